Background: an optimization exercise with open tools, aiming at a short achievable clock period and few clock cycles. Do not read the settings as production practice.
In this exercise RTL edits were held to simulation tests only and were not proved equivalent to the original.
The runs stand in the order in which they began. Some may have run side by side, so a run need not build on the results above it, and the first need not be the original design.
The series may have gaps, and a smaller design here may also do less where the tests do not look.

[design.v]
`default_nettype none
module synchronizer #(
    parameter int FF_COUNT = 3
) (
    input  logic clk,
    input  logic reset_n,
    input  logic in,
    output logic out
);
    reg [FF_COUNT-1:0] pipe;
    always_ff @(posedge clk, negedge reset_n) begin
        if (!reset_n) begin
            pipe <= '0;
        end else begin
            pipe <= {pipe[FF_COUNT-2:0], in};
        end
    end
    assign out = pipe[FF_COUNT-1];
endmodule
`default_nettype none
module spi_receiver (
    input  logic clk_i,     
    input  logic rst_ni,    
    input  logic spi_sclk_i,
    input  logic spi_mosi_i,
    output logic spi_miso_o,
    input  logic spi_cs_i,
    input  logic [7:0] data_i,  
    output logic [7:0] data_o,  
    output logic       stb_o    
);    
    logic spi_mosi_sync;
    synchronizer  #(
        .FF_COUNT(2)
    ) synchronizer_spi_mosi (
        .clk        (clk_i),
        .reset_n    (rst_ni),
        .in         (spi_mosi_i),
        .out        (spi_mosi_sync)
    );
    logic spi_cs_sync;
    synchronizer  #(
        .FF_COUNT(2)
    ) synchronizer_spi_cs (
        .clk        (clk_i),
        .reset_n    (rst_ni),
        .in         (spi_cs_i),
        .out        (spi_cs_sync)
    );
    logic spi_sclk_sync;
    synchronizer  #(
        .FF_COUNT(2)
    ) synchronizer_spi_sclk (
        .clk        (clk_i),
        .reset_n    (rst_ni),
        .in         (spi_sclk_i),
        .out        (spi_sclk_sync)
    );
    logic spi_sclk_delayed;
    always_ff @(posedge clk_i) begin
        spi_sclk_delayed <= spi_sclk_sync;
    end
    logic spi_sclk_falling, spi_sclk_rising;
    assign spi_sclk_rising = !spi_sclk_delayed && spi_sclk_sync;
    assign spi_sclk_falling = spi_sclk_delayed && !spi_sclk_sync;
    logic [2:0] spi_cnt;
    always_ff @(posedge clk_i, negedge rst_ni) begin
        if (!rst_ni) begin
            spi_cnt  <= 3'd0;
            data_o <= '0;
            spi_miso_o <= 1'b0;
        end else begin
            stb_o <= 1'b0;
            if (!spi_cs_sync && spi_sclk_falling) begin
                data_o <= {data_o[6:0], spi_mosi_sync};
                spi_cnt <= spi_cnt + 1;
                if (spi_cnt == 7) begin
                    stb_o <= 1'b1;
                end
            end
            if (!spi_cs_sync && spi_sclk_rising) begin
                spi_miso_o <= data_i[7-spi_cnt];
            end
        end
    end
endmodule
`default_nettype none
module latch_mem #(
    parameter NUM_BITS = 8,
    parameter NUM_WORDS = 64,
    parameter ADDR_BITS = $clog2(NUM_WORDS)
) (
    input  wire                 clk_i,
    input  wire                 rst_ni,
    input  wire [ADDR_BITS-1:0] addr_i,
    input  wire [NUM_BITS-1:0]  data_i,
    output wire [NUM_BITS-1:0]  data_o,
    input  wire                 we_i
);
    reg [NUM_BITS-1:0] RAM [NUM_WORDS];
    reg [NUM_BITS-1:0] rdata;
    always @(posedge clk_i) begin
        if (we_i) begin
            RAM[addr_i] <= data_i;
        end
        rdata <= RAM[addr_i];
    end
    assign data_o = rdata;
endmodule
`default_nettype none
module cpu #(
    parameter bit [5:0] RESET_ADDR = 0,
    parameter int       ADDR_WIDTH = 6
)(
    input  logic        clk_i,
    input  logic        rst_ni,
    input  logic        execute,
    output logic        stb_o,
    input  logic        ack_i,
    output logic [5:0]  addr_o,
    input  logic [7:0]  data_i,
    output logic [7:0]  data_o,
    output logic        write_o,
    input  logic [7:0]  port_i,
    output logic [7:0]  port_o,
    output logic [7:0]  port_sel_o,
    output logic        port_stb_o
);
    localparam NUM_REGS = 4;
    logic [5:0] ip;
    logic [7:0] regs [NUM_REGS];
    logic [7:0] r0, r1, r2, r3;
    assign r0 = regs[0];
    assign r1 = regs[1];
    assign r2 = regs[2];
    assign r3 = regs[3];
    logic skip;
    logic [7:0] instr;
    logic [7:0] data;
    assign port_sel_o = data;
    logic [1:0] arg0;
    logic [1:0] arg1;
    assign arg0 = instr[1:0];
    assign arg1 = instr[3:2];
    logic is_immediate, is_write, is_read;
    assign is_immediate = instr[7:2] == 6'b00_0110   
                      || instr == 8'b00_0000_01   
                      || instr == 8'b00_0000_10  
                      || instr == 8'b00_0000_11;  
    assign is_read = is_immediate
                  || instr[7:4] == 4'b00_11;  
    assign is_write = instr[7:4] == 4'b00_10;  
    typedef enum {
        INIT,
        FETCH,
        READ,
        EXECUTE,
        WRITE
    } state_t;
    state_t cpu_state, prev_state;
    always_comb begin
        stb_o = 1'b0;
        write_o = 1'b0;
        addr_o = '0;
        data_o = '0;
        case (cpu_state)
            FETCH: begin
                stb_o = prev_state != cpu_state;
                addr_o = ip;
            end
            READ: begin
                stb_o = prev_state != cpu_state;
                addr_o = is_immediate ? ip : regs[arg1][ADDR_WIDTH-1:0];
            end
            EXECUTE: begin
            end
            WRITE: begin
                stb_o = prev_state != cpu_state;
                write_o = 1'b1;
                addr_o = regs[arg0][ADDR_WIDTH-1:0];
                data_o = regs[arg1];
            end
        endcase
    end
    always_ff @(posedge clk_i, negedge rst_ni) begin
        if (!rst_ni) begin
            for (int i=0; i<NUM_REGS; i++) begin
                regs[i] <= '0;
            end
            ip          <= RESET_ADDR;
            skip        <= 1'b0;
            instr       <= '0;
            cpu_state   <= INIT;
            port_o      <= '0;
            port_stb_o  <= 1'b0;
            data <= '0;
        end else begin
            port_stb_o <= 1'b0;
            if (execute) begin
                prev_state <= cpu_state;
                case (cpu_state)
                    INIT: begin
                        cpu_state <= FETCH;
                    end
                    FETCH: begin
                        if (ack_i) begin
                            instr <= data_i;
                            ip <= ip+1;
                            if (data_i[7:2] == 6'b00_0110  
                              || data_i == 8'b00_0000_01   
                              || data_i == 8'b00_0000_10   
                              || data_i == 8'b00_0000_11   
                              || data_i[7:4] == 4'b00_11   
                            ) begin
                                cpu_state <= READ;
                            end else begin
                                cpu_state <= EXECUTE;
                            end
                        end
                    end
                    READ: begin
                        if (ack_i) begin
                            data <= data_i;
                            if (is_immediate) begin
                                ip <= ip+1;
                            end
                            cpu_state <= EXECUTE;
                        end
                    end
                    EXECUTE: begin
                        if (is_write && !skip) begin
                            cpu_state <= WRITE;
                        end else begin
                            cpu_state <= FETCH;
                        end
                        if (skip) begin
                            skip <= 1'b0;
                        end else begin
                            casez (instr)
                                8'b00_0000_00: begin  
                                    ;
                                end
                                8'b00_0000_01: begin  
                                    ip <= data[ADDR_WIDTH-1:0];
                                end
                                8'b00_0000_10: begin  
                                    regs[0] <= port_i;
                                end
                                8'b00_0000_11: begin  
                                    port_o <= regs[0];
                                    port_stb_o <= 1'b1;
                                end
                                8'b00_0001_??: begin  
                                    regs[arg0] <= regs[arg0] + 1;
                                end
                                8'b00_0010_??: begin  
                                    regs[arg0] <= regs[arg0] - 1;
                                end
                                8'b00_0011_??: begin  
                                    ip <= regs[arg0][ADDR_WIDTH-1:0];
                                end
                                8'b00_0100_??: begin  
                                    regs[arg0] <= regs[arg0] << 1;
                                end
                                8'b00_0101_??: begin  
                                    regs[arg0] <= regs[arg0] >> 1;
                                end
                                8'b00_0110_??: begin  
                                    regs[arg0] <= data;
                                end
                                8'b00_0111_??: begin  
                                    regs[arg0] <= (~regs[arg0]) + 1;
                                end
                                8'b00_10_??_??: begin  
                                    ;
                                end
                                8'b00_11_??_??: begin  
                                    regs[arg0] <= data;
                                end
                                8'b01_00_??_??: begin  
                                    regs[arg0] <= regs[arg0] & regs[arg1];
                                end
                                8'b01_01_??_??: begin  
                                    regs[arg0] <= regs[arg0] | regs[arg1];
                                end
                                8'b01_10_??_??: begin  
                                    regs[arg0] <= ~regs[arg1];
                                end
                                8'b01_11_??_??: begin  
                                    regs[arg0] <= regs[arg0] ^ regs[arg1];
                                end         
                                8'b10_00_??_??: begin  
                                    regs[arg0] <= regs[arg1];
                                end
                                8'b10_01_??_??: begin  
                                    regs[arg0] <= regs[arg0] + regs[arg1];
                                end
                                8'b10_10_??_??: begin  
                                    regs[arg0] <= regs[arg0] << regs[arg1];
                                end
                                8'b10_11_??_??: begin  
                                    regs[arg0] <= regs[arg0] >> regs[arg1];
                                end
                                8'b11_00_??_??: begin  
                                    skip <= !(regs[arg0] == regs[arg1]);
                                end
                                8'b11_01_??_??: begin  
                                    skip <= !(regs[arg0] != regs[arg1]);
                                end
                                8'b11_10_??_??: begin  
                                    skip <= !(regs[arg0] >= regs[arg1]);
                                end
                                8'b11_11_??_??: begin  
                                    skip <= !(regs[arg0] < regs[arg1]);
                                end
                                default: begin
                                end
                            endcase
                        end
                    end
                    WRITE: begin
                        if (ack_i) begin
                            cpu_state <= FETCH;
                        end
                    end
                endcase
            end
        end
    end
endmodule
`default_nettype none
module dig_ctrl (
    input  logic        clk_i,
    input  logic        rst_ni,
    input  logic spi_sclk_i,
    input  logic spi_mosi_i,
    output logic spi_miso_o,
    input  logic spi_cs_i,
    input  logic mode_i,
    input  logic [7:0]  port_i,
    output logic [7:0]  port_o,
    input  logic        port_ms_i,
    output logic [7:0]  port_ms_o,
    input  logic       debug_i,
    output logic [1:0] debug_o
);
    logic [7:0] spi_data_i;
    logic [7:0] spi_data_o;
    logic       spi_stb_o;
    spi_receiver spi_receiver_inst (
        .clk_i          (clk_i),
        .rst_ni         (rst_ni),
        .spi_sclk_i     (spi_sclk_i),
        .spi_mosi_i     (spi_mosi_i),
        .spi_miso_o     (spi_miso_o),
        .spi_cs_i       (spi_cs_i),
        .data_i         (spi_data_i),
        .data_o         (spi_data_o),
        .stb_o          (spi_stb_o)
    );
    logic [7:0] data_out, cpu_data_out;
    logic [5:0] addr, spi_addr, cpu_addr;
    logic mode_sync;
    synchronizer #(
        .FF_COUNT (2)
    ) synchronizer_mode_i_inst (
        .clk        (clk_i),
        .reset_n    (rst_ni),
        .in         (mode_i),
        .out        (mode_sync)
    );
    always_comb begin
        if (mode_sync == 1'b1) begin
          data_out = spi_data_o;
          addr = spi_addr;
        end else begin
          data_out = cpu_data_out;
          addr = cpu_addr;
        end
    end
    logic mode_d;
    always_ff @(posedge clk_i, negedge rst_ni) begin
        if (!rst_ni) begin
            mode_d <= 1'b0;
            spi_addr <= '0;
        end else begin
            mode_d <= mode_sync;
            if (mode_sync) begin
                if (spi_stb_o) begin
                    spi_addr <= spi_addr + 1;
                end
            end
            if (!mode_d && mode_sync) begin
                spi_addr <= '0;
            end
        end
    end
    logic [7:0] data_in;
    logic wr_en;
    latch_mem #(
        .NUM_WORDS (64)
    ) latch_mem_inst (
        .clk_i      (clk_i),
        .rst_ni     (rst_ni),
        .addr_i     (addr),
        .data_i     (data_out),
        .data_o     (data_in),
        .we_i       (wr_en || (mode_sync && spi_stb_o))
    );
    logic stb_d;
    logic stb, ack;
    always_ff @(posedge clk_i, negedge rst_ni) begin
        if (!rst_ni) begin
            stb_d <= 1'b0;
        end else begin
            stb_d <= stb && !wr_en;
        end
    end
    assign ack = wr_en ? stb : stb_d;
    logic [7:0] port_in;
    logic [7:0] port_out;
    logic [7:0] port_sel;
    logic port_stb;
    cpu #(
        .RESET_ADDR (6'd0) 
    ) cpu_inst (
        .clk_i      (clk_i),
        .rst_ni     (rst_ni && !mode_sync),
        .execute    (1'b1),
        .stb_o      (stb),
        .ack_i      (ack),
        .addr_o     (cpu_addr),
        .data_i     (data_in),
        .data_o     (cpu_data_out),
        .write_o    (wr_en),
        .port_i     (port_in),
        .port_o     (port_out),
        .port_sel_o (port_sel),
        .port_stb_o (port_stb)
    );
    always_ff @(posedge clk_i, negedge rst_ni) begin
        if (!rst_ni) begin
            port_o      <= '0;
            port_ms_o   <= '0;
            spi_data_i  <= '0;
        end else begin
            if (port_stb) begin
                case (port_sel)
                    8'h00: port_o     <= port_out;  
                    8'h01: port_ms_o  <= port_out;  
                    8'h02: spi_data_i <= port_out;  
                    default: ;
                endcase
            end
        end
    end
    logic port_ms_sync_i;
    synchronizer #(
        .FF_COUNT (2)
    ) synchronizer_port_ms_i_inst (
        .clk        (clk_i),
        .reset_n    (rst_ni),
        .in         (port_ms_i),
        .out        (port_ms_sync_i)
    );
    logic [7:0] port_sync_i;
    synchronizer #(
        .FF_COUNT (2)
    ) synchronizer_port_i_inst[7:0] (
        .clk        (clk_i),
        .reset_n    (rst_ni),
        .in         (port_i),
        .out        (port_sync_i)
    );
    always_comb begin
        case (port_sel)
            8'h00: port_in = port_sync_i;                
            8'h01: port_in = {7'b0, port_ms_sync_i};     
            8'h02: port_in = spi_data_o;                 
            default: port_in = 8'h00;
        endcase
    end
    always_comb begin
        case (debug_i)
            1'b0: debug_o = {mode_sync, port_ms_sync_i};
            1'b1: debug_o = {wr_en, spi_stb_o};
        endcase
    end
endmodule
`default_nettype none
module dig_ctrl_top (
    input  logic [7:0] ui_in,     
    output logic [7:0] uo_out,    
    input  logic [7:0] uio_in,    
    output logic [7:0] uio_out,   
    output logic [7:0] uio_oe,    
    input  logic       ena,       
    input  logic       clk,       
    input  logic       rst_n,      
    input  logic       port_ms_i,
    output logic [7:0] port_ms_o
);
    logic rst_n_sync;
    always_ff @(negedge clk) begin
        rst_n_sync <= rst_n;
    end
    logic spi_sclk;
    logic spi_mosi;
    logic spi_miso;
    logic spi_cs;
    logic mode;
    logic debug_i;
    logic [1:0] debug_o;
    dig_ctrl #(
    ) dig_ctrl_inst (
        .clk_i          (clk),
        .rst_ni         (rst_n_sync),
        .spi_sclk_i     (spi_sclk),
        .spi_mosi_i     (spi_mosi),
        .spi_miso_o     (spi_miso),
        .spi_cs_i       (spi_cs),
        .mode_i         (mode),
        .port_i         (ui_in),
        .port_o         (uo_out),
        .port_ms_i      (port_ms_i),
        .port_ms_o      (port_ms_o),
        .debug_i        (debug_i),
        .debug_o        (debug_o)
    );
    assign spi_cs     = uio_in[0];  assign uio_oe[0] = 1'b0; assign uio_out[0] = 1'b0;
    assign spi_mosi   = uio_in[1];  assign uio_oe[1] = 1'b0; assign uio_out[1] = 1'b0;
    assign uio_out[2] = spi_miso;   assign uio_oe[2] = 1'b1;
    assign spi_sclk   = uio_in[3];  assign uio_oe[3] = 1'b0; assign uio_out[3] = 1'b0;
    assign mode = uio_in[4]; assign uio_out[4] = 1'b0; assign uio_oe[4] = 1'b0;  
    assign debug_i = uio_in[5]; assign uio_out[5] = 1'b0; assign uio_oe[5] = 1'b0;  
    assign uio_out[6] = debug_o[0]; assign uio_oe[6] = 1'b1;  
    assign uio_out[7] = debug_o[1]; assign uio_oe[7] = 1'b1;  
endmodule
[config.mk]
export PLATFORM = sky130hd
export DESIGN_NAME = dig_ctrl_top
export DESIGN_NICKNAME = dig_ctrl_top
export VERILOG_FILES = /design/flow/design.v
export SDC_FILE = /design/flow/constraint.sdc
export NUM_CORES = 4
export LEC_CHECK = 0
export CAP_MARGIN = 20
export CORE_MARGIN = 2
export CORE_UTILIZATION = 40
export SLEW_MARGIN = 20
[constraint.sdc]
create_clock -name core_clock -period 10.0 [get_ports {clk}]
set_input_delay 2.0000 -clock core_clock [delete_from_list [all_inputs] [get_ports {clk}]]
set_output_delay 2.0000 -clock core_clock [all_outputs]
set_load 0.01 [all_outputs]
[run.sh]
#!/bin/bash
# synth_recipe.tcl (not shown) runs the flow's synth.tcl, then flattens the netlist and writes it again
# the make line also repeats each setting of config.mk as NAME=value (left out here)
make -C /OpenROAD-flow-scripts/flow DESIGN_CONFIG=/design/flow/config.mk WORK_HOME=/design/flow/orfs CLKGATE_MAP_FILE= SYNTH_SCRIPT=/design/flow/synth_recipe.tcl finish
==> metrics.yaml, run 1 <==
yosys:
  synthTopCellsByArea: "edfxtp_1 54%, dfrtp_1 12%, nand2_1 3.5%"
  postSynth.asyncResetShare: 0.207
  synth-edff-count: 516
  synth_area_um2: 29000
  synth_warnings: 7
  ys_seq_area_frac: 0.660
  netlist_instances: 2216
  synth_area_leader_cell: "edfxtp_1"
  ys_ff_latch: 663
  synth_area_per_cell_um2: 13.1
  synth_ff_type: "edfxtp_1"
  yosysMostFrequentCell: "edfxtp_1"
  synth_top_area_share: 0.535
  synth_cell_types: 78
  synthTopCellsByCount: "516 x edfxtp_1, 268 x nand2_1, 154 x nor2_1, 137 x dfrtp_1, 112 x a21oi_1"
global_routing:
  grt_usage: 0.222
  gr-usage-met1: 0.309
  first_global_vias: 18600
  antenna_found_initial: 1
  grt_pass1_wl_mm: 124
  busiest_layer: "met2"
  grtUsageMet3: 0.0425
  grt_max_degree: 75
  met2_usage: 0.347
  overflow: 0
job:
  max_cap_viol_count: 0
clock_network:
  cts_setup_buffers: 0
  postCtsHoldBufs: 0
  insertion_delay_ns: 0.62
  cts_tree: "yes"
  numCtsBuffers: 71
  cts.clk_slew.worst_paths_ns: 0.05
  clock-root-buffer: "clkbuf_16"
  cts_resized: 0
  clock_sinks: 663
  clock_path_buffers: 3
  htree_levels: 3
run_status:
  outcome: "finished clean"
die:
  initial_core_util: 0.404
  dieWidth_um: 273
  io-pin-count: 52
  dieHeight_um: 273
  row_count: 98
  dieArea_um2: 74600
  coreArea_um2: 71600
critical_path:
  cp_max_fo: 1
  cpLargestDelayFamily: "buffers and inverters"
  endpoint_kind: "flop"
  crit_path_start_kind: "primary input"
  cp.arrival_ns: 2.45
  crit_slowest_cell: "clkdlybuf4s50_1"
  required_ns: 5.56
  critPathMaxStageDelay_ns: 0.45
  cp.buffers_inverters: 1
  crit_path_cell_trace: "clkdlybuf4s50_1"
  reg2reg_setup_slack_ns: 3.11
  criticalPathCategory: "in2reg"
routing:
  vias: 19500
  drtIter0Drc: 2519
  ant_nets: 0
  drtPass1Iterations: 8
  avgViaCountPerCell: 6.04
  totalWireLength_mm: 83.9
  drc: 0
  wl_per_cell_um: 25.9
sta:
  drv_slew: 0
  rsz0062_at_grt: "no"
  slew_headroom: 0.262
  worstMarginPinSlew_ns: 1.08
  hold_viol: 0
  setup_violations: 0
  fin_skew_ns: 0.0259
  setup_tns_ns: 0
cells_and_area:
  area_growth_pct: 12.4
  drive_above_1_share: 0.126
  top_register: "dig_ctrl_inst.latch_mem_inst.RAM"
  reg_top3: "dig_ctrl_inst.latch_mem_inst.RAM x512, dig_ctrl_inst.cpu_inst.regs x32, dig_ctrl_inst.synchronizer_port_i_inst.pipe x16"
  n_fill_cell: 6384
  largest_reg_flops: 512
  final_nets: 2283
  num_antenna_cells: 0
placed_design:
  port_buffers: 34
  gp_congestion: 0.877
  dp_hpwl_mm: 52.1
worst_hold_path:
  min_path_type: "reg2reg"
layout make-up:
class	instances	area, µm²	area share
multi-input cells	1392	9150	0.281
clock inverters	32	344	0.0106
inverters	25	93.8	0.00288
clock buffers	94	1960	0.0601
well taps	950	1190	0.0365
repair buffers	77	676	0.0208
flip-flops and latches	663	19100	0.588
layout by cell type (no fill, tap or decap), types with 34 or more instances in the layout:
cell type	netlist	routed
buf_4	22	42
clkbuf_16	0	74
mux2i_1	69	69
o21ai_0	98	98
clkdlybuf4s50_1	0	34
a22oi_1	77	77
nand3_1	83	81
edfxtp_1	516	516
nor2_1	154	152
nand2_1	268	268
dfrtp_1	137	137
mux2_2	78	78
a21oi_1	112	112
per-stage QoR:
step | area, µm² | setup WS [ns] | utilization | hold WS (ns) | cells
after CTS | 32500 | 3.03 | 0.454 | 0.352 | 3233
after detailed placement | 30200 | 2.48 | 0.422 | 0.335 | 3108
after global placement | 30200 | 2.48 | 0.422 | 0.335 | 3108
after floorplan | 29000 | 0.367 | - | 0.331 | 2227
final | 32500 | 3.10 | 0.454 | 0.349 | 3233
after global routing | 32500 | 2.86 | 0.454 | 0.367 | 3233
logic make-up after synthesis:
family          Yosys count  share of synthesized area
flops                   663                      0.660
compound gates          520                      0.122
xor+xnor                 20                    0.00605
fa+ha+maj                32                     0.0138
simple gates            640                     0.0995
mux                     167                     0.0692
buf+inv                 172                     0.0285
other cells               2                   0.000259
metal layers:
metal,share of wire,up-vias
met4,0.039,0
met2,0.46,1029
met3,0.087,201
li1,-,8473
met1,0.42,9810
met5,0,-
path summary, 6_finish.rpt:
check / from / endpoint / cells past startpoint
max in group asynchronous: rst_n_sync / dig_ctrl_inst.cpu_inst.port_o[7] / 2
setup reg to reg: rst_n_sync / dig_ctrl_inst.cpu_inst.port_o[7] / 2
hold reg to reg: dig_ctrl_inst.synchronizer_port_i_inst[7].pipe[0] / dig_ctrl_inst.synchronizer_port_i_inst[7].pipe[1] / 0
setup / recovery: rst_n / rst_n_sync / 1
hold / removal: dig_ctrl_inst.synchronizer_port_i_inst[7].pipe[0] / dig_ctrl_inst.synchronizer_port_i_inst[7].pipe[1] / 0
min in group asynchronous: dig_ctrl_inst.synchronizer_mode_i_inst.pipe[1] / dig_ctrl_inst.cpu_inst.skip / 2
Testbench counts, summed over its fixed seeds: cycles 153,385.
Power of run 1 is not shown: the default activity estimate is doubtful for this run.
==> run 2: changes to the inputs <==
==> design.v (replaced) <==
`default_nettype none
module synchronizer #(
    parameter int FF_COUNT = 3
) (
    input  logic clk,
    input  logic reset_n,
    input  logic in,
    output logic out
);
    reg [FF_COUNT-1:0] pipe;
    always_ff @(posedge clk, negedge reset_n) begin
        if (!reset_n) begin
            pipe <= '0;
        end else begin
            pipe <= {pipe[FF_COUNT-2:0], in};
        end
    end
    assign out = pipe[FF_COUNT-1];
endmodule
`default_nettype none
module spi_receiver (
    input  logic clk_i,     
    input  logic rst_ni,    
    input  logic spi_sclk_i,
    input  logic spi_mosi_i,
    output logic spi_miso_o,
    input  logic spi_cs_i,
    input  logic [7:0] data_i,  
    output logic [7:0] data_o,  
    output logic       stb_o    
);    
    logic spi_mosi_sync;
    synchronizer  #(
        .FF_COUNT(2)
    ) synchronizer_spi_mosi (
        .clk        (clk_i),
        .reset_n    (rst_ni),
        .in         (spi_mosi_i),
        .out        (spi_mosi_sync)
    );
    logic spi_cs_sync;
    synchronizer  #(
        .FF_COUNT(2)
    ) synchronizer_spi_cs (
        .clk        (clk_i),
        .reset_n    (rst_ni),
        .in         (spi_cs_i),
        .out        (spi_cs_sync)
    );
    logic spi_sclk_sync;
    synchronizer  #(
        .FF_COUNT(2)
    ) synchronizer_spi_sclk (
        .clk        (clk_i),
        .reset_n    (rst_ni),
        .in         (spi_sclk_i),
        .out        (spi_sclk_sync)
    );
    logic spi_sclk_delayed;
    always_ff @(posedge clk_i) begin
        spi_sclk_delayed <= spi_sclk_sync;
    end
    logic spi_sclk_falling, spi_sclk_rising;
    assign spi_sclk_rising = !spi_sclk_delayed && spi_sclk_sync;
    assign spi_sclk_falling = spi_sclk_delayed && !spi_sclk_sync;
    logic [2:0] spi_cnt;
    always_ff @(posedge clk_i, negedge rst_ni) begin
        if (!rst_ni) begin
            spi_cnt  <= 3'd0;
            data_o <= '0;
            spi_miso_o <= 1'b0;
        end else begin
            stb_o <= 1'b0;
            if (!spi_cs_sync && spi_sclk_falling) begin
                data_o <= {data_o[6:0], spi_mosi_sync};
                spi_cnt <= spi_cnt + 1;
                if (spi_cnt == 7) begin
                    stb_o <= 1'b1;
                end
            end
            if (!spi_cs_sync && spi_sclk_rising) begin
                spi_miso_o <= data_i[7-spi_cnt];
            end
        end
    end
endmodule
`default_nettype none
module latch_mem #(
    parameter NUM_BITS = 8,
    parameter NUM_WORDS = 64,
    parameter ADDR_BITS = $clog2(NUM_WORDS)
) (
    input  wire                          clk_i,
    input  wire [ADDR_BITS-1:0]          addr_i,
    input  wire [NUM_BITS-1:0]           data_i,
    input  wire                          we_i,
    output wire [NUM_WORDS*NUM_BITS-1:0] mem_o
);
    reg [NUM_BITS-1:0] RAM [NUM_WORDS];
    always @(posedge clk_i) begin
        if (we_i) begin
            RAM[addr_i] <= data_i;
        end
    end
    genvar i;
    generate
        for (i = 0; i < NUM_WORDS; i++) begin : g_out
            assign mem_o[i*NUM_BITS +: NUM_BITS] = RAM[i];
        end
    endgenerate
endmodule
`default_nettype none
module cpu (
    input  logic         clk_i,
    input  logic         rst_ni,
    input  logic         hold_i,
    input  logic [511:0] mem_i,
    output logic         we_o,
    output logic [5:0]   waddr_o,
    output logic [7:0]   wdata_o,
    input  logic [7:0]   port0_i,
    input  logic         port1_i,
    input  logic [7:0]   port2_i,
    output logic [2:0]   out_stb_o,
    output logic [7:0]   out_data_o
);
    logic [7:0] mw [64];
    genvar gi;
    generate
        for (gi = 0; gi < 64; gi++) begin : g_mw
            assign mw[gi] = mem_i[gi*8 +: 8];
        end
    endgenerate
    logic [7:0] regs [4];
    logic [5:0] fip;         
    logic       e_valid;     
    logic [7:0] e_instr;
    logic [7:0] e_imm;
    assign out_data_o = regs[0];
    logic       ex;
    logic [1:0] a0, a1;
    logic [7:0] ra, rb;
    assign ex = e_valid && !hold_i;
    assign a0 = e_instr[1:0];
    assign a1 = e_instr[3:2];
    assign ra = regs[a0];
    assign rb = regs[a1];
    logic op_jump, op_portout, op_store, op_if;
    assign op_jump    = e_instr[7:2] == 6'b0000_11;
    assign op_portout = e_instr == 8'h03;
    assign op_store   = e_instr[7:4] == 4'b0010;
    assign op_if      = e_instr[7:6] == 2'b11;
    logic cond;
    always_comb begin
        case (e_instr[5:4])
            2'b00: cond = ra == rb;
            2'b01: cond = ra != rb;
            2'b10: cond = ra >= rb;
            2'b11: cond = ra <  rb;
        endcase
    end
    logic skip_next, redirect;
    assign skip_next = ex && op_if && !cond;
    assign redirect  = ex && op_jump;
    assign we_o    = ex && op_store;
    assign waddr_o = ra[5:0];
    assign wdata_o = rb;
    assign out_stb_o[0] = ex && op_portout && e_imm == 8'h00;
    assign out_stb_o[1] = ex && op_portout && e_imm == 8'h01;
    assign out_stb_o[2] = ex && op_portout && e_imm == 8'h02;
    logic [7:0] port_in;
    always_comb begin
        case (e_imm)
            8'h00:   port_in = port0_i;
            8'h01:   port_in = {7'b0, port1_i};
            8'h02:   port_in = port2_i;
            default: port_in = 8'h00;
        endcase
    end
    logic [7:0] ld;
    assign ld = mw[rb[5:0]];
    logic       wen;
    logic [1:0] wsel;
    logic [7:0] res;
    always_comb begin
        wen  = 1'b1;
        wsel = a0;
        res  = 8'h00;
        casez (e_instr)
            8'b0000_0000: wen = 1'b0;                         
            8'b0000_0001: wen = 1'b0;                         
            8'b0000_0010: begin res = port_in; wsel = 2'd0; end  
            8'b0000_0011: wen = 1'b0;                         
            8'b0000_01??: res = ra + 8'd1;                    
            8'b0000_10??: res = ra - 8'd1;                    
            8'b0000_11??: wen = 1'b0;                         
            8'b0001_00??: res = ra << 1;                      
            8'b0001_01??: res = ra >> 1;                      
            8'b0001_10??: res = e_imm;                        
            8'b0001_11??: res = (~ra) + 8'd1;                 
            8'b0010_????: wen = 1'b0;                         
            8'b0011_????: res = ld;                           
            8'b0100_????: res = ra & rb;                      
            8'b0101_????: res = ra | rb;                      
            8'b0110_????: res = ~rb;                          
            8'b0111_????: res = ra ^ rb;                      
            8'b1000_????: res = rb;                           
            8'b1001_????: res = ra + rb;                      
            8'b1010_????: res = ra << rb;                     
            8'b1011_????: res = ra >> rb;                     
            default:      wen = 1'b0;                         
        endcase
    end
    logic [5:0] fa, fa1, fa2, fa3;
    logic [7:0] b0, b1, b2, b3;
    assign fa  = hold_i ? 6'd0 : fip;
    assign fa1 = fa + 6'd1;
    assign fa2 = fa + 6'd2;
    assign fa3 = fa + 6'd3;
    assign b0  = mw[fa];
    assign b1  = mw[fa1];
    assign b2  = mw[fa2];
    assign b3  = mw[fa3];
    function automatic logic has_imm(input logic [7:0] i);
        has_imm = i[7:2] == 6'b0001_10 || (i[7:2] == 6'b0000_00 && i[1:0] != 2'b00);
    endfunction
    logic f_ldi;
    assign f_ldi = b0[7:2] == 6'b0001_10;
    logic imm0, imm2, jumpi0, jumpi2;
    assign imm0   = has_imm(b0);
    assign imm2   = has_imm(b2);
    assign jumpi0 = b0 == 8'h01;
    assign jumpi2 = b2 == 8'h01;
    logic [5:0] next_seq;    
    always_comb begin
        if (f_ldi) next_seq = imm2 ? fa + 6'd4 : fa3;
        else       next_seq = imm0 ? fa2 : fa1;
    end
    logic haz;
    assign haz = we_o && (waddr_o == fa || waddr_o == fa1 || waddr_o == fa2 || waddr_o == fa3);
    logic f_go;              
    assign f_go = !redirect && !haz;
    always_ff @(posedge clk_i, negedge rst_ni) begin
        if (!rst_ni) begin
            for (int i = 0; i < 4; i++) regs[i] <= '0;
            fip     <= '0;
            e_valid <= 1'b0;
            e_instr <= '0;
            e_imm   <= '0;
        end else begin
            if (hold_i) begin
                for (int i = 0; i < 4; i++) regs[i] <= '0;
            end else if (ex && wen) begin
                regs[wsel] <= res;
            end
            if (f_go && f_ldi && !skip_next) begin
                regs[b0[1:0]] <= b1;
            end
            if (redirect) begin
                fip     <= ra[5:0];
                e_valid <= 1'b0;
            end else if (haz) begin
                fip     <= fa;
                e_valid <= 1'b0;
            end else begin
                e_valid <= f_ldi || !skip_next;
                e_instr <= f_ldi ? b2 : b0;
                e_imm   <= f_ldi ? b3 : b1;
                if (f_ldi ? jumpi2 : (jumpi0 && !skip_next)) begin
                    fip <= f_ldi ? b3[5:0] : b1[5:0];
                end else begin
                    fip <= next_seq;
                end
            end
        end
    end
endmodule
`default_nettype none
module dig_ctrl (
    input  logic clk_i,
    input  logic rst_ni,
    input  logic spi_sclk_i,
    input  logic spi_mosi_i,
    output logic spi_miso_o,
    input  logic spi_cs_i,
    input  logic mode_i,
    input  logic [7:0]  port_i,
    output logic [7:0]  port_o,
    input  logic        port_ms_i,
    output logic [7:0]  port_ms_o,
    input  logic       debug_i,
    output logic [1:0] debug_o
);
    logic [7:0] spi_data_i;
    logic [7:0] spi_data_o;
    logic       spi_stb_o;
    spi_receiver spi_receiver_inst (
        .clk_i          (clk_i),
        .rst_ni         (rst_ni),
        .spi_sclk_i     (spi_sclk_i),
        .spi_mosi_i     (spi_mosi_i),
        .spi_miso_o     (spi_miso_o),
        .spi_cs_i       (spi_cs_i),
        .data_i         (spi_data_i),
        .data_o         (spi_data_o),
        .stb_o          (spi_stb_o)
    );
    logic mode_sync;
    synchronizer #(
        .FF_COUNT (2)
    ) synchronizer_mode_i_inst (
        .clk        (clk_i),
        .reset_n    (rst_ni),
        .in         (mode_i),
        .out        (mode_sync)
    );
    logic       mode_d;
    logic [5:0] spi_addr;
    always_ff @(posedge clk_i, negedge rst_ni) begin
        if (!rst_ni) begin
            mode_d <= 1'b0;
            spi_addr <= '0;
        end else begin
            mode_d <= mode_sync;
            if (mode_sync) begin
                if (spi_stb_o) begin
                    spi_addr <= spi_addr + 1;
                end
            end
            if (!mode_d && mode_sync) begin
                spi_addr <= '0;
            end
        end
    end
    logic [1:0] boot;
    always_ff @(posedge clk_i, negedge rst_ni) begin
        if (!rst_ni) begin
            boot <= '0;
        end else begin
            boot <= {boot[0], 1'b1};
        end
    end
    logic         cpu_we;
    logic [5:0]   cpu_waddr;
    logic [7:0]   cpu_wdata;
    logic [511:0] mem;
    latch_mem #(
        .NUM_WORDS (64)
    ) latch_mem_inst (
        .clk_i      (clk_i),
        .addr_i     (mode_sync ? spi_addr : cpu_waddr),
        .data_i     (mode_sync ? spi_data_o : cpu_wdata),
        .we_i       (mode_sync ? spi_stb_o : cpu_we),
        .mem_o      (mem)
    );
    logic port_ms_sync_i;
    synchronizer #(
        .FF_COUNT (2)
    ) synchronizer_port_ms_i_inst (
        .clk        (clk_i),
        .reset_n    (rst_ni),
        .in         (port_ms_i),
        .out        (port_ms_sync_i)
    );
    logic [7:0] port_sync_i;
    synchronizer #(
        .FF_COUNT (2)
    ) synchronizer_port_i_inst[7:0] (
        .clk        (clk_i),
        .reset_n    (rst_ni),
        .in         (port_i),
        .out        (port_sync_i)
    );
    logic [2:0] out_stb;
    logic [7:0] out_data;
    cpu cpu_inst (
        .clk_i      (clk_i),
        .rst_ni     (rst_ni),
        .hold_i     (mode_sync || !boot[1]),
        .mem_i      (mem),
        .we_o       (cpu_we),
        .waddr_o    (cpu_waddr),
        .wdata_o    (cpu_wdata),
        .port0_i    (port_sync_i),
        .port1_i    (port_ms_sync_i),
        .port2_i    (spi_data_o),
        .out_stb_o  (out_stb),
        .out_data_o (out_data)
    );
    always_ff @(posedge clk_i, negedge rst_ni) begin
        if (!rst_ni) begin
            port_o      <= '0;
            port_ms_o   <= '0;
            spi_data_i  <= '0;
        end else begin
            if (out_stb[0]) port_o     <= out_data;  
            if (out_stb[1]) port_ms_o  <= out_data;  
            if (out_stb[2]) spi_data_i <= out_data;  
        end
    end
    assign debug_o = {mode_sync, port_ms_sync_i};
endmodule
`default_nettype none
module dig_ctrl_top (
    input  logic [7:0] ui_in,     
    output logic [7:0] uo_out,    
    input  logic [7:0] uio_in,    
    output logic [7:0] uio_out,   
    output logic [7:0] uio_oe,    
    input  logic       ena,       
    input  logic       clk,       
    input  logic       rst_n,      
    input  logic       port_ms_i,
    output logic [7:0] port_ms_o
);
    logic rst_n_sync;
    assign rst_n_sync = rst_n;
    logic spi_sclk;
    logic spi_mosi;
    logic spi_miso;
    logic spi_cs;
    logic mode;
    logic debug_i;
    logic [1:0] debug_o;
    dig_ctrl #(
    ) dig_ctrl_inst (
        .clk_i          (clk),
        .rst_ni         (rst_n_sync),
        .spi_sclk_i     (spi_sclk),
        .spi_mosi_i     (spi_mosi),
        .spi_miso_o     (spi_miso),
        .spi_cs_i       (spi_cs),
        .mode_i         (mode),
        .port_i         (ui_in),
        .port_o         (uo_out),
        .port_ms_i      (port_ms_i),
        .port_ms_o      (port_ms_o),
        .debug_i        (debug_i),
        .debug_o        (debug_o)
    );
    assign spi_cs     = uio_in[0];  assign uio_oe[0] = 1'b0; assign uio_out[0] = 1'b0;
    assign spi_mosi   = uio_in[1];  assign uio_oe[1] = 1'b0; assign uio_out[1] = 1'b0;
    assign uio_out[2] = spi_miso;   assign uio_oe[2] = 1'b1;
    assign spi_sclk   = uio_in[3];  assign uio_oe[3] = 1'b0; assign uio_out[3] = 1'b0;
    assign mode = uio_in[4]; assign uio_out[4] = 1'b0; assign uio_oe[4] = 1'b0;  
    assign debug_i = uio_in[5]; assign uio_out[5] = 1'b0; assign uio_oe[5] = 1'b0;  
    assign uio_out[6] = debug_o[0]; assign uio_oe[6] = 1'b1;  
    assign uio_out[7] = debug_o[1]; assign uio_oe[7] = 1'b1;  
endmodule
==> metrics.yaml, run 2 <==
run_status:
  outcome: "did not finish"  # was finished clean
  lastStage: "global routing"
  error: "[ERROR GRT-0116] Global routing finished with congestion. Check the congestion regions in the DRC Viewer."
clock_network:
  clock_sinks: 640  # was 663
  cts_resized: 0  # unchanged
  htree_levels: 3  # unchanged
  clock-root-buffer: "clkbuf_16"  # unchanged
  cts_setup_buffers: 0  # unchanged
  clock_path_buffers: 3  # unchanged
  postCtsHoldBufs: 0  # unchanged
  numCtsBuffers: 73  # was 71
placed_design:
  gp_congestion: 1.48  # was 0.877
  port_buffers: 33  # was 34
  dp_hpwl_mm: 324  # was 52.1 mm
die:
  row_count: 122  # was 98
  dieHeight_um: 338  # was 273 µm
  dieWidth_um: 338  # was 273 µm
  initial_core_util: 0.403  # was 0.404
  io-pin-count: 52  # unchanged
yosys:
  synthTopCellsByArea: "edfxtp_1 35%, a22oi_1 8.6%, dfrtp_1 7.1%"  # was edfxtp_1 54%, dfrtp_1 12%, nand2_1 3.5%
  synth_ff_type: "edfxtp_1"  # unchanged
  ys_ff_latch: 640  # was 663
  yosysMostFrequentCell: "edfxtp_1"  # unchanged
  synth_warnings: 7  # unchanged
  synth_top_area_share: 0.346  # was 0.535
  postSynth.asyncResetShare: 0.197  # was 0.207
  ys_seq_area_frac: 0.417  # was 0.660
  synth_area_um2: 44600  # was 29,000 µm²
  synth_cell_types: 118  # was 78
  synthTopCellsByCount: "513 x edfxtp_1, 512 x a22oi_1, 376 x nand2_1, 349 x nor2_1, 257 x nand3_1"  # was 516 x edfxtp_1, 268 x nand2_1, 154 x nor2_1, 137 x dfrtp_1, 112 x a21oi_1
  synth_area_leader_cell: "edfxtp_1"  # unchanged
  netlist_instances: 4649  # was 2,216
  synth_area_per_cell_um2: 9.58  # was 13.1 µm²
  synth-edff-count: 513  # was 516
global_routing:
  grt_usage: 0.882
  grt_max_degree: 67
  grt_pass1_wl_mm: 688
  overflow: 1985
  first_global_vias: 63600
run 2: metal layers:
layer  GRT usage  GRT overflow
met1       0.897           146
met2       0.971          1166
met3       0.820           124
met4       0.811           518
met5       0.629            31
run 2: cells by family after synthesis:
family | synth area share
compound gates | 0.305
simple gates | 0.168
flops | 0.417
buf+inv | 0.0426
mux | 0.0449
xor+xnor | 0.0104
fa+ha+maj | 0.0122
other cells | 0.000169
run 2: worst max-delay path by stage:
| stage | cells after the start | from | end | slack [ns] |
|---|---|---|---|---|
| 2_1_floorplan | 23 | dig_ctrl_inst.synchronizer_mode_i_inst.pipe[1] | dig_ctrl_inst.cpu_inst.fip[2] | 4.75 |
| 3_3_place_gp | 14 | dig_ctrl_inst.synchronizer_mode_i_inst.pipe[1] | dig_ctrl_inst.cpu_inst.fip[2] | 2.52 |
| 3_5_place_dp | 16 | dig_ctrl_inst.synchronizer_mode_i_inst.pipe[1] | dig_ctrl_inst.cpu_inst.e_imm[3] | 2.69 |
| 4_1_cts | 16 | dig_ctrl_inst.synchronizer_mode_i_inst.pipe[1] | dig_ctrl_inst.cpu_inst.e_imm[3] | 2.59 |
run 2: per-stage QoR:
step	hold slack, ns	utilization	setup WS (ns)	instances	area, µm²
after floorplan	0.331	-	4.75	4661	44600
after global placement	0.335	0.444	2.52	6208	49100
after detailed placement	0.335	0.445	2.69	6214	49200
after CTS	0.353	0.467	2.59	6348	51600
Testbench counts for the RTL of run 2, summed over its fixed seeds: cycles 29,269.
==> run 3: changes to the inputs <==
--- a/config.mk
+++ b/config.mk
@@ -5,7 +5,9 @@
 export SDC_FILE = /design/flow/constraint.sdc
 export NUM_CORES = 4
 export LEC_CHECK = 0
+export ABC_CLOCK_PERIOD_IN_PS = 2500
 export CAP_MARGIN = 20
 export CORE_MARGIN = 2
 export CORE_UTILIZATION = 40
+export SETUP_SLACK_MARGIN = 5
 export SLEW_MARGIN = 20
==> metrics.yaml, run 3 <==
yosys:
  synthTopCellsByArea: "edfxtp_1 35%, a22oi_1 8.6%, dfrtp_1 7.1%"  # unchanged
  postSynth.asyncResetShare: 0.197  # unchanged
  synth_top_family_by_area: "compound AO/OA/AOI/OAI gates"  # unchanged
  synth_area_um2: 44600  # unchanged
  synth_mux_area_frac: 0.0449  # unchanged
  synth_area_per_cell_um2: 9.58  # unchanged
  synth_cell_types: 118  # unchanged
  synth_area_leader_cell: "edfxtp_1"  # unchanged
  synth_fa_ha_area_frac: 0.0122  # unchanged
  ys_seq_area_frac: 0.417  # unchanged
  netlist_instances: 4649  # unchanged
  yosysMostFrequentCell: "edfxtp_1"  # unchanged
  yosys.area_share.simple: 0.168  # unchanged
  synth_top_area_share: 0.346  # unchanged
  synth-edff-count: 513  # unchanged
  synthTopCellsByCount: "513 x edfxtp_1, 512 x a22oi_1, 376 x nand2_1, 349 x nor2_1, 257 x nand3_1"  # unchanged
  synth-compound-area-share: 0.305  # unchanged
  synth_ff_type: "edfxtp_1"  # unchanged
  yosys.area_share.xor_xnor: 0.0104  # unchanged
  ys_ff_latch: 640  # unchanged
  synth_warnings: 7  # unchanged
placed_design:
  port_buffers: 33  # unchanged
  dp_hpwl_mm: 322  # was 324 mm
  gp_congestion: 1.45  # was 1.48
run_status:
  lastStage: "global routing"  # unchanged
  outcome: "did not finish"  # unchanged
  error: "[ERROR GRT-0116] Global routing finished with congestion. Check the congestion regions in the DRC Viewer."  # unchanged
clock_network:
  numCtsBuffers: 74  # was 73
  htree_levels: 3  # unchanged
  clock-root-buffer: "clkbuf_16"  # unchanged
  clock_sinks: 640  # unchanged
  clock_path_buffers: 3  # unchanged
die:
  initial_core_util: 0.403  # unchanged
  row_count: 122  # unchanged
  dieHeight_um: 338  # unchanged
  dieWidth_um: 338  # unchanged
  io-pin-count: 52  # unchanged
global_routing:
  overflow: 3181
  first_global_vias: 67300
  grt_max_degree: 78
  grt_usage: 0.895
  grt_pass1_wl_mm: 698
[run 3: worst min path at each step]
stage	startpoint	to	slack [ns]	depth (start not counted)
3_5_place_dp	flop	flop	0.34	0
3_3_place_gp	flop	flop	0.34	0
4_1_cts	dig_ctrl_inst.boot[0]	dig_ctrl_inst.boot[1]	0.35	0
2_1_floorplan	dig_ctrl_inst.boot[0]	dig_ctrl_inst.boot[1]	0.33	0
[run 3: stage by stage]
stage	worst slack, ns	cell area (µm²)	instances	hold WS (ns)
after CTS	4.79	57300	6616	0.350
after detailed placement	2.08	49300	6223	0.336
after global placement	2.14	49200	6220	0.335
after floorplan	5.01	44600	4661	0.331
[run 3: routing by layer]
layer  GRT usage  GRT overflow
met5       0.629            37
met4       0.850           796
met3       0.820           232
met2        1.00          1850
met1       0.893           266
[run 3: repair_timing]
action                     4_1_cts
buffers inserted               239
cloned                          19
setup endpoints to repair       55
hold buffers                     0
pin swaps                      121
resized for setup              574
[run 3: logic make-up after synthesis]
logic type / Yosys count
compound gates: 1804
simple gates: 1512
flops: 640
buf+inv: 434
mux: 165
xor+xnor: 49
fa+ha+maj: 43
other cells: 2
==> run 4: changes to the inputs <==
--- a/design.v
+++ b/design.v
@@ -112,9 +112,8 @@
 `default_nettype none
 module cpu (
     input  logic         clk_i,
-    input  logic         rst_ni,
     input  logic         hold_i,
-    input  logic [511:0] mem_i,
+    input  logic [703:0] mem_i,
     output logic         we_o,
     output logic [5:0]   waddr_o,
     output logic [7:0]   wdata_o,
@@ -124,27 +123,68 @@
     output logic [2:0]   out_stb_o,
     output logic [7:0]   out_data_o
 );
-    logic [7:0] mw [64];
+    localparam int W = 11;
+    logic [7:0]  mw [64];
+    logic [10:0] mword [64];
     genvar gi;
     generate
         for (gi = 0; gi < 64; gi++) begin : g_mw
-            assign mw[gi] = mem_i[gi*8 +: 8];
+            assign mword[gi] = mem_i[gi*W +: W];
+            assign mw[gi]    = mem_i[gi*W +: 8];
         end
     endgenerate
-    logic [7:0] regs [4];
-    logic [5:0] fip;         
-    logic       e_valid;     
-    logic [7:0] e_instr;
-    logic [7:0] e_imm;
+    function automatic logic [15:0] rot16(input logic [15:0] v);
+        rot16 = {v[14:0], v[15]};
+    endfunction
+    function automatic logic [63:0] lane_sel(input logic [15:0] l, input logic [3:0] o);
+        logic later;
+        for (int j = 0; j < 4; j++) begin
+            later = 1'b0;
+            for (int m = j + 1; m < 4; m++) later = later | o[m];
+            lane_sel[j*16 +: 16] = later ? rot16(l) : l;
+        end
+    endfunction
+    localparam int C_PORTIN = 0,  C_INC = 1,  C_DEC = 2,  C_DBL = 3,
+                   C_HALF   = 4,  C_LDI = 5,  C_TWOS = 6, C_LOAD = 7,
+                   C_AND    = 8,  C_OR  = 9,  C_NOT = 10, C_XOR = 11,
+                   C_MOV    = 12, C_ADD = 13, C_SHL = 14, C_SHR = 15;
+    function automatic logic [15:0] classes(input logic [7:0] i);
+        classes = '0;
+        classes[C_PORTIN] = i == 8'h02;
+        classes[C_INC]    = i[7:2] == 6'b0000_01;
+        classes[C_DEC]    = i[7:2] == 6'b0000_10;
+        classes[C_DBL]    = i[7:2] == 6'b0001_00;
+        classes[C_HALF]   = i[7:2] == 6'b0001_01;
+        classes[C_LDI]    = i[7:2] == 6'b0001_10;
+        classes[C_TWOS]   = i[7:2] == 6'b0001_11;
+        classes[C_LOAD]   = i[7:4] == 4'b0011;
+        classes[C_AND]    = i[7:4] == 4'b0100;
+        classes[C_OR]     = i[7:4] == 4'b0101;
+        classes[C_NOT]    = i[7:4] == 4'b0110;
+        classes[C_XOR]    = i[7:4] == 4'b0111;
+        classes[C_MOV]    = i[7:4] == 4'b1000;
+        classes[C_ADD]    = i[7:4] == 4'b1001;
+        classes[C_SHL]    = i[7:4] == 4'b1010;
+        classes[C_SHR]    = i[7:4] == 4'b1011;
+    endfunction
+    logic [7:0]  regs [4];
+    logic        e_valid;    
+    logic [7:0]  e_instr;
+    logic [7:0]  e_imm;
+    logic [15:0] e_cls;      
+    logic [3:0]  e_we;       
+    logic [7:0]  e_ra;       
+    logic [7:0]  e_rb;       
+    logic [15:0] e_ldl;      
+    logic [3:0]  e_ldb;      
+    logic [63:0] lsel;       
+    logic [3:0]  off;        
     assign out_data_o = regs[0];
     logic       ex;
-    logic [1:0] a0, a1;
     logic [7:0] ra, rb;
     assign ex = e_valid && !hold_i;
-    assign a0 = e_instr[1:0];
-    assign a1 = e_instr[3:2];
-    assign ra = regs[a0];
-    assign rb = regs[a1];
+    assign ra = e_ra;
+    assign rb = e_rb;
     logic op_jump, op_portout, op_store, op_if;
     assign op_jump    = e_instr[7:2] == 6'b0000_11;
     assign op_portout = e_instr == 8'h03;
@@ -160,8 +200,8 @@
         endcase
     end
     logic skip_next, redirect;
-    assign skip_next = ex && op_if && !cond;
-    assign redirect  = ex && op_jump;
+    assign skip_next = e_valid && op_if && !cond;
+    assign redirect  = e_valid && op_jump;
     assign we_o    = ex && op_store;
     assign waddr_o = ra[5:0];
     assign wdata_o = rb;
@@ -178,102 +218,214 @@
         endcase
     end
     logic [7:0] ld;
-    assign ld = mw[rb[5:0]];
-    logic       wen;
-    logic [1:0] wsel;
-    logic [7:0] res;
     always_comb begin
-        wen  = 1'b1;
-        wsel = a0;
-        res  = 8'h00;
-        casez (e_instr)
-            8'b0000_0000: wen = 1'b0;                         
-            8'b0000_0001: wen = 1'b0;                         
-            8'b0000_0010: begin res = port_in; wsel = 2'd0; end  
-            8'b0000_0011: wen = 1'b0;                         
-            8'b0000_01??: res = ra + 8'd1;                    
-            8'b0000_10??: res = ra - 8'd1;                    
-            8'b0000_11??: wen = 1'b0;                         
-            8'b0001_00??: res = ra << 1;                      
-            8'b0001_01??: res = ra >> 1;                      
-            8'b0001_10??: res = e_imm;                        
-            8'b0001_11??: res = (~ra) + 8'd1;                 
-            8'b0010_????: wen = 1'b0;                         
-            8'b0011_????: res = ld;                           
-            8'b0100_????: res = ra & rb;                      
-            8'b0101_????: res = ra | rb;                      
-            8'b0110_????: res = ~rb;                          
-            8'b0111_????: res = ra ^ rb;                      
-            8'b1000_????: res = rb;                           
-            8'b1001_????: res = ra + rb;                      
-            8'b1010_????: res = ra << rb;                     
-            8'b1011_????: res = ra >> rb;                     
-            default:      wen = 1'b0;                         
-        endcase
+        ld = '0;
+        for (int j = 0; j < 4; j++) begin
+            logic [7:0] lb;
+            lb = '0;
+            for (int l = 0; l < 16; l++) lb = lb | (mw[4*l + j] & {8{e_ldl[l]}});
+            ld = ld | (lb & {8{e_ldb[j]}});
+        end
     end
-    logic [5:0] fa, fa1, fa2, fa3;
-    logic [7:0] b0, b1, b2, b3;
-    assign fa  = hold_i ? 6'd0 : fip;
-    assign fa1 = fa + 6'd1;
-    assign fa2 = fa + 6'd2;
-    assign fa3 = fa + 6'd3;
-    assign b0  = mw[fa];
-    assign b1  = mw[fa1];
-    assign b2  = mw[fa2];
-    assign b3  = mw[fa3];
-    function automatic logic has_imm(input logic [7:0] i);
-        has_imm = i[7:2] == 6'b0001_10 || (i[7:2] == 6'b0000_00 && i[1:0] != 2'b00);
-    endfunction
-    logic f_ldi;
-    assign f_ldi = b0[7:2] == 6'b0001_10;
-    logic imm0, imm2, jumpi0, jumpi2;
-    assign imm0   = has_imm(b0);
-    assign imm2   = has_imm(b2);
-    assign jumpi0 = b0 == 8'h01;
-    assign jumpi2 = b2 == 8'h01;
-    logic [5:0] next_seq;    
+    logic [7:0] val [16];
+    assign val[C_PORTIN] = port_in;
+    assign val[C_INC]    = ra + 8'd1;
+    assign val[C_DEC]    = ra - 8'd1;
+    assign val[C_DBL]    = ra << 1;
+    assign val[C_HALF]   = ra >> 1;
+    assign val[C_LDI]    = e_imm;
+    assign val[C_TWOS]   = (~ra) + 8'd1;
+    assign val[C_LOAD]   = ld;
+    assign val[C_AND]    = ra & rb;
+    assign val[C_OR]     = ra | rb;
+    assign val[C_NOT]    = ~rb;
+    assign val[C_XOR]    = ra ^ rb;
+    assign val[C_MOV]    = rb;
+    assign val[C_ADD]    = ra + rb;
+    assign val[C_SHL]    = ra << rb;
+    assign val[C_SHR]    = ra >> rb;
+    logic [7:0] res;
     always_comb begin
-        if (f_ldi) next_seq = imm2 ? fa + 6'd4 : fa3;
-        else       next_seq = imm0 ? fa2 : fa1;
+        res = '0;
+        for (int c = 0; c < 16; c++) res = res | (val[c] & {8{e_cls[c]}});
     end
-    logic haz;
-    assign haz = we_o && (waddr_o == fa || waddr_o == fa1 || waddr_o == fa2 || waddr_o == fa3);
-    logic f_go;              
-    assign f_go = !redirect && !haz;
-    always_ff @(posedge clk_i, negedge rst_ni) begin
-        if (!rst_ni) begin
-            for (int i = 0; i < 4; i++) regs[i] <= '0;
-            fip     <= '0;
-            e_valid <= 1'b0;
-            e_instr <= '0;
-            e_imm   <= '0;
-        end else begin
-            if (hold_i) begin
-                for (int i = 0; i < 4; i++) regs[i] <= '0;
-            end else if (ex && wen) begin
-                regs[wsel] <= res;
+    logic [10:0] lane [4];
+    always_comb begin
+        for (int j = 0; j < 4; j++) begin
+            lane[j] = '0;
+            for (int l = 0; l < 16; l++) begin
+                lane[j] = lane[j] | (mword[4*l + j] & {W{lsel[j*16 + l]}});
             end
-            if (f_go && f_ldi && !skip_next) begin
-                regs[b0[1:0]] <= b1;
+        end
+    end
+    logic [10:0] b [4];
+    always_comb begin
+        for (int k = 0; k < 4; k++) begin
+            b[k] = '0;
+            for (int j = 0; j < 4; j++) begin
+                b[k] = b[k] | (lane[(j + k) % 4] & {W{off[j]}});
             end
-            if (redirect) begin
-                fip     <= ra[5:0];
-                e_valid <= 1'b0;
-            end else if (haz) begin
-                fip     <= fa;
-                e_valid <= 1'b0;
+        end
+    end
+    logic       fs_valid, fs_ldi, fh_valid, fh_ldi;
+    logic [7:0] fs_instr, fs_imm, fs_ldi_val, fh_instr, fh_imm, fh_ldi_val;
+    logic [1:0] fs_ldi_reg, fh_ldi_reg;
+    logic [4:0] fs_sel, fh_sel;
+    logic [5:0] fs_target, fh_target;
+    fstep fstep_inst (
+        .b0_i (b[0]), .b1_i (b[1]), .b2_i (b[2]), .b3_i (b[3]), .skip_i (skip_next),
+        .valid_o (fs_valid), .instr_o (fs_instr), .imm_o (fs_imm),
+        .ldi_o (fs_ldi), .ldi_reg_o (fs_ldi_reg), .ldi_val_o (fs_ldi_val),
+        .sel_o (fs_sel), .target_o (fs_target)
+    );
+    fstep fstep_hold_inst (
+        .b0_i (mword[0]), .b1_i (mword[1]), .b2_i (mword[2]), .b3_i (mword[3]), .skip_i (1'b0),
+        .valid_o (fh_valid), .instr_o (fh_instr), .imm_o (fh_imm),
+        .ldi_o (fh_ldi), .ldi_reg_o (fh_ldi_reg), .ldi_val_o (fh_ldi_val),
+        .sel_o (fh_sel), .target_o (fh_target)
+    );
+    logic haz;
+    assign haz = we_o && lsel[waddr_o[1:0]*16 + waddr_o[5:2]];
+    logic        ovr;
+    logic [63:0] ovr_lsel;
+    logic [3:0]  ovr_off;
+    always_comb begin
+        ovr      = hold_i || redirect || haz;
+        ovr_lsel = lsel;
+        ovr_off  = off;
+        if (hold_i) begin
+            if (fh_sel[4]) begin
+                ovr_lsel = lane_sel(16'd1 << fh_target[5:2], 4'd1 << fh_target[1:0]);
+                ovr_off  = 4'd1 << fh_target[1:0];
             end else begin
-                e_valid <= f_ldi || !skip_next;
-                e_instr <= f_ldi ? b2 : b0;
-                e_imm   <= f_ldi ? b3 : b1;
-                if (f_ldi ? jumpi2 : (jumpi0 && !skip_next)) begin
-                    fip <= f_ldi ? b3[5:0] : b1[5:0];
-                end else begin
-                    fip <= next_seq;
+                for (int k = 1; k <= 4; k++) begin
+                    if (fh_sel[k-1]) begin
+                        ovr_lsel = lane_sel(k == 4 ? 16'd2 : 16'd1, 4'd1 << (k % 4));
+                        ovr_off  = 4'd1 << (k % 4);
+                    end
                 end
             end
+        end else if (redirect) begin
+            ovr_lsel = lane_sel(16'd1 << ra[5:2], 4'd1 << ra[1:0]);
+            ovr_off  = 4'd1 << ra[1:0];
+        end
+    end
+    logic [15:0] cur_line;
+    assign cur_line = lsel[48 +: 16];    
+    logic [63:0] n_lsel;
+    logic [3:0]  n_off;
+    always_comb begin
+        n_lsel = '0;
+        n_off  = '0;
+        for (int k = 1; k <= 4; k++) begin
+            logic [3:0]  o;
+            logic        carry;
+            logic [15:0] l;
+            o     = 4'((({off, off} << k) >> 4));
+            carry = 1'b0;
+            for (int m = 4 - k; m < 4; m++) carry = carry | off[m];
+            l     = carry ? rot16(cur_line) : cur_line;
+            n_lsel = n_lsel | ((ovr ? ovr_lsel : lane_sel(l, o)) & {64{fs_sel[k-1]}});
+            n_off  = n_off  | ((ovr ? ovr_off : o) & {4{fs_sel[k-1]}});
         end
+        n_lsel = n_lsel | ((ovr ? ovr_lsel : lane_sel(16'd1 << fs_target[5:2], 4'd1 << fs_target[1:0]))
+                           & {64{fs_sel[4]}});
+        n_off  = n_off  | ((ovr ? ovr_off : 4'd1 << fs_target[1:0]) & {4{fs_sel[4]}});
     end
+    logic       take;            
+    logic       n_valid;
+    logic [7:0] n_instr, n_imm;
+    logic [3:0] l_we;            
+    logic [7:0] l_val;
+    assign take    = hold_i || (!redirect && !haz);
+    assign n_valid = take && (hold_i ? fh_valid : fs_valid);
+    assign n_instr = hold_i ? fh_instr : fs_instr;
+    assign n_imm   = hold_i ? fh_imm : fs_imm;
+    assign l_we    = (hold_i ? fh_ldi : fs_ldi && take) ? 4'd1 << (hold_i ? fh_ldi_reg : fs_ldi_reg) : 4'd0;
+    assign l_val   = hold_i ? fh_ldi_val : fs_ldi_val;
+    logic [7:0] nv_f [4];
+    logic [3:0] nv_e;            
+    always_comb begin
+        for (int r = 0; r < 4; r++) begin
+            if (l_we[r])     nv_f[r] = l_val;
+            else if (hold_i) nv_f[r] = 8'h00;
+            else             nv_f[r] = regs[r];
+            nv_e[r] = e_we[r] && !l_we[r] && !hold_i;
+        end
+    end
+    logic [15:0] n_cls;
+    logic [3:0]  n_we, sa, sb;
+    logic [7:0]  oth_a, oth_b;
+    logic        fwd_a, fwd_b;
+    always_comb begin
+        n_cls = classes(n_instr);
+        n_we  = (n_valid && |n_cls) ? 4'd1 << (n_cls[C_PORTIN] ? 2'd0 : n_instr[1:0]) : 4'd0;
+        sa    = 4'd1 << n_instr[1:0];
+        sb    = 4'd1 << n_instr[3:2];
+        oth_a = '0;
+        oth_b = '0;
+        for (int r = 0; r < 4; r++) begin
+            oth_a = oth_a | (nv_f[r] & {8{sa[r]}});
+            oth_b = oth_b | (nv_f[r] & {8{sb[r]}});
+        end
+        fwd_a = |(sa & nv_e);
+        fwd_b = |(sb & nv_e);
+    end
+    logic [7:0] n_rb;
+    assign n_rb = fwd_b ? res : oth_b;
+    always_ff @(posedge clk_i) begin
+        for (int r = 0; r < 4; r++) regs[r] <= nv_e[r] ? res : nv_f[r];
+        e_ra    <= fwd_a ? res : oth_a;
+        e_rb    <= n_rb;
+        e_ldl   <= 16'd1 << n_rb[5:2];
+        e_ldb   <= 4'd1 << n_rb[1:0];
+        e_valid <= n_valid;
+        e_instr <= n_instr;
+        e_imm   <= n_imm;
+        e_cls   <= n_cls;
+        e_we    <= n_we;
+        lsel    <= n_lsel;
+        off     <= n_off;
+    end
+endmodule
+module fstep (
+    input  logic [10:0] b0_i,
+    input  logic [10:0] b1_i,
+    input  logic [10:0] b2_i,
+    input  logic [10:0] b3_i,
+    input  logic        skip_i,      
+    output logic        valid_o,     
+    output logic [7:0]  instr_o,
+    output logic [7:0]  imm_o,
+    output logic        ldi_o,       
+    output logic [1:0]  ldi_reg_o,
+    output logic [7:0]  ldi_val_o,
+    output logic [4:0]  sel_o,
+    output logic [5:0]  target_o
+);
+    logic f_ldi;
+    assign f_ldi     = b0_i[8];
+    assign ldi_o     = f_ldi && !skip_i;
+    assign ldi_reg_o = b0_i[1:0];
+    assign ldi_val_o = b1_i[7:0];
+    always_comb begin
+        if (f_ldi) begin
+            valid_o  = 1'b1;
+            instr_o  = b2_i[7:0];
+            imm_o    = b3_i[7:0];
+            target_o = b3_i[5:0];
+        end else begin
+            valid_o  = !skip_i;
+            instr_o  = b0_i[7:0];
+            imm_o    = b1_i[7:0];
+            target_o = b1_i[5:0];
+        end
+    end
+    assign sel_o[4] = f_ldi ? b2_i[10] : b0_i[10] && !skip_i;
+    assign sel_o[3] = f_ldi && b2_i[9];
+    assign sel_o[2] = f_ldi && !b2_i[10] && !b2_i[9];
+    assign sel_o[1] = !f_ldi && (b0_i[9] || (b0_i[10] && skip_i));
+    assign sel_o[0] = !f_ldi && !b0_i[10] && !b0_i[9];
 endmodule
 `default_nettype none
 module dig_ctrl (
@@ -340,16 +492,23 @@
             boot <= {boot[0], 1'b1};
         end
     end
+    function automatic logic [10:0] mem_word(input logic [7:0] d);
+        mem_word = {d == 8'h01,
+                    d == 8'h02 || d == 8'h03 || d[7:2] == 6'b0001_10,
+                    d[7:2] == 6'b0001_10,
+                    d};
+    endfunction
     logic         cpu_we;
     logic [5:0]   cpu_waddr;
     logic [7:0]   cpu_wdata;
-    logic [511:0] mem;
+    logic [703:0] mem;
     latch_mem #(
+        .NUM_BITS  (11),
         .NUM_WORDS (64)
     ) latch_mem_inst (
         .clk_i      (clk_i),
         .addr_i     (mode_sync ? spi_addr : cpu_waddr),
-        .data_i     (mode_sync ? spi_data_o : cpu_wdata),
+        .data_i     (mem_word(mode_sync ? spi_data_o : cpu_wdata)),
         .we_i       (mode_sync ? spi_stb_o : cpu_we),
         .mem_o      (mem)
     );
@@ -375,7 +534,6 @@
     logic [7:0] out_data;
     cpu cpu_inst (
         .clk_i      (clk_i),
-        .rst_ni     (rst_ni),
         .hold_i     (mode_sync || !boot[1]),
         .mem_i      (mem),
         .we_o       (cpu_we),
--- a/config.mk
+++ b/config.mk
@@ -5,7 +5,7 @@
 export SDC_FILE = /design/flow/constraint.sdc
 export NUM_CORES = 4
 export LEC_CHECK = 0
-export ABC_CLOCK_PERIOD_IN_PS = 2500
+export ABC_CLOCK_PERIOD_IN_PS = 2000
 export CAP_MARGIN = 20
 export CORE_MARGIN = 2
 export CORE_UTILIZATION = 40
==> metrics.yaml, run 4 <==
routing:
  totalWireLength_mm: 226
  drc: 0
  vias: 46000
  drtPass1Iterations: 12
  ant_nets: 0
  drtIter0Drc: 8869
  avgViaCountPerCell: 7.25
  wl_per_cell_um: 35.7
placed_design:
  dp_hpwl_mm: 145  # was 322 mm
  port_buffers: 33  # unchanged
  gp_congestion: 1.01  # was 1.45
  placed_cell_area_um2: 52200  # was 49,300 µm²
yosys:
  ys_seq_area_frac: 0.532  # was 0.417
  netlist_instances: 4670  # was 4,649
  synth_area_per_cell_um2: 10.6  # was 9.58 µm²
  synth_warnings: 20  # was 7
  synth_area_leader_cell: "edfxtp_1"  # unchanged
  synth-edff-count: 705  # was 513
  synth_top_area_share: 0.426  # was 0.346
  postSynth.asyncResetShare: 0.0747  # was 0.197
  yosysMostFrequentCell: "edfxtp_1"  # unchanged
  synth_area_um2: 49700  # was 44,600 µm²
  ys_ff_latch: 950  # was 640
  synthTopCellsByCount: "705 x edfxtp_1, 408 x nand2_1, 340 x nor2_1, 317 x a21oi_1, 306 x o21ai_0"  # was 513 x edfxtp_1, 512 x a22oi_1, 376 x nand2_1, 349 x nor2_1, 257 x nand3_1
  synth_ff_type: "edfxtp_1"  # unchanged
  synthTopCellsByArea: "edfxtp_1 43%, dfxtp_1 7.0%, a221oi_1 4.9%"  # was edfxtp_1 35%, a22oi_1 8.6%, dfrtp_1 7.1%
  synth_cell_types: 105  # was 118
cells_and_area:
  reg_top3: "dig_ctrl_inst.latch_mem_inst.RAM x704, dig_ctrl_inst.cpu_inst.lsel x64, dig_ctrl_inst.cpu_inst.regs x32"
  drive_above_1_share: 0.130
  finish.instance_area_um2: 55800
  area_growth_pct: 12.4
  final_common_cell: "edfxtp_1"
  final_nets: 4664
  layout_common_cells: "705 x edfxtp_1, 405 x nand2_1, 316 x a21oi_1"
  top_register: "dig_ctrl_inst.latch_mem_inst.RAM"
  final_util: 0.452
  n_fill_cell: 11400
  largest_reg_flops: 704
worst_hold_path:
  min_path_type: "reg2reg"
  hold_depth: 0
  min_from: "dig_ctrl_inst.synchronizer_mode_i_inst.pipe[0]"
  min_to: "dig_ctrl_inst.synchronizer_mode_i_inst.pipe[1]"
critical_path:
  crit_path_cell_trace: "clkbuf_8 > inv_2 > a2111oi_2 > and4b_1 > o311ai_2 > o21ai_2 > buf_4 > nor2_4 > buf_12 > o311ai_0 > a2111oi_1 > a221oi_1"
  cp.buffers_inverters: 4
  cp_max_fo: 156
  cp.arrival_ns: 5.64
  reg2reg_setup_slack_ns: 4.88
  required_ns: 10.52
  criticalPathCategory: "reg2reg"
  endpoint_kind: "flop"
  crit_slowest_cell: "a2111oi_1"
  ff2ff_path_depth: 12
  crit_path_start_kind: "flop"
  reg2reg_from: "dig_ctrl_inst.cpu_inst.e_ra[3]"
  cpLargestDelayFamily: "compound AO/OA/AOI/OAI gates"
  reg2reg_to: "dig_ctrl_inst.cpu_inst.lsel[18]"
  critPathMaxStageDelay_ns: 1.24
clock_network:
  clock_sinks: 950  # was 640
  cts_tree: "yes"
  clock-root-buffer: "clkbuf_16"  # unchanged
  numCtsBuffers: 101  # was 74
  clock_path_buffers: 3  # unchanged
  cts.clk_slew.worst_paths_ns: 0.07
  postCtsHoldBufs: 0  # unchanged
  htree_levels: 3  # unchanged
  insertion_delay_ns: 0.76
die:
  io-pin-count: 52  # unchanged
  initial_core_util: 0.402  # was 0.403
  dieArea_um2: 127000
  dieHeight_um: 356  # was 338 µm
  coreArea_um2: 123000
  row_count: 129  # was 122
  dieWidth_um: 356  # was 338 µm
global_routing:
  grt_pass1_wl_mm: 316
  antenna_found_initial: 14
  first_global_vias: 42200
  grt_max_degree: 157
  grt_usage: 0.345
  overflow: 0
sta:
  slew_headroom: 0.0973
  fmax_mhz: 195
  fin_skew_ns: 0.0660
  drv_slew: 0
  setup_violations: 0
  rsz0062_at_grt: "no"
  hold_viol: 0
  worstMarginPinSlew_ns: 1.35
  fin_crit_ns: 5.12
  hold_slack_ns: 0.348
  setup_tns_ns: 0
  period_share: 0.512
job:
  max_cap_viol_count: 0
run_status:
  outcome: "finished clean"  # was did not finish
run 4: changes by cell type after synthesis, sizes merged, moves of 45 or more:
cell    before  now
a22oi      512  248
edfxtp     513  705
dfxtp        1  174
o21ai      143  309
nand3      257   97
a221oi     126  277
a22o       116  224
a21oi      224  318
a222oi     101   13
a32oi       90    7
clkbuf     214  290
nor3       107   45
dfrtp      126   71
nand4      122   77
run 4: per-stage QoR:
step / std cells / setup WS [ns]
floorplan: 4682 / 5.02
global placement: 6135 / 4.30
detailed placement: 6135 / 4.30
CTS: 6325 / 4.99
global route: 6331 / 5.01
finish: 6335 / 4.88
run 4: kinds of logic after synthesis:
family	share of synthesized area
other cells	0.000151
buf+inv	0.0393
fa+ha+maj	0.00821
flops	0.532
compound gates	0.267
xor+xnor	0.00459
simple gates	0.108
mux	0.0407
run 4: metal layers:
metal / global-route usage / wire length, µm
met4: 0.205 / 16500
met3: 0.113 / 34900
met1: 0.455 / 81700
met5: 0 / 115
met2: 0.493 / 92800
run 4: what timing repair did:
action | in CTS | in global routing
gates cloned | 1 | 0
hold endpoints to repair | 0 | 0
gates resized for setup | 10 | 26
pin swaps | 3 | 2
buffers inserted | 4 | 4
setup endpoints to repair | 85 | 65
run 4: area by class of cell:
cell class                      instances  area, µm²  area share
Clock inverter                         57        694      0.0124
Inverter                               52        199     0.00356
Clock buffer                          128       2650      0.0474
Antenna cell                            4       10.0    0.000179
Timing Repair Buffer                  250       1990      0.0357
Sequential cell                       950      26500       0.474
Multi-Input combinational cell       3257      21800       0.390
Tap cell                             1637       2050      0.0367
run 4: worst max-delay path by stage:
stage                                                               from                                     end  cells after the start
after floorplan           dig_ctrl_inst.synchronizer_mode_i_inst.pipe[1]  dig_ctrl_inst.latch_mem_inst.RAM[0][9]                      4
after global placement                    dig_ctrl_inst.cpu_inst.e_ra[4]         dig_ctrl_inst.cpu_inst.e_ldl[6]                     12
after detailed placement                  dig_ctrl_inst.cpu_inst.e_ra[4]         dig_ctrl_inst.cpu_inst.e_ldl[4]                     12
after CTS                                 dig_ctrl_inst.cpu_inst.e_ra[4]         dig_ctrl_inst.cpu_inst.lsel[37]                     14
after global routing                     dig_ctrl_inst.cpu_inst.lsel[17]         dig_ctrl_inst.cpu_inst.e_ldl[4]                     12
final                                     dig_ctrl_inst.cpu_inst.e_ra[3]         dig_ctrl_inst.cpu_inst.lsel[18]                     12
Testbench counts for the RTL of run 4, summed over its fixed seeds: cycles 29,269.
Power of run 4 is not shown: the default activity estimate is doubtful for this run.
==> run 5: changes to the inputs <==
--- a/design.v
+++ b/design.v
@@ -5,17 +5,22 @@
     input  logic clk,
     input  logic reset_n,
     input  logic in,
-    output logic out
+    output logic out,
+    output logic out_copy    
 );
     reg [FF_COUNT-1:0] pipe;
+    reg                last_copy;
     always_ff @(posedge clk, negedge reset_n) begin
         if (!reset_n) begin
             pipe <= '0;
+            last_copy <= 1'b0;
         end else begin
             pipe <= {pipe[FF_COUNT-2:0], in};
+            last_copy <= pipe[FF_COUNT-2];
         end
     end
     assign out = pipe[FF_COUNT-1];
+    assign out_copy = last_copy;
 endmodule
 `default_nettype none
 module spi_receiver (
@@ -113,19 +118,19 @@
 module cpu (
     input  logic         clk_i,
     input  logic         hold_i,
-    input  logic [703:0] mem_i,
+    input  logic [639:0] mem_i,
     output logic         we_o,
     output logic [5:0]   waddr_o,
     output logic [7:0]   wdata_o,
     input  logic [7:0]   port0_i,
     input  logic         port1_i,
     input  logic [7:0]   port2_i,
-    output logic [2:0]   out_stb_o,
-    output logic [7:0]   out_data_o
+    output logic [2:0]   out_stb_o,      
+    output logic [23:0]  out_data_o      
 );
-    localparam int W = 11;
+    localparam int W = 10;
     logic [7:0]  mw [64];
-    logic [10:0] mword [64];
+    logic [9:0]  mword [64];
     genvar gi;
     generate
         for (gi = 0; gi < 64; gi++) begin : g_mw
@@ -144,6 +149,9 @@
             lane_sel[j*16 +: 16] = later ? rot16(l) : l;
         end
     endfunction
+    function automatic logic [73:0] fa_of(input logic [5:0] a);
+        fa_of = {a, 4'd1 << a[1:0], lane_sel(16'd1 << a[5:2], 4'd1 << a[1:0])};
+    endfunction
     localparam int C_PORTIN = 0,  C_INC = 1,  C_DEC = 2,  C_DBL = 3,
                    C_HALF   = 4,  C_LDI = 5,  C_TWOS = 6, C_LOAD = 7,
                    C_AND    = 8,  C_OR  = 9,  C_NOT = 10, C_XOR = 11,
@@ -175,11 +183,14 @@
     logic [3:0]  e_we;       
     logic [7:0]  e_ra;       
     logic [7:0]  e_rb;       
-    logic [15:0] e_ldl;      
+    logic [3:0]  e_ldh;      
+    logic [3:0]  e_ldm;      
     logic [3:0]  e_ldb;      
-    logic [63:0] lsel;       
-    logic [3:0]  off;        
-    assign out_data_o = regs[0];
+    logic        e_ifj;      
+    logic [73:0] e_fall;     
+    logic [73:0] fa;         
+    logic        pend;       
+    logic [73:0] pend_fa;
     logic       ex;
     logic [7:0] ra, rb;
     assign ex = e_valid && !hold_i;
@@ -205,25 +216,27 @@
     assign we_o    = ex && op_store;
     assign waddr_o = ra[5:0];
     assign wdata_o = rb;
-    assign out_stb_o[0] = ex && op_portout && e_imm == 8'h00;
-    assign out_stb_o[1] = ex && op_portout && e_imm == 8'h01;
-    assign out_stb_o[2] = ex && op_portout && e_imm == 8'h02;
-    logic [7:0] port_in;
-    always_comb begin
-        case (e_imm)
-            8'h00:   port_in = port0_i;
-            8'h01:   port_in = {7'b0, port1_i};
-            8'h02:   port_in = port2_i;
-            default: port_in = 8'h00;
+    logic [2:0] e_pstb;      
+    assign e_pstb[0] = ex && op_portout && e_imm == 8'h00;
+    assign e_pstb[1] = ex && op_portout && e_imm == 8'h01;
+    assign e_pstb[2] = ex && op_portout && e_imm == 8'h02;
+    function automatic logic [7:0] port_read(input logic [7:0] p);
+        case (p)
+            8'h00:   port_read = port0_i;
+            8'h01:   port_read = {7'b0, port1_i};
+            8'h02:   port_read = port2_i;
+            default: port_read = 8'h00;
         endcase
-    end
+    endfunction
+    logic [7:0] port_in;
+    assign port_in = port_read(e_imm);
     logic [7:0] ld;
     always_comb begin
         ld = '0;
         for (int j = 0; j < 4; j++) begin
             logic [7:0] lb;
             lb = '0;
-            for (int l = 0; l < 16; l++) lb = lb | (mw[4*l + j] & {8{e_ldl[l]}});
+            for (int l = 0; l < 16; l++) lb = lb | (mw[4*l + j] & {8{e_ldh[l/4] && e_ldm[l%4]}});
             ld = ld | (lb & {8{e_ldb[j]}});
         end
     end
@@ -249,183 +262,213 @@
         res = '0;
         for (int c = 0; c < 16; c++) res = res | (val[c] & {8{e_cls[c]}});
     end
-    logic [10:0] lane [4];
+    logic [5:0]  f_bin;
+    logic [3:0]  f_off;
+    logic [63:0] f_lsel;
+    assign {f_bin, f_off, f_lsel} = fa;
+    logic [9:0]  lane [4];
     always_comb begin
         for (int j = 0; j < 4; j++) begin
             lane[j] = '0;
             for (int l = 0; l < 16; l++) begin
-                lane[j] = lane[j] | (mword[4*l + j] & {W{lsel[j*16 + l]}});
+                lane[j] = lane[j] | (mword[4*l + j] & {W{f_lsel[j*16 + l]}});
             end
         end
     end
-    logic [10:0] b [4];
+    logic [9:0]  b [4];
     always_comb begin
         for (int k = 0; k < 4; k++) begin
             b[k] = '0;
             for (int j = 0; j < 4; j++) begin
-                b[k] = b[k] | (lane[(j + k) % 4] & {W{off[j]}});
+                b[k] = b[k] | (lane[(j + k) % 4] & {W{f_off[j]}});
             end
         end
     end
-    logic       fs_valid, fs_ldi, fh_valid, fh_ldi;
-    logic [7:0] fs_instr, fs_imm, fs_ldi_val, fh_instr, fh_imm, fh_ldi_val;
-    logic [1:0] fs_ldi_reg, fh_ldi_reg;
-    logic [4:0] fs_sel, fh_sel;
-    logic [5:0] fs_target, fh_target;
+    logic       fs_fx, fs_ifj, fs_jmp0, fh_fx, fh_ifj, fh_jmp0;
+    logic [7:0] fs_instr, fs_imm, fh_instr, fh_imm;
+    logic [6:0] fs_sel, fh_sel;
     fstep fstep_inst (
-        .b0_i (b[0]), .b1_i (b[1]), .b2_i (b[2]), .b3_i (b[3]), .skip_i (skip_next),
-        .valid_o (fs_valid), .instr_o (fs_instr), .imm_o (fs_imm),
-        .ldi_o (fs_ldi), .ldi_reg_o (fs_ldi_reg), .ldi_val_o (fs_ldi_val),
-        .sel_o (fs_sel), .target_o (fs_target)
+        .b0_i (b[0]), .b1_i (b[1]), .b2_i (b[2]), .b3_i (b[3]), .ldi_only_i (1'b0),
+        .instr_o (fs_instr), .imm_o (fs_imm), .fx_o (fs_fx),
+        .ifj_o (fs_ifj), .jmp0_o (fs_jmp0), .sel_o (fs_sel)
     );
     fstep fstep_hold_inst (
-        .b0_i (mword[0]), .b1_i (mword[1]), .b2_i (mword[2]), .b3_i (mword[3]), .skip_i (1'b0),
-        .valid_o (fh_valid), .instr_o (fh_instr), .imm_o (fh_imm),
-        .ldi_o (fh_ldi), .ldi_reg_o (fh_ldi_reg), .ldi_val_o (fh_ldi_val),
-        .sel_o (fh_sel), .target_o (fh_target)
-    );
-    logic haz;
-    assign haz = we_o && lsel[waddr_o[1:0]*16 + waddr_o[5:2]];
-    logic        ovr;
-    logic [63:0] ovr_lsel;
-    logic [3:0]  ovr_off;
-    always_comb begin
-        ovr      = hold_i || redirect || haz;
-        ovr_lsel = lsel;
-        ovr_off  = off;
-        if (hold_i) begin
-            if (fh_sel[4]) begin
-                ovr_lsel = lane_sel(16'd1 << fh_target[5:2], 4'd1 << fh_target[1:0]);
-                ovr_off  = 4'd1 << fh_target[1:0];
-            end else begin
-                for (int k = 1; k <= 4; k++) begin
-                    if (fh_sel[k-1]) begin
-                        ovr_lsel = lane_sel(k == 4 ? 16'd2 : 16'd1, 4'd1 << (k % 4));
-                        ovr_off  = 4'd1 << (k % 4);
-                    end
-                end
-            end
-        end else if (redirect) begin
-            ovr_lsel = lane_sel(16'd1 << ra[5:2], 4'd1 << ra[1:0]);
-            ovr_off  = 4'd1 << ra[1:0];
-        end
-    end
+        .b0_i (mword[0]), .b1_i (mword[1]), .b2_i (mword[2]), .b3_i (mword[3]), .ldi_only_i (1'b1),
+        .instr_o (fh_instr), .imm_o (fh_imm), .fx_o (fh_fx),
+        .ifj_o (fh_ifj), .jmp0_o (fh_jmp0), .sel_o (fh_sel)
+    );
+    logic f_ldi, f_pin, f_pout;
+    assign f_ldi  = fs_fx && b[0][4];
+    assign f_pin  = fs_fx && !b[0][4] && !b[0][0];
+    assign f_pout = fs_fx && !b[0][4] && b[0][0];
+    logic [2:0] f_port;      
+    assign f_port[0] = f_pout && b[1][7:0] == 8'h00;
+    assign f_port[1] = f_pout && b[1][7:0] == 8'h01;
+    assign f_port[2] = f_pout && b[1][7:0] == 8'h02;
+    logic pconf;
+    assign pconf = |(f_port & e_pstb) || (f_port[0] && e_pstb[1]);
     logic [15:0] cur_line;
-    assign cur_line = lsel[48 +: 16];    
-    logic [63:0] n_lsel;
-    logic [3:0]  n_off;
+    assign cur_line = f_lsel[48 +: 16];    
+    logic [73:0] seq [4];     
     always_comb begin
-        n_lsel = '0;
-        n_off  = '0;
         for (int k = 1; k <= 4; k++) begin
             logic [3:0]  o;
             logic        carry;
             logic [15:0] l;
-            o     = 4'((({off, off} << k) >> 4));
+            o     = 4'((({f_off, f_off} << k) >> 4));
             carry = 1'b0;
-            for (int m = 4 - k; m < 4; m++) carry = carry | off[m];
+            for (int m = 4 - k; m < 4; m++) carry = carry | f_off[m];
             l     = carry ? rot16(cur_line) : cur_line;
-            n_lsel = n_lsel | ((ovr ? ovr_lsel : lane_sel(l, o)) & {64{fs_sel[k-1]}});
-            n_off  = n_off  | ((ovr ? ovr_off : o) & {4{fs_sel[k-1]}});
+            seq[k-1] = {6'(f_bin + 6'(k)), o, lane_sel(l, o)};
         end
-        n_lsel = n_lsel | ((ovr ? ovr_lsel : lane_sel(16'd1 << fs_target[5:2], 4'd1 << fs_target[1:0]))
-                           & {64{fs_sel[4]}});
-        n_off  = n_off  | ((ovr ? ovr_off : 4'd1 << fs_target[1:0]) & {4{fs_sel[4]}});
+    end
+    logic [73:0] n_fa_f;
+    always_comb begin
+        n_fa_f = '0;
+        for (int k = 1; k <= 4; k++) n_fa_f = n_fa_f | (seq[k-1] & {74{fs_sel[k-1]}});
+        for (int k = 1; k <= 3; k++) n_fa_f = n_fa_f | (fa_of(b[k][5:0]) & {74{fs_sel[3+k]}});
+    end
+    logic [73:0] h_fa;
+    always_comb begin
+        h_fa = '0;
+        for (int k = 1; k <= 4; k++) h_fa = h_fa | (fa_of(6'(k)) & {74{fh_sel[k-1]}});
+        for (int k = 1; k <= 3; k++) h_fa = h_fa | (fa_of(mw[k][5:0]) & {74{fh_sel[3+k]}});
+    end
+    logic haz;
+    assign haz = we_o && (6'(ra[5:0] - f_bin) < 6'd4);
+    logic ovr;
+    logic [73:0] ovr_fa, n_fa;
+    always_comb begin
+        ovr = hold_i || redirect || pend || haz || pconf;
+        if (hold_i)        ovr_fa = h_fa;
+        else if (redirect) ovr_fa = fa_of(ra[5:0]);
+        else if (pend)     ovr_fa = pend_fa;
+        else               ovr_fa = fa_of(f_bin);
+        n_fa = ovr ? ovr_fa : n_fa_f;
     end
     logic       take;            
     logic       n_valid;
     logic [7:0] n_instr, n_imm;
-    logic [3:0] l_we;            
+    logic [3:0] l_hit;           
+    logic       l_on;            
     logic [7:0] l_val;
-    assign take    = hold_i || (!redirect && !haz);
-    assign n_valid = take && (hold_i ? fh_valid : fs_valid);
+    assign take    = hold_i || !(redirect || pend || haz || pconf || (skip_next && e_ifj));
     assign n_instr = hold_i ? fh_instr : fs_instr;
     assign n_imm   = hold_i ? fh_imm : fs_imm;
-    assign l_we    = (hold_i ? fh_ldi : fs_ldi && take) ? 4'd1 << (hold_i ? fh_ldi_reg : fs_ldi_reg) : 4'd0;
-    assign l_val   = hold_i ? fh_ldi_val : fs_ldi_val;
-    logic [7:0] nv_f [4];
-    logic [3:0] nv_e;            
+    assign n_valid = take && (hold_i || fs_fx || !skip_next);
+    assign l_on    = hold_i || !skip_next;
     always_comb begin
-        for (int r = 0; r < 4; r++) begin
-            if (l_we[r])     nv_f[r] = l_val;
-            else if (hold_i) nv_f[r] = 8'h00;
-            else             nv_f[r] = regs[r];
-            nv_e[r] = e_we[r] && !l_we[r] && !hold_i;
+        if (hold_i) begin
+            l_hit = fh_fx ? 4'd1 << mw[0][1:0] : 4'd0;
+            l_val = mw[1];
+        end else begin
+            l_hit = (take && f_ldi) ? 4'd1 << b[0][1:0] : (take && f_pin) ? 4'd1 : 4'd0;
+            l_val = f_pin ? port_read(b[1][7:0]) : b[1][7:0];
         end
     end
     logic [15:0] n_cls;
     logic [3:0]  n_we, sa, sb;
-    logic [7:0]  oth_a, oth_b;
-    logic        fwd_a, fwd_b;
     always_comb begin
         n_cls = classes(n_instr);
         n_we  = (n_valid && |n_cls) ? 4'd1 << (n_cls[C_PORTIN] ? 2'd0 : n_instr[1:0]) : 4'd0;
         sa    = 4'd1 << n_instr[1:0];
         sb    = 4'd1 << n_instr[3:2];
-        oth_a = '0;
-        oth_b = '0;
+    end
+    logic [3:0] e_hit;
+    logic [7:0] nv_old [4];
+    always_comb begin
         for (int r = 0; r < 4; r++) begin
-            oth_a = oth_a | (nv_f[r] & {8{sa[r]}});
-            oth_b = oth_b | (nv_f[r] & {8{sb[r]}});
+            e_hit[r]  = e_we[r] && !hold_i;
+            nv_old[r] = hold_i ? 8'h00 : regs[r];
+        end
+    end
+    logic [3:0] sel_q [6];
+    logic [7:0] nv [6];
+    assign sel_q[0] = sa;
+    assign sel_q[1] = sb;
+    assign sel_q[2] = 4'b0001;
+    assign sel_q[3] = 4'b0010;
+    assign sel_q[4] = 4'b0100;
+    assign sel_q[5] = 4'b1000;
+    always_comb begin
+        for (int q = 0; q < 6; q++) begin
+            logic [7:0] old_v;
+            logic       ldi_h, e_h;
+            old_v = '0;
+            ldi_h = 1'b0;
+            e_h   = 1'b0;
+            for (int r = 0; r < 4; r++) begin
+                old_v = old_v | (nv_old[r] & {8{sel_q[q][r]}});
+                ldi_h = ldi_h | (l_hit[r] && sel_q[q][r]);
+                e_h   = e_h   | (e_hit[r] && sel_q[q][r]);
+            end
+            if (ldi_h && l_on) nv[q] = l_val;
+            else if (e_h)      nv[q] = res;
+            else               nv[q] = old_v;
+        end
+    end
+    logic [7:0] n_ra, n_rb;
+    assign n_ra = nv[0];
+    assign n_rb = nv[1];
+    logic [7:0] r0_e;
+    assign r0_e = e_hit[0] ? res : regs[0];
+    always_comb begin
+        for (int p = 0; p < 3; p++) begin
+            out_stb_o[p] = e_pstb[p] || (f_port[p] && take && l_on && !hold_i);
+            out_data_o[8*p +: 8] = e_pstb[p] ? regs[0] : r0_e;
         end
-        fwd_a = |(sa & nv_e);
-        fwd_b = |(sb & nv_e);
     end
-    logic [7:0] n_rb;
-    assign n_rb = fwd_b ? res : oth_b;
     always_ff @(posedge clk_i) begin
-        for (int r = 0; r < 4; r++) regs[r] <= nv_e[r] ? res : nv_f[r];
-        e_ra    <= fwd_a ? res : oth_a;
+        for (int r = 0; r < 4; r++) regs[r] <= nv[2+r];
+        e_ra    <= n_ra;
         e_rb    <= n_rb;
-        e_ldl   <= 16'd1 << n_rb[5:2];
+        e_ldh   <= 4'd1 << n_rb[5:4];
+        e_ldm   <= 4'd1 << n_rb[3:2];
         e_ldb   <= 4'd1 << n_rb[1:0];
         e_valid <= n_valid;
         e_instr <= n_instr;
         e_imm   <= n_imm;
         e_cls   <= n_cls;
         e_we    <= n_we;
-        lsel    <= n_lsel;
-        off     <= n_off;
+        e_ifj   <= take && (hold_i ? fh_ifj : (fs_ifj && !skip_next));
+        e_fall  <= hold_i ? fa_of(6'd3) : seq[2];
+        fa      <= n_fa;
+        pend    <= !hold_i && skip_next && (e_ifj || (fs_jmp0 && !redirect && !pend && !haz));
+        pend_fa <= e_ifj ? e_fall : seq[1];
     end
 endmodule
 module fstep (
-    input  logic [10:0] b0_i,
-    input  logic [10:0] b1_i,
-    input  logic [10:0] b2_i,
-    input  logic [10:0] b3_i,
-    input  logic        skip_i,      
-    output logic        valid_o,     
+    input  logic [9:0]  b0_i,
+    input  logic [9:0]  b1_i,
+    input  logic [9:0]  b2_i,
+    input  logic [9:0]  b3_i,
+    input  logic        ldi_only_i,
     output logic [7:0]  instr_o,
     output logic [7:0]  imm_o,
-    output logic        ldi_o,       
-    output logic [1:0]  ldi_reg_o,
-    output logic [7:0]  ldi_val_o,
-    output logic [4:0]  sel_o,
-    output logic [5:0]  target_o
+    output logic        fx_o,        
+    output logic        ifj_o,       
+    output logic        jmp0_o,      
+    output logic [6:0]  sel_o
 );
-    logic f_ldi;
-    assign f_ldi     = b0_i[8];
-    assign ldi_o     = f_ldi && !skip_i;
-    assign ldi_reg_o = b0_i[1:0];
-    assign ldi_val_o = b1_i[7:0];
-    always_comb begin
-        if (f_ldi) begin
-            valid_o  = 1'b1;
-            instr_o  = b2_i[7:0];
-            imm_o    = b3_i[7:0];
-            target_o = b3_i[5:0];
-        end else begin
-            valid_o  = !skip_i;
-            instr_o  = b0_i[7:0];
-            imm_o    = b1_i[7:0];
-            target_o = b1_i[5:0];
-        end
-    end
-    assign sel_o[4] = f_ldi ? b2_i[10] : b0_i[10] && !skip_i;
-    assign sel_o[3] = f_ldi && b2_i[9];
-    assign sel_o[2] = f_ldi && !b2_i[10] && !b2_i[9];
-    assign sel_o[1] = !f_ldi && (b0_i[9] || (b0_i[10] && skip_i));
-    assign sel_o[0] = !f_ldi && !b0_i[10] && !b0_i[9];
+    logic f_x, two0, one0, one2;
+    assign two0 = b0_i[8];
+    assign f_x  = two0 && (!ldi_only_i || b0_i[4]);
+    assign one0 = !b0_i[9] && !b0_i[8];
+    assign one2 = !b2_i[9] && !b2_i[8];
+    assign fx_o    = f_x;
+    assign instr_o = f_x ? b2_i[7:0] : b0_i[7:0];
+    assign imm_o   = f_x ? b3_i[7:0] : b1_i[7:0];
+    logic fold1;
+    assign fold1   = b1_i[9] && b0_i[7:4] != 4'b0010;
+    assign ifj_o   = one0 && fold1 && b0_i[7:6] == 2'b11;
+    assign jmp0_o  = !two0 && b0_i[9];
+    assign sel_o[0] = one0 && !fold1;                           
+    assign sel_o[1] = two0 && !f_x;                             
+    assign sel_o[2] = f_x && one2;                              
+    assign sel_o[3] = f_x && b2_i[8];                           
+    assign sel_o[4] = !two0 && b0_i[9];                         
+    assign sel_o[5] = one0 && fold1;                            
+    assign sel_o[6] = f_x && b2_i[9];                           
 endmodule
 `default_nettype none
 module dig_ctrl (
@@ -457,14 +500,15 @@
         .data_o         (spi_data_o),
         .stb_o          (spi_stb_o)
     );
-    logic mode_sync;
+    logic mode_sync, mode_sync_dbg;
     synchronizer #(
         .FF_COUNT (2)
     ) synchronizer_mode_i_inst (
         .clk        (clk_i),
         .reset_n    (rst_ni),
         .in         (mode_i),
-        .out        (mode_sync)
+        .out        (mode_sync),
+        .out_copy   (mode_sync_dbg)
     );
     logic       mode_d;
     logic [5:0] spi_addr;
@@ -492,18 +536,17 @@
             boot <= {boot[0], 1'b1};
         end
     end
-    function automatic logic [10:0] mem_word(input logic [7:0] d);
+    function automatic logic [9:0] mem_word(input logic [7:0] d);
         mem_word = {d == 8'h01,
                     d == 8'h02 || d == 8'h03 || d[7:2] == 6'b0001_10,
-                    d[7:2] == 6'b0001_10,
                     d};
     endfunction
     logic         cpu_we;
     logic [5:0]   cpu_waddr;
     logic [7:0]   cpu_wdata;
-    logic [703:0] mem;
+    logic [639:0] mem;
     latch_mem #(
-        .NUM_BITS  (11),
+        .NUM_BITS  (10),
         .NUM_WORDS (64)
     ) latch_mem_inst (
         .clk_i      (clk_i),
@@ -512,14 +555,15 @@
         .we_i       (mode_sync ? spi_stb_o : cpu_we),
         .mem_o      (mem)
     );
-    logic port_ms_sync_i;
+    logic port_ms_sync_i, port_ms_sync_dbg;
     synchronizer #(
         .FF_COUNT (2)
     ) synchronizer_port_ms_i_inst (
         .clk        (clk_i),
         .reset_n    (rst_ni),
         .in         (port_ms_i),
-        .out        (port_ms_sync_i)
+        .out        (port_ms_sync_i),
+        .out_copy   (port_ms_sync_dbg)
     );
     logic [7:0] port_sync_i;
     synchronizer #(
@@ -530,8 +574,8 @@
         .in         (port_i),
         .out        (port_sync_i)
     );
-    logic [2:0] out_stb;
-    logic [7:0] out_data;
+    logic [2:0]  out_stb;
+    logic [23:0] out_data;
     cpu cpu_inst (
         .clk_i      (clk_i),
         .hold_i     (mode_sync || !boot[1]),
@@ -551,12 +595,12 @@
             port_ms_o   <= '0;
             spi_data_i  <= '0;
         end else begin
-            if (out_stb[0]) port_o     <= out_data;  
-            if (out_stb[1]) port_ms_o  <= out_data;  
-            if (out_stb[2]) spi_data_i <= out_data;  
+            if (out_stb[0]) port_o     <= out_data[7:0];    
+            if (out_stb[1]) port_ms_o  <= out_data[15:8];   
+            if (out_stb[2]) spi_data_i <= out_data[23:16];  
         end
     end
-    assign debug_o = {mode_sync, port_ms_sync_i};
+    assign debug_o = {mode_sync_dbg, port_ms_sync_dbg};
 endmodule
 `default_nettype none
 module dig_ctrl_top (
==> flow/run.sh (new file) <==
#!/bin/bash
set -euo pipefail
export SETUP_SLACK_MARGIN=7
bash standard.sh > standard.log 2>&1
==> standard.sh (new file) <==
#!/bin/bash
# synth_recipe.tcl (not shown) runs the flow's synth.tcl, then flattens the netlist and writes it again
# the make line also repeats each setting of config.mk as NAME=value (left out here)
make -C /OpenROAD-flow-scripts/flow DESIGN_CONFIG=/design/flow/config.mk WORK_HOME=/design/flow/orfs CLKGATE_MAP_FILE= SYNTH_SCRIPT=/design/flow/synth_recipe.tcl "${@:-finish}"
--- a/config.mk
+++ b/config.mk
@@ -9,5 +9,4 @@
 export CAP_MARGIN = 20
 export CORE_MARGIN = 2
 export CORE_UTILIZATION = 40
-export SETUP_SLACK_MARGIN = 5
 export SLEW_MARGIN = 20
removed: run.sh
==> metrics.yaml, run 5 <==
critical_path:
  cp.arrival_ns: 4.73  # was 5.64 ns
  criticalPathCategory: "reg2reg"  # unchanged
  required_ns: 10.58  # was 10.52 ns
  crit_path_start_kind: "flop"  # unchanged
  endpoint_kind: "flop"  # unchanged
  cp_max_fo: 38  # was 156
yosys:
  synth_cell_types: 105  # unchanged
  ys_ff_latch: 1034  # was 950
  synthTopCellsByArea: "edfxtp_1 33%, dfxtp_1 11%, nand2_1 4.7%"  # was edfxtp_1 43%, dfxtp_1 7.0%, a221oi_1 4.9%
  synth_area_um2: 58000  # was 49,700 µm²
  ys_seq_area_frac: 0.475  # was 0.532
  postSynth.asyncResetShare: 0.0687  # was 0.0747
  synth_area_per_cell_um2: 9.67  # was 10.6 µm²
  synth-edff-count: 647  # was 705
  yosysMostFrequentCell: "nand2_1"  # was edfxtp_1
  synthTopCellsByCount: "726 x nand2_1, 647 x edfxtp_1, 511 x nor2_1, 386 x clkbuf_1, 344 x o21ai_0"  # was 705 x edfxtp_1, 408 x nand2_1, 340 x nor2_1, 317 x a21oi_1, 306 x o21ai_0
  synth_area_leader_cell: "edfxtp_1"  # unchanged
  synth_warnings: 25  # was 20
  synth_top_area_share: 0.335  # was 0.426
  netlist_instances: 6001  # was 4,670
  synth_ff_type: "edfxtp_1"  # unchanged
die:
  dieArea_um2: 148000  # was 127,000 µm²
  coreArea_um2: 144000  # was 123,000 µm²
  row_count: 139  # was 129
  initial_core_util: 0.403  # was 0.402
  io-pin-count: 52  # unchanged
  dieHeight_um: 385  # was 356 µm
  dieWidth_um: 385  # was 356 µm
job:
  max_cap_viol_count: 0  # unchanged
placed_design:
  port_buffers: 33  # unchanged
  dp_hpwl_mm: 207  # was 145 mm
  pre_cts_ws_ns: 3.69  # was 4.30 ns
  gp_congestion: 1.09  # was 1.01
clock_network:
  cts_tree: "yes"  # unchanged
  clock_sinks: 1034  # was 950
  clock_path_buffers: 3  # unchanged
  insertion_delay_ns: 0.80  # was 0.76 ns
  numCtsBuffers: 109  # was 101
  clock-root-buffer: "clkbuf_16"  # unchanged
  cts.clk_slew.worst_paths_ns: 0.07  # about the same
  htree_levels: 3  # unchanged
sta:
  fmax_mhz: 241  # was 195 MHz
  finalWorstSetupSlack_ns: 5.85  # was 4.88 ns
  rsz0062_at_grt: "yes"  # was no
  period_share: 0.415  # was 0.512
  fin_crit_ns: 4.15  # was 5.12 ns
  worstMarginPinSlew_ns: 1.18  # was 1.35 ns
  fin_skew_ns: 0.0624  # was 0.0660 ns
  hold_viol: 0  # unchanged
  setup_violations: 0  # unchanged
  setup_tns_ns: 0  # unchanged
  slew_headroom: 0.202  # was 0.0973
  drv_slew: 0  # unchanged
  hold_slack_ns: 0.347  # was 0.348 ns
cells_and_area:
  layout_common_cells: "675 x nand2_1, 647 x edfxtp_1, 608 x buf_4"  # was 705 x edfxtp_1, 405 x nand2_1, 316 x a21oi_1
  top_register: "dig_ctrl_inst.latch_mem_inst.RAM"  # unchanged
  final_common_cell: "nand2_1"  # was edfxtp_1
  final_util: 0.554  # was 0.452
  drive_above_1_share: 0.328  # was 0.130
  final_nets: 6619  # was 4,664
  n_fill_cell: 12100  # was 11,400
  largest_reg_flops: 640  # was 704
  area_growth_pct: 37.4  # was 12.4%
global_routing:
  grt_max_degree: 110  # was 157
  antenna_found_initial: 26  # was 14
  first_global_vias: 55900  # was 42,200
  grt_usage: 0.439  # was 0.345
  grt_pass1_wl_mm: 456  # was 316 mm
  overflow: 0  # unchanged
routing:
  drc: 0  # unchanged
  wl_per_cell_um: 39.7  # was 35.7 µm
  drtPass1Iterations: 10  # was 12
  ant_nets: 0  # unchanged
  totalWireLength_mm: 339  # was 226 mm
  vias: 61700  # was 46,000
  drtIter0Drc: 12100  # was 8,869
  avgViaCountPerCell: 7.21  # was 7.25
run_status:
  outcome: "finished clean"  # unchanged
worst_hold_path:
  min_path_type: "reg2reg"  # unchanged
[run 5: routing by layer]
layer  up-vias  GRT usage  wire, µm
li1      24400          -         -
met1     30000      0.562    121000
met2      5737      0.604    132000
met3      1509      0.179     54700
met4        16      0.294     30900
met5         -          0        99
[run 5: what timing repair did]
| item | in CTS | in global routing |
|---|---|---|
| resized for setup | 1451 | 313 |
| gates cloned | 70 | 3 |
| pin swaps | 360 | 220 |
| setup endpoints to repair | 960 | 517 |
| hold buffers | 0 | 0 |
| setup buffers | 481 | 152 |
[run 5: logic make-up (layout without fill, tap and decap cells)]
family / count (synthesis) / in the layout / share of synthesized area
AOI/OAI and AO/OA: 2008 / 2008 / 0.251
xor gates and xnor gates: 51 / 51 / 0.00770
adders and majority gates: 48 / 48 / 0.0105
buffers and inverters: 634 / 1254 / 0.0457
DFF: 1034 / 1034 / 0.475
muxes: 313 / 313 / 0.0570
other: 2 / 26 / 0.000129
and+or+nand+nor: 1911 / 1921 / 0.153
[run 5: layout make-up]
type	count	area [µm²]	share of cell area
antenna	12	30.0	0.000377
timing repair buffer	999	11200	0.140
multi-input combinational	4355	34400	0.431
clock buffer	135	2940	0.0369
sequential	1034	27700	0.347
tap	1903	2380	0.0299
inverter	52	320	0.00402
clock inverter	68	835	0.0105
[run 5: stage by stage]
stage,area (µm²),instances
finish,79700,8558
global route,79700,8549
CTS,76700,8391
detailed placement,60900,7637
global placement,60900,7637
floorplan,58600,6013
[run 5: worst paths after layout]
check                                                                      end  slack [ns]  cells after the start                           from
max in group asynchronous       dig_ctrl_inst.synchronizer_mode_i_inst.pipe[1]        7.99                      1                          rst_n
worst max-delay path                              dig_ctrl_inst.cpu_inst.fa[9]        5.85                     11  dig_ctrl_inst.cpu_inst.fa[44]
worst max register to register                    dig_ctrl_inst.cpu_inst.fa[9]        5.85                     11  dig_ctrl_inst.cpu_inst.fa[44]
min in group asynchronous                          dig_ctrl_inst.spi_data_i[1]        1.34                      1                          rst_n
worst min-delay path                                                      flop        0.35                      0                           flop
worst min register to register                                            flop        0.35                      0                           flop
[run 5: critical path, cell delays in order, from the launching register on]
cell and delay [ns]:
dfxtp_1 0.34, buf_4 0.26, a22o_1 0.21, a221oi_1 0.08
and4_2 0.36, o22ai_1 0.51, nor2_4 0.13, nand2_4 0.39
buf_8 0.39, a211oi_1 0.14, nor4_4 0.79, o22ai_2 0.26
Testbench counts for the RTL of run 5, summed over its fixed seeds: cycles 25,535.
Power of run 5 is not shown: the default activity estimate is doubtful for this run.
==> run 6: changes to the inputs <==
--- a/design.v
+++ b/design.v
@@ -175,6 +175,14 @@
         classes[C_SHL]    = i[7:4] == 4'b1010;
         classes[C_SHR]    = i[7:4] == 4'b1011;
     endfunction
+    function automatic logic [7:0] port_read(input logic [7:0] p);
+        case (p)
+            8'h00:   port_read = port0_i;
+            8'h01:   port_read = {7'b0, port1_i};
+            8'h02:   port_read = port2_i;
+            default: port_read = 8'h00;
+        endcase
+    endfunction
     logic [7:0]  regs [4];
     logic        e_valid;    
     logic [7:0]  e_instr;
@@ -186,33 +194,42 @@
     logic [3:0]  e_ldh;      
     logic [3:0]  e_ldm;      
     logic [3:0]  e_ldb;      
+    logic        e_if;       
+    logic [1:0]  e_ifop;     
+    logic [7:0]  e_ia;       
+    logic [7:0]  e_ib;       
+    logic        e_xc;       
     logic        e_ifj;      
     logic [73:0] e_fall;     
     logic [73:0] fa;         
     logic        pend;       
     logic [73:0] pend_fa;
-    logic       ex;
+    logic cond;
+    always_comb begin
+        case (e_ifop)
+            2'b00: cond = e_ia == e_ib;
+            2'b01: cond = e_ia != e_ib;
+            2'b10: cond = e_ia >= e_ib;
+            2'b11: cond = e_ia <  e_ib;
+        endcase
+    end
+    logic if_false, x_kill, skip_next, misp;
+    assign if_false  = e_if && !cond;
+    assign x_kill    = if_false && e_xc;         
+    assign skip_next = if_false && !e_xc;        
+    assign misp      = if_false && e_ifj;        
+    logic       xv, ex;
     logic [7:0] ra, rb;
-    assign ex = e_valid && !hold_i;
+    assign xv = e_valid && !x_kill;
+    assign ex = xv && !hold_i;
     assign ra = e_ra;
     assign rb = e_rb;
-    logic op_jump, op_portout, op_store, op_if;
+    logic op_jump, op_portout, op_store;
     assign op_jump    = e_instr[7:2] == 6'b0000_11;
     assign op_portout = e_instr == 8'h03;
     assign op_store   = e_instr[7:4] == 4'b0010;
-    assign op_if      = e_instr[7:6] == 2'b11;
-    logic cond;
-    always_comb begin
-        case (e_instr[5:4])
-            2'b00: cond = ra == rb;
-            2'b01: cond = ra != rb;
-            2'b10: cond = ra >= rb;
-            2'b11: cond = ra <  rb;
-        endcase
-    end
-    logic skip_next, redirect;
-    assign skip_next = e_valid && op_if && !cond;
-    assign redirect  = e_valid && op_jump;
+    logic redirect;
+    assign redirect = xv && op_jump;
     assign we_o    = ex && op_store;
     assign waddr_o = ra[5:0];
     assign wdata_o = rb;
@@ -220,16 +237,6 @@
     assign e_pstb[0] = ex && op_portout && e_imm == 8'h00;
     assign e_pstb[1] = ex && op_portout && e_imm == 8'h01;
     assign e_pstb[2] = ex && op_portout && e_imm == 8'h02;
-    function automatic logic [7:0] port_read(input logic [7:0] p);
-        case (p)
-            8'h00:   port_read = port0_i;
-            8'h01:   port_read = {7'b0, port1_i};
-            8'h02:   port_read = port2_i;
-            default: port_read = 8'h00;
-        endcase
-    endfunction
-    logic [7:0] port_in;
-    assign port_in = port_read(e_imm);
     logic [7:0] ld;
     always_comb begin
         ld = '0;
@@ -241,7 +248,7 @@
         end
     end
     logic [7:0] val [16];
-    assign val[C_PORTIN] = port_in;
+    assign val[C_PORTIN] = port_read(e_imm);
     assign val[C_INC]    = ra + 8'd1;
     assign val[C_DEC]    = ra - 8'd1;
     assign val[C_DBL]    = ra << 1;
@@ -266,7 +273,7 @@
     logic [3:0]  f_off;
     logic [63:0] f_lsel;
     assign {f_bin, f_off, f_lsel} = fa;
-    logic [9:0]  lane [4];
+    logic [9:0] lane [4];
     always_comb begin
         for (int j = 0; j < 4; j++) begin
             lane[j] = '0;
@@ -275,7 +282,7 @@
             end
         end
     end
-    logic [9:0]  b [4];
+    logic [9:0] b [4];
     always_comb begin
         for (int k = 0; k < 4; k++) begin
             b[k] = '0;
@@ -284,18 +291,21 @@
             end
         end
     end
-    logic       fs_fx, fs_ifj, fs_jmp0, fh_fx, fh_ifj, fh_jmp0;
-    logic [7:0] fs_instr, fs_imm, fh_instr, fh_imm;
+    logic       fs_fx, fs_ifp, fs_ifb0, fs_xp, fs_xb0, fs_xc, fs_ifj, fs_jmp0;
+    logic       fh_fx, fh_ifp, fh_ifb0, fh_xp, fh_xb0, fh_xc, fh_ifj, fh_jmp0;
+    logic [7:0] fs_ifw, fs_xw, fs_ximm, fh_ifw, fh_xw, fh_ximm;
     logic [6:0] fs_sel, fh_sel;
     fstep fstep_inst (
         .b0_i (b[0]), .b1_i (b[1]), .b2_i (b[2]), .b3_i (b[3]), .ldi_only_i (1'b0),
-        .instr_o (fs_instr), .imm_o (fs_imm), .fx_o (fs_fx),
-        .ifj_o (fs_ifj), .jmp0_o (fs_jmp0), .sel_o (fs_sel)
+        .fx_o (fs_fx), .if_p_o (fs_ifp), .if_b0_o (fs_ifb0), .if_w_o (fs_ifw),
+        .x_p_o (fs_xp), .x_b0_o (fs_xb0), .x_w_o (fs_xw), .x_imm_o (fs_ximm),
+        .xc_o (fs_xc), .ifj_o (fs_ifj), .jmp0_o (fs_jmp0), .sel_o (fs_sel)
     );
     fstep fstep_hold_inst (
         .b0_i (mword[0]), .b1_i (mword[1]), .b2_i (mword[2]), .b3_i (mword[3]), .ldi_only_i (1'b1),
-        .instr_o (fh_instr), .imm_o (fh_imm), .fx_o (fh_fx),
-        .ifj_o (fh_ifj), .jmp0_o (fh_jmp0), .sel_o (fh_sel)
+        .fx_o (fh_fx), .if_p_o (fh_ifp), .if_b0_o (fh_ifb0), .if_w_o (fh_ifw),
+        .x_p_o (fh_xp), .x_b0_o (fh_xb0), .x_w_o (fh_xw), .x_imm_o (fh_ximm),
+        .xc_o (fh_xc), .ifj_o (fh_ifj), .jmp0_o (fh_jmp0), .sel_o (fh_sel)
     );
     logic f_ldi, f_pin, f_pout;
     assign f_ldi  = fs_fx && b[0][4];
@@ -347,51 +357,62 @@
         n_fa = ovr ? ovr_fa : n_fa_f;
     end
     logic       take;            
-    logic       n_valid;
-    logic [7:0] n_instr, n_imm;
+    logic       n_xv, n_if, n_xc, n_ifj;
+    logic [7:0] n_xw, n_ximm, n_ifw;
     logic [3:0] l_hit;           
     logic       l_on;            
     logic [7:0] l_val;
-    assign take    = hold_i || !(redirect || pend || haz || pconf || (skip_next && e_ifj));
-    assign n_instr = hold_i ? fh_instr : fs_instr;
-    assign n_imm   = hold_i ? fh_imm : fs_imm;
-    assign n_valid = take && (hold_i || fs_fx || !skip_next);
-    assign l_on    = hold_i || !skip_next;
+    assign take = hold_i || !(redirect || pend || haz || pconf || misp);
+    assign l_on = hold_i || !skip_next;
     always_comb begin
         if (hold_i) begin
-            l_hit = fh_fx ? 4'd1 << mw[0][1:0] : 4'd0;
-            l_val = mw[1];
+            n_xv   = fh_xp;
+            n_if   = fh_ifp;
+            n_xc   = fh_xc;
+            n_ifj  = fh_ifj;
+            n_xw   = fh_xw;
+            n_ximm = fh_ximm;
+            n_ifw  = fh_ifw;
+            l_hit  = fh_fx ? 4'd1 << mw[0][1:0] : 4'd0;
+            l_val  = mw[1];
         end else begin
-            l_hit = (take && f_ldi) ? 4'd1 << b[0][1:0] : (take && f_pin) ? 4'd1 : 4'd0;
-            l_val = f_pin ? port_read(b[1][7:0]) : b[1][7:0];
+            n_xv   = take && fs_xp && !(skip_next && fs_xb0);
+            n_if   = take && fs_ifp && !(skip_next && fs_ifb0);
+            n_xc   = fs_xc;
+            n_ifj  = take && fs_ifj && !skip_next;
+            n_xw   = fs_xw;
+            n_ximm = fs_ximm;
+            n_ifw  = fs_ifw;
+            l_hit  = (take && f_ldi) ? 4'd1 << b[0][1:0] : (take && f_pin) ? 4'd1 : 4'd0;
+            l_val  = f_pin ? port_read(b[1][7:0]) : b[1][7:0];
         end
     end
     logic [15:0] n_cls;
-    logic [3:0]  n_we, sa, sb;
+    logic [3:0]  n_we;
     always_comb begin
-        n_cls = classes(n_instr);
-        n_we  = (n_valid && |n_cls) ? 4'd1 << (n_cls[C_PORTIN] ? 2'd0 : n_instr[1:0]) : 4'd0;
-        sa    = 4'd1 << n_instr[1:0];
-        sb    = 4'd1 << n_instr[3:2];
+        n_cls = classes(n_xw);
+        n_we  = (n_xv && |n_cls) ? 4'd1 << (n_cls[C_PORTIN] ? 2'd0 : n_xw[1:0]) : 4'd0;
     end
     logic [3:0] e_hit;
     logic [7:0] nv_old [4];
     always_comb begin
         for (int r = 0; r < 4; r++) begin
-            e_hit[r]  = e_we[r] && !hold_i;
+            e_hit[r]  = e_we[r] && !x_kill && !hold_i;
             nv_old[r] = hold_i ? 8'h00 : regs[r];
         end
     end
-    logic [3:0] sel_q [6];
-    logic [7:0] nv [6];
-    assign sel_q[0] = sa;
-    assign sel_q[1] = sb;
-    assign sel_q[2] = 4'b0001;
-    assign sel_q[3] = 4'b0010;
-    assign sel_q[4] = 4'b0100;
-    assign sel_q[5] = 4'b1000;
+    logic [3:0] sel_q [8];
+    logic [7:0] nv [8];
+    assign sel_q[0] = 4'd1 << n_xw[1:0];
+    assign sel_q[1] = 4'd1 << n_xw[3:2];
+    assign sel_q[2] = 4'd1 << n_ifw[1:0];
+    assign sel_q[3] = 4'd1 << n_ifw[3:2];
+    assign sel_q[4] = 4'b0001;
+    assign sel_q[5] = 4'b0010;
+    assign sel_q[6] = 4'b0100;
+    assign sel_q[7] = 4'b1000;
     always_comb begin
-        for (int q = 0; q < 6; q++) begin
+        for (int q = 0; q < 8; q++) begin
             logic [7:0] old_v;
             logic       ldi_h, e_h;
             old_v = '0;
@@ -407,9 +428,6 @@
             else               nv[q] = old_v;
         end
     end
-    logic [7:0] n_ra, n_rb;
-    assign n_ra = nv[0];
-    assign n_rb = nv[1];
     logic [7:0] r0_e;
     assign r0_e = e_hit[0] ? res : regs[0];
     always_comb begin
@@ -419,21 +437,26 @@
         end
     end
     always_ff @(posedge clk_i) begin
-        for (int r = 0; r < 4; r++) regs[r] <= nv[2+r];
-        e_ra    <= n_ra;
-        e_rb    <= n_rb;
-        e_ldh   <= 4'd1 << n_rb[5:4];
-        e_ldm   <= 4'd1 << n_rb[3:2];
-        e_ldb   <= 4'd1 << n_rb[1:0];
-        e_valid <= n_valid;
-        e_instr <= n_instr;
-        e_imm   <= n_imm;
+        for (int r = 0; r < 4; r++) regs[r] <= nv[4+r];
+        e_valid <= n_xv;
+        e_instr <= n_xw;
+        e_imm   <= n_ximm;
         e_cls   <= n_cls;
         e_we    <= n_we;
-        e_ifj   <= take && (hold_i ? fh_ifj : (fs_ifj && !skip_next));
+        e_ra    <= nv[0];
+        e_rb    <= nv[1];
+        e_ldh   <= 4'd1 << nv[1][5:4];
+        e_ldm   <= 4'd1 << nv[1][3:2];
+        e_ldb   <= 4'd1 << nv[1][1:0];
+        e_if    <= n_if;
+        e_ifop  <= n_ifw[5:4];
+        e_ia    <= nv[2];
+        e_ib    <= nv[3];
+        e_xc    <= n_xc;
+        e_ifj   <= n_ifj;
         e_fall  <= hold_i ? fa_of(6'd3) : seq[2];
         fa      <= n_fa;
-        pend    <= !hold_i && skip_next && (e_ifj || (fs_jmp0 && !redirect && !pend && !haz));
+        pend    <= !hold_i && (misp || (skip_next && fs_jmp0 && take));
         pend_fa <= e_ifj ? e_fall : seq[1];
     end
 endmodule
@@ -443,32 +466,100 @@
     input  logic [9:0]  b2_i,
     input  logic [9:0]  b3_i,
     input  logic        ldi_only_i,
-    output logic [7:0]  instr_o,
-    output logic [7:0]  imm_o,
     output logic        fx_o,        
+    output logic        if_p_o,      
+    output logic        if_b0_o,     
+    output logic [7:0]  if_w_o,      
+    output logic        x_p_o,       
+    output logic        x_b0_o,      
+    output logic [7:0]  x_w_o,       
+    output logic [7:0]  x_imm_o,     
+    output logic        xc_o,        
     output logic        ifj_o,       
     output logic        jmp0_o,      
     output logic [6:0]  sel_o
 );
-    logic f_x, two0, one0, one2;
-    assign two0 = b0_i[8];
-    assign f_x  = two0 && (!ldi_only_i || b0_i[4]);
-    assign one0 = !b0_i[9] && !b0_i[8];
-    assign one2 = !b2_i[9] && !b2_i[8];
-    assign fx_o    = f_x;
-    assign instr_o = f_x ? b2_i[7:0] : b0_i[7:0];
-    assign imm_o   = f_x ? b3_i[7:0] : b1_i[7:0];
-    logic fold1;
-    assign fold1   = b1_i[9] && b0_i[7:4] != 4'b0010;
-    assign ifj_o   = one0 && fold1 && b0_i[7:6] == 2'b11;
-    assign jmp0_o  = !two0 && b0_i[9];
-    assign sel_o[0] = one0 && !fold1;                           
-    assign sel_o[1] = two0 && !f_x;                             
-    assign sel_o[2] = f_x && one2;                              
-    assign sel_o[3] = f_x && b2_i[8];                           
-    assign sel_o[4] = !two0 && b0_i[9];                         
-    assign sel_o[5] = one0 && fold1;                            
-    assign sel_o[6] = f_x && b2_i[9];                           
+    function automatic logic one(input logic [9:0] w);      
+        one = !w[9] && !w[8];
+    endfunction
+    function automatic logic isif(input logic [9:0] w);
+        isif = w[7:6] == 2'b11;
+    endfunction
+    function automatic logic store(input logic [9:0] w);
+        store = w[7:4] == 4'b0010;
+    endfunction
+    function automatic logic fuse(input logic [9:0] w);
+        fuse = one(w) && !isif(w);
+    endfunction
+    logic f_x;
+    assign f_x  = b0_i[8] && (!ldi_only_i || b0_i[4]);
+    assign fx_o = f_x;
+    always_comb begin
+        if_p_o  = 1'b0;
+        if_b0_o = 1'b0;
+        if_w_o  = b0_i[7:0];
+        x_p_o   = 1'b0;
+        x_b0_o  = 1'b0;
+        x_w_o   = b0_i[7:0];
+        x_imm_o = b1_i[7:0];
+        xc_o    = 1'b0;
+        ifj_o   = 1'b0;
+        jmp0_o  = 1'b0;
+        sel_o   = '0;
+        if (f_x) begin
+            if_w_o  = b2_i[7:0];
+            x_w_o   = b2_i[7:0];
+            x_imm_o = b3_i[7:0];
+            if (b2_i[9]) begin
+                sel_o[6] = 1'b1;                         
+            end else if (b2_i[8]) begin
+                x_p_o    = 1'b1;                         
+                sel_o[3] = 1'b1;
+            end else if (isif(b2_i) && fuse(b3_i)) begin
+                if_p_o   = 1'b1;                         
+                x_p_o    = 1'b1;
+                x_w_o    = b3_i[7:0];
+                xc_o     = 1'b1;
+                sel_o[3] = 1'b1;
+            end else if (isif(b2_i)) begin
+                if_p_o   = 1'b1;                         
+                sel_o[2] = 1'b1;
+            end else begin
+                x_p_o    = 1'b1;                         
+                sel_o[2] = 1'b1;
+            end
+        end else if (b0_i[9]) begin
+            jmp0_o   = 1'b1;                             
+            sel_o[4] = 1'b1;
+        end else if (b0_i[8]) begin
+            x_p_o    = 1'b1;                             
+            x_b0_o   = 1'b1;                             
+            sel_o[1] = 1'b1;
+        end else if (isif(b0_i)) begin
+            if_b0_o = 1'b1;
+            if (fuse(b1_i)) begin
+                if_p_o  = 1'b1;                          
+                x_p_o   = 1'b1;
+                x_w_o   = b1_i[7:0];
+                x_imm_o = b2_i[7:0];
+                xc_o    = 1'b1;
+                if (b2_i[9] && !store(b1_i)) sel_o[6] = 1'b1;    
+                else                         sel_o[1] = 1'b1;
+            end else if (b1_i[9]) begin
+                if_p_o   = 1'b1;                         
+                ifj_o    = 1'b1;
+                sel_o[5] = 1'b1;
+            end else begin
+                if_p_o   = 1'b1;                         
+                sel_o[0] = 1'b1;
+            end
+        end else begin
+            x_p_o  = 1'b1;                               
+            x_b0_o = 1'b1;
+            if (b1_i[9] && !store(b0_i)) sel_o[5] = 1'b1;    
+            else                         sel_o[0] = 1'b1;
+        end
+    end
 endmodule
 `default_nettype none
 module dig_ctrl (
==> metrics.yaml, run 6 <==
cells_and_area:
  finish.instance_area_um2: 82600  # was 79,700 µm²
  top_register: "dig_ctrl_inst.latch_mem_inst.RAM"  # unchanged
  drive_above_1_share: 0.330  # was 0.328
  final_cells: 8841  # was 8,558
  final_common_cell: "edfxtp_1"  # was nand2_1
  layout_common_cells: "647 x edfxtp_1, 629 x nand2_1, 531 x buf_4"  # was 675 x nand2_1, 647 x edfxtp_1, 608 x buf_4
  multi_input_area_um2: 35200  # was 34,400 µm²
  final_nets: 6877  # was 6,619
  largest_reg_flops: 640  # unchanged
  regArea_um2: 28100  # was 27,700 µm²
  area_growth_pct: 39.6  # was 37.4%
  n_fill_cell: 12100  # about the same
yosys:
  synth_area_leader_cell: "edfxtp_1"  # unchanged
  yosysMostFrequentCell: "nand2_1"  # unchanged
  synth_warnings: 26  # was 25
  synth_top_area_share: 0.328  # was 0.335
  ys_ff_latch: 1054  # was 1,034
  synth_area_um2: 59200  # was 58,000 µm²
  synth-edff-count: 647  # unchanged
  postSynth.asyncResetShare: 0.0674  # was 0.0687
  synth_cell_types: 107  # was 105
  synth_ff_type: "edfxtp_1"  # unchanged
  synthTopCellsByCount: "709 x nand2_1, 647 x edfxtp_1, 565 x nor2_1, 459 x clkbuf_1, 413 x o21ai_0"  # was 726 x nand2_1, 647 x edfxtp_1, 511 x nor2_1, 386 x clkbuf_1, 344 x o21ai_0
  ys_seq_area_frac: 0.472  # was 0.475
  synth_area_per_cell_um2: 9.51  # was 9.67 µm²
  netlist_instances: 6224  # was 6,001
  synthTopCellsByArea: "edfxtp_1 33%, dfxtp_1 11%, nand2_1 4.5%"  # was edfxtp_1 33%, dfxtp_1 11%, nand2_1 4.7%
routing:
  totalWireLength_mm: 345  # was 339 mm
  vias: 64400  # was 61,700
  wl_per_cell_um: 39.0  # was 39.7 µm
  ant_nets: 0  # unchanged
  drtIter0Drc: 11800  # was 12,100
  avgViaCountPerCell: 7.28  # was 7.21
  drtPass1Iterations: 15  # was 10
  drc: 0  # unchanged
sta:
  hold_slack_ns: 0.347  # about the same
  period_share: 0.452  # was 0.415
  setup_violations: 0  # unchanged
  hold_viol: 0  # unchanged
  fin_crit_ns: 4.52  # was 4.15 ns
  worstMarginPinSlew_ns: 1.16  # was 1.18 ns
  fin_skew_ns: 0.0523  # was 0.0624 ns
  rsz0062_at_grt: "yes"  # unchanged
  fmax_mhz: 221  # was 241 MHz
  drv_slew: 0  # unchanged
  slew_headroom: 0.221  # was 0.202
  setup_tns_ns: 0  # unchanged
critical_path:
  criticalPathCategory: "reg2reg"  # unchanged
  ff2ff_path_depth: 15  # was 11
  cp.buffers_inverters: 3  # was 2
  crit_slowest_cell: "or4_4"  # was nor4_4
  crit_path_start_kind: "flop"  # unchanged
  required_ns: 10.57  # was 10.58 ns
  reg2reg_setup_slack_ns: 5.48  # was 5.85 ns
  cpLargestDelayFamily: "compound AO/OA/AOI/OAI gates"  # was simple AND/OR/NAND/NOR gates
  worst-path-stages: 15  # was 11
  endpoint_kind: "flop"  # unchanged
  cp.arrival_ns: 5.10  # was 4.73 ns
  reg2reg_to: "dig_ctrl_inst.cpu_inst.fa[9]"  # unchanged
  cp_max_fo: 20  # was 38
  critPathMaxStageDelay_ns: 0.47  # was 0.79 ns
  crit_path_cell_trace: "a22oi_1 > nand2_2 > or4_4 > o21ai_4 > o2111ai_4 > buf_6 > nor2_4 > a21o_4 > buf_4 > bufbuf_16 > o21ai_0 > a211oi_1 > o211ai_1 > o211ai_1 > o21ai_4"  # was buf_4 > a22o_1 > a221oi_1 > and4_2 > o22ai_1 > nor2_4 > nand2_4 > buf_8 > a211oi_1 > nor4_4 > o22ai_2
  reg2reg_from: "dig_ctrl_inst.cpu_inst.fa[15]"  # was dig_ctrl_inst.cpu_inst.fa[44]
global_routing:
  overflow: 0  # unchanged
  first_global_vias: 58200  # was 55,900
  grt_pass1_wl_mm: 463  # was 456 mm
  antenna_found_initial: 15  # was 26
  grt_max_degree: 121  # was 110
  grt_usage: 0.430  # was 0.439
clock_network:
  cts.clk_slew.worst_paths_ns: 0.06  # was 0.07 ns
  htree_levels: 3  # unchanged
  clock_sinks: 1054  # was 1,034
  clock-root-buffer: "clkbuf_16"  # unchanged
  clock_path_buffers: 3  # unchanged
  insertion_delay_ns: 0.81  # was 0.80 ns
  cts_tree: "yes"  # unchanged
  numCtsBuffers: 112  # was 109
worst_hold_path:
  min_to: "dig_ctrl_inst.synchronizer_port_i_inst[5].pipe[1]"
  hold_depth: 0  # unchanged
  min_path_type: "reg2reg"  # unchanged
  min_from: "dig_ctrl_inst.synchronizer_port_i_inst[5].pipe[0]"
placed_design:
  gp_congestion: 1.06  # was 1.09
  placed_cell_area_um2: 62900  # was 60,900 µm²
  dp.cells: 7827  # was 7,637
  dp_hpwl_mm: 213  # was 207 mm
  port_buffers: 33  # unchanged
die:
  dieWidth_um: 389  # was 385 µm
  dieArea_um2: 151000  # was 148,000 µm²
  dieHeight_um: 389  # was 385 µm
  row_count: 141  # was 139
  initial_core_util: 0.402  # was 0.403
  io-pin-count: 52  # unchanged
  coreArea_um2: 147000  # was 144,000 µm²
job:
  max_cap_viol_count: 0  # unchanged
run_status:
  outcome: "finished clean"  # unchanged
[run 6: cell count changes in the layout (fill, tap and decap cells not counted), sizes merged, moves of 22 or more]
cell | before | now
a21oi | 193 | 347
a221oi | 207 | 268
a22o | 206 | 230
a22oi | 323 | 252
buf | 959 | 993
inv | 44 | 87
mux2i | 235 | 208
nand2 | 732 | 710
nor2 | 517 | 566
nor4 | 54 | 27
o21ai | 366 | 436
[run 6: worst register-to-register path, delay by kind of cell (launching register included)]
kind	cells	cell delay (ns)
and+or+nand+nor	3	0.82
AOI/OAI and AO/OA	9	2.24
buffers and inverters	3	0.80
DFF	1	0.44
[run 6: logic make-up (layout without fill, tap and decap cells)]
logic type | after synthesis | count (layout) | share of synthesized area
AOI/OAI and AO/OA | 2218 | 2222 | 0.266
xor gates and xnor gates | 46 | 46 | 0.00681
adders and majority gates | 48 | 48 | 0.0103
buffers and inverters | 667 | 1332 | 0.0447
DFF | 1054 | 1054 | 0.472
muxes | 304 | 304 | 0.0590
other | 2 | 20 | 0.000127
and+or+nand+nor | 1885 | 1885 | 0.141
[run 6: how the worst max path moves through the flow]
| stage | endpoint | slack, ns | startpoint |
|---|---|---|---|
| 2_1_floorplan | dig_ctrl_inst.cpu_inst.e_ra[4] | 6.27 | dig_ctrl_inst.cpu_inst.fa[18] |
| 3_3_place_gp | dig_ctrl_inst.cpu_inst.e_ldb[1] | 3.33 | dig_ctrl_inst.cpu_inst.fa[49] |
| 3_5_place_dp | dig_ctrl_inst.cpu_inst.e_ldb[1] | 3.28 | dig_ctrl_inst.cpu_inst.fa[49] |
| 4_1_cts | dig_ctrl_inst.cpu_inst.e_ra[2] | 5.79 | dig_ctrl_inst.cpu_inst.fa[51] |
| 5_1_grt | dig_ctrl_inst.cpu_inst.e_ldm[3] | 5.56 | dig_ctrl_inst.cpu_inst.fa[51] |
| 6_report | dig_ctrl_inst.cpu_inst.fa[9] | 5.48 | dig_ctrl_inst.cpu_inst.fa[15] |
[run 6: through the flow]
stage / util / setup WS (ns)
after floorplan: - / 6.27
after global placement: 0.427 / 3.33
after detailed placement: 0.427 / 3.28
after CTS: 0.535 / 5.79
after global routing: 0.561 / 5.56
final: 0.561 / 5.48
[run 6: routing by layer]
metal,track usage,vias to the layer above,share of wire
met5,0.000319,-,0.00086
li1,-,25300,-
met3,0.178,1826,0.16
met4,0.275,23,0.094
met1,0.539,31000,0.35
met2,0.608,6239,0.40
[run 6: cell type report]
| class | count | share of cell area |
|---|---|---|
| inverters | 88 | 0.00442 |
| clock inverters | 79 | 0.0135 |
| flip-flops and latches | 1054 | 0.341 |
| repair buffers | 1034 | 0.150 |
| clock buffers | 131 | 0.0361 |
| well taps | 1930 | 0.0292 |
| multi-input cells | 4519 | 0.426 |
| diodes | 6 | 0.000182 |
[run 6: timing repair]
item / 4_1_cts / 5_1_grt
setup endpoints to repair: 1026 / 1018
hold buffers: 0 / 0
pin swaps: 328 / 212
buffers inserted: 555 / 173
gates cloned: 54 / 15
gates resized for setup: 1173 / 447
hold endpoints to repair: 0 / 0
Testbench counts for the RTL of run 6, summed over its fixed seeds: cycles 24,014.
Power of run 6 is not shown: the default activity estimate is doubtful for this run.
==> run 7: changes to the inputs <==
--- a/design.v
+++ b/design.v
@@ -118,7 +118,7 @@
 module cpu (
     input  logic         clk_i,
     input  logic         hold_i,
-    input  logic [639:0] mem_i,
+    input  logic [703:0] mem_i,
     output logic         we_o,
     output logic [5:0]   waddr_o,
     output logic [7:0]   wdata_o,
@@ -128,9 +128,9 @@
     output logic [2:0]   out_stb_o,      
     output logic [23:0]  out_data_o      
 );
-    localparam int W = 10;
+    localparam int W = 11;
     logic [7:0]  mw [64];
-    logic [9:0]  mword [64];
+    logic [10:0] mword [64];
     genvar gi;
     generate
         for (gi = 0; gi < 64; gi++) begin : g_mw
@@ -189,21 +189,25 @@
     logic [7:0]  e_imm;
     logic [15:0] e_cls;      
     logic [3:0]  e_we;       
-    logic [7:0]  e_ra;       
-    logic [7:0]  e_rb;       
-    logic [3:0]  e_ldh;      
-    logic [3:0]  e_ldm;      
-    logic [3:0]  e_ldb;      
+    logic        e_yv;       
+    logic [15:0] e_ycls;
+    logic [3:0]  e_ywe;
+    logic [3:0]  e_yrr;      
+    logic [5:0]  e_yaddr;    
     logic        e_if;       
     logic [1:0]  e_ifop;     
-    logic [7:0]  e_ia;       
-    logic [7:0]  e_ib;       
+    logic [3:0]  e_ifrr;     
     logic        e_xc;       
     logic        e_ifj;      
     logic [73:0] e_fall;     
     logic [73:0] fa;         
     logic        pend;       
     logic [73:0] pend_fa;
+    logic [7:0] e_ia, e_ib, e_ya, e_yb;
+    assign e_ia = regs[e_ifrr[1:0]];
+    assign e_ib = regs[e_ifrr[3:2]];
+    assign e_ya = regs[e_yrr[1:0]];
+    assign e_yb = regs[e_yrr[3:2]];
     logic cond;
     always_comb begin
         case (e_ifop)
@@ -221,22 +225,26 @@
     logic       xv, ex;
     logic [7:0] ra, rb;
     assign xv = e_valid && !x_kill;
-    assign ex = xv && !hold_i;
-    assign ra = e_ra;
-    assign rb = e_rb;
+    assign ex = xv && !hold_i;      
+    assign ra = regs[e_instr[1:0]];
+    assign rb = regs[e_instr[3:2]];
     logic op_jump, op_portout, op_store;
     assign op_jump    = e_instr[7:2] == 6'b0000_11;
     assign op_portout = e_instr == 8'h03;
     assign op_store   = e_instr[7:4] == 4'b0010;
     logic redirect;
-    assign redirect = xv && op_jump;
+    assign redirect = e_valid && op_jump;
     assign we_o    = ex && op_store;
     assign waddr_o = ra[5:0];
     assign wdata_o = rb;
     logic [2:0] e_pstb;      
-    assign e_pstb[0] = ex && op_portout && e_imm == 8'h00;
-    assign e_pstb[1] = ex && op_portout && e_imm == 8'h01;
-    assign e_pstb[2] = ex && op_portout && e_imm == 8'h02;
+    assign e_pstb[0] = e_valid && !hold_i && op_portout && e_imm == 8'h00;
+    assign e_pstb[1] = e_valid && !hold_i && op_portout && e_imm == 8'h01;
+    assign e_pstb[2] = e_valid && !hold_i && op_portout && e_imm == 8'h02;
+    logic [3:0] e_ldh, e_ldm, e_ldb;     
+    assign e_ldh = 4'd1 << rb[5:4];
+    assign e_ldm = 4'd1 << rb[3:2];
+    assign e_ldb = 4'd1 << rb[1:0];
     logic [7:0] ld;
     always_comb begin
         ld = '0;
@@ -264,16 +272,51 @@
     assign val[C_ADD]    = ra + rb;
     assign val[C_SHL]    = ra << rb;
     assign val[C_SHR]    = ra >> rb;
-    logic [7:0] res;
+    localparam logic [15:0] LATE = (16'd1 << C_INC) | (16'd1 << C_DEC) | (16'd1 << C_TWOS)
+                                 | (16'd1 << C_ADD) | (16'd1 << C_SHL) | (16'd1 << C_SHR);
+    logic [7:0] res_early, res_late, res;
+    always_comb begin
+        res_early = '0;
+        res_late  = '0;
+        for (int c = 0; c < 16; c++) begin
+            if (c == C_LOAD) begin
+            end else if (LATE[c]) begin
+                res_late  = res_late  | (val[c] & {8{e_cls[c]}});
+            end else begin
+                res_early = res_early | (val[c] & {8{e_cls[c]}});
+            end
+        end
+        if (e_cls[C_LOAD])     res = ld;
+        else if (|(e_cls & LATE)) res = res_late;
+        else                   res = res_early;
+    end
+    logic [7:0] yval [16];
+    assign yval[C_PORTIN] = 8'h00;
+    assign yval[C_INC]    = e_ya + 8'd1;
+    assign yval[C_DEC]    = e_ya - 8'd1;
+    assign yval[C_DBL]    = e_ya << 1;
+    assign yval[C_HALF]   = e_ya >> 1;
+    assign yval[C_LDI]    = 8'h00;
+    assign yval[C_TWOS]   = (~e_ya) + 8'd1;
+    assign yval[C_LOAD]   = 8'h00;
+    assign yval[C_AND]    = e_ya & e_yb;
+    assign yval[C_OR]     = e_ya | e_yb;
+    assign yval[C_NOT]    = ~e_yb;
+    assign yval[C_XOR]    = e_ya ^ e_yb;
+    assign yval[C_MOV]    = e_yb;
+    assign yval[C_ADD]    = e_ya + e_yb;
+    assign yval[C_SHL]    = e_ya << e_yb;
+    assign yval[C_SHR]    = e_ya >> e_yb;
+    logic [7:0] res_y;
     always_comb begin
-        res = '0;
-        for (int c = 0; c < 16; c++) res = res | (val[c] & {8{e_cls[c]}});
+        res_y = '0;
+        for (int c = 0; c < 16; c++) res_y = res_y | (yval[c] & {8{e_ycls[c]}});
     end
     logic [5:0]  f_bin;
     logic [3:0]  f_off;
     logic [63:0] f_lsel;
     assign {f_bin, f_off, f_lsel} = fa;
-    logic [9:0] lane [4];
+    logic [10:0] lane [4];
     always_comb begin
         for (int j = 0; j < 4; j++) begin
             lane[j] = '0;
@@ -282,7 +325,7 @@
             end
         end
     end
-    logic [9:0] b [4];
+    logic [10:0] b [4];
     always_comb begin
         for (int k = 0; k < 4; k++) begin
             b[k] = '0;
@@ -291,21 +334,23 @@
             end
         end
     end
-    logic       fs_fx, fs_ifp, fs_ifb0, fs_xp, fs_xb0, fs_xc, fs_ifj, fs_jmp0;
-    logic       fh_fx, fh_ifp, fh_ifb0, fh_xp, fh_xb0, fh_xc, fh_ifj, fh_jmp0;
-    logic [7:0] fs_ifw, fs_xw, fs_ximm, fh_ifw, fh_xw, fh_ximm;
+    logic       fs_fx, fs_ifp, fs_ifb0, fs_xp, fs_xb0, fs_xc, fs_ifj, fs_jmp0, fs_yp;
+    logic       fh_fx, fh_ifp, fh_ifb0, fh_xp, fh_xb0, fh_xc, fh_ifj, fh_jmp0, fh_yp;
+    logic [7:0] fs_ifw, fs_xw, fs_ximm, fh_ifw, fh_xw, fh_ximm, fs_yw, fh_yw;
     logic [6:0] fs_sel, fh_sel;
     fstep fstep_inst (
         .b0_i (b[0]), .b1_i (b[1]), .b2_i (b[2]), .b3_i (b[3]), .ldi_only_i (1'b0),
         .fx_o (fs_fx), .if_p_o (fs_ifp), .if_b0_o (fs_ifb0), .if_w_o (fs_ifw),
         .x_p_o (fs_xp), .x_b0_o (fs_xb0), .x_w_o (fs_xw), .x_imm_o (fs_ximm),
-        .xc_o (fs_xc), .ifj_o (fs_ifj), .jmp0_o (fs_jmp0), .sel_o (fs_sel)
+        .xc_o (fs_xc), .ifj_o (fs_ifj), .jmp0_o (fs_jmp0), .sel_o (fs_sel),
+        .y_p_o (fs_yp), .y_w_o (fs_yw)
     );
     fstep fstep_hold_inst (
         .b0_i (mword[0]), .b1_i (mword[1]), .b2_i (mword[2]), .b3_i (mword[3]), .ldi_only_i (1'b1),
         .fx_o (fh_fx), .if_p_o (fh_ifp), .if_b0_o (fh_ifb0), .if_w_o (fh_ifw),
         .x_p_o (fh_xp), .x_b0_o (fh_xb0), .x_w_o (fh_xw), .x_imm_o (fh_ximm),
-        .xc_o (fh_xc), .ifj_o (fh_ifj), .jmp0_o (fh_jmp0), .sel_o (fh_sel)
+        .xc_o (fh_xc), .ifj_o (fh_ifj), .jmp0_o (fh_jmp0), .sel_o (fh_sel),
+        .y_p_o (fh_yp), .y_w_o (fh_yw)
     );
     logic f_ldi, f_pin, f_pout;
     assign f_ldi  = fs_fx && b[0][4];
@@ -345,126 +390,163 @@
         for (int k = 1; k <= 3; k++) h_fa = h_fa | (fa_of(mw[k][5:0]) & {74{fh_sel[3+k]}});
     end
     logic haz;
-    assign haz = we_o && (6'(ra[5:0] - f_bin) < 6'd4);
+    assign haz = e_valid && op_store && (6'(ra[5:0] - f_bin) < 6'd4);
+    logic ysm;
+    assign ysm = e_valid && op_store && e_yv && ra[5:0] == e_yaddr;
     logic ovr;
     logic [73:0] ovr_fa, n_fa;
     always_comb begin
-        ovr = hold_i || redirect || pend || haz || pconf;
-        if (hold_i)        ovr_fa = h_fa;
-        else if (redirect) ovr_fa = fa_of(ra[5:0]);
+        ovr = redirect || ysm || pend || haz || pconf;
+        if (redirect)      ovr_fa = fa_of(ra[5:0]);
+        else if (ysm)      ovr_fa = fa_of(e_yaddr);
         else if (pend)     ovr_fa = pend_fa;
         else               ovr_fa = fa_of(f_bin);
         n_fa = ovr ? ovr_fa : n_fa_f;
     end
     logic       take;            
-    logic       n_xv, n_if, n_xc, n_ifj;
-    logic [7:0] n_xw, n_ximm, n_ifw;
+    logic       n_xv, n_if, n_xc, n_ifj, n_yv;
+    logic [7:0] n_xw, n_ximm, n_ifw, n_yw;
     logic [3:0] l_hit;           
     logic       l_on;            
     logic [7:0] l_val;
-    assign take = hold_i || !(redirect || pend || haz || pconf || misp);
-    assign l_on = hold_i || !skip_next;
-    always_comb begin
-        if (hold_i) begin
-            n_xv   = fh_xp;
-            n_if   = fh_ifp;
-            n_xc   = fh_xc;
-            n_ifj  = fh_ifj;
-            n_xw   = fh_xw;
-            n_ximm = fh_ximm;
-            n_ifw  = fh_ifw;
-            l_hit  = fh_fx ? 4'd1 << mw[0][1:0] : 4'd0;
-            l_val  = mw[1];
-        end else begin
-            n_xv   = take && fs_xp && !(skip_next && fs_xb0);
-            n_if   = take && fs_ifp && !(skip_next && fs_ifb0);
-            n_xc   = fs_xc;
-            n_ifj  = take && fs_ifj && !skip_next;
-            n_xw   = fs_xw;
-            n_ximm = fs_ximm;
-            n_ifw  = fs_ifw;
-            l_hit  = (take && f_ldi) ? 4'd1 << b[0][1:0] : (take && f_pin) ? 4'd1 : 4'd0;
-            l_val  = f_pin ? port_read(b[1][7:0]) : b[1][7:0];
-        end
-    end
-    logic [15:0] n_cls;
-    logic [3:0]  n_we;
+    assign take = !(redirect || ysm || pend || haz || pconf || misp);
+    assign l_on = !skip_next;
     always_comb begin
-        n_cls = classes(n_xw);
-        n_we  = (n_xv && |n_cls) ? 4'd1 << (n_cls[C_PORTIN] ? 2'd0 : n_xw[1:0]) : 4'd0;
+        n_xv   = take && fs_xp && !(skip_next && fs_xb0);
+        n_if   = take && fs_ifp && !(skip_next && fs_ifb0);
+        n_xc   = fs_xc;
+        n_ifj  = take && fs_ifj && !skip_next;
+        n_xw   = fs_xw;
+        n_ximm = fs_ximm;
+        n_ifw  = fs_ifw;
+        n_yv   = take && fs_yp;
+        n_yw   = fs_yw;
+        l_hit  = (take && f_ldi) ? 4'd1 << b[0][1:0] : (take && f_pin) ? 4'd1 : 4'd0;
+        l_val  = f_pin ? port_read(b[1][7:0]) : b[1][7:0];
+    end
+    logic [15:0] n_cls, n_ycls;
+    logic [3:0]  n_we, n_ywe;
+    logic [5:0]  n_yaddr;
+    always_comb begin
+        n_cls  = classes(n_xw);
+        n_we   = (n_xv && |n_cls) ? 4'd1 << (n_cls[C_PORTIN] ? 2'd0 : n_xw[1:0]) : 4'd0;
+        n_ycls = classes(n_yw);
+        n_ywe  = n_yv ? 4'd1 << n_yw[1:0] : 4'd0;
+        n_yaddr = fs_fx ? seq[2][73:68] : seq[0][73:68];
     end
-    logic [3:0] e_hit;
+    logic [3:0] e_hit, y_hit;
     logic [7:0] nv_old [4];
     always_comb begin
         for (int r = 0; r < 4; r++) begin
-            e_hit[r]  = e_we[r] && !x_kill && !hold_i;
-            nv_old[r] = hold_i ? 8'h00 : regs[r];
+            e_hit[r]  = e_we[r] && !x_kill;
+            y_hit[r]  = e_ywe[r] && !ysm;
+            nv_old[r] = regs[r];
         end
     end
-    logic [3:0] sel_q [8];
-    logic [7:0] nv [8];
-    assign sel_q[0] = 4'd1 << n_xw[1:0];
-    assign sel_q[1] = 4'd1 << n_xw[3:2];
-    assign sel_q[2] = 4'd1 << n_ifw[1:0];
-    assign sel_q[3] = 4'd1 << n_ifw[3:2];
-    assign sel_q[4] = 4'b0001;
-    assign sel_q[5] = 4'b0010;
-    assign sel_q[6] = 4'b0100;
-    assign sel_q[7] = 4'b1000;
-    always_comb begin
-        for (int q = 0; q < 8; q++) begin
-            logic [7:0] old_v;
-            logic       ldi_h, e_h;
-            old_v = '0;
-            ldi_h = 1'b0;
-            e_h   = 1'b0;
-            for (int r = 0; r < 4; r++) begin
-                old_v = old_v | (nv_old[r] & {8{sel_q[q][r]}});
-                ldi_h = ldi_h | (l_hit[r] && sel_q[q][r]);
-                e_h   = e_h   | (e_hit[r] && sel_q[q][r]);
-            end
-            if (ldi_h && l_on) nv[q] = l_val;
-            else if (e_h)      nv[q] = res;
-            else               nv[q] = old_v;
+    logic [7:0] nv_reg [4];
+    always_comb begin
+        for (int r = 0; r < 4; r++) begin
+            if (l_hit[r] && l_on) nv_reg[r] = l_val;
+            else if (y_hit[r])    nv_reg[r] = res_y;
+            else if (e_hit[r])    nv_reg[r] = res;
+            else                  nv_reg[r] = nv_old[r];
         end
     end
     logic [7:0] r0_e;
-    assign r0_e = e_hit[0] ? res : regs[0];
+    assign r0_e = y_hit[0] ? res_y : e_hit[0] ? res : regs[0];
     always_comb begin
         for (int p = 0; p < 3; p++) begin
             out_stb_o[p] = e_pstb[p] || (f_port[p] && take && l_on && !hold_i);
             out_data_o[8*p +: 8] = e_pstb[p] ? regs[0] : r0_e;
         end
     end
+    logic [7:0]  h_reg [4];      
+    logic [15:0] h_cls, h_ycls;
+    always_comb begin
+        for (int r = 0; r < 4; r++) h_reg[r] = (fh_fx && mw[0][1:0] == 2'(r)) ? mw[1] : 8'h00;
+        h_cls  = classes(fh_xw);
+        h_ycls = classes(fh_yw);
+    end
+    logic        hold_d;
+    logic [7:0]  hs_reg [4];
+    logic        hs_xv, hs_if, hs_xc, hs_ifj, hs_yv;
+    logic [7:0]  hs_xw, hs_ximm;
+    logic [1:0]  hs_ifop;
+    logic [3:0]  hs_ifrr, hs_yrr;
+    logic [15:0] hs_cls, hs_ycls;
+    logic [3:0]  hs_we, hs_ywe;
+    logic [5:0]  hs_yaddr;
+    logic [73:0] hs_fa;
+    always_ff @(posedge clk_i) begin
+        hold_d   <= hold_i;
+        for (int r = 0; r < 4; r++) hs_reg[r] <= h_reg[r];
+        hs_xv    <= fh_xp;
+        hs_if    <= fh_ifp;
+        hs_xc    <= fh_xc;
+        hs_ifj   <= fh_ifj;
+        hs_yv    <= fh_yp;
+        hs_xw    <= fh_xw;
+        hs_ximm  <= fh_ximm;
+        hs_ifop  <= fh_ifw[5:4];
+        hs_cls   <= h_cls;
+        hs_ycls  <= h_ycls;
+        hs_we    <= (fh_xp && |h_cls) ? 4'd1 << (h_cls[C_PORTIN] ? 2'd0 : fh_xw[1:0]) : 4'd0;
+        hs_ywe   <= fh_yp ? 4'd1 << fh_yw[1:0] : 4'd0;
+        hs_yaddr <= fh_fx ? 6'd3 : 6'd1;
+        hs_ifrr  <= fh_ifw[3:0];
+        hs_yrr   <= fh_yw[3:0];
+        hs_fa    <= h_fa;
+    end
     always_ff @(posedge clk_i) begin
-        for (int r = 0; r < 4; r++) regs[r] <= nv[4+r];
-        e_valid <= n_xv;
-        e_instr <= n_xw;
-        e_imm   <= n_ximm;
-        e_cls   <= n_cls;
-        e_we    <= n_we;
-        e_ra    <= nv[0];
-        e_rb    <= nv[1];
-        e_ldh   <= 4'd1 << nv[1][5:4];
-        e_ldm   <= 4'd1 << nv[1][3:2];
-        e_ldb   <= 4'd1 << nv[1][1:0];
-        e_if    <= n_if;
-        e_ifop  <= n_ifw[5:4];
-        e_ia    <= nv[2];
-        e_ib    <= nv[3];
-        e_xc    <= n_xc;
-        e_ifj   <= n_ifj;
-        e_fall  <= hold_i ? fa_of(6'd3) : seq[2];
-        fa      <= n_fa;
-        pend    <= !hold_i && (misp || (skip_next && fs_jmp0 && take));
-        pend_fa <= e_ifj ? e_fall : seq[1];
+        if (hold_i) begin
+            for (int r = 0; r < 4; r++) regs[r] <= hold_d ? hs_reg[r] : 8'h00;
+            e_valid <= hs_xv && hold_d;
+            e_instr <= hs_xw;
+            e_imm   <= hs_ximm;
+            e_cls   <= hs_cls;
+            e_we    <= hold_d ? hs_we : 4'd0;
+            e_yv    <= hs_yv && hold_d;
+            e_ycls  <= hs_ycls;
+            e_ywe   <= hold_d ? hs_ywe : 4'd0;
+            e_yrr   <= hs_yrr;
+            e_yaddr <= hs_yaddr;
+            e_if    <= hs_if && hold_d;
+            e_ifop  <= hs_ifop;
+            e_ifrr  <= hs_ifrr;
+            e_xc    <= hs_xc;
+            e_ifj   <= hs_ifj && hold_d;
+            e_fall  <= fa_of(6'd3);
+            fa      <= hold_d ? hs_fa : fa_of(6'd0);
+            pend    <= 1'b0;
+        end else begin
+            for (int r = 0; r < 4; r++) regs[r] <= nv_reg[r];
+            e_valid <= n_xv;
+            e_instr <= n_xw;
+            e_imm   <= n_ximm;
+            e_cls   <= n_cls;
+            e_we    <= n_we;
+            e_yv    <= n_yv;
+            e_ycls  <= n_ycls;
+            e_ywe   <= n_ywe;
+            e_yrr   <= n_yw[3:0];
+            e_yaddr <= n_yaddr;
+            e_if    <= n_if;
+            e_ifop  <= n_ifw[5:4];
+            e_ifrr  <= n_ifw[3:0];
+            e_xc    <= n_xc;
+            e_ifj   <= n_ifj;
+            e_fall  <= seq[2];
+            fa      <= n_fa;
+            pend    <= misp || (skip_next && fs_jmp0 && take);
+            pend_fa <= e_ifj ? e_fall : seq[1];
+        end
     end
 endmodule
 module fstep (
-    input  logic [9:0]  b0_i,
-    input  logic [9:0]  b1_i,
-    input  logic [9:0]  b2_i,
-    input  logic [9:0]  b3_i,
+    input  logic [10:0] b0_i,
+    input  logic [10:0] b1_i,
+    input  logic [10:0] b2_i,
+    input  logic [10:0] b3_i,
     input  logic        ldi_only_i,
     output logic        fx_o,        
     output logic        if_p_o,      
@@ -477,19 +559,27 @@
     output logic        xc_o,        
     output logic        ifj_o,       
     output logic        jmp0_o,      
-    output logic [6:0]  sel_o
+    output logic [6:0]  sel_o,
+    output logic        y_p_o,       
+    output logic [7:0]  y_w_o        
 );
-    function automatic logic one(input logic [9:0] w);      
+    function automatic logic one(input logic [10:0] w);      
         one = !w[9] && !w[8];
     endfunction
-    function automatic logic isif(input logic [9:0] w);
+    function automatic logic isif(input logic [10:0] w);
         isif = w[7:6] == 2'b11;
     endfunction
-    function automatic logic store(input logic [9:0] w);
+    function automatic logic store(input logic [10:0] w);
         store = w[7:4] == 4'b0010;
     endfunction
-    function automatic logic fuse(input logic [9:0] w);
-        fuse = one(w) && !isif(w);
+    function automatic logic fuse(input logic [10:0] w);
+        fuse = one(w) && !isif(w) && w[7:2] != 6'b0000_11;
+    endfunction
+    function automatic logic pair(input logic [10:0] x, input logic [10:0] y);
+        logic xw;
+        xw   = x[10] || x[7:4] == 4'b0011;
+        pair = y[10] && (xw || store(x))
+            && !(xw && (x[1:0] == y[1:0] || x[1:0] == y[3:2]));
     endfunction
     logic f_x;
     assign f_x  = b0_i[8] && (!ldi_only_i || b0_i[4]);
@@ -506,6 +596,8 @@
         ifj_o   = 1'b0;
         jmp0_o  = 1'b0;
         sel_o   = '0;
+        y_p_o   = 1'b0;
+        y_w_o   = b1_i[7:0];
         if (f_x) begin
             if_w_o  = b2_i[7:0];
             x_w_o   = b2_i[7:0];
@@ -524,6 +616,11 @@
             end else if (isif(b2_i)) begin
                 if_p_o   = 1'b1;                         
                 sel_o[2] = 1'b1;
+            end else if (pair(b2_i, b3_i)) begin
+                x_p_o    = 1'b1;                         
+                y_p_o    = 1'b1;
+                y_w_o    = b3_i[7:0];
+                sel_o[3] = 1'b1;
             end else begin
                 x_p_o    = 1'b1;                         
                 sel_o[2] = 1'b1;
@@ -556,8 +653,15 @@
         end else begin
             x_p_o  = 1'b1;                               
             x_b0_o = 1'b1;
-            if (b1_i[9] && !store(b0_i)) sel_o[5] = 1'b1;    
-            else                         sel_o[0] = 1'b1;
+            if (pair(b0_i, b1_i)) begin
+                y_p_o = 1'b1;                            
+                if (b2_i[9] && !store(b0_i)) sel_o[6] = 1'b1;    
+                else                         sel_o[1] = 1'b1;
+            end else if (b1_i[9] && !store(b0_i)) begin
+                sel_o[5] = 1'b1;                         
+            end else begin
+                sel_o[0] = 1'b1;
+            end
         end
     end
 endmodule
@@ -627,17 +731,20 @@
             boot <= {boot[0], 1'b1};
         end
     end
-    function automatic logic [9:0] mem_word(input logic [7:0] d);
-        mem_word = {d == 8'h01,
+    function automatic logic [10:0] mem_word(input logic [7:0] d);
+        mem_word = {(d[7:4] >= 4'b0100 && d[7:4] <= 4'b1011)
+                        || d[7:3] == 5'b0000_0 && d[2] != d[3]
+                        || d[7:4] == 4'b0001 && d[3:2] != 2'b10,
+                    d == 8'h01,
                     d == 8'h02 || d == 8'h03 || d[7:2] == 6'b0001_10,
                     d};
     endfunction
     logic         cpu_we;
     logic [5:0]   cpu_waddr;
     logic [7:0]   cpu_wdata;
-    logic [639:0] mem;
+    logic [703:0] mem;
     latch_mem #(
-        .NUM_BITS  (10),
+        .NUM_BITS  (11),
         .NUM_WORDS (64)
     ) latch_mem_inst (
         .clk_i      (clk_i),
==> metrics.yaml, run 7 <==
run_status:
  outcome: "finished clean"  # unchanged
yosys:
  synth_cell_types: 105  # was 107
  synth_area_leader_cell: "edfxtp_1"  # unchanged
  netlist_instances: 7388  # was 6,224
  ys_seq_area_frac: 0.483  # was 0.472
  synth_area_um2: 70500  # was 59,200 µm²
  synth_ff_type: "edfxtp_1"  # unchanged
  synth-edff-count: 809  # was 647
  synth_area_per_cell_um2: 9.55  # was 9.51 µm²
  synthTopCellsByArea: "edfxtp_1 34%, dfxtp_1 11%, nand2_1 4.7%"  # was edfxtp_1 33%, dfxtp_1 11%, nand2_1 4.5%
  postSynth.asyncResetShare: 0.0554  # was 0.0674
  yosysMostFrequentCell: "nand2_1"  # unchanged
  synth_warnings: 30  # was 26
  ys_ff_latch: 1281  # was 1,054
  synth_top_area_share: 0.344  # was 0.328
  synthTopCellsByCount: "881 x nand2_1, 809 x edfxtp_1, 737 x nor2_1, 502 x o21ai_0, 493 x clkbuf_1"  # was 709 x nand2_1, 647 x edfxtp_1, 565 x nor2_1, 459 x clkbuf_1, 413 x o21ai_0
die:
  dieArea_um2: 180000  # was 151,000 µm²
  row_count: 154  # was 141
  dieHeight_um: 424  # was 389 µm
  initial_core_util: 0.401  # was 0.402
  coreArea_um2: 176000  # was 147,000 µm²
  dieWidth_um: 424  # was 389 µm
  io-pin-count: 52  # unchanged
sta:
  worstMarginPinSlew_ns: 1.14  # was 1.16 ns
  setup_tns_ns: 0  # unchanged
  fin_skew_ns: 0.0573  # was 0.0523 ns
  finalWorstSetupSlack_ns: 5.20  # was 5.48 ns
  fmax_mhz: 209  # was 221 MHz
  hold_slack_ns: 0.348  # was 0.347 ns
  hold_viol: 0  # unchanged
  slew_headroom: 0.241  # was 0.221
  drv_slew: 0  # unchanged
  period_share: 0.480  # was 0.452
  setup_violations: 0  # unchanged
  fin_crit_ns: 4.80  # was 4.52 ns
  rsz0062_at_grt: "yes"  # unchanged
critical_path:
  critPathMaxStageDelay_ns: 0.71  # was 0.47 ns
  required_ns: 10.56  # was 10.57 ns
  crit_slowest_cell: "nand4_1"  # was or4_4
  cpLargestDelayFamily: "compound AO/OA/AOI/OAI gates"  # unchanged
  crit_path_cell_trace: "buf_6 > buf_12 > buf_6 > mux4_2 > buf_12 > buf_12 > buf_6 > nor4_4 > bufbuf_16 > buf_12 > a22o_1 > a221oi_1 > nand4_1 > o311a_4 > o21ai_4 > o21ai_4 > mux2i_1 > o31ai_2"  # was a22oi_1 > nand2_2 > or4_4 > o21ai_4 > o2111ai_4 > buf_6 > nor2_4 > a21o_4 > buf_4 > bufbuf_16 > o21ai_0 > a211oi_1 > o211ai_1 > o211ai_1 > o21ai_4
  endpoint_kind: "flop"  # unchanged
  cp.buffers_inverters: 8  # was 3
  cp_common_cell: "buf_12"
  cp.arrival_ns: 5.36  # was 5.10 ns
  criticalPathCategory: "reg2reg"  # unchanged
  cp_max_fo: 8  # was 20
  crit_path_start_kind: "flop"  # unchanged
placed_design:
  dp.cells: 9339  # was 7,827
  dp_hpwl_mm: 273  # was 213 mm
  port_buffers: 33  # unchanged
  gp_congestion: 1.05  # was 1.06
  pre_cts_ws_ns: 3.35  # was 3.28 ns
clock_network:
  cts.clk_slew.worst_paths_ns: 0.06  # about the same
  cts_tree: "yes"  # unchanged
  clock_sinks: 1281  # was 1,054
  postCtsHoldBufs: 0  # unchanged
  insertion_delay_ns: 0.90  # was 0.81 ns
  clock-root-buffer: "clkbuf_16"  # unchanged
  clock_path_buffers: 3  # unchanged
  htree_levels: 4  # was 3
  numCtsBuffers: 146  # was 112
cells_and_area:
  area_growth_pct: 42.4  # was 39.6%
  final_nets: 8361  # was 6,877
  top_register: "dig_ctrl_inst.latch_mem_inst.RAM"  # unchanged
  final_common_cell: "edfxtp_1"  # unchanged
  multi_input_area_um2: 40800  # was 35,200 µm²
  drive_above_1_share: 0.342  # was 0.330
  final_cells: 10700  # was 8,841
  largest_reg_flops: 704  # was 640
  layout_common_cells: "809 x edfxtp_1, 790 x nand2_1, 725 x buf_4"  # was 647 x edfxtp_1, 629 x nand2_1, 531 x buf_4
  n_fill_cell: 14500  # was 12,100
  regArea_um2: 34400  # was 28,100 µm²
global_routing:
  first_global_vias: 68500  # was 58,200
  grt_pass1_wl_mm: 582  # was 463 mm
  overflow: 0  # unchanged
  grt_usage: 0.468  # was 0.430
  grt_max_degree: 115  # was 121
  antenna_found_initial: 36  # was 15
routing:
  totalWireLength_mm: 445  # was 345 mm
  wl_per_cell_um: 41.4  # was 39.0 µm
  drc: 0  # unchanged
  drtIter0Drc: 13900  # was 11,800
  avgViaCountPerCell: 7.10  # was 7.28
  drtPass1Iterations: 10  # was 15
  ant_nets: 0  # unchanged
  vias: 76300  # was 64,400
job:
  max_cap_viol_count: 0  # unchanged
worst_hold_path:
  min_path_type: "reg2reg"  # unchanged
==> run 7: worst paths after layout <==
kind	startpoint	end	slack, ns	depth (start not counted)
setup / recovery	dig_ctrl_inst.cpu_inst.e_instr[3]	dig_ctrl_inst.cpu_inst.regs[1][5]	5.20	18
hold / removal	dig_ctrl_inst.synchronizer_port_i_inst[3].pipe[0]	dig_ctrl_inst.synchronizer_port_i_inst[3].pipe[1]	0.35	0
setup reg to reg	dig_ctrl_inst.cpu_inst.e_instr[3]	dig_ctrl_inst.cpu_inst.regs[1][5]	5.20	18
hold reg to reg	dig_ctrl_inst.synchronizer_port_i_inst[3].pipe[0]	dig_ctrl_inst.synchronizer_port_i_inst[3].pipe[1]	0.35	0
max in group asynchronous	rst_n	dig_ctrl_inst.synchronizer_mode_i_inst.pipe[1]	7.99	2
min in group asynchronous	rst_n	dig_ctrl_inst.port_ms_o[3]	0.96	1
==> run 7: what timing repair did <==
item	in CTS	in global routing
endpoints found under the setup margin	1548	1278
cloned	75	27
pin swaps	377	305
buffers inserted	781	241
resized for setup	1462	640
==> run 7: cell type report <==
class / instances / area share
well taps: 2340 / 0.0292
multi-input cells: 5324 / 0.407
flip-flops and latches: 1281 / 0.342
inverters: 129 / 0.00547
repair buffers: 1389 / 0.166
clock inverters: 74 / 0.00937
diodes: 20 / 0.000498
clock buffers: 192 / 0.0408
==> run 7: kinds of logic after synthesis <==
logic type	after synthesis	synth area share
adder cells (fa/ha/maj)	70	0.0126
AO/OA/AOI/OAI	2495	0.249
flip-flops	1281	0.483
XOR/XNOR	93	0.0115
buffers and inverters	803	0.0459
multiplexers	232	0.0431
AND/OR/NAND/NOR	2412	0.154
other	2	0.000106
==> run 7: per-layer routing <==
layer | vias up | wire (µm) | global-route usage
met3 | 2145 | 67800 | 0.192
li1 | 30200 | - | -
met1 | 36800 | 153000 | 0.569
met4 | 36 | 46000 | 0.350
met5 | - | 569 | 0.00161
met2 | 7112 | 177000 | 0.660
==> run 7: stage by stage <==
| stage | cell area [µm²] | utilization |
|---|---|---|
| detailed placement | 74300 | 0.423 |
| CTS | 94800 | 0.539 |
| finish | 100000 | 0.572 |
| global route | 100000 | 0.571 |
| global placement | 74300 | 0.423 |
| floorplan | 72100 | - |
==> run 7: worst reg2reg max path, delay by kind of cell, from the launching register on <==
kind                   cells  cell delay, ns
AO/OA/AOI/OAI              6            1.54
multiplexers               2            0.58
AND/OR/NAND/NOR            2            0.74
buffers and inverters      8            1.25
flip-flops                 1            0.38
Testbench counts for the RTL of run 7, summed over its fixed seeds: cycles 22,065.
Power of run 7 is not shown: the default activity estimate is doubtful for this run.
==> run 8: changes to the inputs <==
--- a/design.v
+++ b/design.v
@@ -814,7 +814,9 @@
     output logic [7:0] port_ms_o
 );
     logic rst_n_sync;
-    assign rst_n_sync = rst_n;
+    always_ff @(negedge clk) begin
+        rst_n_sync <= rst_n;
+    end
     logic spi_sclk;
     logic spi_mosi;
     logic spi_miso;
==> metrics.yaml, run 8 <==
run_status:
  outcome: "finished with violations"  # was finished clean
  violations: "max-capacitance violations, max-slew violations"
die:
  row_count: 155  # was 154
  initial_core_util: 0.402  # was 0.401
  dieArea_um2: 183000  # was 180,000 µm²
  dieWidth_um: 428  # was 424 µm
  coreArea_um2: 178000  # was 176,000 µm²
  io-pin-count: 52  # unchanged
  dieHeight_um: 428  # was 424 µm
cells_and_area:
  top_register: "dig_ctrl_inst.latch_mem_inst.RAM"  # unchanged
  final_cells: 10800  # was 10,700
  drive_above_1_share: 0.323  # was 0.342
  largest_reg_flops: 704  # unchanged
  layout_common_cells: "809 x edfxtp_1, 789 x nand2_1, 609 x buf_4"  # was 809 x edfxtp_1, 790 x nand2_1, 725 x buf_4
  regArea_um2: 34300  # was 34,400 µm²
  final_nets: 8408  # was 8,361
  n_fill_cell: 14800  # was 14,500
  final_common_cell: "edfxtp_1"  # unchanged
  final_util: 0.564  # was 0.572
  multi_input_area_um2: 41200  # was 40,800 µm²
  area_growth_pct: 40.2  # was 42.4%
critical_path:
  critPathLaunch: "rst_n"  # was dig_ctrl_inst.cpu_inst.e_instr[3]
  cpLargestDelayFamily: "buffers and inverters"  # was compound AO/OA/AOI/OAI gates
  worst-path-stages: 1  # was 18
  ff2ff_path_depth: 1  # was 18
  crit_slowest_cell: "buf_6"  # was nand4_1
  required_ns: 5.74  # was 10.56 ns
  endpoint_kind: "flop"  # unchanged
  criticalPathCategory: "in2reg"  # was reg2reg
  endpoint: "rst_n_sync"  # was dig_ctrl_inst.cpu_inst.regs[1][5]
  reg2reg_setup_slack_ns: 4.28  # was 5.20 ns
  cp.buffers_inverters: 1  # was 8
  reg2reg_to: "dig_ctrl_inst.spi_receiver_inst.stb_o"  # was dig_ctrl_inst.cpu_inst.regs[1][5]
  critPathMaxStageDelay_ns: 0.09  # was 0.71 ns
  cp_max_fo: 1  # was 8
  crit_path_cell_trace: "buf_6"  # was buf_6 > buf_12 > buf_6 > mux4_2 > buf_12 > buf_12 > buf_6 > nor4_4 > bufbuf_16 > buf_12 > a22o_1 > a221oi_1 > nand4_1 > o311a_4 > o21ai_4 > o21ai_4 > mux2i_1 > o31ai_2
  cp.arrival_ns: 2.09  # was 5.36 ns
  reg2reg_from: "rst_n_sync"  # was dig_ctrl_inst.cpu_inst.e_instr[3]
  crit_path_start_kind: "primary input"  # was flop
routing:
  avgViaCountPerCell: 7.18  # was 7.10
  drtIter0Drc: 14100  # was 13,900
  drtPass1Iterations: 10  # unchanged
  drc: 0  # unchanged
  totalWireLength_mm: 440  # was 445 mm
  ant_nets: 0  # unchanged
  wl_per_cell_um: 40.7  # was 41.4 µm
  vias: 77800  # was 76,300
sta:
  fin_skew_ns: 0.0491  # was 0.0573 ns
  worstMarginPinSlew_ns: 1.82  # was 1.14 ns
  hold_slack_ns: 0.346  # was 0.348 ns
  setup_tns_ns: 0  # unchanged
  rsz0062_at_grt: "yes"  # unchanged
  setup_violations: 0  # unchanged
  drv_slew: 3  # was 0
  slew_headroom: -0.219  # was 0.241
  hold_viol: 0  # unchanged
yosys:
  synth_area_um2: 71800  # was 70,500 µm²
  synth_warnings: 31  # was 30
  netlist_instances: 7546  # was 7,388
  postSynth.asyncResetShare: 0.0554  # about the same
  ys_seq_area_frac: 0.475  # was 0.483
  ys_ff_latch: 1282  # was 1,281
  synth_cell_types: 125  # was 105
  synth_area_per_cell_um2: 9.51  # was 9.55 µm²
  synth_ff_type: "edfxtp_1"  # unchanged
  synth-edff-count: 809  # unchanged
  synthTopCellsByArea: "edfxtp_1 34%, dfxtp_1 11%, nand2_1 4.5%"  # was edfxtp_1 34%, dfxtp_1 11%, nand2_1 4.7%
  synthTopCellsByCount: "856 x nand2_1, 809 x edfxtp_1, 703 x nor2_1, 563 x o21ai_0, 488 x clkbuf_1"  # was 881 x nand2_1, 809 x edfxtp_1, 737 x nor2_1, 502 x o21ai_0, 493 x clkbuf_1
  yosysMostFrequentCell: "nand2_1"  # unchanged
  synth_top_area_share: 0.338  # was 0.344
  synth_area_leader_cell: "edfxtp_1"  # unchanged
global_routing:
  grt_max_degree: 84  # was 115
  first_global_vias: 69000  # was 68,500
  grt_usage: 0.450  # was 0.468
  antenna_found_initial: 52  # was 36
  grt_pass1_wl_mm: 572  # was 582 mm
  overflow: 0  # unchanged
clock_network:
  insertion_delay_ns: 0.88  # was 0.90 ns
  clock_sinks: 1282  # was 1,281
  cts.clk_slew.worst_paths_ns: 0.05  # was 0.06 ns
  clock-root-buffer: "clkbuf_16"  # unchanged
  htree_levels: 4  # unchanged
  cts_tree: "yes"  # unchanged
  numCtsBuffers: 147  # was 146
  clock_path_buffers: 3  # unchanged
placed_design:
  gp_congestion: 1.03  # was 1.05
  dp_hpwl_mm: 262  # was 273 mm
  dp.cells: 9466  # was 9,339
  port_buffers: 33  # unchanged
job:
  max_cap_viol_count: 1  # was 0
worst_hold_path:
  min_path_type: "reg2reg"  # unchanged
## run 8: final cells by class
cell class | instances | share of cell area
Timing Repair Buffer | 1314 | 0.165
Sequential cell | 1282 | 0.341
Clock buffer | 186 | 0.0397
Multi-Input combinational cell | 5450 | 0.409
Antenna cell | 30 | 0.000746
Tap cell | 2355 | 0.0293
Inverter | 122 | 0.00501
Clock inverter | 87 | 0.0103
## run 8: worst min path at each step
stage                     cells after the start                                            from                                             end  slack, ns
after floorplan                               0                           dig_ctrl_inst.boot[0]                           dig_ctrl_inst.boot[1]       0.33
after global placement                        0  dig_ctrl_inst.synchronizer_mode_i_inst.pipe[0]  dig_ctrl_inst.synchronizer_mode_i_inst.pipe[1]       0.33
after global routing                          0                                            flop                                            flop       0.36
after CTS                                     0                                            flop                                            flop       0.35
final                                         0                                            flop                                            flop       0.35
after detailed placement                      0                                            flop                                            flop       0.33
## run 8: metal layers
metal	global-route usage	wire (µm)	up-vias
met4	0.349	46100	50
met2	0.624	173000	7368
met3	0.196	69400	2333
met5	0.00313	483	-
met1	0.543	151000	37500
li1	-	-	30500
## run 8: logic make-up (layout without fill, tap and decap cells)
logic type / count (synthesis) / in the layout / synth area share
compound gates: 2650 / 2650 / 0.256
simple gates: 2376 / 2385 / 0.153
flops: 1282 / 1282 / 0.475
buf+inv: 836 / 1709 / 0.0491
mux: 245 / 246 / 0.0439
xor+xnor: 85 / 85 / 0.0104
fa+ha+maj: 70 / 70 / 0.0124
other cells: 2 / 44 / 0.000105
## run 8: what timing repair did
action,CTS,global route
buffers inserted,688,250
gates cloned,84,36
endpoints found under the setup margin,1734,1365
pin swaps,397,394
resized for setup,1293,654
hold buffers,0,0
## run 8: through the flow
stage	setup WS [ns]	cell area, µm²
2_1_floorplan	2.90	74000
3_3_place_gp	2.48	75600
3_5_place_dp	2.48	75600
4_1_cts	3.65	94500
5_1_grt	3.66	101000
6_report	3.66	101000
Testbench counts for the RTL of run 8, summed over its fixed seeds: cycles 22,065.
Power of run 8 is not shown: the default activity estimate is doubtful for this run.
==> run 9: changes to the inputs <==
==> run.sh (new file) <==
#!/bin/bash
# synth_recipe.tcl (not shown) runs the flow's synth.tcl, then flattens the netlist and writes it again
# the make line also repeats each setting of config.mk as NAME=value (left out here)
make -C /OpenROAD-flow-scripts/flow DESIGN_CONFIG=/design/flow/config.mk WORK_HOME=/design/flow/orfs CLKGATE_MAP_FILE= SYNTH_SCRIPT=/design/flow/synth_recipe.tcl finish
--- a/config.mk
+++ b/config.mk
@@ -6,7 +6,8 @@
 export NUM_CORES = 4
 export LEC_CHECK = 0
 export ABC_CLOCK_PERIOD_IN_PS = 2000
-export CAP_MARGIN = 20
+export CAP_MARGIN = 30
 export CORE_MARGIN = 2
 export CORE_UTILIZATION = 40
-export SLEW_MARGIN = 20
+export SETUP_SLACK_MARGIN = 5
+export SLEW_MARGIN = 30
removed: flow/run.sh
removed: standard.sh
==> metrics.yaml, run 9 <==
run_status:
  outcome: "finished clean"  # was finished with violations
placed_design:
  dp_hpwl_mm: 252  # was 262 mm
  port_buffers: 33  # unchanged
  gp_congestion: 1.05  # was 1.03
yosys:
  synth_area_leader_cell: "edfxtp_1"  # unchanged
  ys_ff_latch: 1282  # unchanged
  yosysMostFrequentCell: "nand2_1"  # unchanged
  postSynth.asyncResetShare: 0.0554  # unchanged
  synth_ff_type: "edfxtp_1"  # unchanged
  netlist_instances: 7546  # unchanged
  synthTopCellsByCount: "856 x nand2_1, 809 x edfxtp_1, 703 x nor2_1, 563 x o21ai_0, 488 x clkbuf_1"  # unchanged
  synth_warnings: 31  # unchanged
  synth_cell_types: 125  # unchanged
  synth_area_per_cell_um2: 9.51  # unchanged
  ys_seq_area_frac: 0.475  # unchanged
  synthTopCellsByArea: "edfxtp_1 34%, dfxtp_1 11%, nand2_1 4.5%"  # unchanged
  synth_area_um2: 71800  # unchanged
  synth-edff-count: 809  # unchanged
  synth_top_area_share: 0.338  # unchanged
clock_network:
  htree_levels: 4  # unchanged
  clock_path_buffers: 3  # unchanged
  insertion_delay_ns: 0.87  # was 0.88 ns
  cts.clk_slew.worst_paths_ns: 0.06  # was 0.05 ns
  numCtsBuffers: 142  # was 147
  cts_tree: "yes"  # unchanged
  clock-root-buffer: "clkbuf_16"  # unchanged
  clock_sinks: 1282  # unchanged
die:
  initial_core_util: 0.402  # unchanged
  row_count: 155  # unchanged
  dieArea_um2: 183000  # unchanged
  io-pin-count: 52  # unchanged
  dieHeight_um: 428  # unchanged
  coreArea_um2: 178000  # unchanged
  dieWidth_um: 428  # unchanged
routing:
  drc: 0  # unchanged
  wl_per_cell_um: 37.0  # was 40.7 µm
  totalWireLength_mm: 366  # was 440 mm
  met3WireLength_mm: 54.0  # was 69.4 mm
  route.met2.wl_mm: 149  # was 173 mm
  avgViaCountPerCell: 7.01  # was 7.18
  ant_nets: 0  # unchanged
  top_layer: "met5"  # unchanged
  drtIter0Drc: 12300  # was 14,100
  vias: 69400  # was 77,800
  drtPass1Iterations: 7  # was 10
  drt-met1-wl_mm: 137  # was 151 mm
sta:
  slew_headroom: 0.238  # was -0.219
  fin_skew_ns: 0.0642  # was 0.0491 ns
  setup_violations: 0  # unchanged
  worstMarginPinSlew_ns: 1.13  # was 1.82 ns
  drv_slew: 0  # was 3
  rsz0062_at_grt: "yes"  # unchanged
  hold_viol: 0  # unchanged
  setup_tns_ns: 0  # unchanged
cells_and_area:
  area_growth_pct: 14.2  # was 40.2%
  final_common_cell: "nand2_1"  # was edfxtp_1
  final_nets: 7507  # was 8,408
  layout_common_cells: "849 x nand2_1, 809 x edfxtp_1, 645 x nor2_1"  # was 809 x edfxtp_1, 789 x nand2_1, 609 x buf_4
  largest_reg_flops: 704  # unchanged
  top_register: "dig_ctrl_inst.latch_mem_inst.RAM"  # unchanged
  drive_above_1_share: 0.143  # was 0.323
critical_path:
  cp.buffers_inverters: 1  # unchanged
  cp.arrival_ns: 2.09  # about the same
  crit_slowest_cell: "buf_6"  # unchanged
  required_ns: 5.74  # about the same
  cp_max_fo: 1  # unchanged
  endpoint_kind: "flop"  # unchanged
  cpLargestDelayFamily: "buffers and inverters"  # unchanged
  criticalPathCategory: "in2reg"  # unchanged
  crit_path_start_kind: "primary input"  # unchanged
  crit_path_cell_trace: "buf_6"  # unchanged
  critPathMaxStageDelay_ns: 0.09  # about the same
global_routing:
  antenna_found_initial: 20  # was 52
  grt_max_degree: 132  # was 84
  first_global_vias: 63000  # was 69,000
  overflow: 0  # unchanged
  grt_usage: 0.388  # was 0.450
  grt_pass1_wl_mm: 501  # was 572 mm
job:
  max_cap_viol_count: 0  # was 1
worst_hold_path:
  min_path_type: "reg2reg"  # unchanged
-- run 9: cell counts after synthesis --
Identical to the previous run, type by type.
-- run 9: area by class of cell --
class | count | area [µm²]
fillers | 16700 | 96500
multi-input cells | 5442 | 35600
flip-flops and latches | 1282 | 34200
repair buffers | 426 | 3890
clock buffers | 179 | 3890
well taps | 2355 | 2950
clock inverters | 84 | 961
inverters | 122 | 465
diodes | 14 | 35.0
-- run 9: metal layers --
| layer | global-route usage | vias up |
|---|---|---|
| met5 | 0 | - |
| met4 | 0.219 | 24 |
| met3 | 0.151 | 1251 |
| met2 | 0.552 | 5775 |
| met1 | 0.500 | 33700 |
| li1 | - | 28600 |
-- run 9: per-stage QoR --
step	util	hold slack (ns)	instance area, µm²	setup slack, ns	cells
after floorplan	-	0.331	71900	2.90	7558
after global placement	0.417	0.332	74400	2.48	9496
after detailed placement	0.418	0.337	74500	2.48	9496
after CTS	0.455	0.334	81200	3.65	9860
after global routing	0.459	0.349	81900	3.67	9895
final	0.459	0.338	82000	3.65	9904
-- run 9: logic make-up after synthesis --
group / after synthesis / share of synthesized area
other: 2 / 0.000105
buffers and inverters: 836 / 0.0491
multiplexers: 245 / 0.0439
adder cells (fa/ha/maj): 70 / 0.0124
XOR/XNOR: 85 / 0.0104
AND/OR/NAND/NOR: 2376 / 0.153
flip-flops: 1282 / 0.475
AO/OA/AOI/OAI: 2650 / 0.256
-- run 9: timing repair --
item | in CTS | in global routing
endpoints found under the setup margin | 519 | 604
hold buffers | 0 | 0
buffers inserted | 90 | 28
gates resized for setup | 160 | 103
gates cloned | 12 | 1
pin swaps | 48 | 18
-- run 9: worst paths after layout --
kind	cells after the start	to	slack [ns]	startpoint
max reg2reg	5	dig_ctrl_inst.port_ms_o[1]	4.26	rst_n_sync
min reg2reg	0	dig_ctrl_inst.synchronizer_port_i_inst[2].pipe[1]	0.34	dig_ctrl_inst.synchronizer_port_i_inst[2].pipe[0]
max in group asynchronous	5	dig_ctrl_inst.port_ms_o[1]	4.26	rst_n_sync
max	1	rst_n_sync	3.65	rst_n
min	0	dig_ctrl_inst.synchronizer_port_i_inst[2].pipe[1]	0.34	dig_ctrl_inst.synchronizer_port_i_inst[2].pipe[0]
min in group asynchronous	4	dig_ctrl_inst.spi_receiver_inst.data_o[2]	5.53	rst_n_sync
Power of run 9 is not shown: the default activity estimate is doubtful for this run.

[static timing again, ports no longer ideal]
The flow's constraints put no driver on any port. The routed layouts listed below were extracted and timed again, unchanged, in two steps.
Step 1, drivers: a clkbuf_16 drives clk and a buf_2 each remaining input, both assumed.
Step 2 moves the port delays by t, midway between the first and last clock arrival at a register: inputs arrive t later, outputs are due t later. That takes back most of the time a late clock gives input paths.
a / b / c = no drivers / after step 1 / after step 2; a / b = the first two.
run	shift t [ns]	setup WS [ns]	worst hold slack (ns)	worst setup path at the end	slew at the worst register clock pin (ns)
run 4	0.805	4.881 / 4.881 / 4.881	0.348 / 0.348 / 0.348	register to register	0.07 / 0.07
run 5	0.849	5.850 / 5.850 / 5.850	0.347 / 0.347 / 0.347	register to register	0.08 / 0.08
run 6	0.862	5.477 / 5.477 / 5.477	0.347 / 0.347 / 0.347	register to register	0.08 / 0.08
run 7	0.961	5.205 / 5.205 / 5.205	0.348 / 0.348 / 0.348	register to register	0.08 / 0.08
After both steps setup and hold are still met in every run listed.
